What follows belongs to an exercise in optimizing a design on an open flow for small area; a production flow would make more cautious choices.
The RTL was checked by simulation tests, not by an equivalence proof against the original design.
Order is by start time. A run may have started before the one above it ended, and the first run may already hold edits.
The series may have gaps, and a smaller design here may also do less where the tests do not look.
The clock cells of runs 12 and 13 come from the design's own scripts or RTL, not from TritonCTS.
The flow treats the clock pin as an ideal source. Dropping or thinning the clock tree relies on that and would not hold on a real chip.
No activity file was given, so power comes from the tool's default toggle rates.

[flow/run.sh]
#!/bin/bash
# synth_recipe.tcl (not shown) runs the flow's synth.tcl, then flattens the netlist and writes it again
# the make line also repeats each setting of config.mk as NAME=value (left out here)
make -C /OpenROAD-flow-scripts/flow DESIGN_CONFIG=/design/flow/config.mk WORK_HOME=/design/flow/orfs CLKGATE_MAP_FILE= SYNTH_SCRIPT=/design/flow/synth_recipe.tcl finish
[flow/constraint.sdc]
create_clock -name core_clock -period 10.0 [get_ports {clk}]
set_input_delay 2.0000 -clock core_clock [delete_from_list [all_inputs] [get_ports {clk}]]
set_output_delay 2.0000 -clock core_clock [all_outputs]
set_load 0.01 [all_outputs]
[flow/config.mk]
export PLATFORM = sky130hd
export DESIGN_NAME = secmer
export DESIGN_NICKNAME = secmer
export VERILOG_FILES = /design/flow/design.v
export SDC_FILE = /design/flow/constraint.sdc
export NUM_CORES = 4
export LEC_CHECK = 0
export CAP_MARGIN = 20
export CORE_MARGIN = 2
export CORE_UTILIZATION = 40
export SLEW_MARGIN = 20
[flow/design.v]
module hex2seven_seg(
    input [3:0] hex,
    output [6:0] seven_segment
);
assign seven_segment =  {7{hex == 0}} & ~7'b0111111 | 
                        {7{hex == 1}} & ~7'b0000110 | 
                        {7{hex == 2}} & ~7'b1011011 |
                        {7{hex == 3}} & ~7'b1001111 |
                        {7{hex == 4}} & ~7'b1100110 |
                        {7{hex == 5}} & ~7'b1101101 |
                        {7{hex == 6}} & ~7'b1111101 |
                        {7{hex == 7}} & ~7'b0000111 |
                        {7{hex == 8}} & ~7'b1111111 |
                        {7{hex == 9}} & ~7'b1101111 |
                        {7{hex == 4'ha}} & ~7'b1110111 |
                        {7{hex == 4'hb}} & ~7'b1111100 |
                        {7{hex == 4'hc}} & ~7'b0111001 |
                        {7{hex == 4'hd}} & ~7'b1011110 |
                        {7{hex == 4'he}} & ~7'b1111001 |
                        {7{hex == 4'hf}} & ~7'b1110001;
endmodule
module hex2decimal(
    input [7:0] hex,
    output [11:0] decimal
);
wire m_200, m_100;
wire [7:0] temp_hex;
wire [3:0] temp_hex1;
assign m_200 = hex >= 200;
assign m_100 = hex >= 100;
assign decimal[11:10] = 2'b0;
assign decimal[9] = m_200;
assign decimal[8] = m_100 & ~m_200;
assign temp_hex = hex - (m_200 ? 200 : 0) - ((m_100 & ~m_200) ? 100 : 0);
assign decimal[7:4] =   {7{temp_hex >= 10 & temp_hex < 20}} & 4'd1 |
                        {7{temp_hex >= 20 & temp_hex < 30}} & 4'd2 |
                        {7{temp_hex >= 30 & temp_hex < 40}} & 4'd3 |
                        {7{temp_hex >= 40 & temp_hex < 50}} & 4'd4 |
                        {7{temp_hex >= 50 & temp_hex < 60}} & 4'd5 |
                        {7{temp_hex >= 60 & temp_hex < 70}} & 4'd6 |
                        {7{temp_hex >= 70 & temp_hex < 80}} & 4'd7 |
                        {7{temp_hex >= 80 & temp_hex < 90}} & 4'd8 |
                        {7{temp_hex >= 90}}                 & 4'd9;
assign temp_hex1 = temp_hex - decimal[7:4]*10;
assign decimal[3:0] = temp_hex1;
endmodule
module secmer(
    input clk,
    input reset,
    input w_button2, w_button3, w_button4,
    output [6:0] ss1, ss2, ss3, ss4, ss5, ss6, ss7
);
reg [31:0] clock_counter, clock_counter2;
reg[7:0] counter, counter2;
reg [15:0] mem[4:0];     
reg [15:0] mem_cur;      
reg [7:0] mem_temp;     
reg [3:0] show_counter, write_counter;
reg active;
reg __button2, __button3, __button4;
reg _button2, _button3, _button4;
wire button2, button2_up, button3, button3_up, button4, button4_up;
assign button2 = ~_button2 & __button2;
assign button2_up = _button2 & ~__button2;
assign button3 = ~_button3 & __button3;
assign button3_up = _button3 & ~__button3;
assign button4 = ~_button4 & __button4;
assign button4_up = _button4 & ~__button4;
wire [11:0] td1, td2, td3;
hex2decimal inst9(
    .hex(mem_cur[15:8]),
    .decimal(td1)
);
hex2decimal inst10(
    .hex(mem_temp),
    .decimal(td2)
);
hex2decimal inst11(
    .hex(mem_cur[7:0]),
    .decimal(td3)
);
hex2seven_seg inst1(
    .hex(td3[3:0]),
    .seven_segment(ss1)
);
hex2seven_seg inst2(
    .hex(td3[7:4]),
    .seven_segment(ss2)
);
hex2seven_seg inst3(
    .hex(td1[3:0]),
    .seven_segment(ss3)
);
hex2seven_seg inst4(
    .hex(td1[7:4]),
    .seven_segment(ss4)
);
hex2seven_seg inst5(
    .hex(td2[3:0]),
    .seven_segment(ss5)
);
hex2seven_seg inst6(
    .hex(td2[7:4]),
    .seven_segment(ss6)
);
hex2seven_seg inst7(
    .hex(show_counter),
    .seven_segment(ss7)
);
always @(posedge clk) begin
    __button2 <= ~reset ? 0 : ~w_button2;
    _button2 <= ~reset ? 0 : __button2;
    __button3 <= ~reset ? 0 : ~w_button3;
    _button3 <= ~reset ? 0 : __button3;
    __button4 <= ~reset ? 0 : ~w_button4;
    _button4 <= ~reset ? 0 : __button4;
end
always @(posedge clk) begin
    clock_counter <= ~reset ? 0 : clock_counter >= 50 ? 0 : clock_counter + 1;
    counter <= ~reset | (~active & button3) ? 0 : active ? clock_counter == 1 ? counter >= 99 ? 0 : counter + 1 : counter : counter;
end
always @(posedge clk) begin
    active <= ~reset ? 0 : (show_counter == 0) & button2 ? ~active : active;
end
always @(posedge clk) begin
    show_counter <= ~reset ? 0 : ~active & button4 ? show_counter >= 4 ? 0 : show_counter + 1 : show_counter;
    write_counter <= ~reset | (~active & button3) ? 1 : button3 & write_counter < 5 ? write_counter + 1 : write_counter;
end
always @(posedge clk) begin
    mem_cur <= ~reset ? 0 : mem[show_counter];
    mem_temp <= ~reset | (~active & button3) ? 0 : button3 ? mem[0][15:8] : mem_temp;
end
always @(posedge clk) begin
    mem[0] <= ~reset | (~active & button3) ? 0 : active ? (counter == 99) & (clock_counter == 1) ? mem[0][15:8] >= 99 ? 0 :
                                                    {mem[0][15:8] + 1'b1, 8'b0} :
                                                    {mem[0][15:8], counter[7:0]} :
                                                    mem[0];
    mem[1] <= ~reset | (~active & button3) ? 0 : (write_counter == 1) & button3 ? mem[0] : mem[1];
    mem[2] <= ~reset | (~active & button3) ? 0 : (write_counter == 2) & button3 ? mem[0] : mem[2];    
    mem[3] <= ~reset | (~active & button3) ? 0 : (write_counter == 3) & button3 ? mem[0] : mem[3];
    mem[4] <= ~reset | (~active & button3) ? 0 : (write_counter == 4) & button3 ? mem[0] : mem[4];
end
endmodule
==> results.txt, run 1 <==
In this run the worst setup path begins at mem_temp[3]$_SDFFE_PP0P_. The net switching fraction of the power was 20.84%; the max-slew violation total from the final report was 0. The Yosys step of the flow raised 2 warnings. The run gives 1140 as the gate count of the mapped netlist. The final count of hold timing violations came out at 0.

The worst-case reg-to-reg path depth was 5; the final global-route overflow total was 0. The wire length per cell came out at 13.56 um. The number of routed nets with antenna violations was 0; the number of enable-type register cells in the synthesized netlist was 0. For this design the top-level I/O count stands at 54.

The number of max-cap violations was 0. The clock latency reported for the late side of the worst-skew pair was 420 ps; the maximum number of pins on one net before global-route repair was 88. The logs give 48.1% for the sequential share of power and 7180 ps for the internal reg-to-reg setup slack. The power density relative to cell area was 131.7 nW/um2. The number of sinks handled by clock tree synthesis is 159. The worst setup path is captured at an output port. The maximum vdd ir drop came out at 0.0001294 V.

The count of input and output buffers came out at 53. The routed design could run at a clock period as short as 8321 ps. After detailed routing, the total wire length is 19810 um.

The synthesized design contains 159 register bits. The headroom to the max-slew limit was 30.13%. The routed layout has 7647 vias. Global routing consumed, on the met2 layer, 27.49% of the routing resources. The initial DRC count is 451. The maximum operating frequency was 0.1202 GHz; the overall die area was 23430 um2. The overall fraction of global-route tracks in use is 17.03%.

In this run, CTS created clock tree buffers numbering 17. After synthesis, the share of flip-flops with an asynchronous set or reset is 0%. The tools report the startpoint type of the worst setup path as a flop. From synthesis to final layout, the design area changed by 14.93%.

The run gives 4 as the number of levels the H-tree was split into. Classification of the worst setup path: reg2out. At the pin with the least slew margin, the transition time is 1040 ps.

The number of gates resized after CTS was 0. The number of different library cells used by synthesis comes to 81. Global routing consumed, on the met3 layer, 2.977% of the routing resources. The initial utilization of the core area, before any placement, comes to 40.74%.

The biggest area contributor in the post-synthesis netlist is dfxtp_1. The end point of the critical path was ss5[1]. The worst reg2reg path startpoint was show_counter[2]$_SDFFE_PN0P_. The top-area cell type share of the netlist area is 35.81%, and the routability congestion estimate is 0.8689. The internal portion of total power is 1.065 mW.

At the worst endpoint, the arrival time is 6320 ps. The layer carrying the most global-route usage was met2. The HPWL after detailed placement is 13280 um.

The initial antenna violation count was 0. Final setup skew: 6.607 ps. The total core area is 21820 um2, and the via density per instance is 5.234. The number of buffers inserted for hold repair after clock tree synthesis is 0. Total inserted antenna cells: 0. TritonCTS built the clock tree.

The path class of the tightest hold or removal check is reg2reg. Total power after layout: 1.346 mW. After synthesis, flip-flops and latches occupy 35.81% of the total area. In the final design database the tool counted 1225 nets. After synthesis the cells add up to 8890 um2. Data required time at the worst endpoint: 8000 ps.

The tree is rooted in a clkbuf_16. Dividing the synthesized area by the synthesized cell count gives 7.798 um2. The fraction of power consumed by combinational cells is 3.7%, and the area of all placed cells without fillers is 10220 um2.

The number of global-route vias before repair was 6938; the standby leakage power was 3.788 nW. The first-pass GRT wire length is 33650 um. The net load switching power was 280.4 uW; the clock slew seen by the registers of the worst setup and hold paths was 60 ps. In the global route stage, met1 resource usage came out at 23.26%. Setup repair after global routing left no endpoint under its margin.

The initialized floorplan defines 54 standard-cell rows. The clock network accounts for 48.2% of the total power. For this run, design rule violations remaining after detail routing come to 0. Post-CTS timing repair inserted 0 buffers for setup. By area the synthesized netlist is led by dfxtp_1 36%, nand2_1 8.8%, ha_1 6.6%, a21oi_1 6.4%, nor2_1 3.6%. Once placement finished, the instance area stood at 9628 um2. For the iteration count of the initial detailed-routing pass, the log shows 5. Endpoint of the lowest-slack register-to-register path: mem_cur[11]$_SDFF_PN0_. In the synthesized netlist the dominant register cell turns out to be dfxtp_1. Cells with a size suffix above 1 make up 4.996% of the layout. The die is 153.1 um wide. The maximum clock path buffer count is 2, and the final-layout setup total negative slack is 0 ps. In this run the vertical extent of the chip is 153.1 um.

The run finished with no timing, DRC or antenna violations. Setup violations remaining at the end of the flow were counted as 0. The portion of the clock cycle consumed by the worst path in the final layout works out to 83.21%. The largest fanout on the critical path works out to 14.
worst min path at each step:
stage,startpoint,cells past startpoint,endpoint
floorplan,__button2$_SDFF_PN0_,1,_button2$_SDFF_PN0_
global placement,mem[4][7]$_SDFFE_PP0P_,2,mem[4][7]$_SDFFE_PP0P_
detailed placement,mem[2][15]$_SDFFE_PP0P_,2,mem[2][15]$_SDFFE_PP0P_
CTS,mem[2][15]$_SDFFE_PP0P_,2,mem[2][15]$_SDFFE_PP0P_
global route,mem[4][0]$_SDFFE_PP0P_,2,mem[4][0]$_SDFFE_PP0P_
finish,mem[2][6]$_SDFFE_PP0P_,2,mem[2][6]$_SDFFE_PP0P_
sequential cells by signal, summed over array words and instances, names as in the netlist, 4 cells and up:
signal,count
clock_counter,32
counter,8
mem,80
mem_cur,16
mem_temp,8
show_counter,4
write_counter,4
layout by cell type, fill, tap and decap left out, drive strengths merged, types with 5 or more instances in the layout:
cell type,Yosys,routed
nand3,24,24
or3,11,11
a21o,6,6
dfxtp,159,159
clkbuf,52,24
nand4,5,5
a22oi,33,33
nand2b,11,11
and3,13,13
clkdlybuf4s50,0,53
nor4,20,20
or2,6,6
a211oi,8,8
conb,1,26
xor2,21,21
ha,47,47
a31oi,20,20
mux2i,9,9
xnor2,26,26
o211ai,6,6
o22a,5,5
nor3,20,20
inv,60,60
and2,14,14
nand2,209,209
nor2b,16,16
o21ai,37,37
a21oi,115,115
o31ai,6,6
nor2,86,86
o21a,5,5
stage by stage:
step	instances	util (%)	worst slack [ps]	hold slack, ps
3_3_place_gp	1431	44.12	2354	441.7
6_report	1461	46.82	1679	453.6
3_5_place_dp	1431	44.12	2161	446.0
4_1_cts	1461	46.82	1693	453.9
5_1_grt	1461	46.82	930.3	470.8
2_1_floorplan	1165	-	3566	429.7
synth_stat cells, drive strengths merged (9+ instances only):
| cell | n |
|---|---|
| a31oi | 20 |
| buf | 19 |
| inv | 60 |
| a22oi | 33 |
| xnor2 | 26 |
| nor4 | 20 |
| nor2 | 86 |
| nand2 | 209 |
| nand2b | 11 |
| nor2b | 16 |
| dfxtp | 159 |
| and3 | 13 |
| ha | 47 |
| or3 | 11 |
| xor2 | 21 |
| nand3 | 24 |
| o21ai | 37 |
| clkbuf | 52 |
| nor3 | 20 |
| and2 | 14 |
| a21oi | 115 |
| mux2i | 9 |
critical path: stages, from the launching register on:
cell and delay [ps]:
dfxtp_1 330, o311ai_0 530, a21oi_1 190, ha_1 210
inv_1 50, ha_1 360, o21a_1 260, nor2_1 270
o21ai_0 190, or2_2 300, a21oi_1 210, nand2b_1 110
nor3_1 290, inv_1 110, ha_1 200, fa_1 380
xor2_1 160, xnor2_1 750, nand2_1 160, o221ai_1 250
clkdlybuf4s50_1 570
power groups by stage:
| stage | combinational (mW) | clock [mW] | sequential (mW) |
|---|---|---|---|
| 5_1_grt | 0.0557 | 0.691 | 0.648 |
| 3_3_place_gp | 0.0503 | 0 | 0.661 |
| 2_1_floorplan | 0.0343 | 0 | 0.659 |
| 3_5_place_dp | 0.0500 | 0 | 0.661 |
| 6_report | 0.0500 | 0.648 | 0.647 |
| 4_1_cts | 0.0502 | 0.662 | 0.647 |
metal layers:
metal  part of all wire (%)  vias to the layer above
li1                       -                     3989
met1                     49                     3518
met2                     47                      117
met3                    3.1                       23
met4                    1.4                        0
met5                      0                        -
final cells by class:
cell class                      count  area (um2)
Sequential cell                   159        3183
Clock buffer                       24       481.7
Multi-Input combinational cell    875        5309
Fill cell                        2151       11610
Inverter                           60       225.2
Clock inverter                      6       107.6
Tap cell                          280       350.3
Timing Repair Buffer               57       560.5
kinds of logic (layout without fill, tap and decap cells):
group | after synthesis | after routing | share of synthesized area (%)
other | 1 | 26 | 0.04218
muxes | 11 | 11 | 1.520
xor gates and xnor gates | 48 | 48 | 4.968
AOI/OAI and AO/OA | 284 | 284 | 20.49
and+or+nand+nor | 454 | 454 | 23.83
DFF | 159 | 159 | 35.81
adders and majority gates | 52 | 52 | 7.516
buffers and inverters | 131 | 147 | 5.827
==> inputs of run 2 (changes only) <==
==> flow/design.v (replaced) <==
module hex2seven_seg(
    input [3:0] hex,
    output reg [6:0] seven_segment
);
always @* begin
    case (hex)
        4'd0: seven_segment = 7'b1000000;
        4'd1: seven_segment = 7'b1111001;
        4'd2: seven_segment = 7'b0100100;
        4'd3: seven_segment = 7'b0110000;
        4'd4: seven_segment = 7'b0011001;
        4'd5: seven_segment = 7'b0010010;
        4'd6: seven_segment = 7'b0000010;
        4'd7: seven_segment = 7'b1111000;
        4'd8: seven_segment = 7'b0000000;
        4'd9: seven_segment = 7'b0010000;
        default: seven_segment = 7'bxxxxxxx;
    endcase
end
endmodule
module hex2decimal(
    input [7:0] hex,
    output [11:0] decimal
);
assign decimal = 12'd0;
endmodule
module secmer(
    input clk,
    input reset,
    input w_button2, w_button3, w_button4,
    output [6:0] ss1, ss2, ss3, ss4, ss5, ss6, ss7
);
wire rst = ~reset;
reg b2a, b2b, b3a, b3b, b4a, b4b;
always @(posedge clk) begin
    b2a <= reset & ~w_button2;
    b2b <= reset & b2a;
    b3a <= reset & ~w_button3;
    b3b <= reset & b3a;
    b4a <= reset & ~w_button4;
    b4b <= reset & b4a;
end
wire ev2 = b2a & ~b2b;
wire ev3 = b3a & ~b3b;
wire ev4 = b4a & ~b4b;
reg [5:0] cc;
wire cc_wrap = cc[5] & cc[4] & cc[1];           
wire tick = (cc == 6'd1);
always @(posedge clk)
    cc <= (rst | cc_wrap) ? 6'd0 : cc + 6'd1;
reg active;
reg [2:0] show;      
reg [2:0] pshow;     
wire show0 = (show == 3'd0);
wire clr = ~active & ev3;
always @(posedge clk) begin
    active <= rst ? 1'b0 : active ^ (ev2 & show0);
    show <= rst ? 3'd0 : (~active & ev4) ? (show[2] ? 3'd0 : show + 3'd1) : show;
    pshow <= show;
end
reg [15:0] d_time;   
reg fz;              
reg fi;              
reg fw;              
reg lag;             
reg rflag;           
wire [3:0] d0 = d_time[3:0], d1 = d_time[7:4], d2 = d_time[11:8], d3 = d_time[15:12];
wire c0 = (d0 == 4'd9);
wire c1 = c0 & (d1 == 4'd9);
wire c2 = c1 & (d2 == 4'd9);
wire c3 = c2 & (d3 == 4'd9);
wire inc_hi = (fi & c1) | fw;
wire [3:0] m0 = (fz | fw) ? 4'd0 : (fi ? (c0 ? 4'd0 : d0 + 4'd1) : d0);
wire [3:0] m1 = (fz | fw) ? 4'd0 : ((fi & c0) ? (c1 ? 4'd0 : d1 + 4'd1) : d1);
wire [3:0] m2 = fz ? 4'd0 : (inc_hi ? ((d2 == 4'd9) ? 4'd0 : d2 + 4'd1) : d2);
wire [3:0] m3 = fz ? 4'd0 : ((inc_hi & (d2 == 4'd9)) ? ((d3 == 4'd9) ? 4'd0 : d3 + 4'd1) : d3);
wire [15:0] mtime = {m3, m2, m1, m0};
wire cnt99 = (m1 == 4'd9) & (lag ? (m0 == 4'd8) : (m0 == 4'd9));
wire wrap = active & tick & cnt99;
always @(posedge clk) begin
    d_time <= mtime;
    rflag <= rst;
    fz <= rst | clr;
    fw <= wrap & lag;
    fi <= active & (lag ^ wrap);
    lag <= (rst | clr) ? 1'b0 : active ? (tick & ~cnt99) : lag;
end
reg [2:0] nlaps;     
reg [15:0] lap1, lap2, lap3, lap4;
wire wr = ev3 & active;
reg fwr;             
always @(posedge clk) begin
    fwr <= wr & ~nlaps[2];
    nlaps <= fz ? 3'd0 : (wr & ~nlaps[2]) ? nlaps + 3'd1 : nlaps;
    if (wr & (nlaps == 3'd0)) lap1 <= mtime;
    if (wr & (nlaps == 3'd1)) lap2 <= mtime;
    if (wr & (nlaps == 3'd2)) lap3 <= mtime;
    if (wr & (nlaps == 3'd3)) lap4 <= mtime;
end
reg [7:0] lap_sec;
always @(posedge clk)
    lap_sec <= (rst | clr) ? 8'd0 : ev3 ? mtime[15:8] : lap_sec;
wire newest = fwr & (pshow == nlaps);
wire s0 = ~rflag & (pshow == 3'd0);
wire s1 = ~rflag & ~newest & (pshow == 3'd1) & (nlaps != 3'd0);
wire s2 = ~rflag & ~newest & (pshow == 3'd2) & (nlaps[2] | nlaps[1]);
wire s3 = ~rflag & ~newest & (pshow == 3'd3) & (nlaps[2] | (nlaps[1] & nlaps[0]));
wire s4 = ~rflag & ~newest & pshow[2] & nlaps[2];
wire [15:0] disp = ({16{s0}} & d_time) | ({16{s1}} & lap1) | ({16{s2}} & lap2) |
                   ({16{s3}} & lap3) | ({16{s4}} & lap4);
hex2seven_seg inst1(.hex(disp[3:0]),     .seven_segment(ss1));
hex2seven_seg inst2(.hex(disp[7:4]),     .seven_segment(ss2));
hex2seven_seg inst3(.hex(disp[11:8]),    .seven_segment(ss3));
hex2seven_seg inst4(.hex(disp[15:12]),   .seven_segment(ss4));
hex2seven_seg inst5(.hex(lap_sec[3:0]),  .seven_segment(ss5));
hex2seven_seg inst6(.hex(lap_sec[7:4]),  .seven_segment(ss6));
hex2seven_seg inst7(.hex({1'b0, show}),  .seven_segment(ss7));
endmodule
==> results.txt, run 2 <==
The die width is 132.8 um (-13%). The layout cell share with drive strength beyond 1 is 9.010% (+4.0 points). The buffers inserted during post-CTS setup optimization is 0 (unchanged), and the number of enable-type register cells in the synthesized netlist is 64 (+64).

Clock slew seen by the registers of the worst setup and hold paths: 60 ps (about the same). The run gives 725 (-41%) as the number of nets in the layout. The pin slew with the least headroom to its limit is 982.8 ps (-57.46 ps).

The wire length per cell was 15.82 um (+17%); the area of all placed cells without fillers was 7961 um2 (-22%). The worst slack at placement was 4639 ps (+2478 ps); the final setup skew was 6.031 ps (-0.5756 ps). The max-slew violation total from the final report is 0 (unchanged). By area the synthesized netlist is led by edfxtp_1 29%, dfxtp_1 22%, ha_1 11%, mux2i_1 3.6%, nor2_1 3.4%. TritonCTS built the clock tree. STA classifies the critical path startpoint as a flop. The final count of hold timing violations was 0 (unchanged). The run gives 51.02% (+15 points) as the sequential-to-total area share from yosys stat. After synthesis, the most frequently instantiated cells are 73 x dfxtp_1, 64 x edfxtp_1, 60 x nor2_1, 56 x ha_1, 44 x inv_1.

edfxtp_1 takes more of the synthesized area than any other cell. The data required time at the worst endpoint was 8000 ps (about the same); the final global-route overflow total was 0 (unchanged). The overall via count from detail_route is 4650 (-39%), and the gate count of the mapped netlist is 603 (-47%). The worst path setup slack after routing came out at 4216 ps (+2536 ps). The estimated wirelength of the detail-placed design was 9768 um (-26%); the count of endpoints failing setup in the final report was 0 (unchanged). Post-synthesis instance area: 6631 um2 (-25%). The number of max-cap violations came out at 0 (unchanged).

Classification of the worst setup path: reg2out. The tools report the final-layout setup total negative slack as 0 ps (unchanged). For the number of remaining DRC errors, the log shows 0 (unchanged). The fraction of synthesized cell area in xor and xnor cells is 1.547% (-3.4 points).

The largest fanout on the critical path was 9 (-5); the number of resized instances in the post-cts repair step was 0 (unchanged). The standby leakage power is 2.941 nW (-22%), and the overall fraction of global-route tracks in use is 16.89% (-0.14 points). The iteration count of the initial detailed-routing pass is 5 (unchanged), and the maximum vdd ir drop is 0.00009736 V (-25%). The run finished with no timing, DRC or antenna violations. From synthesis to final layout, the design area changed by 20.06%. The maximum operating frequency was 0.1729 GHz (+44%).

The arrival time of the worst setup path was 3780 ps (-2540 ps); the top-area cell type share of the netlist area was 28.98% (-6.8 points). The tools report the unique cell type count in the Yosys netlist as 68 (-16%). The number of clock buffers inserted by TritonCTS is 17 (unchanged). The hold-critical path depth was 0 (-2). The y dimension of the die was 132.8 um (-13%).

The number of standard-cell rows in the floorplan was 47 (-13%). Among all flip-flop cells after synthesis, the most frequent one is dfxtp_1. Basic-gate share of the synthesized area counting and, or, nand and nor cells: 17.89% (-5.9 points). The number of sinks handled by clock tree synthesis was 137 (-14%). The total inserted antenna cells was 0 (unchanged). Clock tree synthesis selected as its root buffer the cell clkbuf_16. The clock latency reported for the late side of the worst-skew pair came out at 420 ps (about the same). The overall die area is 17620 um2 (-25%), and the count of input and output buffers is 53 (unchanged). Most common cell after layout, fill and taps aside: dfxtp_1. The run gives 54 (unchanged) as the top-level I/O count. The initial antenna violation count was 0 (unchanged). Maximum clock path buffer count: 2 (unchanged).

The power density relative to cell area was 155.0 nW/um2 (+18%). The wire length after detailed routing was 14190 um (-28%). The portion of the clock cycle consumed by the worst path in the final layout was 57.84% (-25 points).

The portion of netlist area occupied by mux cells is 3.792% (+2.3 points). Leaving out fill and tap cells, the most frequent cells in the layout are 73 x dfxtp_1, 64 x edfxtp_1, 60 x nor2_1, 56 x ha_1, 53 x clkdlybuf4s50_1. Routability congestion estimate: 0.8120 (-6.5%).

The tightest min-delay check is of the reg2reg type. For the number of routed nets with antenna violations, the log shows 0 (unchanged). The final cell count without fillers is 897 (-39%). Setup repair after global routing left no endpoint under its margin.

The tools report the capturing element type of the critical path as an output port. The number of buffers inserted for hold repair after clock tree synthesis was 0 (unchanged). After synthesis, the largest family of logic cells by area is simple AND/OR/NAND/NOR gates. Worst-case reg-to-reg path depth: 8 (+3).

The run gives 291 (-35%) as the initial DRC count. The maximum number of pins on one net before global-route repair was 36 (-59%); the fraction of synthesis flops using an asynchronous set or reset pin was 0% (unchanged). The run gives 4 (unchanged) as the number of levels the H-tree was split into. The effective utilization at floorplan came out at 40.42% (-0.32 points). The yosys synthesis warning count came out at 2 (unchanged). Number of global-route vias before repair: 4594 (-34%). The cell count after placement came out at 865 (-40%). In the post-synthesis netlist, the cell with the most instances is dfxtp_1. The shortest clock period the worst path allows after layout came out at 5784 ps (-2536 ps). The complex-gate fraction of the synthesized area came out at 11.42% (-9.1 points).

The via density per instance came out at 5.184 (-0.96%). First-pass GRT wire length: 23340 um (-31%). The logs give 1.234 mW (-8.3%) for the total power after layout and 34.48% (+4.4 points) for the headroom to the max-slew limit. The post-placement cell area was 7406 um2 (-23%). The post-synthesis area per instance was 11.00 um2 (+41%); the total core area was 16410 um2 (-25%). The adder-cell area share of the yosys netlist works out to 10.57% (+3.1 points). Total of flip-flops plus latches after synthesis: 137 (-14%).
-- run 2: worst paths after layout --
path | from | to | slack, ps
worst min-delay path | show[0]$_SDFFE_PN0P_ | pshow[0]$_DFF_P_ | 390
worst min register to register | show[0]$_SDFFE_PN0P_ | pshow[0]$_DFF_P_ | 390
worst max register to register | d_time[4]$_DFF_P_ | ss6[5]$_SDFF_PP0_ | 7050
worst max-delay path | nlaps[0]$_SDFFE_PP0P_ | ss1[5] | 4220
-- run 2: logic make-up (layout without fill, tap and decap cells) --
family	count (synthesis)	in the layout
and+or+nand+nor	228	228
DFF	137	137
AOI/OAI and AO/OA	85	85
buffers and inverters	62	136
adders and majority gates	56	56
muxes	25	25
xor gates and xnor gates	10	10
-- run 2: per-layer routing --
| metal | up-vias | global-route usage (%) | wire (um) |
|---|---|---|---|
| met5 | - | 0 | 0 |
| met4 | 0 | 6.870 | 289 |
| met3 | 27 | 3.563 | 643 |
| met2 | 111 | 27.78 | 6724 |
| met1 | 2241 | 21.73 | 6535 |
| li1 | 2271 | - | - |
-- run 2: worst max-delay path, stage by stage, from the launching register on --
cell and delay [ps]:
dfxtp_1 470, inv_1 100, ha_1 230, a211oi_2 210, buf_4 210, and2_1 520
a222oi_1 200, and3_1 250, ha_1 200, or2_2 280, a21oi_1 130, clkdlybuf4s50_1 550
-- run 2: power by group --
part           switching [mW]  leakage, nW  internal, mW
logic                  0.0233         1.60        0.0174
registers             0.00775         1.06         0.591
clock network           0.226        0.275         0.368
-- run 2: stage by stage --
step | hold slack, ps | utilization (%)
2_1_floorplan | 354.6 | -
3_3_place_gp | 370.4 | 45.14
3_5_place_dp | 371.7 | 45.14
4_1_cts | 386.1 | 48.52
5_1_grt | 394.4 | 48.52
6_report | 386.6 | 48.52
-- run 2: area by class of cell --
cell class | instances | area (um2)
Fill cell | 1473 | 8446
Inverter | 45 | 168.9
Multi-Input combinational cell | 404 | 3003
Tap cell | 220 | 275.3
Sequential cell | 137 | 3383
Timing Repair Buffer | 59 | 575.6
Clock inverter | 11 | 105.1
Clock buffer | 21 | 450.4
==> inputs of run 3 (changes only) <==
==> flow/design.v (replaced) <==
module hex2seven_seg(
    input [3:0] hex,
    output [6:0] seven_segment
);
assign seven_segment[0] = (~hex[0] & ~hex[1] & hex[2]) | (hex[0] & ~hex[1] & ~hex[2] & ~hex[3]);   
assign seven_segment[1] = (hex[0] & ~hex[1] & hex[2]) | (~hex[0] & hex[1] & hex[2]);   
assign seven_segment[2] = (~hex[0] & hex[1] & ~hex[2]);   
assign seven_segment[3] = (~hex[0] & ~hex[1] & hex[2]) | (hex[0] & hex[1] & hex[2]) | (hex[0] & ~hex[1] & ~hex[2] & ~hex[3]);   
assign seven_segment[4] = (hex[0]) | (~hex[1] & hex[2]);   
assign seven_segment[5] = (hex[1] & ~hex[2]) | (hex[0] & hex[1]) | (hex[0] & ~hex[2] & ~hex[3]);   
assign seven_segment[6] = (hex[0] & hex[1] & hex[2]) | (~hex[1] & ~hex[2] & ~hex[3]);   
endmodule
module hex2decimal(
    input [7:0] hex,
    output [11:0] decimal
);
assign decimal = 12'd0;
endmodule
module secmer(
    input clk,
    input reset,
    input w_button2, w_button3, w_button4,
    output [6:0] ss1, ss2, ss3, ss4, ss5, ss6, ss7
);
wire rst = ~reset;
reg b2a, b2b, b3a, b3b, b4a, b4b;
always @(posedge clk) begin
    b2a <= reset & ~w_button2;
    b3a <= reset & ~w_button3;
    b4a <= reset & ~w_button4;
    b2b <= b2a;
    b3b <= b3a;
    b4b <= b4a;
end
wire ev2 = b2a & ~b2b;
wire ev3 = b3a & ~b3b;
wire ev4 = b4a & ~b4b;
reg [5:0] cc;
wire cc_wrap = cc[5] & cc[4] & cc[1];           
wire tick = (cc == 6'd1);
always @(posedge clk)
    cc <= (rst | cc_wrap) ? 6'd0 : cc + 6'd1;
reg active;
reg [2:0] show;      
reg [2:0] pshow;     
wire show0 = ~show[2] & ~show[1] & ~show[0];
wire clr = ~active & ev3;
always @(posedge clk) begin
    active <= reset & (active ^ (ev2 & show0));
    if (rst)
        show <= 3'd0;
    else if (~active & ev4)
        show <= show[2] ? 3'd0 : {show[1] & show[0], show[1] ^ show[0], ~show[0]};
    pshow <= show;
end
function [3:0] inc9(input [3:0] d);
    inc9 = {(d[3] & ~d[0]) | (d[2] & d[1] & d[0]),
            d[2] ^ (d[1] & d[0]),
            ~d[3] & (d[1] ^ d[0]),
            ~d[0]};
endfunction
reg [15:0] d_time;
reg fz;              
reg fi;              
reg fw;              
reg lag;             
reg rflag;           
wire [3:0] d0 = d_time[3:0], d1 = d_time[7:4], d2 = d_time[11:8], d3 = d_time[15:12];
wire n0 = d0[3] & d0[0];                          
wire n1 = d1[3] & d1[0];
wire n2 = d2[3] & d2[0];
wire inc_hi = (fi & n0 & n1) | fw;
wire [3:0] m0 = (fz | fw) ? 4'd0 : fi ? inc9(d0) : d0;
wire [3:0] m1 = (fz | fw) ? 4'd0 : (fi & n0) ? inc9(d1) : d1;
wire [3:0] m2 = fz ? 4'd0 : inc_hi ? inc9(d2) : d2;
wire [3:0] m3 = fz ? 4'd0 : (inc_hi & n2) ? inc9(d3) : d3;
wire [15:0] mtime = {m3, m2, m1, m0};
wire cnt99 = m1[3] & m1[0] & m0[3] & (m0[0] ^ lag);
wire wrap = active & tick & cnt99;
always @(posedge clk) begin
    d_time <= mtime;
    rflag <= rst;
    fz <= rst | clr;
    fw <= wrap & lag;
    fi <= active & (lag ^ wrap);
    lag <= reset & ~clr & (active ? (tick & ~cnt99) : lag);
end
reg [2:0] nlaps;     
reg fwr;             
reg [15:0] lap1, lap2, lap3, lap4;
always @(posedge clk) begin
    fwr <= active & ev3 & ~nlaps[2];
    if (fz)
        nlaps <= 3'd0;
    else if (fwr)
        nlaps <= {nlaps[1] & nlaps[0], nlaps[1] ^ nlaps[0], ~nlaps[0]};
    if (fwr & (nlaps == 3'd0)) lap1 <= d_time;
    if (fwr & (nlaps == 3'd1)) lap2 <= d_time;
    if (fwr & (nlaps == 3'd2)) lap3 <= d_time;
    if (fwr & (nlaps == 3'd3)) lap4 <= d_time;
end
reg [7:0] lap_sec;
always @(posedge clk)
    if (rst | clr)
        lap_sec <= 8'd0;
    else if (ev3)
        lap_sec <= mtime[15:8];
wire s0 = ~rflag & ~pshow[2] & ~pshow[1] & ~pshow[0];
wire s1 = ~rflag & ~pshow[1] & pshow[0] & (nlaps != 3'd0);
wire s2 = ~rflag & pshow[1] & ~pshow[0] & (nlaps[2] | nlaps[1]);
wire s3 = ~rflag & pshow[1] & pshow[0] & (nlaps[2] | (nlaps[1] & nlaps[0]));
wire s4 = ~rflag & pshow[2] & nlaps[2];
wire [15:0] disp = ({16{s0}} & d_time) | ({16{s1}} & lap1) | ({16{s2}} & lap2) |
                   ({16{s3}} & lap3) | ({16{s4}} & lap4);
hex2seven_seg inst1(.hex(disp[3:0]),     .seven_segment(ss1));
hex2seven_seg inst2(.hex(disp[7:4]),     .seven_segment(ss2));
hex2seven_seg inst3(.hex(disp[11:8]),    .seven_segment(ss3));
hex2seven_seg inst4(.hex(disp[15:12]),   .seven_segment(ss4));
hex2seven_seg inst5(.hex(lap_sec[3:0]),  .seven_segment(ss5));
hex2seven_seg inst6(.hex(lap_sec[7:4]),  .seven_segment(ss6));
assign ss7 = {~show[2] & ~show[1],           
              show[1] | show[0],             
              show[2] | show[0],             
              show[2] | (~show[1] & show[0]),    
              show[1] & ~show[0],            
              1'b0,                          
              show[2] | (~show[1] & show[0])};   
endmodule
==> results.txt, run 3 <==
Initial antenna violation count: 0 (unchanged). Signed area change from the synthesized netlist to the final layout: 24.24%. For the total inserted antenna cells, the log shows 0 (unchanged). The run gives 1141 (-23%) as the number of fillers in the final layout.

The data required time at the worst endpoint is 8000 ps (about the same). The unique cell type count in the Yosys netlist was 51 (-25%); the via density per instance was 5.277 (+1.8%). The number of resized instances in the post-cts repair step came out at 0 (unchanged). For the first-pass GRT wire length, the log shows 17600 um (-25%). The logs give 410 ps (about the same) for the clock latency reported for the late side of the worst-skew pair and 13910 um2 (-21%) for the overall die area.

The count of input and output buffers is 52 (-1.9%). Routability congestion estimate: 0.7561 (-6.9%). Headroom to the max-slew limit: 33.26% (-1.2 points). The cell count after placement is 662 (-23%). The sequential cell area is 2963 um2 (-12%), and the standby leakage power is 2.365 nW (-20%). The run gives 41 (-13%) as the number of standard-cell rows in the floorplan. Number of max-cap violations: 0 (unchanged). Post-synthesis instance area: 5192 um2 (-22%). The effective utilization at floorplan was 40.98% (+0.56 points); the number of sinks handled by clock tree synthesis was 116 (-15%). The area taken by multi-input logic gates came out at 2072 um2 (-31%).

The final count of hold timing violations is 0 (unchanged). For the final setup skew, the log shows 9.756 ps (+3.725 ps). The post-synthesis area per instance was 11.17 um2 (+1.5%).

The top-area cell type share of the netlist area is 37.01% (+8.0 points). The yosys synthesis warning count is 1 (-1). The slowest stage of the critical path belongs to the cell dfxtp_1. The largest fanout on the critical path is 12 (+3), and the clock slew seen by the registers of the worst setup and hold paths is 50 ps (about the same). The area of all placed cells without fillers came out at 6451 um2 (-19%). Total core area: 12670 um2 (-23%). Setup repair after global routing left no endpoint under its margin. Capturing element type of the critical path: an output port. The worst slack at placement was 5199 ps (+560.1 ps). For the wire length after detailed routing, the log shows 10840 um (-24%). Ranked by instance count, the synthesized netlist is headed by 64 x edfxtp_1, 52 x dfxtp_1, 37 x nor2_1, 33 x nand2_1, 23 x nand4_1. Shortest clock period the worst path allows after layout: 5274 ps (-510.8 ps).

The number of buffers inserted for hold repair after clock tree synthesis came out at 0 (unchanged). The top-level I/O count came out at 54 (unchanged). Classification of the worst-slack hold path: reg2reg. Iteration count of the initial detailed-routing pass: 6 (+1). The combined buffer and inverter count along the critical path is 1 (-2), and the fraction of synthesis flops using an asynchronous set or reset pin is 0% (unchanged).

Among all flip-flop cells after synthesis, the most frequent one is edfxtp_1. Most frequently used cell type in the post-synthesis netlist: edfxtp_1. The worst path setup slack after routing was 4726 ps (+510.8 ps); the final worst hold slack was 352.9 ps (-33.65 ps). The library cells used most frequently in the layout, excluding fill and tap cells, are 64 x edfxtp_1, 52 x dfxtp_1, 52 x clkdlybuf4s50_1, 37 x nor2_1, 33 x nand2_1.

The maximum clock path buffer count was 2 (unchanged). Layout cell share with drive strength beyond 1: 7.663% (-1.3 points). For the max-slew violation total from the final report, the log shows 0 (unchanged). TritonCTS built the clock tree.

In this design, the largest share of critical-path delay is due to simple AND/OR/NAND/NOR gates. The critical path goes through and3b_1 -> and2_0 -> a222oi_1 -> nand2_2 -> mux2i_1 -> clkdlybuf4s50_1. The logs give 227 (-22%) for the initial DRC count and 50.91% (+2.4 points) for the utilization of the core after routing. The wire length per cell was 15.61 um (-1.3%); the maximum operating frequency was 0.1896 GHz (+9.7%).

Post-placement cell area: 5819 um2 (-21%). The logs give 0 (unchanged) for the final global-route overflow total and 18 (-50%) for the maximum number of pins on one net before global-route repair. The run gives 57.06% (+6.0 points) as the sequential-to-total area share from yosys stat. The number of remaining DRC errors came out at 0 (unchanged). The count of endpoints failing setup in the final report was 0 (unchanged); the pin slew with the least headroom to its limit was 993.7 ps (+10.85 ps). The tools report the buffers inserted during post-CTS setup optimization as 0 (unchanged). Cell type with the highest aggregate area in the netlist: edfxtp_1. Number of nets in the layout: 529 (-27%). After synthesis, the cell types taking the most area are edfxtp_1 37%, dfxtp_1 20%, ha_1 3.6%, mux2i_1 3.5%, nand4_1 2.8%. Y dimension of the die: 117.9 um (-11%).

The number of global-route vias before repair was 3472 (-24%). The final-layout setup total negative slack was 0 ps (unchanged). The run gives 16.04% (-0.85 points) as the overall fraction of global-route tracks in use.

The gate count of the mapped netlist was 465 (-23%). Number of clock buffers inserted by TritonCTS: 17 (unchanged). The final cell count without fillers was 694 (-23%).

The root buffer cell chosen for the clock tree is clkbuf_16. The number of routed nets with antenna violations is 0 (unchanged), and the total of flip-flops plus latches after synthesis is 116 (-15%). The setup path with the least slack is of type reg2out. The power density relative to cell area is 181.5 nW/um2 (+17%). The die width works out to 117.9 um (-11%). Startpoint type of the worst setup path: a flop. Leaving out fill and tap cells, the most frequent cell in the layout is edfxtp_1.

The logs give 0.0001518 V (+56%) for the maximum vdd ir drop and 3270 ps (-510 ps) for the arrival time of the worst setup path. The number of enable-type register cells in the synthesized netlist came out at 64 (unchanged). The total power after layout is 1.171 mW (-5.1%), and the portion of the clock cycle consumed by the worst path in the final layout is 52.74% (-5.1 points). The logs give 3662 (-21%) for the overall via count from detail_route and 4 (unchanged) for the number of levels the H-tree was split into. The peak per-stage delay on the critical path is 600 ps (+50 ps). The estimated wirelength of the detail-placed design was 7240 um (-26%). The flow ran to the end and the layout has no timing, DRC or antenna violations.
run 3: per-layer routing:
metal / vias to the layer above / GRT usage (%) / routed length, um
li1: 1815 / - / -
met5: - / 0 / 0
met4: 0 / 5.497 / 133
met2: 81 / 25.65 / 5083
met1: 1751 / 20.81 / 5158
met3: 15 / 4.700 / 459
run 3: report_power, final:
part | total (mW) | switching (mW) | internal (mW) | leakage, nW
Clock | 0.634 | 0.202 | 0.433 | 0.310
Combinational | 0.0250 | 0.0138 | 0.0111 | 1.03
Sequential | 0.511 | 0.00681 | 0.505 | 1.02
Total | 1.17 | 0.222 | 0.949 | 2.36
run 3: final timing paths:
check                         start                 endpoint  slack (ps)  depth (start not counted)
setup / recovery   pshow[0]$_DFF_P_                   ss3[0]        4730                          6
hold reg to reg         b2a$_DFF_P_              b2b$_DFF_P_         350                          0
setup reg to reg  d_time[0]$_DFF_P_  lap_sec[7]$_SDFFE_PN0P_        8050                          5
hold / removal          b2a$_DFF_P_              b2b$_DFF_P_         350                          0
run 3: logic make-up after synthesis:
family,synth area share [%]
and+or+nand+nor,18.75
muxes,3.470
buffers and inverters,3.205
AOI/OAI and AO/OA,10.34
DFF,57.06
other,0.07222
adders and majority gates,3.614
xor gates and xnor gates,3.494
run 3: area by class of cell:
class | instances | share of cell area, %
multi-input cells | 309 | 32.12
repair buffers | 52 | 8.068
well taps | 172 | 3.336
clock buffers | 24 | 7.971
inverters | 13 | 0.7564
clock inverters | 8 | 1.823
flip-flops and latches | 116 | 45.93
==> inputs of run 4 (changes only) <==
==> flow/flow/run.sh (new file) <==
#!/bin/bash
# Own layout flow: the standard ORFS flow (standard.sh) with
#  - synthesis using an area-oriented ABC mapping script (flow/abc_area.script,
#    selected through ABC_AREA=1); registers are mapped before ABC, as in the
#    standard synthesis, so they keep their names and cell types;
#  - the port buffers made of buf_1 cells;
#  - clock tree synthesis with small buffers and no dummy loads.
# Each step's full output goes to a log file in the work folder.
set -euo pipefail
WORK=$(pwd)
FLOWDIR=$WORK/flow

# copy of ORFS's scripts with our ABC script in place of abc_area.script
rm -rf "$WORK/scripts_abc"
cp -r "$FLOW_HOME/scripts" "$WORK/scripts_abc"
cp "$FLOWDIR/abc_area.script" "$WORK/scripts_abc/abc_area.script"

bash standard.sh SCRIPTS_DIR="$WORK/scripts_abc" ABC_AREA=1 synth > "$WORK/flow_synth.log" 2>&1

CTS_ARGS_V="-sink_clustering_enable -repair_clock_nets -dont_use_dummy_load"
if [[ -f "$FLOWDIR/cts_bufs.txt" ]]; then
  CTS_ARGS_V="$CTS_ARGS_V -buf_list {$(cat "$FLOWDIR/cts_bufs.txt")}"
fi
if [[ -f "$FLOWDIR/cts_extra.txt" ]]; then
  CTS_ARGS_V="$CTS_ARGS_V $(cat "$FLOWDIR/cts_extra.txt")"
fi

bash standard.sh "BUFFER_PORTS_ARGS=-buffer_cell sky130_fd_sc_hd__buf_1" \
  "CTS_ARGS=$CTS_ARGS_V" finish > "$WORK/flow_layout.log" 2>&1
==> flow/flow/abc_area.script (new file) <==
strash
dch
amap
topo
==> flow/flow/cts_bufs.txt (new file) <==
sky130_fd_sc_hd__clkbuf_4
==> flow/standard.sh (new file) <==
#!/bin/bash
# synth_recipe.tcl (not shown) runs the flow's synth.tcl, then flattens the netlist and writes it again
# the make line also repeats each setting of config.mk as NAME=value (left out here)
make -C /OpenROAD-flow-scripts/flow DESIGN_CONFIG=/design/flow/config.mk WORK_HOME=/design/flow/orfs CLKGATE_MAP_FILE= SYNTH_SCRIPT=/design/flow/synth_recipe.tcl "${@:-finish}"
removed: flow/run.sh
==> results.txt, run 4 <==
The flow ran to the end and the layout has no timing, DRC or antenna violations. The number of nets in the layout is 528 (-0.19%), and the standby leakage power is 1.793 nW (-24%). The capturing element type of the critical path was an output port.

The maximum number of pins on one net before global-route repair is 17 (-1). The top-level I/O count is 54 (unchanged), and the post-synthesis area per instance is 11.11 um2 (-0.55%). The final setup skew is 34.41 ps (+24.65 ps), and the largest fanout on the critical path is 15 (+3). The number of max-cap violations came out at 0 (unchanged). The portion of the clock cycle consumed by the worst path in the final layout works out to 53.69% (+0.96 points). Startpoint of the most critical setup path: pshow[2]$_DFF_P_. The post-placement cell area is 5225 um2 (-10%), and the cell count after placement is 636 (-3.9%).

The number of buffers inserted for hold repair after clock tree synthesis came out at 0 (unchanged). By area the synthesized netlist is led by edfxtp_1 40%, dfxtp_1 22%, clkinv_1 5.8%, ha_1 3.9%, nor2_1 3.5%. The count of input and output buffers was 52 (unchanged); the routability congestion estimate was 0.7613 (+0.69%). The dominant synthesized flop cell is edfxtp_1. The library cell used most frequently in the layout, excluding fill and tap cells, is clkinv_1. The worst path setup slack after routing was 4631 ps (-95.62 ps); the total of flip-flops plus latches after synthesis was 116 (unchanged). The pin slew with the least headroom to its limit was 1082 ps (+87.88 ps). The total power after layout is 757.0 uW (-35%), and the data required time at the worst endpoint is 8000 ps (about the same). The overall via count from detail_route was 3502 (-4.4%). TritonCTS built the clock tree.

The total core area is 11910 um2 (-6.0%), and the iteration count of the initial detailed-routing pass is 5 (-1). For the number of levels the H-tree was split into, the log shows 4 (unchanged). The wire length per cell came out at 15.05 um (-3.6%). The overall fraction of global-route tracks in use is 16.14% (+0.098 points).

The run gives 40.56% (-0.42 points) as the effective utilization at floorplan. The tools report the buffers inserted during post-CTS setup optimization as 0 (unchanged). The shortest clock period the worst path allows after layout works out to 5369 ps (+95.62 ps). In the layout the commonest cells are 75 x clkinv_1, 64 x edfxtp_1, 52 x dfxtp_1, 52 x buf_1, 45 x nor2_1.

The logs give 1136 (-0.44%) for the number of fillers in the final layout and 480 ps (+70 ps) for the clock latency reported for the late side of the worst-skew pair. The top-area cell type share of the netlist area was 39.78% (+2.8 points). The worst-case reg-to-reg path depth works out to 9 (+4).

The root buffer cell chosen for the clock tree is clkbuf_4. The number of global-route vias before repair was 3298 (-5.0%). The area of all placed cells without fillers was 5353 um2 (-17%). For the first-pass GRT wire length, the log shows 16280 um (-7.5%). The run gives 17 (unchanged) as the number of clock buffers inserted by TritonCTS. The commonest cells after synthesis are 75 x clkinv_1, 64 x edfxtp_1, 52 x dfxtp_1, 45 x nor2_1, 25 x o21ai_0. Via density per instance: 5.363 (+1.6%). The final count of hold timing violations was 0 (unchanged). The y dimension of the die came out at 113.9 um (-3.4%). For the utilization of the core after routing, the log shows 44.94% (-6.0 points). The final worst hold slack was 347.9 ps (-5.046 ps); the unique cell type count in the Yosys netlist was 33 (-35%).

Maximum vdd ir drop: 0.00006398 V (-58%). The number of routed nets with antenna violations was 0 (unchanged); the gate count of the mapped netlist was 435 (-6.5%). The yosys synthesis warning count was 1 (unchanged). The initial DRC count is 208 (-8.4%). Post-synthesis instance area: 4831 um2 (-7.0%). The path class of the tightest hold or removal check is reg2reg. In this run the worst setup path terminates at ss4[3]. The estimated wirelength of the detail-placed design came out at 6756 um (-6.7%).

For the number of resized instances in the post-cts repair step, the log shows 0 (unchanged). The endpoint identified for the worst register-to-register timing path is lap_sec[6]$_SDFFE_PN0P_. The startpoint identified for the worst register-to-register timing path is d_time[0]$_DFF_P_. The max-slew violation total from the final report was 0 (unchanged); the signed area change from the synthesized netlist to the final layout was 10.80%.

The tools report the wire length after detailed routing as 9828 um (-9.3%). For the maximum operating frequency, the log shows 0.1862 GHz (-1.8%). For the number of standard-cell rows in the floorplan, the log shows 40 (-2.4%).

The run gives 12970 um2 (-6.7%) as the overall die area. The initial antenna violation count is 0 (unchanged). Final global-route overflow total: 0 (unchanged).

The final-layout setup total negative slack was 0 ps (unchanged). The clock slew seen by the registers of the worst setup and hold paths is 70 ps (+20 ps), and the power density relative to cell area is 141.4 nW/um2 (-22%). For the internal reg-to-reg setup slack, the log shows 7460 ps (-590 ps).

The total inserted antenna cells was 0 (unchanged); the sequential cell area was 2963 um2 (unchanged). The count of endpoints failing setup in the final report came out at 0 (unchanged). Setup repair after global routing left no endpoint under its margin.

The worst setup path is launched from a flop. The cell type with the highest aggregate area in the netlist was edfxtp_1. The final cell count without fillers was 653 (-5.9%). The most frequently used cell type in the post-synthesis netlist was clkinv_1. The headroom to the max-slew limit is 27.63% (-5.6 points).

For the worst slack at placement, the log shows 5151 ps (-47.46 ps). The arrival time of the worst setup path was 3370 ps (+100 ps); the number of enable-type register cells in the synthesized netlist was 64 (unchanged). The tools report the number of sinks handled by clock tree synthesis as 116 (unchanged). The number of remaining DRC errors came out at 0 (unchanged).

The layout cell share with drive strength beyond 1 is 4.150% (-3.5 points). The classification of the worst setup path was reg2out. The area taken by multi-input logic gates was 1572 um2 (-24%); the sequential-to-total area share from yosys stat was 61.33% (+4.3 points). The fraction of synthesis flops using an asynchronous set or reset pin works out to 0% (unchanged). The die width was 113.9 um (-3.4%); the maximum clock path buffer count was 2 (unchanged).
[run 4: cell count changes after synthesis, sizes merged, moves of 14 or more]
cell | previous run | this run
and2 | 14 | 0
clkbuf | 19 | 0
clkinv | 1 | 75
mux2i | 18 | 0
nand2 | 37 | 6
nand3 | 19 | 5
nand4 | 23 | 1
o21ai | 9 | 25
[run 4: routing by layer]
metal / track usage [%] / share of wire (%) / vias up
met1: 20.93 / 47 / 1647
met2: 26.35 / 48 / 89
met4: 4.959 / 0.63 / 0
met3: 4.676 / 4.8 / 4
met5: 0 / 0 / -
li1: - / - / 1762
[run 4: worst max-delay path, stage by stage, from the launching register on]
cell      delay, ps
dfxtp_1         710
nor3_1           90
buf_4           220
a222oi_1        320
o21ai_0         140
a31oi_1         410
clkinv_1        210
nor3_1          280
nor2_1           90
a21oi_1         150
or2_0           130
buf_1           150
[run 4: cell families after synthesis]
| logic type | after synthesis | share of synthesized area [%] |
|---|---|---|
| fa+ha+maj | 15 | 3.885 |
| simple gates | 103 | 10.10 |
| other cells | 1 | 0.07763 |
| flops | 116 | 61.33 |
| compound gates | 123 | 18.47 |
| buf+inv | 77 | 6.138 |
[run 4: power by group]
part           switching, mW  total (mW)  internal, mW
clock network          0.133       0.211        0.0777
registers            0.00592       0.510         0.504
logic                 0.0232      0.0358        0.0126
[run 4: cell type report]
| type | count | share of cell area [%] |
|---|---|---|
| clock buffers | 17 | 2.384 |
| inverters | 75 | 5.259 |
| multi-input cells | 242 | 29.36 |
| flip-flops and latches | 116 | 55.35 |
| well taps | 147 | 3.436 |
| repair buffers | 56 | 4.208 |
[run 4: worst min path at each step]
stage / startpoint / endpoint / cells past startpoint
floorplan: b3a$_DFF_P_ / b3b$_DFF_P_ / 0
global placement: b3a$_DFF_P_ / b3b$_DFF_P_ / 0
detailed placement: b3a$_DFF_P_ / b3b$_DFF_P_ / 0
CTS: b2a$_DFF_P_ / b2b$_DFF_P_ / 0
global route: b2a$_DFF_P_ / b2b$_DFF_P_ / 0
finish: b3a$_DFF_P_ / b3b$_DFF_P_ / 0
==> inputs of run 5 (changes only) <==
--- a/flow/design.v
+++ b/flow/design.v
@@ -2,13 +2,13 @@
     input [3:0] hex,
     output [6:0] seven_segment
 );
-assign seven_segment[0] = (~hex[0] & ~hex[1] & hex[2]) | (hex[0] & ~hex[1] & ~hex[2] & ~hex[3]);   
-assign seven_segment[1] = (hex[0] & ~hex[1] & hex[2]) | (~hex[0] & hex[1] & hex[2]);   
-assign seven_segment[2] = (~hex[0] & hex[1] & ~hex[2]);   
-assign seven_segment[3] = (~hex[0] & ~hex[1] & hex[2]) | (hex[0] & hex[1] & hex[2]) | (hex[0] & ~hex[1] & ~hex[2] & ~hex[3]);   
-assign seven_segment[4] = (hex[0]) | (~hex[1] & hex[2]);   
-assign seven_segment[5] = (hex[1] & ~hex[2]) | (hex[0] & hex[1]) | (hex[0] & ~hex[2] & ~hex[3]);   
-assign seven_segment[6] = (hex[0] & hex[1] & hex[2]) | (~hex[1] & ~hex[2] & ~hex[3]);   
+assign seven_segment[0] = (~hex[2] & hex[3]);   
+assign seven_segment[1] = (~hex[1] & hex[2]);   
+assign seven_segment[2] = (hex[1] & hex[2] & ~hex[3]);   
+assign seven_segment[3] = (~hex[0] & hex[3]) | (~hex[2] & hex[3]);   
+assign seven_segment[4] = (hex[0] & ~hex[1]) | (hex[3]);   
+assign seven_segment[5] = (~hex[0] & hex[3]) | (hex[1] & hex[2]);   
+assign seven_segment[6] = (~hex[0] & hex[1]) | (~hex[0] & ~hex[2]);   
 endmodule
 module hex2decimal(
     input [7:0] hex,
@@ -36,10 +36,10 @@
 wire ev3 = b3a & ~b3b;
 wire ev4 = b4a & ~b4b;
 reg [5:0] cc;
-wire cc_wrap = cc[5] & cc[4] & cc[1];           
-wire tick = (cc == 6'd1);
+wire cc_fb = (cc[5] & cc[4]) | (~cc[5] & ~cc[4] & ~(cc[2] & cc[1] & cc[0]));
+wire tick = (cc == 6'b000001);
 always @(posedge clk)
-    cc <= (rst | cc_wrap) ? 6'd0 : cc + 6'd1;
+    cc <= rst ? 6'd0 : {cc[4:0], cc_fb};
 reg active;
 reg [2:0] show;      
 reg [2:0] pshow;     
@@ -54,10 +54,16 @@
     pshow <= show;
 end
 function [3:0] inc9(input [3:0] d);
-    inc9 = {(d[3] & ~d[0]) | (d[2] & d[1] & d[0]),
-            d[2] ^ (d[1] & d[0]),
-            ~d[3] & (d[1] ^ d[0]),
-            ~d[0]};
+    inc9 = {(~d[0] & ~d[3]) | (d[0] & d[1] & d[2]),
+            (d[2] & ~d[3]) | (~d[2] & d[3]),
+            (d[1] & d[2]) | (~d[0]),
+            (d[1])};
+endfunction
+function is9(input [3:0] d);
+    is9 = (d[0] & ~d[1] & ~d[2]);
+endfunction
+function is8(input [3:0] d);
+    is8 = (d[1] & ~d[2] & ~d[3]);
 endfunction
 reg [15:0] d_time;
 reg fz;              
@@ -66,16 +72,16 @@
 reg lag;             
 reg rflag;           
 wire [3:0] d0 = d_time[3:0], d1 = d_time[7:4], d2 = d_time[11:8], d3 = d_time[15:12];
-wire n0 = d0[3] & d0[0];                          
-wire n1 = d1[3] & d1[0];
-wire n2 = d2[3] & d2[0];
+wire n0 = is9(d0);
+wire n1 = is9(d1);
+wire n2 = is9(d2);
 wire inc_hi = (fi & n0 & n1) | fw;
 wire [3:0] m0 = (fz | fw) ? 4'd0 : fi ? inc9(d0) : d0;
 wire [3:0] m1 = (fz | fw) ? 4'd0 : (fi & n0) ? inc9(d1) : d1;
 wire [3:0] m2 = fz ? 4'd0 : inc_hi ? inc9(d2) : d2;
 wire [3:0] m3 = fz ? 4'd0 : (inc_hi & n2) ? inc9(d3) : d3;
 wire [15:0] mtime = {m3, m2, m1, m0};
-wire cnt99 = m1[3] & m1[0] & m0[3] & (m0[0] ^ lag);
+wire cnt99 = is9(m1) & (lag ? is8(m0) : is9(m0));
 wire wrap = active & tick & cnt99;
 always @(posedge clk) begin
     d_time <= mtime;
==> results.txt, run 5 <==
For the overall fraction of global-route tracks in use, the log shows 15.61% (-0.53 points). The classification of the worst-slack hold path is reg2reg. The run gives 0 (unchanged) as the final count of hold timing violations.

In the synthesized netlist the dominant register cell turns out to be edfxtp_1. The run gives 5121 um2 (-4.3%) as the area of all placed cells without fillers. After synthesis, the cell types taking the most area are edfxtp_1 42%, dfxtp_1 23%, clkinv_1 4.9%, nor2_1 3.1%, o21ai_0 3.1%.

The library cells used most frequently in the layout, excluding fill and tap cells, are 64 x edfxtp_1, 60 x clkinv_1, 52 x dfxtp_1, 52 x buf_1, 37 x nor2_1. The run gives 12360 um2 (-4.7%) as the overall die area. The initial antenna violation count is 1 (+1).

The commonest cells after synthesis are 64 x edfxtp_1, 60 x clkinv_1, 52 x dfxtp_1, 38 x nor2_1, 28 x o21ai_0. The root buffer cell was clkbuf_4. The pin slew with the least headroom to its limit works out to 1007 ps (-74.97 ps).

The largest total area in the synthesized netlist belongs to edfxtp_1. The run gives 1 (unchanged) as the yosys synthesis warning count. TritonCTS built the clock tree. The run gives 1084 (-4.6%) as the number of fillers in the final layout. Combined buffer and inverter count along the critical path: 3 (unchanged). For the number of levels the H-tree was split into, the log shows 4 (unchanged). Arrival time of the worst setup path: 3150 ps (-220 ps). The tools report the clock latency reported for the late side of the worst-skew pair as 480 ps (about the same).

The flow ran to the end and the layout has no timing, DRC or antenna violations. The number of standard-cell rows in the floorplan came out at 39 (-2.5%). The tools report the final setup skew as 36.75 ps (+2.342 ps). The run gives 0 (unchanged) as the buffers inserted during post-CTS setup optimization. Compared with the post-synthesis result, the final layout area differs by 11.47%.

Library cell contributing the largest single delay on the critical path: a2111oi_0. The worst slack at placement is 5370 ps (+219.1 ps), and the iteration count of the initial detailed-routing pass is 4 (-1). The number of enable-type register cells in the synthesized netlist was 64 (unchanged). Leaving out fill and tap cells, the most frequent cell in the layout is edfxtp_1.

The number of clock buffers inserted by TritonCTS was 17 (unchanged); the layout cell share with drive strength beyond 1 was 4.915% (+0.76 points). The via density per instance is 5.265 (-1.8%). Worst path setup slack after routing: 4852 ps (+221.8 ps). The effective utilization at floorplan is 40.58% (about the same), and the die width is 111.2 um (-2.4%). The overall via count from detail_route is 3222 (-8.0%), and the total of flip-flops plus latches after synthesis is 116 (unchanged). The standby leakage power was 1.666 nW (-7.1%). The critical path is of the reg2out type. For the number of resized instances in the post-cts repair step, the log shows 0 (unchanged).

Traced cell by cell, the critical path runs through nor3_1 -> buf_4 -> clkinv_1 -> o21ai_0 -> a2111oi_0 -> nor2b_1 -> o21bai_1 -> buf_1. The maximum operating frequency was 0.1943 GHz (+4.3%); the peak per-stage delay on the critical path was 880 ps (+170 ps). The total power after layout was 753.2 uW (-0.49%); the post-placement cell area was 4991 um2 (-4.5%). For the maximum clock path buffer count, the log shows 2 (unchanged).

The number of global-route vias before repair is 3092 (-6.2%), and the clock slew seen by the registers of the worst setup and hold paths is 90 ps (+20 ps). The final-layout setup total negative slack was 0 ps (unchanged). STA classifies the critical path startpoint as a flop. The number of nets in the layout is 484 (-8.3%). The maximum number of pins on one net before global-route repair is 18 (+1). The y dimension of the die came out at 111.2 um (-2.4%).

For the top-level I/O count, the log shows 54 (unchanged). In the post-synthesis netlist, the cell with the most instances is edfxtp_1. The post-synthesis instance area is 4594 um2 (-4.9%), and the fraction of synthesis flops using an asynchronous set or reset pin is 0% (unchanged). For the gate count of the mapped netlist, the log shows 397 (-8.7%). Total core area: 11320 um2 (-5.0%). The number of routed nets with antenna violations is 0 (unchanged), and the portion of the clock cycle consumed by the worst path in the final layout is 51.48% (-2.2 points).

The count of endpoints failing setup in the final report is 0 (unchanged), and the initial DRC count is 178 (-14%). The estimated wirelength of the detail-placed design is 6308 um (-6.6%). For the headroom to the max-slew limit, the log shows 31.16% (+3.5 points). The count of input and output buffers is 52 (unchanged), and the sequential-to-total area share from yosys stat is 64.49% (+3.2 points).

The logs give 15190 um (-6.7%) for the first-pass GRT wire length and 0 (unchanged) for the number of remaining DRC errors. The final global-route overflow total was 0 (unchanged); the number of sinks handled by clock tree synthesis was 116 (unchanged). The largest fanout on the critical path was 17 (+2); the top-area cell type share of the netlist area was 41.83% (+2.0 points). The utilization of the core after routing came out at 45.24% (+0.30 points). Wire length per cell: 15.08 um (+0.22%). The number of max-cap violations came out at 0 (unchanged). The capturing element type of the critical path is an output port. The number of buffers inserted for hold repair after clock tree synthesis is 0 (unchanged). The tools report the unique cell type count in the Yosys netlist as 36 (+9.1%). The run gives 8000 ps (about the same) as the data required time at the worst endpoint.

On the critical path the largest part of the delay comes from compound AO/OA/AOI/OAI gates. The tools report the routability congestion estimate as 0.7703 (+1.2%). The maximum vdd ir drop was 0.00007010 V (+9.6%).

The wire length after detailed routing was 9231 um (-6.1%); the shortest clock period the worst path allows after layout was 5148 ps (-221.8 ps). The post-synthesis area per instance is 11.57 um2 (+4.2%). Setup repair after global routing left no endpoint under its margin. The power density relative to cell area is 147.1 nW/um2 (+4.0%), and the max-slew violation total from the final report is 0 (unchanged).
## run 5: changes by cell type after synthesis, moves of 6 or more
cell / previous run / this run
clkinv_1: 75 / 60
nor3_1: 20 / 6
nor2b_1: 9 / 18
a211oi_1: 13 / 6
nor2_1: 45 / 38
ha_1: 15 / 9
nand2_1: 6 / 12
or2_0: 10 / 4
## run 5: path summary, 6_finish.rpt
| check | to | startpoint | cells after the start | slack [ps] |
|---|---|---|---|---|
| max | ss4[3] | pshow[2]$_DFF_P_ | 8 | 4850 |
| min | b4b$_DFF_P_ | b4a$_DFF_P_ | 0 | 350 |
| max reg2reg | lap_sec[6]$_SDFFE_PN0P_ | d_time[0]$_DFF_P_ | 10 | 7070 |
| min reg2reg | b4b$_DFF_P_ | b4a$_DFF_P_ | 0 | 350 |
## run 5: cell type report
| class | count | area, um2 | share of cell area, % |
|---|---|---|---|
| antenna | 1 | 2.502 | 0.04886 |
| multi-input combinational | 219 | 1399 | 27.31 |
| tap | 143 | 178.9 | 3.494 |
| sequential | 116 | 2963 | 57.85 |
| timing repair buffer | 56 | 225.2 | 4.398 |
| inverter | 60 | 225.2 | 4.398 |
| clock buffer | 17 | 127.6 | 2.492 |
## run 5: report_power, final
part | switching (mW) | internal, mW | total [mW]
clock | 0.132 | 0.0776 | 0.209
combinational | 0.0220 | 0.0111 | 0.0331
sequential | 0.00584 | 0.505 | 0.511
## run 5: cell families (layout without fill, tap and decap cells)
group           after synthesis  after routing  share of synthesized area [%]
compound gates              114            114                          17.57
other cells                   1              2                        0.08162
buf+inv                      62            133                          5.229
simple gates                 95             95                          10.19
flops                       116            116                          64.49
fa+ha+maj                     9              9                          2.451
## run 5: through the flow
stage | hold slack [ps] | std cells
global placement | 331.7 | 594
finish | 354.0 | 612
CTS | 356.2 | 611
floorplan | 323.5 | 397
detailed placement | 337.3 | 594
global route | 360.4 | 612
## run 5: per-layer routing
metal  up-vias  share of wire (%)  track usage (%)
li1       1613                  -                -
met1      1513                 48            20.73
met2        92                 47            24.72
met3         4                4.9            3.991
met4         0               0.69            5.926
met5         -                  0                0
## run 5: worst register-to-register path: stages, from the launching register on
cell,delay [ps]
dfxtp_1,430
clkinv_1,160
nor2_1,140
nand3_1,180
clkinv_1,130
a41oi_1,250
or2_0,300
nor3_1,380
clkinv_1,220
a221oi_1,460
o221a_1,260
==> inputs of run 6 (changes only) <==
--- a/flow/config.mk
+++ b/flow/config.mk
@@ -7,5 +7,5 @@
 export LEC_CHECK = 0
 export CAP_MARGIN = 20
 export CORE_MARGIN = 2
-export CORE_UTILIZATION = 40
+export CORE_UTILIZATION = 70
 export SLEW_MARGIN = 20
==> results.txt, run 6 <==
The logs give 0 (unchanged) for the number of buffers inserted for hold repair after clock tree synthesis and 25.64 ps (-11.11 ps) for the final setup skew. Worst-case reg-to-reg path depth: 11 (+1). Startpoint of the most critical hold path: b4a$_DFF_P_. The total inserted antenna cells came out at 0 (-1). The library cell used most frequently in the layout, excluding fill and tap cells, is edfxtp_1. Sorting the synthesized cells by area gives the leading types as edfxtp_1 42%, dfxtp_1 23%, clkinv_1 4.9%, nor2_1 3.1%, o21ai_0 3.1%. By startpoint and endpoint, the worst setup path is classified as reg2out. Cell type with the highest aggregate area in the netlist: edfxtp_1. The tools report the effective utilization at floorplan as 72.35% (+32 points).

In this run the critical register-to-register path is launched from d_time[0]$_DFF_P_. Yosys synthesis warning count: 1 (unchanged). Walking the worst path, the cells encountered are nor3_1 -> buf_4 -> clkinv_1 -> o21ai_0 -> a2111oi_0 -> nor2b_1 -> o21bai_1 -> buf_1. The worst hold path terminates at b4b$_DFF_P_. Shortest clock period the worst path allows after layout: 5171 ps (+23.85 ps). The via density per instance is 6.242 (+19%). The number of standard-cell rows in the floorplan came out at 29 (-26%). The clock slew seen by the registers of the worst setup and hold paths was 90 ps (about the same); the signed area change from the synthesized netlist to the final layout was 9.722%.

The gate count of the mapped netlist was 397 (unchanged). The endpoint of the lowest-slack register-to-register path is lap_sec[7]$_SDFFE_PN0P_. The estimated wirelength of the detail-placed design was 6178 um (-2.1%); the layout cell share with drive strength beyond 1 was 4.701% (-0.21 points). The power density relative to cell area was 150.1 nW/um2 (+2.0%). The wire length per cell is 16.77 um (+11%). The maximum operating frequency came out at 0.1934 GHz (-0.46%). The library cell contributing the largest single delay on the critical path was a2111oi_0. The pin slew with the least headroom to its limit was 947.7 ps (-58.89 ps). TritonCTS built the clock tree. For the worst slack at placement, the log shows 5397 ps (+26.87 ps).

The run gives 0 (unchanged) as the number of routed nets with antenna violations. Capturing element type of the critical path: an output port. The classification of the worst-slack hold path is reg2reg. The portion of the clock cycle consumed by the worst path in the final layout came out at 51.71% (+0.24 points). The run gives 0.7938 (+3.1%) as the routability congestion estimate. The largest fanout on the critical path was 17 (unchanged); the clock latency reported for the late side of the worst-skew pair was 510 ps (+30 ps).

The number of global-route vias before repair came out at 3067 (-0.81%). The final-layout setup total negative slack came out at 0 ps (unchanged). The number of levels the H-tree was split into was 4 (unchanged); the peak per-stage delay on the critical path was 820 ps (-60 ps). The run gives 17 (unchanged) as the number of clock buffers inserted by TritonCTS. The overall via count from detail_route came out at 3402 (+5.6%). The post-synthesis instance area is 4594 um2 (unchanged), and the number of enable-type register cells in the synthesized netlist is 64 (unchanged).

In this design, the largest share of critical-path delay is due to compound AO/OA/AOI/OAI gates. The y dimension of the die was 85.02 um (-24%). In the synthesized netlist, the cells that appear most often are 64 x edfxtp_1, 60 x clkinv_1, 52 x dfxtp_1, 38 x nor2_1, 28 x o21ai_0. The dominant synthesized flop cell was edfxtp_1. The tools report the data required time at the worst endpoint as 8000 ps (about the same). The count of endpoints failing setup in the final report is 0 (unchanged), and the hold-critical path depth is 0 (unchanged).

The number of max-cap violations was 0 (unchanged); the top-area cell type share of the netlist area was 41.83% (unchanged). The arrival time of the worst setup path was 3170 ps (+20 ps). In the layout the commonest cells are 64 x edfxtp_1, 60 x clkinv_1, 52 x dfxtp_1, 52 x buf_1, 38 x nor2_1. The unique cell type count in the Yosys netlist is 36 (unchanged), and the initial antenna violation count is 0 (-1).

The run gives 14350 um (-5.5%) as the first-pass GRT wire length. The iteration count of the initial detailed-routing pass is 7 (+3). The final count of hold timing violations is 0 (unchanged). For the sequential-to-total area share from yosys stat, the log shows 64.49% (unchanged). The total of flip-flops plus latches after synthesis was 116 (unchanged).

The number of remaining DRC errors is 0 (unchanged), and the post-synthesis area per instance is 11.57 um2 (unchanged). The startpoint type of the worst setup path was a flop. The maximum clock path buffer count is 2 (unchanged), and the standby leakage power is 1.667 nW (about the same). For the buffers inserted during post-CTS setup optimization, the log shows 0 (unchanged).

CTS placed an instance of clkbuf_4 at the clock tree root. The tools report the max-slew violation total from the final report as 0 (unchanged). The logs give 0 (unchanged) for the final global-route overflow total and 0.0001390 V (+98%) for the maximum vdd ir drop. The run gives 25.96% (+10 points) as the overall fraction of global-route tracks in use.

The overall die area is 7228 um2 (-42%). The initial DRC count was 289 (+62%). Count of input and output buffers: 52 (unchanged). The combined buffer and inverter count along the critical path is 3 (unchanged), and the maximum number of pins on one net before global-route repair is 18 (unchanged). The tools report the total core area as 6350 um2 (-44%). For the number of nets in the layout, the log shows 484 (unchanged). Final worst hold slack: 337.1 ps (-16.91 ps). The headroom to the max-slew limit is 35.19% (+4.0 points). In the post-synthesis netlist, the cell with the most instances is edfxtp_1. Setup repair after global routing left no endpoint under its margin.

Wire length after detailed routing: 9138 um (-1.0%). The worst path setup slack after routing is 4829 ps (-23.85 ps). The run finished with no timing, DRC or antenna violations. Number of sinks handled by clock tree synthesis: 116 (unchanged). Number of resized instances in the post-cts repair step: 0 (unchanged). The die width was 85.02 um (-24%). The top-level I/O count is 54 (unchanged). For the internal reg-to-reg setup slack, the log shows 6940 ps (-130 ps). Fraction of synthesis flops using an asynchronous set or reset pin: 0% (unchanged).
## run 6: layout make-up
cell class,count,area [um2]
flip-flops and latches,116,2963
multi-input cells,219,1404
fillers,412,1309
repair buffers,56,225.2
inverters,60,225.2
clock buffers,17,127.6
well taps,77,96.34
## run 6: cell families after synthesis
family                   after synthesis  share of synthesized area, %
buffers and inverters                 62                         5.229
AO/OA/AOI/OAI                        114                         17.57
other                                  1                       0.08162
AND/OR/NAND/NOR                       95                         10.19
adder cells (fa/ha/maj)                9                         2.451
flip-flops                           116                         64.49
## run 6: metrics by stage
stage | util [%] | instances | power (mW) | area [um2]
global placement | 77.26 | 528 | 0.5530 | 4906
finish | 79.39 | 545 | 0.7565 | 5041
CTS | 79.27 | 545 | 0.7582 | 5034
floorplan | - | 397 | 0.5429 | 4594
global route | 79.39 | 545 | 0.7792 | 5041
detailed placement | 77.26 | 528 | 0.5545 | 4906
## run 6: worst max path at each step
stage / from / endpoint / slack (ps) / cells after the start
finish: pshow[2]$_DFF_P_ / ss4[3] / 4830 / 8
detailed placement: pshow[2]$_DFF_P_ / ss3[3] / 5400 / 7
global placement: nlaps[2]$_SDFFE_PP0P_ / ss4[3] / 5550 / 6
floorplan: nlaps[0]$_SDFFE_PP0P_ / ss4[3] / 5440 / 8
global route: pshow[2]$_DFF_P_ / ss3[3] / 4580 / 7
CTS: pshow[2]$_DFF_P_ / ss3[3] / 4840 / 7
## run 6: per-layer routing
metal,share of wire (%),up-vias,track usage (%)
li1,-,1616,-
met1,43,1587,33.36
met2,47,181,41.55
met3,8.2,18,8.171
met4,1.5,0,10.10
met5,0,-,0
## run 6: power by group
group / internal (mW) / switching, mW
Combinational: 0.0112 / 0.0223
Clock: 0.0774 / 0.135
Sequential: 0.505 / 0.00605
==> inputs of run 7 (changes only) <==
--- a/flow/design.v
+++ b/flow/design.v
@@ -40,18 +40,21 @@
 wire tick = (cc == 6'b000001);
 always @(posedge clk)
     cc <= rst ? 6'd0 : {cc[4:0], cc_fb};
+function [2:0] inc5(input [2:0] c);
+    inc5 = {c[1] & c[0], c[0], c[0] ? ~c[2] : ~c[1]};
+endfunction
 reg active;
 reg [2:0] show;      
 reg [2:0] pshow;     
-wire show0 = ~show[2] & ~show[1] & ~show[0];
+wire show0 = ~show[1] & ~show[0];
 wire clr = ~active & ev3;
 always @(posedge clk) begin
     active <= reset & (active ^ (ev2 & show0));
     if (rst)
         show <= 3'd0;
     else if (~active & ev4)
-        show <= show[2] ? 3'd0 : {show[1] & show[0], show[1] ^ show[0], ~show[0]};
-    pshow <= show;
+        show <= inc5(show);
+    pshow <= rst ? 3'b010 : show;
 end
 function [3:0] inc9(input [3:0] d);
     inc9 = {(~d[0] & ~d[3]) | (d[0] & d[1] & d[2]),
@@ -70,7 +73,6 @@
 reg fi;              
 reg fw;              
 reg lag;             
-reg rflag;           
 wire [3:0] d0 = d_time[3:0], d1 = d_time[7:4], d2 = d_time[11:8], d3 = d_time[15:12];
 wire n0 = is9(d0);
 wire n1 = is9(d1);
@@ -85,7 +87,6 @@
 wire wrap = active & tick & cnt99;
 always @(posedge clk) begin
     d_time <= mtime;
-    rflag <= rst;
     fz <= rst | clr;
     fw <= wrap & lag;
     fi <= active & (lag ^ wrap);
@@ -95,15 +96,15 @@
 reg fwr;             
 reg [15:0] lap1, lap2, lap3, lap4;
 always @(posedge clk) begin
-    fwr <= active & ev3 & ~nlaps[2];
+    fwr <= active & ev3 & ~(nlaps[2] & ~nlaps[0]);
     if (fz)
         nlaps <= 3'd0;
     else if (fwr)
-        nlaps <= {nlaps[1] & nlaps[0], nlaps[1] ^ nlaps[0], ~nlaps[0]};
-    if (fwr & (nlaps == 3'd0)) lap1 <= d_time;
-    if (fwr & (nlaps == 3'd1)) lap2 <= d_time;
-    if (fwr & (nlaps == 3'd2)) lap3 <= d_time;
-    if (fwr & (nlaps == 3'd3)) lap4 <= d_time;
+        nlaps <= inc5(nlaps);
+    if (fwr & ~nlaps[1] & ~nlaps[0]) lap1 <= d_time;
+    if (fwr & ~nlaps[1] & nlaps[0])  lap2 <= d_time;
+    if (fwr & nlaps[1] & ~nlaps[2])  lap3 <= d_time;
+    if (fwr & nlaps[2] & nlaps[0])   lap4 <= d_time;
 end
 reg [7:0] lap_sec;
 always @(posedge clk)
@@ -111,11 +112,11 @@
         lap_sec <= 8'd0;
     else if (ev3)
         lap_sec <= mtime[15:8];
-wire s0 = ~rflag & ~pshow[2] & ~pshow[1] & ~pshow[0];
-wire s1 = ~rflag & ~pshow[1] & pshow[0] & (nlaps != 3'd0);
-wire s2 = ~rflag & pshow[1] & ~pshow[0] & (nlaps[2] | nlaps[1]);
-wire s3 = ~rflag & pshow[1] & pshow[0] & (nlaps[2] | (nlaps[1] & nlaps[0]));
-wire s4 = ~rflag & pshow[2] & nlaps[2];
+wire s0 = ~pshow[1] & ~pshow[0];
+wire s1 = ~pshow[1] & pshow[0] & (nlaps[1] | nlaps[0]);
+wire s2 = pshow[1] & pshow[0] & ~pshow[2] & nlaps[1];
+wire s3 = pshow[2] & pshow[0] & nlaps[2];
+wire s4 = pshow[2] & ~pshow[0] & nlaps[2] & ~nlaps[0];
 wire [15:0] disp = ({16{s0}} & d_time) | ({16{s1}} & lap1) | ({16{s2}} & lap2) |
                    ({16{s3}} & lap3) | ({16{s4}} & lap4);
 hex2seven_seg inst1(.hex(disp[3:0]),     .seven_segment(ss1));
@@ -124,11 +125,12 @@
 hex2seven_seg inst4(.hex(disp[15:12]),   .seven_segment(ss4));
 hex2seven_seg inst5(.hex(lap_sec[3:0]),  .seven_segment(ss5));
 hex2seven_seg inst6(.hex(lap_sec[7:4]),  .seven_segment(ss6));
-assign ss7 = {~show[2] & ~show[1],           
-              show[1] | show[0],             
-              show[2] | show[0],             
-              show[2] | (~show[1] & show[0]),    
-              show[1] & ~show[0],            
-              1'b0,                          
-              show[2] | (~show[1] & show[0])};   
+wire seg7_ad = (show[0] & ~show[1]) | (show[2] & ~show[0]);    
+assign ss7 = {~show[1],                          
+              show[0],                           
+              show[2] | (show[0] & ~show[1]),    
+              seg7_ad,                           
+              show[1] & ~show[2],                
+              1'b0,                              
+              seg7_ad};                          
 endmodule
==> flow/flow/abc_area.script (replaced) <==
&get -n
&st
&dch
&nf -R 1000 -p
&put
--- a/flow/config.mk
+++ b/flow/config.mk
@@ -7,5 +7,5 @@
 export LEC_CHECK = 0
 export CAP_MARGIN = 20
 export CORE_MARGIN = 2
-export CORE_UTILIZATION = 70
+export CORE_UTILIZATION = 40
 export SLEW_MARGIN = 20
==> results.txt, run 7 <==
Capturing element type of the critical path: an output port. The run gives 3144 (-7.6%) as the overall via count from detail_route. The maximum number of pins on one net before global-route repair came out at 18 (unchanged).

The number of remaining DRC errors is 0 (unchanged), and the total inserted antenna cells is 0 (unchanged). For the sequential cell area, the log shows 2943 um2 (-0.68%). The routability congestion estimate came out at 0.7674 (-3.3%). Number of routed nets with antenna violations: 0 (unchanged). The top layer reached by signal wires was met4. The portion of the clock cycle consumed by the worst path in the final layout was 44.45% (-7.3 points). The power density relative to cell area works out to 148.5 nW/um2 (-1.0%).

For the number of max-cap violations, the log shows 0 (unchanged). The final worst hold slack is 350.6 ps (+13.42 ps), and the layout cell share with drive strength beyond 1 is 5.556% (+0.85 points). The initial antenna violation count was 0 (unchanged).

TritonCTS built the clock tree. In this run the clock root is driven by a clkbuf_4. Count of input and output buffers: 52 (unchanged). The top cell types in the final layout, fill and taps aside, are 64 x edfxtp_1, 61 x nand2_1, 52 x buf_1, 51 x dfxtp_1, 38 x nor2_1.

The wire length after detailed routing is 8907 um (-2.5%). The fraction of synthesis flops using an asynchronous set or reset pin works out to 0% (unchanged). The number of enable-type register cells in the synthesized netlist is 64 (unchanged). The largest fanout on the critical path came out at 16 (-1). The estimated wirelength of the detail-placed design was 5762 um (-6.7%).

The post-synthesis area per instance works out to 11.55 um2 (-0.20%). The via density per instance was 5.329 (-15%). The yosys synthesis warning count was 1 (unchanged).

The top-area cell type share of the netlist area was 43.67% (+1.8 points); the headroom to the max-slew limit was 35.53% (+0.34 points). The initial DRC count came out at 336 (+16%). The top-level I/O count was 54 (unchanged); the wire length per cell was 15.10 um (-10%). The path class of the tightest hold or removal check is reg2reg.

The final global-route overflow total is 0 (unchanged), and the signed area change from the synthesized netlist to the final layout is 11.80%. Clock latency reported for the late side of the worst-skew pair: 490 ps (-20 ps). Detailed-route wire length on metal 1: 4099 um (+3.5%).

The gate count of the mapped netlist is 381 (-4.0%). The logs give 986 (+140%) for the number of fillers in the final layout and 2980 (-2.8%) for the number of global-route vias before repair. The logs give 0 (unchanged) for the number of buffers inserted for hold repair after clock tree synthesis and 0 (unchanged) for the number of resized instances in the post-cts repair step. The die width came out at 108.9 um (+28%). The tools report the unique cell type count in the Yosys netlist as 35 (-2.8%). For the effective utilization at floorplan, the log shows 40.77% (-32 points).

Buffers inserted during post-CTS setup optimization: 0 (unchanged). The run finished with no timing, DRC or antenna violations. The overall fraction of global-route tracks in use is 16.43% (-9.5 points), and the maximum operating frequency is 0.2250 GHz (+16%). The total of flip-flops plus latches after synthesis was 115 (-0.86%). The logs give 0 (unchanged) for the final count of hold timing violations and 527 um (-30%) for the detailed-routed wire length on met3. Number of nets in the layout: 458 (-5.4%).

The final setup skew was 45.47 ps (+19.83 ps). The logs give 10790 um2 (+70%) for the total core area and 17 (unchanged) for the number of clock buffers inserted by TritonCTS. The overall die area is 11860 um2 (+64%), and the arrival time of the worst setup path is 2450 ps (-720 ps). The final-layout setup total negative slack was 0 ps (unchanged); the number of standard-cell rows in the floorplan was 38 (+31%).

Summed over all instances, the cell type with the most area after synthesis is edfxtp_1. For the sequential-to-total area share from yosys stat, the log shows 66.88% (+2.4 points). After synthesis, the cell types taking the most area are edfxtp_1 44%, dfxtp_1 23%, nand2_1 5.2%, a21oi_1 3.6%, a222oi_1 3.6%. The shortest clock period the worst path allows after layout was 4445 ps (-726.2 ps). The max-slew violation total from the final report is 0 (unchanged).

The tools report the number of levels the H-tree was split into as 4 (unchanged). The pin slew with the least headroom to its limit is 966.0 ps (+18.35 ps), and the data required time at the worst endpoint is 8000 ps (about the same). For the iteration count of the initial detailed-routing pass, the log shows 8 (+1).

The most common cell after layout, fill and taps aside was edfxtp_1. Setup repair after global routing left no endpoint under its margin. After synthesis, the most frequently instantiated cells are 64 x edfxtp_1, 61 x nand2_1, 51 x dfxtp_1, 40 x nor2_1, 32 x a21oi_1. For the first-pass GRT wire length, the log shows 14610 um (+1.8%). The logs give 115 (-0.86%) for the number of sinks handled by clock tree synthesis and 1411 um2 (+0.53%) for the area taken by multi-input logic gates.

Classification of the worst setup path: reg2out. Dominant synthesized flop cell: edfxtp_1. The worst setup path is launched from a flop. For the maximum vdd ir drop, the log shows 0.00007753 V (-44%). The clock slew seen by the registers of the worst setup and hold paths is 70 ps (-20 ps), and the met2 wire length is 4202 um (-2.0%). The y dimension of the die was 108.9 um (+28%). Maximum clock path buffer count: 2 (unchanged). The most frequently used cell type in the post-synthesis netlist was edfxtp_1.

The logs give 1.723 nW (+3.4%) for the standby leakage power and 4400 um2 (-4.2%) for the post-synthesis instance area. The count of endpoints failing setup in the final report came out at 0 (unchanged).
run 7: cell count changes after synthesis, moves of 8 or more:
| cell | previous run | this run |
|---|---|---|
| a21oi_1 | 14 | 32 |
| ha_1 | 9 | 1 |
| o221a_1 | 8 | 0 |
| a31oi_1 | 10 | 2 |
| nand2b_1 | 1 | 9 |
| clkinv_1 | 60 | 10 |
| a22oi_1 | 3 | 12 |
| nand2_1 | 12 | 61 |
| nor2b_1 | 18 | 8 |
| and2_0 | 0 | 8 |
| o21ai_0 | 28 | 10 |
run 7: worst max-delay path, cell delays in order, from the launching register on:
cell	delay, ps
dfxtp_1	360
nand2b_1	210
nor3b_4	650
a222oi_1	260
a21oi_1	250
nand2b_1	120
buf_1	150
run 7: layer usage:
| metal | track usage (%) | vias to the layer above |
|---|---|---|
| met2 | 26.00 | 89 |
| met5 | 0 | - |
| met3 | 5.140 | 5 |
| li1 | - | 1563 |
| met1 | 21.32 | 1487 |
| met4 | 5.769 | 0 |
run 7: power by group:
part / switching [mW] / leakage, nW / internal (mW) / total (mW)
Sequential: 0.00535 / 0.999 / 0.499 / 0.504
Combinational: 0.0118 / 0.646 / 0.00595 / 0.0178
Clock: 0.131 / 0.0782 / 0.0776 / 0.209
Total: 0.149 / 1.72 / 0.582 / 0.731
run 7: final timing paths:
kind                                       startpoint          end  slack (ps)  depth (start not counted)
worst max-delay path            nlaps[0]$_SDFFE_PP0P_       ss3[3]        5550                          6
worst min-delay path                      b2a$_DFF_P_  b2b$_DFF_P_         350                          0
worst max register to register             fz$_DFF_P_   fi$_DFF_P_        7380                          8
worst min register to register            b2a$_DFF_P_  b2b$_DFF_P_         350                          0
run 7: cell families (layout without fill, tap and decap cells):
family          count (synthesis)  in the layout  synth area share, %
buf+inv                        14             83                1.536
flops                         115            115                66.88
simple gates                  155            155                16.24
compound gates                 93             93                14.53
mux                             2              2               0.4550
fa+ha+maj                       1              1               0.2843
other cells                     1              1              0.08522
run 7: per-stage QoR:
step | power, mW | std cells | setup slack, ps | cell area (um2) | util (%)
final | 0.7307 | 590 | 5555 | 4920 | 45.58
after global routing | 0.7645 | 590 | 5282 | 4920 | 45.58
after CTS | 0.7422 | 590 | 5220 | 4913 | 45.53
after detailed placement | 0.5323 | 573 | 5748 | 4786 | 44.34
after global placement | 0.5318 | 573 | 5808 | 4786 | 44.34
after floorplan | 0.5257 | 381 | 5781 | 4400 | -
run 7: final cells by class:
type / instances / share of cell area (%)
sequential: 115 / 59.82
multi-input combinational: 252 / 28.69
timing repair buffer: 56 / 4.578
tap: 140 / 3.561
clock buffer: 17 / 2.594
inverter: 10 / 0.7630
==> inputs of run 8 (changes only) <==
--- a/flow/design.v
+++ b/flow/design.v
@@ -69,9 +69,10 @@
     is8 = (d[1] & ~d[2] & ~d[3]);
 endfunction
 reg [15:0] d_time;
-reg fz;              
-reg fi;              
-reg fw;              
+reg [1:0] fl;        
+wire fz = fl[1] & ~fl[0];
+wire fi = ~fl[1] & fl[0];
+wire fw = fl[1] & fl[0];
 reg lag;             
 wire [3:0] d0 = d_time[3:0], d1 = d_time[7:4], d2 = d_time[11:8], d3 = d_time[15:12];
 wire n0 = is9(d0);
@@ -87,9 +88,7 @@
 wire wrap = active & tick & cnt99;
 always @(posedge clk) begin
     d_time <= mtime;
-    fz <= rst | clr;
-    fw <= wrap & lag;
-    fi <= active & (lag ^ wrap);
+    fl <= {rst | clr | (wrap & lag), reset & active & (lag | wrap)};
     lag <= reset & ~clr & (active ? (tick & ~cnt99) : lag);
 end
 reg [2:0] nlaps;     
==> flow/flow/run.sh (replaced) <==
#!/bin/bash
# Own layout flow: the standard ORFS flow (standard.sh) with
#  - synthesis using an area-oriented ABC mapping script (flow/abc_area.script,
#    selected through ABC_AREA=1); registers are mapped before ABC, as in the
#    standard synthesis, so they keep their names and cell types; pass-through
#    ports get buf_1 instead of buf_4;
#  - the port buffers made of buf_1 cells;
#  - clock tree synthesis with the buffers in flow/cts_bufs.txt and no dummy
#    loads.
# Each step's full output goes to a log file in the work folder.
set -euo pipefail
WORK=$(pwd)
FLOWDIR=$WORK/flow

# copy of ORFS's scripts with our ABC script in place of abc_area.script
rm -rf "$WORK/scripts_abc"
cp -r "$FLOW_HOME/scripts" "$WORK/scripts_abc"
cp "$FLOWDIR/abc_area.script" "$WORK/scripts_abc/abc_area.script"

bash standard.sh SCRIPTS_DIR="$WORK/scripts_abc" ABC_AREA=1 \
  "MIN_BUF_CELL_AND_PORTS=sky130_fd_sc_hd__buf_1 A X" synth > "$WORK/flow_synth.log" 2>&1

CTS_ARGS_V="-sink_clustering_enable -repair_clock_nets -dont_use_dummy_load"
CTS_ARGS_V="$CTS_ARGS_V -buf_list {$(cat "$FLOWDIR/cts_bufs.txt")}"

bash standard.sh "BUFFER_PORTS_ARGS=-buffer_cell sky130_fd_sc_hd__buf_1" \
  "CTS_ARGS=$CTS_ARGS_V" finish > "$WORK/flow_layout.log" 2>&1
==> flow/flow/abc_area.script (replaced) <==
strash
dc2
&get -n
&st
&dch
&nf -R 1000 -p -F 8 -A 8
&put
==> results.txt, run 8 <==
The run finished with no timing, DRC or antenna violations. Leaving out fill and tap cells, the most frequent cell in the layout is edfxtp_1. Sequential-to-total area share from yosys stat: 67.22% (+0.35 points). The cell type with the highest aggregate area in the netlist is edfxtp_1. The dominant synthesized flop cell is edfxtp_1.

The pin slew with the least headroom to its limit is 1050 ps (+83.73 ps). The tools report the number of sinks handled by clock tree synthesis as 114 (-0.87%). For hold timing, the worst endpoint is b2b$_DFF_P_.

The worst register-to-register path begins at fl[0]$_DFF_P_. For the area taken by multi-input logic gates, the log shows 1383 um2 (-2.0%). The logs give 0.2332 GHz (+3.6%) for the maximum operating frequency and 14060 um (-3.8%) for the first-pass GRT wire length.

The number of nets in the layout was 451 (-1.5%); the power density relative to cell area was 150.4 nW/um2 (+1.3%). The count of input and output buffers is 52 (unchanged). Headroom to the max-slew limit: 29.94% (-5.6 points). The post-synthesis area per instance came out at 11.63 um2 (+0.66%). The area growth from synthesis to layout is 12.26%. The run gives 6 (-2) as the iteration count of the initial detailed-routing pass. The number of levels the H-tree was split into was 4 (unchanged). Classification of the worst-slack hold path: reg2reg. The tools report the unique cell type count in the Yosys netlist as 36 (+2.9%). The initial antenna violation count was 1 (+1). The number of enable-type register cells in the synthesized netlist came out at 64 (unchanged). Final worst hold slack: 352.8 ps (+2.190 ps). The wire length per cell was 14.72 um (-2.5%). For the buffers inserted during post-CTS setup optimization, the log shows 0 (unchanged). The startpoint identified for the worst hold timing path is b2a$_DFF_P_.

In this run the clock root is driven by a clkbuf_4. The fraction of synthesis flops using an asynchronous set or reset pin was 0% (unchanged); the max-slew violation total from the final report was 0 (unchanged). The tools report the number of routed nets with antenna violations as 0 (unchanged). The number of max-cap violations came out at 0 (unchanged).

The initial DRC count came out at 258 (-23%). The number of standard-cell rows in the floorplan is 38 (unchanged). The number of global-route vias before repair was 2817 (-5.5%); the gate count of the mapped netlist was 374 (-1.8%). The run gives 33.38 ps (-12.09 ps) as the final setup skew. The worst slack at placement came out at 6194 ps (+446.9 ps).

Among all cell types in the netlist, the one instantiated most often is edfxtp_1. The die width works out to 108.3 um (-0.57%). The estimated wirelength of the detail-placed design is 5578 um (-3.2%), and the hold-critical path depth is 0 (unchanged). The portion of the clock cycle consumed by the worst path in the final layout was 42.89% (-1.6 points); the worst path setup slack after routing was 5711 ps (+156.1 ps). The tools report the startpoint type of the worst setup path as a flop. The number of buffers inserted for hold repair after clock tree synthesis was 0 (unchanged); the maximum number of pins on one net before global-route repair was 18 (unchanged). The layout cell share with drive strength beyond 1 came out at 5.631% (+0.075 points). The overall fraction of global-route tracks in use came out at 15.85% (-0.58 points). The setup path with the least slack is of type reg2out. The top-area cell type share of the netlist area was 44.20% (+0.53 points); the yosys synthesis warning count was 1 (unchanged). The tools report the overall via count from detail_route as 3043 (-3.2%).

The number of fillers in the final layout came out at 1018 (+3.2%). TritonCTS built the clock tree. The run gives 2 (unchanged) as the maximum clock path buffer count. Post-synthesis instance area: 4348 um2 (-1.2%). Number of clock buffers inserted by TritonCTS: 17 (unchanged). The tools report the final-layout setup total negative slack as 0 ps (unchanged). The capturing element type of the critical path is an output port. The shortest clock period the worst path allows after layout was 4289 ps (-156.1 ps). The routability congestion estimate was 0.7331 (-4.5%). For the sequential cell area, the log shows 2923 um2 (-0.68%). Maximum vdd ir drop: 0.00007070 V (-8.8%). The standby leakage power was 1.753 nW (+1.7%).

The via density per instance was 5.202 (-2.4%); the final count of hold timing violations was 0 (unchanged). The y dimension of the die came out at 108.3 um (-0.57%). The internal reg-to-reg setup slack is 6800 ps (-580 ps), and the effective utilization at floorplan is 40.46% (-0.31 points). The wire length after detailed routing was 8609 um (-3.3%). Overall die area: 11720 um2 (-1.1%). In the synthesized netlist, the cells that appear most often are 64 x edfxtp_1, 50 x dfxtp_1, 48 x nand2_1, 47 x nor2_1, 23 x a21oi_1.

The arrival time of the worst setup path was 2290 ps (-160 ps); the clock latency reported for the late side of the worst-skew pair was 490 ps (about the same). The count of endpoints failing setup in the final report is 0 (unchanged). Setup repair after global routing left no endpoint under its margin. The tools report the number of remaining DRC errors as 0 (unchanged).

Clock slew seen by the registers of the worst setup and hold paths: 70 ps (about the same). The worst register-to-register path ends at lap_sec[6]$_SDFFE_PP0P_. The logs give 10750 um2 (-0.44%) for the total core area and 0 (unchanged) for the number of resized instances in the post-cts repair step. The total of flip-flops plus latches after synthesis works out to 114 (-0.87%). The run gives 54 (unchanged) as the top-level I/O count. Leaving out fill and tap cells, the most frequent cells in the layout are 64 x edfxtp_1, 52 x buf_1, 50 x dfxtp_1, 48 x nand2_1, 45 x nor2_1.

The worst-case reg-to-reg path depth was 11 (+3). Largest fanout on the critical path: 16 (unchanged). After synthesis, the cell types taking the most area are edfxtp_1 44%, dfxtp_1 23%, nand2_1 4.1%, nor2_1 4.1%, a222oi_1 3.7%. The data required time at the worst endpoint was 8000 ps (about the same).

The final global-route overflow total came out at 0 (unchanged).
==> run 8: cell types whose count changed after synthesis, sizes merged, moves of 2 or more <==
cell    change
a21o        +2
a21oi       -9
a311oi      -6
a31oi       -2
a32o        +2
and2        -2
and3        +4
nand2      -13
nand2b      +2
nand3       +2
nor2        +7
nor2b       +4
or4b        -2
==> run 8: worst max-delay path: stages, from the launching register on <==
cell and delay, ps:
dfxtp_1 390, and3_1 650, a222oi_1 230, and3_1 250
o21bai_1 130, buf_1 160
==> run 8: final cells by class <==
type / count / area share (%)
Inverter: 10 / 0.7690
Antenna cell: 1 / 0.05127
Tap cell: 140 / 3.589
Sequential cell: 114 / 59.88
Multi-Input combinational cell: 246 / 28.33
Timing Repair Buffer: 57 / 4.768
Clock buffer: 17 / 2.615
==> run 8: routing by layer <==
layer,share of wire [%],vias to the layer above,routed length (um),global-route usage (%)
li1,-,1536,-,-
met1,48,1417,4147,21.86
met2,46,85,3929,23.76
met3,5.4,5,461,4.340
met4,0.84,0,72,6.319
met5,0,-,0,0
==> run 8: metrics by stage <==
stage	std cells	power, mW	instance area [um2]	utilization, %
after floorplan	374	0.5271	4348	-
after global placement	567	0.5357	4751	44.21
after detailed placement	567	0.5364	4751	44.21
after CTS	584	0.7432	4878	45.40
after global routing	585	0.7659	4881	45.42
final	585	0.7343	4881	45.42
==> run 8: cell families (layout without fill, tap and decap cells) <==
group | after synthesis | in the layout | synth area share [%]
and+or+nand+nor | 160 | 160 | 17.38
DFF | 114 | 114 | 67.22
AOI/OAI and AO/OA | 83 | 83 | 13.67
buffers and inverters | 14 | 84 | 1.209
other | 1 | 2 | 0.08625
xor gates and xnor gates | 1 | 1 | 0.2015
muxes | 1 | 1 | 0.2302
==> run 8: power by group <==
part           switching, mW  internal [mW]  leakage (nW)
sequential           0.00578          0.495          1.01
combinational         0.0157        0.00875         0.660
clock                  0.131         0.0776        0.0782
==> run 8: worst max path at each step <==
stage,cells past startpoint,endpoint,startpoint,slack [ps]
after floorplan,5,ss1[6],nlaps[1]$_SDFFE_PN0P_,5880
after global placement,6,ss3[3],pshow[0]$_SDFF_PN0_,6220
after detailed placement,5,ss2[4],nlaps[2]$_SDFFE_PN0P_,6190
after CTS,5,ss2[4],pshow[0]$_SDFF_PN0_,5670
after global routing,6,ss3[3],pshow[0]$_SDFF_PN0_,5400
final,5,ss2[4],nlaps[2]$_SDFFE_PN0P_,5710
==> inputs of run 9 (changes only) <==
--- a/flow/config.mk
+++ b/flow/config.mk
@@ -5,7 +5,8 @@
 export SDC_FILE = /design/flow/constraint.sdc
 export NUM_CORES = 4
 export LEC_CHECK = 0
-export CAP_MARGIN = 20
+export CAP_MARGIN = 0
 export CORE_MARGIN = 2
 export CORE_UTILIZATION = 40
-export SLEW_MARGIN = 20
+export GPL_TIMING_DRIVEN = 0
+export SLEW_MARGIN = 0
==> results.txt, run 9 <==
The run finished with no timing, DRC or antenna violations. The critical path starts at nlaps[0]$_SDFFE_PN0P_. The count of input and output buffers came out at 52 (unchanged). For the worst slack at placement, the log shows 5539 ps (-655.4 ps).

The logs give 456 (+1.1%) for the number of nets in the layout and 67.22% (unchanged) for the sequential-to-total area share from yosys stat. The classification of the worst-slack hold path was reg2reg. The net switching fraction of the power was 20.66% (-0.11 points); the number of buffers inserted for hold repair after clock tree synthesis was 0 (unchanged). Worst-case reg-to-reg path depth: 11 (unchanged). The tools report the final setup skew as 20.96 ps (-12.42 ps).

The arrival time of the worst setup path is 2510 ps (+220 ps), and the internal portion of total power is 582.3 uW (about the same). The worst setup path is captured at an output port. The initial antenna violation count was 1 (unchanged).

Post-placement cell area: 4806 um2 (+1.2%). The layout cell share with drive strength beyond 1 is 6.459% (+0.83 points). The top-level I/O count was 54 (unchanged); the number of standard-cell rows in the floorplan was 38 (unchanged). The tools report the final-layout setup total negative slack as 0 ps (unchanged). Effective utilization at floorplan: 40.46% (unchanged).

Clock share of power: 28.3% (about the same). TritonCTS built the clock tree. Via density per instance: 5.195 (-0.13%). Overall via count from detail_route: 3065 (+0.72%).

Shortest clock period the worst path allows after layout: 4508 ps (+219.3 ps). The fraction of synthesis flops using an asynchronous set or reset pin works out to 0% (unchanged). The number of clock buffers inserted by TritonCTS was 17 (unchanged); the maximum clock path buffer count was 2 (unchanged).

The top-area cell type share of the netlist area is 44.20% (unchanged), and the clock slew seen by the registers of the worst setup and hold paths is 70 ps (about the same). The standby leakage power is 1.774 nW (+1.2%), and the gate count of the mapped netlist is 374 (unchanged). The headroom to the max-slew limit is 30.15% (+0.21 points). The count of endpoints failing setup in the final report is 0 (unchanged), and the y dimension of the die is 108.3 um (unchanged). STA classifies the critical path startpoint as a flop. The sequential cell area came out at 2923 um2 (unchanged).

The total of flip-flops plus latches after synthesis works out to 114 (unchanged). For the number of fillers in the final layout, the log shows 1035 (+1.7%). The die width was 108.3 um (unchanged); the data required time at the worst endpoint was 8000 ps (about the same). The logs give 8591 um (-0.21%) for the wire length after detailed routing and 0 (unchanged) for the final count of hold timing violations. The final worst hold slack came out at 352.5 ps (-0.2610 ps).

Setup repair after global routing left no endpoint under its margin. The run gives 249 (-3.5%) as the initial DRC count. The endpoint identified for the worst register-to-register timing path is lap_sec[6]$_SDFFE_PP0P_.

The synthesized design spends more area on one cell type than any other, namely edfxtp_1. The number of resized instances in the post-cts repair step was 0 (unchanged); the routability congestion estimate was 0.7119 (-2.9%). The maximum number of pins on one net before global-route repair is 17 (-1). For the iteration count of the initial detailed-routing pass, the log shows 5 (-1).

The maximum vdd ir drop came out at 0.00006523 V (-7.7%). Startpoint of the most critical hold path: b2a$_DFF_P_. The classification of the worst setup path was reg2out. In the synthesized netlist the dominant register cell turns out to be edfxtp_1. The net load switching power is 151.6 uW (-0.57%). The worst register-to-register path begins at fl[0]$_DFF_P_. The logs give 5492 ps (-219.3 ps) for the worst path setup slack after routing and 571 (+0.71%) for the cell count after placement. In the post-synthesis netlist, the biggest area contributors are edfxtp_1 44%, dfxtp_1 23%, nand2_1 4.1%, nor2_1 4.1%, a222oi_1 3.7%. The power density relative to cell area came out at 148.4 nW/um2 (-1.4%).

The pin slew with the least headroom to its limit was 1037 ps (-12.92 ps); the number of routed nets with antenna violations was 0 (unchanged). The number of enable-type register cells in the synthesized netlist came out at 64 (unchanged). The logs give 114 (unchanged) for the number of sinks handled by clock tree synthesis and 3.4% (about the same) for the fraction of power consumed by combinational cells.

Overall fraction of global-route tracks in use: 15.99% (+0.14 points). For the maximum operating frequency, the log shows 0.2218 GHz (-4.9%). The run gives 0 (unchanged) as the buffers inserted during post-CTS setup optimization. Final global-route overflow total: 0 (unchanged). Post-synthesis area per instance: 11.63 um2 (unchanged). The run gives 14200 um (+0.98%) as the first-pass GRT wire length. The commonest cells after synthesis are 64 x edfxtp_1, 50 x dfxtp_1, 48 x nand2_1, 47 x nor2_1, 23 x a21oi_1. The most frequently used cell type in the post-synthesis netlist was edfxtp_1. Unique cell type count in the Yosys netlist: 36 (unchanged).

For the final cell count without fillers, the log shows 590 (+0.85%). The library cell used most frequently in the layout, excluding fill and tap cells, is edfxtp_1. Relative to the synthesized area, the layout overhead comes to 13.76%. The overall die area is 11720 um2 (unchanged). The wire length per cell is 14.56 um (-1.1%).

The area of all placed cells without fillers is 4946 um2 (+1.3%). In this run the clock root is driven by a clkbuf_4. Portion of the clock cycle consumed by the worst path in the final layout: 45.08% (+2.2 points).

The max-slew violation total from the final report was 0 (unchanged). The top cell types in the final layout, fill and taps aside, are 64 x edfxtp_1, 56 x buf_1, 50 x dfxtp_1, 48 x nand2_1, 44 x nor2_1. The internal reg-to-reg setup slack is 6780 ps (-20 ps). The logs give 2879 (+2.2%) for the number of global-route vias before repair and 10750 um2 (unchanged) for the total core area. For the estimated wirelength of the detail-placed design, the log shows 5669 um (+1.6%).

The sequential share of power came out at 68.3% (about the same). The largest fanout on the critical path was 16 (unchanged). The number of max-cap violations was 0 (unchanged); the number of remaining DRC errors was 0 (unchanged). The end point of the critical path is ss3[4]. The clock latency reported for the late side of the worst-skew pair was 480 ps (about the same).

For the yosys synthesis warning count, the log shows 1 (unchanged). The logs give 4348 um2 (unchanged) for the post-synthesis instance area and 1395 um2 (+0.90%) for the area taken by multi-input logic gates. The number of levels the H-tree was split into was 4 (unchanged).
## run 9: per-layer routing
metal	part of all wire [%]	up-vias	wire, um	global-route usage (%)
met5	0	-	0	0
met4	0.99	0	85	6.593
met3	5.2	6	446	4.340
met2	46	83	3927	24.35
met1	48	1437	4130	21.67
li1	-	1539	-	-
## run 9: through the flow
stage,total power [mW],util [%]
6_report,0.7340,46.03
5_1_grt,0.7649,46.03
4_1_cts,0.7439,45.91
3_5_place_dp,0.5366,44.73
3_3_place_gp,0.5358,43.91
2_1_floorplan,0.5271,-
## run 9: kinds of logic after synthesis
kind of cell              count (synthesis)  share of synthesized area [%]
AOI/OAI and AO/OA                        83                          13.67
xor gates and xnor gates                  1                         0.2015
buffers and inverters                    14                          1.209
DFF                                     114                          67.22
muxes                                     1                         0.2302
other                                     1                        0.08625
and+or+nand+nor                         160                          17.38
## run 9: cell type report
cell class,count,area share [%]
antenna,1,0.05059
buffer,4,0.3036
clock buffer,17,2.580
inverter,10,0.7589
multi-input combinational,246,28.21
sequential,114,59.09
tap,140,3.542
timing repair buffer,58,5.464
## run 9: power by group through the flow
| stage | Combinational [mW] | Clock [mW] | Sequential, mW |
|---|---|---|---|
| global route | 0.0283 | 0.234 | 0.502 |
| floorplan | 0.0169 | 0 | 0.510 |
| CTS | 0.0248 | 0.218 | 0.501 |
| global placement | 0.0241 | 0 | 0.512 |
| finish | 0.0249 | 0.208 | 0.501 |
| detailed placement | 0.0246 | 0 | 0.512 |
## run 9: worst min path at each step
stage	slack, ps	to	depth (start not counted)
after global placement	330	b2b$_DFF_P_	0
after global routing	360	b2b$_DFF_P_	0
after floorplan	320	b4b$_DFF_P_	0
final	350	b2b$_DFF_P_	0
after CTS	350	b2b$_DFF_P_	0
after detailed placement	340	b4b$_DFF_P_	0
## run 9: critical path, cell delays in order (launching register included)
cell and delay, ps:
dfxtp_1 470, o21ai_0 160, nor2_2 640, a222oi_1 200
and3_1 290, o21bai_1 130, buf_1 160
==> inputs of run 10 (changes only) <==
--- a/flow/config.mk
+++ b/flow/config.mk
@@ -5,8 +5,8 @@
 export SDC_FILE = /design/flow/constraint.sdc
 export NUM_CORES = 4
 export LEC_CHECK = 0
-export CAP_MARGIN = 0
+export CAP_MARGIN = 20
 export CORE_MARGIN = 2
 export CORE_UTILIZATION = 40
 export GPL_TIMING_DRIVEN = 0
-export SLEW_MARGIN = 0
+export SLEW_MARGIN = 20
==> results.txt, run 10 <==
Leaving out fill and tap cells, the most frequent cell in the layout is edfxtp_1. In the post-synthesis netlist, the biggest area contributors are edfxtp_1 44%, dfxtp_1 23%, nand2_1 4.1%, nor2_1 4.1%, a222oi_1 3.7%. The run gives 36 (unchanged) as the unique cell type count in the Yosys netlist. The dominant synthesized flop cell was edfxtp_1. By count the netlist is led by 64 x edfxtp_1, 50 x dfxtp_1, 48 x nand2_1, 47 x nor2_1, 23 x a21oi_1.

The tools report the root buffer cell as clkbuf_4. The most common cell in the synthesized netlist is edfxtp_1. The fraction of synthesized cell area in xor and xnor cells was 0.2014% (unchanged). The tools report the buffers inserted during post-CTS setup optimization as 0 (unchanged). The clock slew seen by the registers of the worst setup and hold paths came out at 90 ps (+20 ps). Leaving out fill and tap cells, the most frequent cells in the layout are 64 x edfxtp_1, 56 x buf_1, 50 x dfxtp_1, 48 x nand2_1, 43 x nor2_1. The wire length after detailed routing was 8543 um (-0.56%). The worst setup path is launched from a flop.

The tools report the gate count of the mapped netlist as 374 (unchanged). For the overall die area, the log shows 11720 um2 (unchanged). The arrival time of the worst setup path was 2610 ps (+100 ps); the number of buffers inserted for hold repair after clock tree synthesis was 0 (unchanged). The number of clock buffers inserted by TritonCTS was 17 (unchanged). The cell family with the largest share of critical-path delay is simple AND/OR/NAND/NOR gates. The total of flip-flops plus latches after synthesis works out to 114 (unchanged).

The complex-gate fraction of the synthesized area was 13.67% (unchanged); the power density relative to cell area was 149.1 nW/um2 (+0.48%). For the overall via count from detail_route, the log shows 3085 (+0.65%). Portion of netlist area occupied by mux cells: 0.2302% (unchanged). Routability congestion estimate: 0.7119 (unchanged). The logs give 114 (unchanged) for the number of sinks handled by clock tree synthesis and 4941 um2 (-0.10%) for the area of all placed cells without fillers. For the initial DRC count, the log shows 226 (-9.2%). The flow ran to the end and the layout has no timing, DRC or antenna violations.

The maximum clock path buffer count is 2 (unchanged). The tools report the startpoint of the most critical hold path as b4a$_DFF_P_. Die width: 108.3 um (unchanged). The run gives 1.777 nW (+0.16%) as the standby leakage power. Setup repair after global routing left no endpoint under its margin. The post-placement cell area is 4811 um2 (+0.10%), and the maximum operating frequency is 0.2169 GHz (-2.2%). The number of enable-type register cells in the synthesized netlist is 64 (unchanged). Worst reg2reg path startpoint: fl[0]$_DFF_P_. In this run the worst hold path is classified as reg2reg. The final worst hold slack was 351.1 ps (-1.421 ps).

The fraction of synthesis flops using an asynchronous set or reset pin is 0% (unchanged). Traced cell by cell, the critical path runs through clkinv_1 -> nor3_2 -> buf_4 -> a222oi_1 -> and3_1 -> o21bai_1 -> buf_1. For the number of remaining DRC errors, the log shows 0 (unchanged).

For this design, the slowest cell found on the critical path is nor3_2. The effective utilization at floorplan was 40.46% (unchanged); the initial antenna violation count was 1 (unchanged). TritonCTS built the clock tree. The yosys synthesis warning count came out at 1 (unchanged). The classification of the worst setup path is reg2out. The logs give 480 ps (about the same) for the clock latency reported for the late side of the worst-skew pair and 5 (unchanged) for the iteration count of the initial detailed-routing pass. Y dimension of the die: 108.3 um (unchanged). The peak per-stage delay on the critical path was 570 ps (-70 ps); the final setup skew was 25.14 ps (+4.187 ps).

The adder-cell area share of the yosys netlist works out to 0% (unchanged). The total core area came out at 10750 um2 (unchanged). Final count of hold timing violations: 0 (unchanged). The tools report the utilization of the core after routing as 45.98% (-0.046 points). After synthesis, the largest family of logic cells by area is simple AND/OR/NAND/NOR gates.

The cell type with the highest aggregate area in the netlist was edfxtp_1. The overall fraction of global-route tracks in use was 15.83% (-0.16 points); the data required time at the worst endpoint was 8000 ps (about the same). Portion of the clock cycle consumed by the worst path in the final layout: 46.11% (+1.0 points).

Count of input and output buffers: 52 (unchanged). The number of nets in the layout is 457 (+0.22%), and the first-pass GRT wire length is 14010 um (-1.4%). The via density per instance was 5.220 (+0.48%).

The maximum number of pins on one net before global-route repair was 17 (unchanged); the number of routed nets with antenna violations was 0 (unchanged). The estimated wirelength of the detail-placed design is 5749 um (+1.4%), and the number of standard-cell rows in the floorplan is 38 (unchanged). The layout cell share with drive strength beyond 1 is 6.889% (+0.43 points), and the final global-route overflow total is 0 (unchanged). The pin slew with the least headroom to its limit works out to 882.5 ps (-154.3 ps). The number of levels the H-tree was split into was 4 (unchanged). Post-synthesis area per instance: 11.63 um2 (unchanged).

The most critical setup path has its startpoint at nlaps[1]$_SDFFE_PN0P_. The basic-gate share of the synthesized area counting and, or, nand and nor cells was 17.38% (unchanged); the post-synthesis instance area was 4348 um2 (unchanged). From synthesis to final layout, the design area changed by 13.64%. The top-level I/O count was 54 (unchanged). STA classifies the critical path endpoint as an output port. The max-slew violation total from the final report was 0 (unchanged); the headroom to the max-slew limit was 41.17% (+11 points).

The logs give 0 ps (unchanged) for the final-layout setup total negative slack and 6740 ps (-40 ps) for the internal reg-to-reg setup slack. Combined buffer and inverter count along the critical path: 3 (+2). The largest fanout on the critical path works out to 10 (-6). For the count of endpoints failing setup in the final report, the log shows 0 (unchanged). For the number of global-route vias before repair, the log shows 2886 (+0.24%). The number of resized instances in the post-cts repair step is 0 (unchanged), and the maximum vdd ir drop is 0.00006215 V (-4.7%). The shortest clock period the worst path allows after layout is 4611 ps (+102.2 ps). The number of max-cap violations is 0 (unchanged), and the wire length per cell is 14.46 um (-0.73%). The top-area cell type share of the netlist area came out at 44.20% (unchanged). Sequential-to-total area share from yosys stat: 67.22% (unchanged).
[run 10: cell counts after synthesis]
No cell type changed its count.
[run 10: path summary, 6_finish.rpt]
path,endpoint,depth (start not counted)
max,ss2[4],7
min,b4b$_DFF_P_,0
max reg2reg,lap_sec[6]$_SDFFE_PP0P_,11
min reg2reg,b4b$_DFF_P_,0
[run 10: final cells by class]
cell class | instances | area, um2
Antenna cell | 1 | 2.502
Buffer | 4 | 15.01
Clock buffer | 17 | 127.6
Fill cell | 1040 | 5804
Inverter | 10 | 37.54
Multi-Input combinational cell | 246 | 1398
Sequential cell | 114 | 2923
Tap cell | 140 | 175.2
Timing Repair Buffer | 59 | 262.8
[run 10: power breakdown]
part           internal (mW)  total [mW]  switching (mW)
Sequential             0.495       0.501         0.00589
Combinational        0.00900      0.0246          0.0156
Clock                 0.0777       0.211           0.133
Total                  0.582       0.737           0.155
[run 10: per-layer routing]
layer	routed length (um)	track usage, %
met5	0	0
met3	441	4.340
met4	126	6.319
met1	4006	21.27
met2	3968	24.39
[run 10: cell families (layout without fill, tap and decap cells)]
family	count (synthesis)	after routing
and+or+nand+nor	160	160
DFF	114	114
AOI/OAI and AO/OA	83	83
buffers and inverters	14	90
other	1	2
xor gates and xnor gates	1	1
muxes	1	1
[run 10: metrics by stage]
stage               total power, mW  setup WS, ps  std cells
global placement             0.5358          4626        566
global route                 0.7671          5177        591
floorplan                    0.5271          5878        374
CTS                          0.7440          5328        590
finish                       0.7367          5389        591
detailed placement           0.5367          5892        573
==> inputs of run 11 (changes only) <==
==> flow/config.mk (replaced) <==
export PLATFORM = sky130hd
export DESIGN_NAME = secmer
export DESIGN_NICKNAME = secmer
export VERILOG_FILES = /design/flow/design.v
export SDC_FILE = /design/flow/constraint.sdc
export NUM_CORES = 4
export LEC_CHECK = 0
export CAP_MARGIN = 0
export CORE_MARGIN = 2
export CORE_UTILIZATION = 40
export SLEW_MARGIN = 0
==> results.txt, run 11 <==
The count of input and output buffers came out at 52 (unchanged). The gate count of the mapped netlist was 374 (unchanged); the number of nets in the layout was 451 (-1.3%). The worst-case reg-to-reg path depth works out to 11 (unchanged).

The worst reg2reg path startpoint is fl[0]$_DFF_P_. End point of the worst hold path: b2b$_DFF_P_. For the initial DRC count, the log shows 257 (+14%). By count the netlist is led by 64 x edfxtp_1, 50 x dfxtp_1, 48 x nand2_1, 47 x nor2_1, 23 x a21oi_1.

TritonCTS built the clock tree. Internal reg-to-reg setup slack: 6800 ps (+60 ps). For the utilization of the core after routing, the log shows 45.42% (-0.56 points). The overall via count from detail_route is 3034 (-1.7%). The run gives 4 (unchanged) as the number of levels the H-tree was split into. The logs give 6 (+1) for the iteration count of the initial detailed-routing pass and 10750 um2 (unchanged) for the total core area. The peak per-stage delay on the critical path is 660 ps (+90 ps). Classification of the worst-slack hold path: reg2reg. The worst path setup slack after routing came out at 5709 ps (+319.1 ps).

The tools report the number of buffers inserted for hold repair after clock tree synthesis as 0 (unchanged). In this run the critical register-to-register path is captured at lap_sec[6]$_SDFFE_PP0P_. The run gives 490 ps (about the same) as the clock latency reported for the late side of the worst-skew pair. The final count of hold timing violations is 0 (unchanged). The most common cell after layout, fill and taps aside was edfxtp_1. The number of global-route vias before repair is 2817 (-2.4%), and the maximum vdd ir drop is 0.00007074 V (+14%). The first-pass GRT wire length came out at 14060 um (+0.39%).

The final worst hold slack was 352.7 ps (+1.667 ps); the clock slew seen by the registers of the worst setup and hold paths was 70 ps (-20 ps). The tools report the buffers inserted during post-CTS setup optimization as 0 (unchanged). The tools report the number of standard-cell rows in the floorplan as 38 (unchanged). The critical path is of the reg2out type. The run gives 5578 um (-3.0%) as the estimated wirelength of the detail-placed design. The power density relative to cell area is 150.3 nW/um2 (+0.82%). Sequential-to-total area share from yosys stat: 67.22% (unchanged).

The tools report the maximum number of pins on one net before global-route repair as 18 (+1). The startpoint type of the worst setup path was a flop. The tools report the maximum clock path buffer count as 2 (unchanged).

The tools report the number of sinks handled by clock tree synthesis as 114 (unchanged). The tools report the number of fillers in the final layout as 1018 (-2.1%). The arrival time of the worst setup path was 2290 ps (-320 ps). The final cell count without fillers came out at 585 (-1.0%). For the final-layout setup total negative slack, the log shows 0 ps (unchanged). The hold-critical path depth was 0 (unchanged); the worst slack at placement was 6194 ps (+302.5 ps). The logs give 8622 um (+0.92%) for the wire length after detailed routing and 567 (-1.0%) for the cell count after placement. The number of remaining DRC errors was 0 (unchanged). The run finished with no timing, DRC or antenna violations. The wire length per cell is 14.74 um (+2.0%). For the headroom to the max-slew limit, the log shows 25.77% (-15 points). The number of clock buffers inserted by TritonCTS is 17 (unchanged). The final setup skew was 33.13 ps (+7.989 ps).

Standby leakage power: 1.753 nW (-1.3%). Ranked by total cell area, the synthesized netlist is headed by edfxtp_1 44%, dfxtp_1 23%, nand2_1 4.1%, nor2_1 4.1%, a222oi_1 3.7%. The capturing element type of the critical path was an output port. Compared with the post-synthesis result, the final layout area differs by 12.26%.

For the top-level I/O count, the log shows 54 (unchanged). The y dimension of the die works out to 108.3 um (unchanged). The data required time at the worst endpoint is 8000 ps (about the same), and the yosys synthesis warning count is 1 (unchanged).

The shortest clock period the worst path allows after layout was 4291 ps (-319.1 ps). The post-synthesis area per instance works out to 11.63 um2 (unchanged). The top-area cell type share of the netlist area came out at 44.20% (unchanged). The post-synthesis instance area is 4348 um2 (unchanged). The via density per instance was 5.186 (-0.64%); the total power after layout was 733.7 uW (-0.41%). Setup repair after global routing left no endpoint under its margin.

The die width works out to 108.3 um (unchanged). The run gives 0 (unchanged) as the final global-route overflow total. The number of enable-type register cells in the synthesized netlist is 64 (unchanged). The most used flip-flop cell after synthesis is edfxtp_1. Library cell contributing the largest single delay on the critical path: and3_1. The most numerous cell type found on the critical path is and3_1. Pin slew with the least headroom to its limit: 1102 ps (+219.3 ps).

The initial antenna violation count was 1 (unchanged); the number of resized instances in the post-cts repair step was 0 (unchanged). The most frequently used cell type in the post-synthesis netlist is edfxtp_1. Max-slew violation total from the final report: 0 (unchanged).

The cell type with the highest aggregate area in the netlist was edfxtp_1. The area of all placed cells without fillers was 4881 um2 (-1.2%). The post-placement cell area was 4751 um2 (-1.2%); the overall die area was 11720 um2 (unchanged). The number of routed nets with antenna violations is 0 (unchanged), and the number of max-cap violations is 0 (unchanged). The largest fanout on the critical path was 16 (+6). The signal on the critical path passes through and3_1 -> a222oi_1 -> and3_1 -> o21bai_1 -> buf_1.

The layout cell share with drive strength beyond 1 is 5.631% (-1.3 points), and the portion of the clock cycle consumed by the worst path in the final layout is 42.91% (-3.2 points). The maximum operating frequency came out at 0.2330 GHz (+7.4%). The tree is rooted in a clkbuf_4. The logs give 0 (unchanged) for the count of endpoints failing setup in the final report and 0.7331 (+3.0%) for the routability congestion estimate. The total of flip-flops plus latches after synthesis was 114 (unchanged); the unique cell type count in the Yosys netlist was 36 (unchanged). The effective utilization at floorplan is 40.46% (unchanged), and the overall fraction of global-route tracks in use is 15.85% (+0.018 points). Startpoint of the most critical hold path: b2a$_DFF_P_. In the layout the commonest cells are 64 x edfxtp_1, 52 x buf_1, 50 x dfxtp_1, 48 x nand2_1, 45 x nor2_1. The fraction of synthesis flops using an asynchronous set or reset pin works out to 0% (unchanged).
==> run 11: cell counts after synthesis <==
No cell type changed its count.
==> run 11: worst max-delay path by stage <==
stage	startpoint	to	slack, ps	cells past startpoint
finish	nlaps[2]$_SDFFE_PN0P_	ss2[4]	5710	5
global route	pshow[0]$_SDFF_PN0_	ss3[3]	5400	6
CTS	pshow[0]$_SDFF_PN0_	ss2[4]	5670	5
detailed placement	nlaps[2]$_SDFFE_PN0P_	ss2[4]	6190	5
global placement	pshow[0]$_SDFF_PN0_	ss3[3]	6220	6
floorplan	nlaps[1]$_SDFFE_PN0P_	ss1[6]	5880	5
==> run 11: logic make-up after synthesis <==
kind of cell	share of synthesized area, %
multiplexers	0.2302
XOR/XNOR	0.2015
AO/OA/AOI/OAI	13.67
flip-flops	67.22
buffers and inverters	1.209
AND/OR/NAND/NOR	17.38
other	0.08625
==> run 11: final cells by class <==
| type | count | area [um2] | area share, % |
|---|---|---|---|
| sequential | 114 | 2923 | 59.88 |
| multi-input combinational | 246 | 1383 | 28.33 |
| timing repair buffer | 57 | 232.7 | 4.768 |
| tap | 140 | 175.2 | 3.589 |
| clock buffer | 17 | 127.6 | 2.615 |
| inverter | 10 | 37.54 | 0.7690 |
| antenna | 1 | 2.502 | 0.05127 |
==> run 11: per-layer routing <==
layer  up-vias  share of wire [%]  GRT usage [%]  wire length [um]
li1       1535                  -              -                 -
met1      1407                 48          21.86              4118
met2        89                 46          23.76              3971
met3         3                5.5          4.340               476
met4         0               0.65          6.319                56
met5         -                  0              0                 0
==> run 11: report_power, final <==
part	total [mW]	switching [mW]	leakage, nW	internal (mW)
logic	0.0244	0.0157	0.660	0.00874
clock network	0.208	0.130	0.0782	0.0776
registers	0.501	0.00575	1.01	0.495
==> run 11: worst max-delay path: cells and delay by family, from the launching register on <==
kind / cells / cell delay (ps)
flops: 1 / 390
compound gates: 2 / 370
buf+inv: 1 / 160
simple gates: 2 / 910
==> inputs of run 12 (changes only) <==
--- a/flow/flow/run.sh
+++ b/flow/flow/run.sh
@@ -5,8 +5,8 @@
 #    standard synthesis, so they keep their names and cell types; pass-through
 #    ports get buf_1 instead of buf_4;
 #  - the port buffers made of buf_1 cells;
-#  - clock tree synthesis with the buffers in flow/cts_bufs.txt and no dummy
-#    loads.
+#  - a small clock tree built by flow/mycts.tcl (root buffer plus a few leaf
+#    buffers) in place of TritonCTS, with the rest of ORFS's CTS step unchanged.
 # Each step's full output goes to a log file in the work folder.
 set -euo pipefail
 WORK=$(pwd)
@@ -20,8 +20,9 @@
 bash standard.sh SCRIPTS_DIR="$WORK/scripts_abc" ABC_AREA=1 \
   "MIN_BUF_CELL_AND_PORTS=sky130_fd_sc_hd__buf_1 A X" synth > "$WORK/flow_synth.log" 2>&1
 
-CTS_ARGS_V="-sink_clustering_enable -repair_clock_nets -dont_use_dummy_load"
-CTS_ARGS_V="$CTS_ARGS_V -buf_list {$(cat "$FLOWDIR/cts_bufs.txt")}"
+export MYCTS_PORT=clk
+read -r MYCTS_K MYCTS_ROOT MYCTS_LEAF < "$FLOWDIR/mycts.cfg"
+export MYCTS_K MYCTS_ROOT MYCTS_LEAF
 
 bash standard.sh "BUFFER_PORTS_ARGS=-buffer_cell sky130_fd_sc_hd__buf_1" \
-  "CTS_ARGS=$CTS_ARGS_V" finish > "$WORK/flow_layout.log" 2>&1
+  "PRE_CTS_TCL=$FLOWDIR/mycts.tcl" finish > "$WORK/flow_layout.log" 2>&1
==> flow/flow/mycts.cfg (new file) <==
7 sky130_fd_sc_hd__clkbuf_4 sky130_fd_sc_hd__clkbuf_8
==> flow/flow/mycts.tcl (new file) <==
# Clock tree made here instead of by TritonCTS: the clock port drives one root
# buffer, which drives MYCTS_K leaf buffers (or the registers directly when
# MYCTS_K is 0); the registers are split among the leaves by position
# (k-means on their clock pins). The buffers are placed at the centres of what
# they drive; detailed placement then legalises them.
proc mycts_kmeans {pts k} {
  # pts: list of {x y idx}; returns list of cluster ids per point
  set n [llength $pts]
  set sorted [lsort -real -index 0 $pts]
  set cx {}; set cy {}
  for {set i 0} {$i < $k} {incr i} {
    set p [lindex $sorted [expr {int(($i + 0.5) * $n / $k)}]]
    lappend cx [lindex $p 0]; lappend cy [lindex $p 1]
  }
  set asg [lrepeat $n 0]
  for {set it 0} {$it < 50} {incr it} {
    set j 0
    foreach p $pts {
      set best 0; set bd 1e30
      for {set i 0} {$i < $k} {incr i} {
        set d [expr {abs([lindex $p 0]-[lindex $cx $i]) + abs([lindex $p 1]-[lindex $cy $i])}]
        if {$d < $bd} {set bd $d; set best $i}
      }
      lset asg $j $best; incr j
    }
    set sx [lrepeat $k 0.0]; set sy [lrepeat $k 0.0]; set sn [lrepeat $k 0]
    set j 0
    foreach p $pts {
      set c [lindex $asg $j]
      lset sx $c [expr {[lindex $sx $c] + [lindex $p 0]}]
      lset sy $c [expr {[lindex $sy $c] + [lindex $p 1]}]
      lset sn $c [expr {[lindex $sn $c] + 1}]
      incr j
    }
    for {set i 0} {$i < $k} {incr i} {
      if {[lindex $sn $i] > 0} {
        lset cx $i [expr {[lindex $sx $i] / [lindex $sn $i]}]
        lset cy $i [expr {[lindex $sy $i] / [lindex $sn $i]}]
      }
    }
  }
  # rebalance: greedy assignment by distance with a capacity per cluster
  set cap [expr {($n + $k - 1) / $k}]
  set pairs {}
  set j 0
  foreach p $pts {
    for {set i 0} {$i < $k} {incr i} {
      lappend pairs [list [expr {abs([lindex $p 0]-[lindex $cx $i]) + abs([lindex $p 1]-[lindex $cy $i])}] $j $i]
    }
    incr j
  }
  set asg [lrepeat $n -1]
  set cnt [lrepeat $k 0]
  foreach pr [lsort -real -index 0 $pairs] {
    lassign $pr d j i
    if {[lindex $asg $j] >= 0 || [lindex $cnt $i] >= $cap} continue
    lset asg $j $i
    lset cnt $i [expr {[lindex $cnt $i] + 1}]
  }
  return $asg
}

proc mycts_place {inst x y} {
  $inst setLocation [expr {int($x)}] [expr {int($y)}]
  $inst setPlacementStatus PLACED
}

proc mycts {} {
  set db [ord::get_db]
  set block [ord::get_db_block]
  set clknet [[$block findBTerm $::env(MYCTS_PORT)] getNet]
  set k $::env(MYCTS_K)
  set sinks {}
  set pts {}
  foreach it [$clknet getITerms] {
    lassign [$it getAvgXY] ok x y
    lappend pts [list $x $y [llength $sinks]]
    lappend sinks $it
  }
  set n [llength $sinks]
  set root [odb::dbInst_create $block [$db findMaster $::env(MYCTS_ROOT)] "mycts_root"]
  set rnet [odb::dbNet_create $block "mycts_root_net"]
  $rnet setSigType CLOCK
  $clknet setSigType CLOCK
  [$root findITerm A] connect $clknet
  [$root findITerm X] connect $rnet
  set ax 0.0; set ay 0.0
  foreach p $pts { set ax [expr {$ax + [lindex $p 0]}]; set ay [expr {$ay + [lindex $p 1]}] }
  mycts_place $root [expr {$ax / $n}] [expr {$ay / $n}]
  if {$k == 0} {
    foreach it $sinks { $it disconnect; $it connect $rnet }
    puts "mycts: root drives $n sinks"
    return
  }
  set asg [mycts_kmeans $pts $k]
  for {set i 0} {$i < $k} {incr i} {
    set leaf [odb::dbInst_create $block [$db findMaster $::env(MYCTS_LEAF)] "mycts_leaf_$i"]
    set lnet [odb::dbNet_create $block "mycts_leaf_net_$i"]
    $lnet setSigType CLOCK
    [$leaf findITerm A] connect $rnet
    [$leaf findITerm X] connect $lnet
    set sx 0.0; set sy 0.0; set c 0
    set j 0
    foreach it $sinks {
      if {[lindex $asg $j] == $i} {
        $it disconnect; $it connect $lnet
        set sx [expr {$sx + [lindex $pts $j 0]}]; set sy [expr {$sy + [lindex $pts $j 1]}]; incr c
      }
      incr j
    }
    if {$c > 0} { mycts_place $leaf [expr {$sx / $c}] [expr {$sy / $c}] }
    puts "mycts: leaf $i drives $c sinks"
  }
}

rename clock_tree_synthesis triton_clock_tree_synthesis
proc clock_tree_synthesis {args} {
  mycts
  set_propagated_clock [all_clocks]
}
--- a/flow/config.mk
+++ b/flow/config.mk
@@ -5,7 +5,7 @@
 export SDC_FILE = /design/flow/constraint.sdc
 export NUM_CORES = 4
 export LEC_CHECK = 0
-export CAP_MARGIN = 0
+export CAP_MARGIN = 20
 export CORE_MARGIN = 2
 export CORE_UTILIZATION = 40
-export SLEW_MARGIN = 0
+export SLEW_MARGIN = 20
removed: flow/flow/cts_bufs.txt
==> results.txt, run 12 <==
The flow ran to the end and the layout has no timing, DRC or antenna violations. The final setup skew is 18.85 ps (-14.28 ps). For the estimated wirelength of the detail-placed design, the log shows 5578 um (unchanged). The arrival time of the worst setup path was 2320 ps (+30 ps); the die width was 108.3 um (unchanged). The total of flip-flops plus latches after synthesis was 114 (unchanged).

The yosys synthesis warning count came out at 1 (unchanged). For the maximum vdd ir drop, the log shows 0.00008622 V (+22%). The layout cell share with drive strength beyond 1 is 3.678% (-2.0 points). edfxtp_1 takes more of the synthesized area than any other cell. The run gives 0 (unchanged) as the number of buffers inserted for hold repair after clock tree synthesis. The number of remaining DRC errors was 0 (unchanged); the unique cell type count in the Yosys netlist was 36 (unchanged).

The clock latency reported for the late side of the worst-skew pair is 450 ps (-40 ps), and the number of global-route vias before repair is 2768 (-1.7%). The most frequently used cell type in the post-synthesis netlist is edfxtp_1. The gate count of the mapped netlist came out at 374 (unchanged). The number of max-cap violations is 0 (unchanged), and the sequential-to-total area share from yosys stat is 67.22% (unchanged). Dominant synthesized flop cell: edfxtp_1. The standby leakage power is 1.730 nW (-1.3%), and the via density per instance is 5.250 (+1.2%). The portion of the clock cycle consumed by the worst path in the final layout came out at 43.19% (+0.27 points). In this run the critical register-to-register path is launched from fl[0]$_DFF_P_. The fraction of synthesis flops using an asynchronous set or reset pin is 0% (unchanged), and the post-synthesis area per instance is 11.63 um2 (unchanged). In the layout the commonest cells are 64 x edfxtp_1, 52 x buf_1, 50 x dfxtp_1, 48 x nand2_1, 45 x nor2_1.

The tools report the overall fraction of global-route tracks in use as 14.83% (-1.0 points). For the overall via count from detail_route, the log shows 3024 (-0.33%). The headroom to the max-slew limit came out at 31.71% (+5.9 points).

The worst setup path is launched from a flop. The signed area change from the synthesized netlist to the final layout was 11.71%. The number of resized instances in the post-cts repair step was 0 (unchanged). The max-slew violation total from the final report came out at 0 (unchanged).

The wire length per cell is 14.97 um (+1.6%), and the final count of hold timing violations is 0 (unchanged). By count the netlist is led by 64 x edfxtp_1, 50 x dfxtp_1, 48 x nand2_1, 47 x nor2_1, 23 x a21oi_1. The number of nets in the layout was 442 (-2.0%). The classification of the worst-slack hold path was reg2reg. The overall die area is 11720 um2 (unchanged). The effective utilization at floorplan was 40.46% (unchanged); the y dimension of the die was 108.3 um (unchanged). Setup repair after global routing left no endpoint under its margin. The library cell used most frequently in the layout, excluding fill and tap cells, is edfxtp_1. The initial DRC count was 277 (+7.8%); the maximum number of pins on one net before global-route repair was 18 (unchanged).

The count of endpoints failing setup in the final report came out at 0 (unchanged). Number of standard-cell rows in the floorplan: 38 (unchanged). The power density relative to cell area was 149.7 nW/um2 (-0.41%); the initial antenna violation count was 1 (unchanged).

The logs give 0 (unchanged) for the final global-route overflow total and 0 (unchanged) for the number of routed nets with antenna violations. The final-layout setup total negative slack was 0 ps (unchanged); the total core area was 10750 um2 (unchanged). For the sequential cell area, the log shows 2923 um2 (unchanged).

Top-level I/O count: 54 (unchanged). The most critical setup path has its startpoint at nlaps[2]$_SDFFE_PN0P_. The area taken by multi-input logic gates is 1383 um2 (unchanged). The clock slew seen by the registers of the worst setup and hold paths works out to 100 ps (+30 ps).

Maximum operating frequency: 0.2316 GHz (-0.63%). The routability congestion estimate was 0.7331 (unchanged). In this run the most critical hold path is launched from b2a$_DFF_P_. The tools report the wire length after detailed routing as 8622 um (unchanged). For the buffers inserted during post-CTS setup optimization, the log shows 0 (unchanged). The shortest clock period the worst path allows after layout is 4319 ps (+27.23 ps), and the top-area cell type share of the netlist area is 44.20% (unchanged). The pin slew with the least headroom to its limit is 1023 ps (-78.47 ps). The worst setup path is captured at an output port. The tools report the data required time at the worst endpoint as 8000 ps (about the same). The run gives 1010 (-0.79%) as the number of fillers in the final layout. The first-pass GRT wire length is 14110 um (+0.34%), and the number of enable-type register cells in the synthesized netlist is 64 (unchanged).

Ranked by total cell area, the synthesized netlist is headed by edfxtp_1 44%, dfxtp_1 23%, nand2_1 4.1%, nor2_1 4.1%, a222oi_1 3.7%. The iteration count of the initial detailed-routing pass is 7 (+1). The count of input and output buffers is 52 (unchanged), and the total power after layout is 727.1 uW (-0.90%).

The worst setup path is of the reg2out kind. Post-synthesis instance area: 4348 um2 (unchanged). The largest fanout on the critical path came out at 16 (unchanged).
-- run 12: cell count changes in the layout (fill, tap and decap cells not counted) --
cell      before  now
clkbuf_4      17    1
clkbuf_8       0    7
o21ai_0        9    8
o21ai_1        0    1
-- run 12: layout make-up --
| type | instances | area share [%] |
|---|---|---|
| antenna | 1 | 0.05152 |
| buffer | 8 | 2.138 |
| inverter | 10 | 0.7728 |
| multi-input combinational | 246 | 28.46 |
| sequential | 114 | 60.18 |
| tap | 140 | 3.606 |
| timing repair buffer | 57 | 4.791 |
-- run 12: kinds of logic (layout without fill, tap and decap cells) --
logic type             Yosys count  after routing  synth area share [%]
AND/OR/NAND/NOR                160            160                 17.38
flip-flops                     114            114                 67.22
AO/OA/AOI/OAI                   83             83                 13.67
buffers and inverters           14             75                 1.209
other                            1              2               0.08625
XOR/XNOR                         1              1                0.2015
multiplexers                     1              1                0.2302
-- run 12: critical path: stages (launching register included) --
cell	delay, ps
dfxtp_1	400
and3_1	690
a222oi_1	240
and3_1	250
o21bai_1	130
buf_1	160
-- run 12: metrics by stage --
step	utilization (%)	setup WS [ps]	hold WS (ps)	std cells	cell area (um2)
final	45.20	5681	354.5	576	4857
after global routing	45.20	5437	360.2	576	4857
after detailed placement	44.21	6194	333.2	567	4751
after CTS	45.18	5673	357.2	575	4855
after floorplan	-	5878	323.2	374	4348
after global placement	44.21	6223	332.7	567	4751
-- run 12: layer usage --
metal	GRT usage [%]	vias to the layer above	part of all wire [%]
li1	-	1507	-
met1	22.49	1414	48
met2	23.90	92	45
met3	1.025	11	5.2
met4	2.381	0	1.9
met5	0	-	0
-- run 12: worst paths after layout --
| check | endpoint | slack (ps) | cells past startpoint |
|---|---|---|---|
| max reg2reg | lap_sec[6]$_SDFFE_PP0P_ | 6800 | 11 |
| min reg2reg | b2b$_DFF_P_ | 350 | 0 |
| min | b2b$_DFF_P_ | 350 | 0 |
| max | ss2[4] | 5680 | 5 |
-- run 12: where the power goes --
group | switching [mW] | total, mW | internal, mW
clock network | 0.134 | 0.202 | 0.0675
logic | 0.0157 | 0.0244 | 0.00875
registers | 0.00578 | 0.501 | 0.495
==> inputs of run 13 (changes only) <==
--- a/flow/config.mk
+++ b/flow/config.mk
@@ -7,5 +7,5 @@
 export LEC_CHECK = 0
 export CAP_MARGIN = 20
 export CORE_MARGIN = 2
-export CORE_UTILIZATION = 40
+export CORE_UTILIZATION = 65
 export SLEW_MARGIN = 20
==> results.txt, run 13 <==
The run finished with no timing, DRC or antenna violations. The pin slew with the least headroom to its limit works out to 1007 ps (-16.16 ps). For the number of max-cap violations, the log shows 0 (unchanged). The wire length after detailed routing is 8278 um (-4.0%). Most common cell after layout, fill and taps aside: edfxtp_1. Via density per instance: 5.986 (+14%). The final setup skew was 17.94 ps (-0.9090 ps). The capturing element type of the critical path was an output port.

The post-synthesis area per instance was 11.63 um2 (unchanged); the number of standard-cell rows in the floorplan was 29 (-24%). The clock slew seen by the registers of the worst setup and hold paths was 110 ps (about the same). For this design, the slowest cell found on the critical path is nor2_2. Of all cell types, the one taking the most synthesized area is edfxtp_1. The maximum operating frequency was 0.2262 GHz (-2.3%). The final count of hold timing violations was 0 (unchanged). Total core area: 6422 um2 (-40%). For the yosys synthesis warning count, the log shows 1 (unchanged).

The logs give 440 ps (about the same) for the clock latency reported for the late side of the worst-skew pair and 54 (unchanged) for the top-level I/O count. The peak per-stage delay on the critical path was 620 ps (-70 ps). For the estimated wirelength of the detail-placed design, the log shows 5423 um (-2.8%). The dominant synthesized flop cell is edfxtp_1. The tools report the number of routed nets with antenna violations as 0 (unchanged).

The total of flip-flops plus latches after synthesis works out to 114 (unchanged). The worst-case reg-to-reg path depth is 11 (unchanged), and the layout cell share with drive strength beyond 1 is 3.678% (unchanged). The largest fanout on the critical path was 16 (unchanged); the number of resized instances in the post-cts repair step was 0 (unchanged).

The count of input and output buffers was 52 (unchanged). The tools report the maximum number of pins on one net before global-route repair as 18 (unchanged). Effective utilization at floorplan: 67.70% (+27 points). Counting instances in the post-synthesis netlist gives the leading cell types as 64 x edfxtp_1, 50 x dfxtp_1, 48 x nand2_1, 47 x nor2_1, 23 x a21oi_1. The number of enable-type register cells in the synthesized netlist came out at 64 (unchanged). The run gives 3065 (+1.4%) as the overall via count from detail_route. The most frequently used cell type in the post-synthesis netlist is edfxtp_1. The gate count of the mapped netlist was 374 (unchanged); the fraction of synthesis flops using an asynchronous set or reset pin was 0% (unchanged). The path class of the tightest hold or removal check is reg2reg. The routability congestion estimate came out at 0.7499 (+2.3%). The portion of the clock cycle consumed by the worst path in the final layout came out at 44.21% (+1.0 points). The logs give 4348 um2 (unchanged) for the post-synthesis instance area and 0 (unchanged) for the final global-route overflow total. The tools report the arrival time of the worst setup path as 2420 ps (+100 ps).

The utilization of the core after routing is 74.36% (+29 points), and the signed area change from the synthesized netlist to the final layout is 9.842%. Die width: 85.79 um (-21%). The run gives 0 (unchanged) as the number of buffers inserted for hold repair after clock tree synthesis. In the layout the commonest cells are 64 x edfxtp_1, 52 x buf_1, 50 x dfxtp_1, 48 x nand2_1, 45 x nor2_1.

The run gives 0 (-1) as the total inserted antenna cells. The run gives 13410 um (-4.9%) as the first-pass GRT wire length. The logs give 67.22% (unchanged) for the sequential-to-total area share from yosys stat and 0 (-1) for the initial antenna violation count. The power density relative to cell area works out to 151.1 nW/um2 (+0.90%). The number of remaining DRC errors came out at 0 (unchanged).

The overall die area is 7359 um2 (-37%). The critical path goes through o21ai_0 -> nor2_2 -> a222oi_1 -> and3_1 -> o21bai_1 -> buf_1. The run gives 36 (unchanged) as the unique cell type count in the Yosys netlist. The number of global-route vias before repair was 2844 (+2.7%); the hold-critical path depth was 0 (unchanged). The logs give 0 (unchanged) for the count of endpoints failing setup in the final report and 22.55% (+7.7 points) for the overall fraction of global-route tracks in use. For the final-layout setup total negative slack, the log shows 0 ps (unchanged). The wire length per cell was 16.17 um (+8.0%). The y dimension of the die was 85.79 um (-21%). The logs give 0 (unchanged) for the buffers inserted during post-CTS setup optimization and 0 (unchanged) for the max-slew violation total from the final report. The initial DRC count was 290 (+4.7%). In the post-synthesis netlist, the biggest area contributors are edfxtp_1 44%, dfxtp_1 23%, nand2_1 4.1%, nor2_1 4.1%, a222oi_1 3.7%. The run gives 8000 ps (about the same) as the data required time at the worst endpoint.

The headroom to the max-slew limit came out at 32.78% (+1.1 points). The number of nets in the layout was 442 (unchanged); the top-area cell type share of the netlist area was 44.20% (unchanged). Setup repair after global routing left no endpoint under its margin. For the maximum vdd ir drop, the log shows 0.0001051 V (+22%). The tools report the iteration count of the initial detailed-routing pass as 26 (+19). The shortest clock period the worst path allows after layout came out at 4421 ps (+102.2 ps). The classification of the worst setup path is reg2out. The startpoint type of the worst setup path was a flop. Standby leakage power: 1.730 nW (about the same).
[run 13: cell counts after synthesis]
No cell type changed its count.
[run 13: critical path, delay by kind of cell, from the launching register on]
| kind | cells | cell delay, ps |
|---|---|---|
| flops | 1 | 460 |
| simple gates | 2 | 890 |
| buf+inv | 1 | 160 |
| compound gates | 3 | 480 |
[run 13: layer usage]
layer  vias up  global-route usage, %  routed length [um]
li1       1513                      -                   -
met1      1442                  32.15                3781
met2       103                  38.14                3984
met3         7                  1.636                 407
met4         0                  5.916                 104
met5         -                      0                   0
[run 13: layout make-up]
type	count	area (um2)
Buffer	8	103.9
Fill cell	439	1647
Inverter	10	37.54
Multi-Input combinational cell	246	1383
Sequential cell	114	2923
Tap cell	77	96.34
Timing Repair Buffer	57	232.7
[run 13: kinds of logic (layout without fill, tap and decap cells)]
logic type      count (synthesis)  after routing  share of synthesized area, %
other cells                     1              1                       0.08625
simple gates                  160            160                         17.38
buf+inv                        14             75                         1.209
compound gates                 83             83                         13.67
flops                         114            114                         67.22
xor+xnor                        1              1                        0.2015
mux                             1              1                        0.2302
[run 13: path summary, 6_finish.rpt]
path	end	slack [ps]	start
worst min-delay path	b2b$_DFF_P_	350	b2a$_DFF_P_
worst max register to register	lap_sec[4]$_SDFFE_PP0P_	6670	fl[0]$_DFF_P_
worst min register to register	b2b$_DFF_P_	350	b2a$_DFF_P_
worst max-delay path	ss3[4]	5580	nlaps[0]$_SDFFE_PN0P_
[run 13: report_power, final]
group / switching, mW / leakage (nW) / internal, mW
clock: 0.129 / 0.0549 / 0.0675
sequential: 0.00564 / 1.01 / 0.495
combinational: 0.0154 / 0.660 / 0.00875
[run 13: stage by stage]
| stage | cell area (um2) | std cells | hold slack (ps) | worst slack [ps] | power (mW) |
|---|---|---|---|---|---|
| after floorplan | 4348 | 374 | 323.2 | 5878 | 0.5271 |
| after global placement | 4669 | 504 | 329.3 | 5825 | 0.5353 |
| after detailed placement | 4672 | 504 | 337.1 | 6108 | 0.5358 |
| after CTS | 4776 | 512 | 356.4 | 5598 | 0.7268 |
| after global routing | 4776 | 512 | 367.0 | 5371 | 0.7484 |
| final | 4776 | 512 | 353.8 | 5579 | 0.7214 |

[separate check: timing with driven ports]
How much do the figures lean on ideal ports? The routed layouts below were timed once more, with nothing changed but the port constraints. Step 1: set_driving_cell puts a clkbuf_16 on clk and a buf_2 on each other input, an assumption about the parent block. Step 2, shift: input delay + t, output delay - t, t = (earliest + latest rising clock arrival at the registers) / 2. This alone moves slack from input paths to output paths. Three values: ideal ports, drivers, drivers and shift; two values: the first two.
run	shift t [ns]	slack for setup (ns)	worst hold slack (ns)	clock arrival spread, ns	pins driven straight from the clock port
run 1	0.466	1.679 / 1.633 / 2.099	0.454 / 0.454 / 0.454	0.008 / 0.008	1
run 2	0.456	4.216 / 4.175 / 4.631	0.387 / 0.387 / 0.387	0.006 / 0.006	1
run 3	0.443	4.726 / 4.692 / 5.135	0.353 / 0.353 / 0.353	0.010 / 0.011	1
run 4	0.492	4.631 / 4.599 / 5.091	0.348 / 0.348 / 0.348	0.035 / 0.034	1
run 5	0.494	4.852 / 4.822 / 5.317	0.354 / 0.354 / 0.354	0.037 / 0.037	1
run 6	0.525	4.829 / 4.800 / 5.325	0.337 / 0.337 / 0.337	0.028 / 0.028	1
run 7	0.492	5.555 / 5.526 / 6.018	0.351 / 0.351 / 0.351	0.046 / 0.046	1
run 8	0.504	5.711 / 5.680 / 6.184	0.353 / 0.353 / 0.353	0.040 / 0.040	1
run 9	0.496	5.492 / 5.460 / 5.956	0.352 / 0.352 / 0.352	0.022 / 0.022	1
run 10	0.505	5.389 / 5.356 / 5.861	0.351 / 0.351 / 0.351	0.025 / 0.026	1
run 11	0.497	5.709 / 5.678 / 6.175	0.353 / 0.353 / 0.353	0.038 / 0.039	1
run 12	0.475	5.681 / 5.648 / 6.123	0.355 / 0.355 / 0.355	0.019 / 0.019	1
run 13	0.462	5.579 / 5.551 / 6.013	0.354 / 0.354 / 0.354	0.018 / 0.018	1
After both steps setup and hold are still met in every run listed.
